Source: an optimization exercise on an open RTL-to-GDS flow (aim: small area). Production flows keep margins and buffers that such runs may drop. Where RTL was checked, it was by simulation tests only, not by an equivalence proof against the original. The runs stand in the order in which they began. Some may have run side by side, so a run need not build on the results above it, and the first need not be the original design. The series may have gaps, and a smaller design here may also do less where the tests do not look. Function not checked in runs 8, 10, 11 and 13: the RTL went through the layout flow alone. The clock cells of runs 15 to 21 come from the design's own scripts or RTL, not from TritonCTS. The clock port is modelled as an ideal driver, which makes a skipped or thinned clock tree look cheaper than it is; a real chip needs a root buffer or a tree. Power and IR drop assume default switching activity.

==> flow/run.sh <==
#!/bin/bash
# synth_recipe.tcl (not shown) runs the flow's synth.tcl, then flattens the netlist and writes it again
# the make line also repeats each setting of config.mk as NAME=value (left out here)
make -C /OpenROAD-flow-scripts/flow DESIGN_CONFIG=/design/flow/config.mk WORK_HOME=/design/flow/orfs CLKGATE_MAP_FILE= SYNTH_SCRIPT=/design/flow/synth_recipe.tcl finish
==> flow/config.mk <==
export PLATFORM = sky130hd
export DESIGN_NAME = ALU_DESIGN
export DESIGN_NICKNAME = ALU_DESIGN
export VERILOG_FILES = /design/flow/design.v
export SDC_FILE = /design/flow/constraint.sdc
export NUM_CORES = 4
export LEC_CHECK = 0
export CAP_MARGIN = 20
export CORE_MARGIN = 2
export CORE_UTILIZATION = 40
export SLEW_MARGIN = 20
==> flow/constraint.sdc <==
create_clock -name core_clock -period 6.0 [get_ports {CLK}]
set_input_delay 1.2000 -clock core_clock [delete_from_list [all_inputs] [get_ports {CLK}]]
set_output_delay 1.2000 -clock core_clock [all_outputs]
set_load 0.01 [all_outputs]
==> flow/design.v <==
module ALU_DESIGN #(parameter DW = 8, CW = 4)(INP_VALID,OPA,OPB,CIN,CLK,RST,CMD,CE,MODE,COUT,OFLOW,RES,G,E,L,ERR);
  input [DW-1:0] OPA,OPB;
  input CLK,RST,CE,MODE,CIN;
  input [CW-1:0] CMD;
  input [1:0] INP_VALID;
  output reg [DW:0] RES;
  output reg COUT;
  output reg OFLOW;
  output reg G;
  output reg E;
  output reg L;
  output reg ERR;
  reg [DW-1:0] OPA_1, OPB_1;
  reg [DW-1:0] oprd1, oprd2;
  reg [3:0] CMD_tmp;
  reg [DW-1:0] AU_out_tmp1,AU_out_tmp2 ;
  reg [4:0] wait_counter;
  reg oprd1_valid, oprd2_valid;
  always @ (posedge CLK) begin
      if(RST) begin
        oprd1<=0;
        oprd2<=0;
        CMD_tmp<=0;
        wait_counter<=0;
        oprd1_valid<=0;
        oprd2_valid<=0;
      end
      else if (INP_VALID==2'b01)  begin    
        oprd1<=OPA;
        CMD_tmp<=CMD;
        oprd1_valid<=1;
        wait_counter<=0;
      end
      else if (INP_VALID==2'b10)  begin    
        oprd2<=OPB;
        CMD_tmp<=CMD;
        oprd2_valid<=1;
        wait_counter<=0;
      end
      else if (INP_VALID==2'b11)  begin    
        oprd1<=OPA;
        oprd2<=OPB;
        CMD_tmp<=CMD;
        oprd1_valid<=1;
        oprd2_valid<=1;
        wait_counter<=0;
      end
      else begin    
        if((oprd1_valid && !oprd2_valid) || (!oprd1_valid && oprd2_valid)) begin
          if(wait_counter < 16) begin
            wait_counter <= wait_counter + 1;
          end else begin
            wait_counter <= 16;
          end
        end
      end
    end
    always@(posedge CLK)
      begin
       if(CE)                   
        begin
         if(RST)                
          begin
            RES=9'b0;
            COUT=1'b0;
            OFLOW=1'b0;
            G=1'b0;
            E=1'b0;
            L=1'b0;
            ERR=1'b0;
            AU_out_tmp1=0;
            AU_out_tmp2=0;
          end
         else if(MODE && oprd1_valid && oprd2_valid)          
         begin
           RES=9'b0;
           COUT=1'b0;
           OFLOW=1'b0;
           G=1'b0;
           E=1'b0;
           L=1'b0;
           ERR=1'b0;
          case(CMD_tmp)             
    4'b0000:                   begin             
              RES=oprd1+oprd2;
              COUT=RES[8]?1:0;
            end
      4'b0001 :                begin
             OFLOW=(oprd1<oprd2)?1:0;
             RES=oprd1-oprd2;
            end
           4'h2:            
            begin
             RES=oprd1+oprd2+CIN;
             COUT=RES[8]?1:0;
            end
           4'b0011:             
           begin
            OFLOW=(oprd1<oprd2)?1:0;
            RES=oprd1-oprd2-CIN;
           end
           4'b0100:RES=oprd1+1;    
           4'b0101:RES=oprd1-1;    
           4'b0110:RES=oprd2+1;    
           4'b0111:RES=oprd2-1;    
           4'b1000:              
           begin
            RES=9'b0;
            if(oprd1==oprd2)
             begin
               E=1'b1;
               G=1'b0;
               L=1'b0;
             end
            else if(oprd1>oprd2)
             begin
               E=1'b0;
               G=1'b1;
               L=1'b0;
             end
            else 
             begin
               E=1'b0;
               G=1'b0;
               L=1'b1;
             end
           end
	   4'b1001: begin   
                    RES =AU_out_tmp1 * AU_out_tmp2;
                    AU_out_tmp1 = oprd1 + 1;
                    AU_out_tmp2 = oprd2 + 1;
                  end
           4'b1010: begin   
                    RES =AU_out_tmp1 * AU_out_tmp2;
                    AU_out_tmp1 = oprd1 << 1;
                    AU_out_tmp2 = oprd2;
                  end
           default:   
            begin
            RES=9'b0;
            COUT=1'b0;
            OFLOW=1'b0;
            G=1'b0;
            E=1'b0;
            L=1'b0;
            ERR=1'b0;
           end
          endcase
         end
        else if(!MODE && oprd1_valid && oprd2_valid)          
        begin 
           RES=9'b0;
           COUT=1'b0;
           OFLOW=1'b0;
           G=1'b0;
           E=1'b0;
           L=1'b0;
           ERR=1'b0;
           case(CMD_tmp)    
             4'b0000:RES={1'b0,oprd1&oprd2};     
             4'b0001:RES={1'b0,~(oprd1&oprd2)};  
             4'b0010:RES={1'b0,oprd1|oprd2};     
             4'b0011:RES={1'b0,~(oprd1|oprd2)};  
             4'b0100:RES={1'b0,oprd1^oprd2};     
             4'b0101:RES={1'b0,~(oprd1^oprd2)};  
             4'b0110:RES={1'b0,~oprd1};        
             4'b0111:RES={1'b0,~oprd2};        
             4'b1000:RES={1'b0,oprd1>>1};      
             4'b1001:RES={1'b0,oprd1<<1};      
             4'b1010:RES={1'b0,oprd2>>1};      
             4'b1011:RES={1'b0,oprd2<<1};     
             4'b1100:                        
             begin
               if(oprd2[0])
                 OPA_1 = {oprd1[6:0], oprd1[7]};
               else
                 OPA_1 = oprd1;
               if(oprd2[1])
                 OPB_1 =  {OPA_1[5:0], OPA_1[7:6]}; 
               else
                 OPB_1= OPA_1;
               if(oprd2[2])
                 RES =  {OPB_1[3:0], OPB_1[7:4]} ;
               else
                 RES = OPB_1;
               if(oprd2[4] | oprd2[5] | oprd2[6] | oprd2[7])
                 ERR=1'b1;
             end
             4'b1101:                        
             begin
               if(oprd2[0])
                 OPA_1 = {oprd1[0], oprd1[7:1]};
               else
                 OPA_1 = oprd1;
               if(oprd2[1])
                 OPB_1 =  {OPA_1[1:0], OPA_1[7:2]}; 
               else
                 OPB_1= OPA_1;
               if(oprd2[2])
                 RES =  {OPB_1[3:0], OPB_1[7:4]} ;
               else
                 RES = OPB_1;
               if(oprd2[4] | oprd2[5] | oprd2[6] | oprd2[7])
                 ERR=1'b0;
             end
             default:   
               begin
               RES=9'b0;
               COUT=1'b0;
               OFLOW=1'b0;
               G=1'b0;
               E=1'b0;
               L=1'b0;
               ERR=1'b0;
               end
          endcase
     end
    end
      if(!RST && wait_counter >= 16 &&
         ((INP_VALID==2'b01 && oprd2_valid) || (INP_VALID==2'b10 && oprd1_valid)))
        ERR = 1'b1;
   end
endmodule
==> out/qor.yml, run 1 <==
run_status:
  status: "complete, no violations"
logic_synthesis:
  ys_warn_count: 1
  synthMuxAreaShare: 0.100
  synthArstFlopShare: 0
  synth_top_family_by_area: "simple AND/OR/NAND/NOR gates"
  synth.largest_area_cell: "edfxtp_1"
  ys_ff_latch: 58
  syn_nets: 996
  synth_compound_area_frac: 0.184
  yosys.cell_types.count: 76
  synth_flop_cell: "edfxtp_1"
  synth_xor_area_frac: 0.0803
  avgSynthCellArea_um2: 8.08
  synth_fa_ha_area_frac: 0.147
  synth_edf_count: 30
  synth_area_leaders: "edfxtp_1, ha_1, dfxtp_1"
  ys_seq_area_frac: 0.202
  synth_top_area_frac: 0.124
  syn_inst: 896
  yosys.area_share.simple: 0.219
  netlist_area_um2: 7240
worst_setup_path:
  crit_type: "reg2reg"
  critPathLaunchType: "flip-flop"
  rr_worst_depth: 14
  crit_path_frequent_cell: "fa_1"
  critPathSlowestCell: "fa_1"
  path_cells: "nand2_1, fa_1, inv_1, fa_1, fa_1, inv_1, fa_1, inv_1, ha_1, or3_1, a32oi_1, o221ai_1, a211oi_2, o211ai_1"
  rrSetupSlack_ns: 1.51
  arrival_ns: 4.56
  cp_top_family: "adder cells"
  critPathMaxStageDelay_ns: 0.55
  cp.depth: 14
  r2r-start: "AU_out_tmp1[0]$_SDFFCE_PP0P_"
  cp_num_buf_inv: 3
  cp-end-kind: "flip-flop"
  r2r-end: "RES[7]$_SDFFCE_PP0P_"
  cp_max_fo: 8
  required_ns: 6.06
clock_network:
  cts_sinks: 58
  h-tree-depth: 3
  cts_root_buf: "clkbuf_16"
  numCtsBuffers: 9
  holdBufCountCts: 0
  post_cts_buffers: 0
  cts.path.max_buffers: 2
  path_clk_slew_ns: 0.05
  cts_tree: "yes"
  clock_latency_ns: 0.34
  cts_resized: 0
finish:
  fillerInstances: 1783
  nNetsFinal: 1003
  syn2layout_area_growth_pct: 12.3
  antennaDiodeCount: 0
  drive_gt1_frac: 0.0705
  layout.cells.most_common: "nand2_1"
  post-route-util: 0.456
  layout_common_cells: "nand2_1, nor2_1, inv_1"
  stdcell_count: 1137
sta:
  rsz0062_at_grt: "false"
  fin_crit_sh: 0.749
  holdWs_ns: 0.506
  timing.fmax_ghz: 0.223
  drv_slew: 0
  slew_headroom: 0.314
  hold_violations: 0
  fin_ws_ns: 1.51
  min_period_ns: 4.49
  fin_setup_tns_ns: 0
  setup_viol: 0
  fin_worst_skew_ns: 0.00748
  tightest_slew_ns: 1.02
placed_design:
  dp_worst_setup_slack_ns: 1.50
  dp.cells: 1121
  gp_congestion: 0.960
  dpl.hpwl_um: 16700
  port_buffers: 41
drt:
  drt_pass1_iterations: 5
  drtIter0Drc: 659
  vias: 6705
  antenna_left: 0
  wirelength_um: 22500
  wl_per_cell_um: 19.8
  drc: 0
  drt-vias-per-instance: 5.90
hold_path:
  min_from: "ERR$_SDFFE_PP1P_"
  hold_class: "reg2reg"
  whs_path_depth: 1
  min_to: "ERR$_SDFFE_PP1P_"
flow_run:
  drv_cap: 0
die:
  start_util: 0.406
  num_rows: 49
  die_area_um2: 19200
  die_h_um: 139
  core_um2: 17800
  fp.dieW_um: 139
  pin_count: 42
global_routing:
  grt-ovfl-total: 0
  antenna_found_initial: 0
  grt_pass1_wl_um: 35900
  grt_pass1_vias: 6363
  grt_max_degree: 54
  track_usage: 0.236
pwr:
  vdd_drop_max_uv: 129
  p_leak_nw: 3.05
  powerDensity_nw_per_um2: 200
## where the power goes
part	leakage, nW	switching (mW)	internal [mW]	total, mW
registers	0.515	0.0178	0.439	0.457
clock network	0.159	0.180	0.352	0.532
logic	2.37	0.378	0.257	0.635
total	3.05	0.576	1.05	1.62
## Yosys cell counts (all sizes together), types with 4 or more instances
cell / n
o32a: 5
a21o: 4
nand3: 33
o221ai: 4
or2: 5
dfxtp: 28
and3: 9
o21ai: 37
a211oi: 10
a31oi: 6
inv: 61
nor3: 26
a221oi: 5
nand4: 7
ha: 53
a22oi: 8
nand2: 96
buf: 15
mux2: 4
nor2: 65
nand2b: 10
clkbuf: 47
nor2b: 13
mux4: 16
a21oi: 53
o211ai: 10
o22ai: 22
fa: 20
o211a: 4
and2: 27
xor2: 18
nor3b: 6
edfxtp: 30
or3: 7
xnor2: 45
mux2i: 32
nor4: 12
## per-stage QoR
step	power [mW]	instance area [um2]
floorplan	0.915	7240
global route	1.72	8130
CTS	1.63	8130
finish	1.62	8130
detailed placement	1.09	7810
global placement	1.08	7810
## worst max-delay path by stage
stage,end,from,slack (ns)
after global routing,RES[7]$_SDFFCE_PP0P_,AU_out_tmp1[0]$_SDFFCE_PP0P_,1.22
after detailed placement,RES[7]$_SDFFCE_PP0P_,AU_out_tmp1[0]$_SDFFCE_PP0P_,1.50
after floorplan,RES[7]$_SDFFCE_PP0P_,AU_out_tmp1[0]$_SDFFCE_PP0P_,1.79
after CTS,RES[7]$_SDFFCE_PP0P_,AU_out_tmp1[0]$_SDFFCE_PP0P_,1.48
after global placement,RES[7]$_SDFFCE_PP0P_,AU_out_tmp1[0]$_SDFFCE_PP0P_,1.61
final,RES[7]$_SDFFCE_PP0P_,AU_out_tmp1[0]$_SDFFCE_PP0P_,1.51
## layout make-up
type | count | area (um2) | area share
clock buffers | 14 | 307 | 0.0377
clock inverters | 2 | 13.8 | 0.00169
inverters | 61 | 229 | 0.0282
multi-input cells | 715 | 5300 | 0.651
flip-flops and latches | 58 | 1460 | 0.180
well taps | 229 | 287 | 0.0352
repair buffers | 58 | 538 | 0.0662
## registers in the layout, indices dropped and copies added (netlist names)
register / count
COUT: 1
AU_out_tmp1: 8
wait_counter: 5
OFLOW: 1
E: 1
oprd2: 8
G: 1
L: 1
oprd1: 8
AU_out_tmp2: 8
ERR: 1
oprd1_valid: 1
oprd2_valid: 1
RES: 9
CMD_tmp: 4
## cells by family after synthesis
logic type      after synthesis
compound gates              202
xor+xnor                     64
fa+ha+maj                    73
buf+inv                     123
flops                        58
mux                          52
simple gates                324
## per-layer routing
layer | track usage | share of wire | up-vias
met5 | 0 | 0 | -
met4 | 0.0811 | 0.028 | 0
met3 | 0.0439 | 0.078 | 39
met2 | 0.367 | 0.45 | 258
met1 | 0.331 | 0.44 | 3178
li1 | - | - | 3230
==> run 2, diff against run 1 <==
==> flow/design.v (replaced) <==
module ALU_DESIGN #(parameter DW = 8, CW = 4)(INP_VALID,OPA,OPB,CIN,CLK,RST,CMD,CE,MODE,COUT,OFLOW,RES,G,E,L,ERR);
  input [DW-1:0] OPA,OPB;
  input CLK,RST,CE,MODE,CIN;
  input [CW-1:0] CMD;
  input [1:0] INP_VALID;
  output reg [DW:0] RES;
  output reg COUT;
  output reg OFLOW;
  output reg G;
  output reg E;
  output reg L;
  output reg ERR;
  reg [7:0] A, B;
  reg [3:0] C;
  reg       VA, VB;
  reg [4:0] W;
  reg [8:0] P;
  always @(posedge CLK) begin
    if (INP_VALID[0]) A <= OPA;
    if (INP_VALID[1]) B <= OPB;
    if (|INP_VALID)   C <= CMD;
    if (RST) begin
      VA <= 1'b0;
      VB <= 1'b0;
      W  <= 5'd0;
    end else begin
      if (INP_VALID[0]) VA <= 1'b1;
      if (INP_VALID[1]) VB <= 1'b1;
      if (|INP_VALID) W <= 5'd0;
      else if ((VA ^ VB) && !W[4]) W <= W + 5'd1;
    end
  end
  wire both = VA & VB;
  wire tmo  = !RST && W[4] && ((INP_VALID == 2'b01 && VB) || (INP_VALID == 2'b10 && VA));
  wire [15:0] k = 16'd1 << C;
  wire am = MODE;
  wire lm = !MODE;
  wire selB = (am & (k[6] | k[7])) | (lm & (k[10] | k[11]));
  wire yB   = k[0] | k[1] | k[2] | k[3] | k[8];
  wire yI   = k[1] | k[3] | k[5] | k[7] | k[8];
  wire cin  = k[0] ? 1'b0 : k[1] ? 1'b1 : k[2] ? CIN : k[3] ? ~CIN :
              (k[4] | k[6] | k[9]);
  wire [7:0] X = selB ? B : A;
  wire [7:0] Y = ({8{yB}} & B) ^ {8{yI}};
  wire [8:0] sum = X + Y + cin;
  wire allff = &sum[7:0];
  wire cy = sum[8];
  wire lt = ~cy & ~(allff & ~cin);
  wire s9 = C[0];
  wire [7:0] U = s9 ? A + 8'd1 : {A[6:0], 1'b0};
  wire [7:0] V = B + {7'd0, s9};
  wire [8:0] prod = U * V;
  wire rot  = lm & (k[12] | k[13]);
  wire [2:0] amt = (lm & (k[8] | k[10])) ? 3'd7 :
                   (lm & (k[9] | k[11])) ? 3'd1 :
                   k[13] ? (3'd0 - B[2:0]) : B[2:0];
  wire [7:0] r1 = amt[0] ? {X[6:0], X[7]} : X;
  wire [7:0] r2 = amt[1] ? {r1[5:0], r1[7:6]} : r1;
  wire [7:0] r3 = amt[2] ? {r2[3:0], r2[7:4]} : r2;
  wire shr = lm & (k[8] | k[10]);
  wire shl = lm & (k[9] | k[11]);
  wire [7:0] rmask = {~shr, 6'b111111, ~shl};
  wire useR = lm & (C[3] & ~(C[2] & C[1]));
  wire [7:0] rv = r3 & rmask & {8{useR}};
  wire [3:0] lut = {4{lm}} & {k[0] | k[2] | k[5],
                               k[1] | k[2] | k[4] | k[7],
                               k[1] | k[2] | k[4] | k[6],
                               k[1] | k[3] | k[5] | k[6] | k[7]};
  wire [7:0] lv;
  genvar i;
  generate for (i = 0; i < 8; i = i + 1) begin : g
    assign lv[i] = lut[{A[i], B[i]}];
  end endgenerate
  wire useS = am & (k[0] | k[1] | k[2] | k[3] | k[4] | k[5] | k[6] | k[7]);
  wire useP = am & (k[9] | k[10]);
  wire [8:0] res_n = ({9{useS}} & {cy ^ yI, sum[7:0]}) | ({9{useP}} & P) | {1'b0, lv | rv};
  wire step = CE & (RST | both);
  wire mul  = am & (k[9] | k[10]);
  always @(posedge CLK) begin
    if (step) begin
      RES   <= RST ? 9'd0 : res_n;
      COUT  <= !RST & am & (k[0] | k[2]) & cy;
      OFLOW <= !RST & am & (k[1] | k[3]) & lt;
      G     <= !RST & am & k[8] & cy;
      E     <= !RST & am & k[8] & allff;
      L     <= !RST & am & k[8] & lt;
      ERR   <= !RST & lm & k[12] & (|B[7:4]);
      if (RST) P <= 9'd0;
      else if (mul) P <= prod;
    end
    if (tmo) ERR <= 1'b1;
  end
endmodule
--- a/flow/config.mk
+++ b/flow/config.mk
@@ -6,4 +6,5 @@
 export NUM_CORES = 4
 export LEC_CHECK = 0
+export ABC_AREA = 1
 export CAP_MARGIN = 20
 export CORE_MARGIN = 2
==> run 2 against run 1 <==
Net effect:
- still clean on timing, DRC and antenna
- wire length fell by 41%
- core utilization is 1.2 points higher
- worst hold slack worse by 0.021 ns
- via count shrank 32%
- synthesized cell count down 25%
- sequential share of layout area increased by 8.0 points
- cell area fell by 31%
- sequential cell count is 7 lower
- first-iteration DRC count fell by 42%
- register-to-register slack worse by 0.81 ns
- final cell count shrank 24%
- synthesized area fell by 33%
- critical endpoint is now P[8]$_SDFFCE_PP0P_
==> out/qor.yml, run 2 <==
logic_synthesis:
  synth_fa_ha_area_frac: 0.159  # was 0.147
  yosys.cell_types.count: 40  # was 76
  ys_ff_latch: 51  # was 58
  synthArstFlopShare: 0  # unchanged
  ys_top_cells_by_count: "nand2_1, inv_1, nor2_1, nand3_1"  # was nand2_1, nor2_1, inv_1, a21oi_1, ha_1
  syn_inst: 673  # was 896
  synth_flop_cell: "edfxtp_1"  # unchanged
  synth_edf_count: 43  # was 30
  yosysMostFrequentCell: "nand2_1"  # unchanged
  synth_area_leaders: "edfxtp_1, nand2_1, inv_1"  # was edfxtp_1, ha_1, dfxtp_1
  synth_top_family_by_area: "simple AND/OR/NAND/NOR gates"  # unchanged
  ys_warn_count: 1  # unchanged
  synth.largest_area_cell: "edfxtp_1"  # unchanged
  netlist_area_um2: 4890  # was 7240 um2
  avgSynthCellArea_um2: 7.26  # was 8.08 um2
  ys_seq_area_frac: 0.297  # was 0.202
  syn_nets: 750  # was 996
  synth_xor_area_frac: 0.0376  # was 0.0803
  yosys.area_share.simple: 0.288  # was 0.219
  synthMuxAreaShare: 0  # was 0.100
  synth_compound_area_frac: 0.120  # was 0.184
  synth_top_area_frac: 0.264  # was 0.124
finish:
  syn2layout_area_growth_pct: 14.5  # was 12.3%
  reg.largest.list: "P: 9 flops, RES: 9 flops"
  drive_gt1_frac: 0.0463  # was 0.0705
  nNetsFinal: 788  # was 1003
  antennaDiodeCount: 0  # unchanged
  layout.cells.most_common: "nand2_1"  # unchanged
  layout_common_cells: "nand2_1, inv_1, nor2_1"  # was nand2_1, nor2_1, inv_1
  fillerInstances: 1205  # was 1783
pwr:
  vdd_drop_max_uv: 121  # was 129 uV
  p_comb_frac: 0.514  # was 0.391
  power_frac_seq: 0.290  # was 0.281
  pwr-share-clk: 0.196  # was 0.328
  p_sw_mw: 0.668  # was 0.576 mW
  powerDensity_nw_per_um2: 283  # was 200 nW/um2
  p_leak_nw: 2.59  # was 3.05 nW
  p_sw_frac: 0.422  # was 0.355
  internal_power_mw: 0.915  # was 1.05 mW
clock_network:
  h-tree-depth: 2  # was 3
  path_clk_slew_ns: 0.07  # was 0.05 ns
  cts_tree: "yes"  # unchanged
  cts.path.max_buffers: 2  # unchanged
  clock_latency_ns: 0.29  # was 0.34 ns
  cts_sinks: 51  # was 58
  cts_root_buf: "clkbuf_16"  # unchanged
  numCtsBuffers: 5  # was 9
  post_cts_buffers: 0  # unchanged
  holdBufCountCts: 0  # unchanged
  cts_resized: 0  # unchanged
global_routing:
  grt_pass1_wl_um: 21700  # was 35900 um
  grt_pass1_vias: 4368  # was 6363
  met2_usage: 0.351  # was 0.367
  track_usage: 0.211  # was 0.236
  use_met3: 0.0270  # was 0.0439
  grt_max_degree: 24  # was 54
  grt-ovfl-total: 0  # unchanged
  grtUsageMet1: 0.293  # was 0.331
  antenna_found_initial: 0  # unchanged
  busiest_layer: "met2"  # unchanged
drt:
  wirelength_um: 13300  # was 22500 um
  drt_pass1_iterations: 5  # unchanged
  antenna_left: 0  # unchanged
  wl_per_cell_um: 15.5  # was 19.8 um
  drt-vias-per-instance: 5.33  # was 5.90
  vias: 4576  # was 6705
  drc: 0  # unchanged
  drtIter0Drc: 384  # was 659
placed_design:
  gp_congestion: 0.937  # was 0.960
  dpl.hpwl_um: 10900  # was 16700 um
  dp_worst_setup_slack_ns: 0.763  # was 1.50 ns
  port_buffers: 41  # unchanged
die:
  fp.dieW_um: 115  # was 139 um
  core_um2: 12000  # was 17800 um2
  die_area_um2: 13100  # was 19200 um2
  die_h_um: 115  # was 139 um
  num_rows: 40  # was 49
  pin_count: 42  # unchanged
  start_util: 0.408  # was 0.406
run_status:
  status: "complete, no violations"  # unchanged
sta:
  fin_setup_tns_ns: 0  # unchanged
  fin_worst_skew_ns: 0.0110  # was 0.00748 ns
  tightest_slew_ns: 0.970  # was 1.02 ns
  rsz0062_at_grt: "false"  # unchanged
  hold_violations: 0  # unchanged
  fin_crit_sh: 0.884  # was 0.749
  holdWs_ns: 0.485  # was 0.506 ns
  timing.fmax_ghz: 0.189  # was 0.223 GHz
  fin_ws_ns: 0.699  # was 1.51 ns
  setup_viol: 0  # unchanged
  drv_slew: 0  # unchanged
  min_period_ns: 5.30  # was 4.49 ns
  slew_headroom: 0.353  # was 0.314
worst_setup_path:
  cp_max_fo: 6  # was 8
  arrival_ns: 5.35  # was 4.56 ns
  required_ns: 6.05  # was 6.06 ns
  cp-end-kind: "flip-flop"  # unchanged
  critPathLaunchType: "flip-flop"  # unchanged
  crit_type: "reg2reg"  # unchanged
  rrSetupSlack_ns: 0.70  # was 1.51 ns
hold_path:
  hold_class: "reg2reg"  # unchanged
flow_run:
  drv_cap: 0  # unchanged
run 2: cell types whose count changed after synthesis, sizes merged, moves of 23 or more:
cell / previous run / this run
xnor2: 45 / 9
inv: 61 / 111
nand2: 96 / 169
and2: 27 / 0
ha: 53 / 30
nand3: 33 / 64
mux2i: 32 / 0
clkbuf: 47 / 4
run 2: final cells by class:
class / instances / area [um2] / share of cell area
multi-input combinational: 498 / 2950 / 0.527
sequential: 51 / 1450 / 0.259
timing repair buffer: 43 / 425 / 0.0760
inverter: 112 / 420 / 0.0751
tap: 147 / 184 / 0.0329
clock buffer: 6 / 150 / 0.0268
clock inverter: 2 / 13.8 / 0.00246
run 2: cell families after synthesis:
group                    count (synthesis)
AO/OA/AOI/OAI                          100
XOR/XNOR                                21
AND/OR/NAND/NOR                        327
flip-flops                              51
buffers and inverters                  124
adder cells (fa/ha/maj)                 50
run 2: power by group through the flow:
stage | Combinational, mW | Sequential (mW) | Clock (mW)
6_report | 0.814 | 0.459 | 0.311
3_3_place_gp | 0.793 | 0.466 | 0
5_1_grt | 0.933 | 0.462 | 0.327
4_1_cts | 0.812 | 0.459 | 0.315
2_1_floorplan | 0.609 | 0.452 | 0
3_5_place_dp | 0.804 | 0.467 | 0
run 2: per-stage QoR:
stage | instances | area [um2] | util | total power [mW]
floorplan | 673 | 4890 | - | 1.06
global placement | 851 | 5430 | 0.454 | 1.26
detailed placement | 851 | 5430 | 0.454 | 1.27
CTS | 859 | 5600 | 0.468 | 1.59
global route | 859 | 5600 | 0.468 | 1.72
finish | 859 | 5600 | 0.468 | 1.58
run 2: worst max-delay path, cell delays in order (launching register included):
cell	delay (ns)
edfxtp_1	0.47
ha_1	0.26
ha_1	0.19
nand2_1	0.13
nor2_1	0.07
xor2_1	0.44
nand2_1	0.16
fa_1	0.49
fa_1	0.54
inv_1	0.05
fa_1	0.47
inv_1	0.06
fa_1	0.54
inv_1	0.04
ha_1	0.35
nand2_1	0.09
nand2_1	0.04
a21oi_1	0.15
xnor2_1	0.16
nand3_1	0.13
a21oi_1	0.16
nor2_1	0.06
run 2: routing by layer:
layer / vias to the layer above / share of wire
met4: 0 / 0.016
met2: 148 / 0.46
li1: 2275 / -
met1: 2136 / 0.47
met3: 17 / 0.052
met5: - / 0
run 2: path summary, 6_finish.rpt:
kind | start | endpoint | depth (start not counted)
hold / removal | VB$_SDFFE_PP0P_ | VB$_SDFFE_PP0P_ | 2
hold reg to reg | VB$_SDFFE_PP0P_ | VB$_SDFFE_PP0P_ | 2
setup / recovery | B[0]$_DFFE_PP_ | P[8]$_SDFFCE_PP0P_ | 21
setup reg to reg | B[0]$_DFFE_PP_ | P[8]$_SDFFCE_PP0P_ | 21
==> run 3, diff against run 2 <==
==> flow/flow/run.sh (new file) <==
#!/bin/bash
# Own layout flow: the standard ORFS flow (standard.sh), with two changes:
#  - synthesis maps logic with an area-only ABC script (flow/abc_area.script);
#    everything else in synthesis, including flip-flop mapping, is the standard one;
#  - every input and output port still gets a buffer, but a buf_1 one.
# Each step's full output goes to a log file in the work folder.
set -euo pipefail
W="$(pwd)"
S="SYNTH_SCRIPT=$W/flow/synth_area.tcl"
bash standard.sh "$S" synth > "$W/log_synth.txt" 2>&1
bash standard.sh "$S" "BUFFER_PORTS_ARGS=-buffer_cell sky130_fd_sc_hd__buf_1" finish > "$W/log_layout.txt" 2>&1
==> flow/flow/abc_area.script (new file) <==
strash
dch -f
amap
strash
dc2
dch -f
amap
topo
==> flow/flow/synth_area.tcl (new file) <==
# Standard synthesis (synth_recipe.tcl), except that the final ABC mapping uses
# an area-only script without a delay target.
set ::own_flow_dir [file dirname [file normalize [info script]]]
proc abc {args} {
  set i [lsearch -exact $args -script]
  if {$i >= 0} {
    set args [lreplace $args [expr {$i + 1}] [expr {$i + 1}] [file join $::own_flow_dir abc_area.script]]
  }
  set j [lsearch -exact $args -D]
  if {$j >= 0} { set args [lreplace $args $j [expr {$j + 1}]] }
  yosys abc {*}$args
}
source [file join [file dirname $::own_flow_dir] synth_recipe.tcl]
==> flow/standard.sh (new file) <==
#!/bin/bash
# synth_recipe.tcl (not shown) runs the flow's synth.tcl, then flattens the netlist and writes it again
# the make line also repeats each setting of config.mk as NAME=value (left out here)
make -C /OpenROAD-flow-scripts/flow DESIGN_CONFIG=/design/flow/config.mk WORK_HOME=/design/flow/orfs CLKGATE_MAP_FILE= SYNTH_SCRIPT=/design/flow/synth_recipe.tcl "${@:-finish}"
removed: flow/run.sh
==> run 3 against run 2 <==
Net effect:
- worst hold slack improved by 0.0032 ns
- sequential share of layout area grew 4.3 points
- largest cell class unchanged
- non-clock buffer count increased by 7
- sequential cell count unchanged
- sequential power fell by 2%
- wire length down 6.3%
- combinational power decreased by 11%
- via count decreased by 11%
- maximum frequency is 6.1% lower
==> out/qor.yml, run 3 <==
logic_synthesis:
  syn_nets: 596  # was 750
  yosysMostFrequentCell: "nor2_1"  # was nand2_1
  synthArstFlopShare: 0  # unchanged
  ys_seq_area_frac: 0.336  # was 0.297
  synth.largest_area_cell: "edfxtp_1"  # unchanged
  synth_top_area_frac: 0.299  # was 0.264
  syn_inst: 519  # was 673
  synth_area_leaders: "edfxtp_1, nor2_1, fa_1"  # was edfxtp_1, nand2_1, inv_1
  synth_edf_count: 43  # unchanged
  ys_warn_count: 1  # unchanged
  ys_top_cells_by_count: "nor2_1, clkinv_1, edfxtp_1, a21oi_1, o22ai_1"  # was nand2_1, inv_1, nor2_1, nand3_1
  ys_ff_latch: 51  # unchanged
  avgSynthCellArea_um2: 8.31  # was 7.26 um2
  yosys.cell_types.count: 35  # was 40
  synth_flop_cell: "edfxtp_1"  # unchanged
  netlist_area_um2: 4320  # was 4890 um2
clock_network:
  post_cts_buffers: 0  # unchanged
  numCtsBuffers: 5  # unchanged
  cts_tree: "yes"  # unchanged
  cts_root_buf: "clkbuf_8"  # was clkbuf_16
  holdBufCountCts: 0  # unchanged
  cts.path.max_buffers: 2  # unchanged
  clock_latency_ns: 0.32  # was 0.29 ns
  cts_sinks: 51  # unchanged
  cts_resized: 0  # unchanged
  h-tree-depth: 2  # unchanged
  path_clk_slew_ns: 0.11  # was 0.07 ns
global_routing:
  grt_pass1_wl_um: 20200  # was 21700 um
  antenna_found_initial: 0  # unchanged
  grt_max_degree: 25  # was 24
  grt-ovfl-total: 0  # unchanged
  track_usage: 0.227  # was 0.211
  grt_pass1_vias: 3798  # was 4368
hold_path:
  whs_path_depth: 2  # unchanged
  hold_class: "reg2reg"  # unchanged
pwr:
  powerDensity_nw_per_um2: 290  # was 283 nW/um2
  p_leak_nw: 1.67  # was 2.59 nW
  vdd_drop_max_uv: 189  # was 121 uV
  finalPower_mw: 1.39  # was 1.58 mW
finish:
  syn2layout_area_growth_pct: 11.3  # was 14.5%
  register_area_um2: 1450  # unchanged
  fillerInstances: 1052  # was 1205
  antennaDiodeCount: 0  # unchanged
  nNetsFinal: 653  # was 788
  drive_gt1_frac: 0.0295  # was 0.0463
  layout.cells.most_common: "nor2_1"  # was nand2_1
  multi_input_area_um2: 2560  # was 2950 um2
  reg.largest.list: "P: 9 flops, RES: 9 flops"  # unchanged
  post-route-util: 0.461  # was 0.468
  layout_common_cells: "nor2_1, clkinv_1, edfxtp_1"  # was nand2_1, inv_1, nor2_1
placed_design:
  gp_congestion: 0.995  # was 0.937
  dpl.hpwl_um: 9950  # was 10900 um
  dp_worst_setup_slack_ns: 0.424  # was 0.763 ns
  port_buffers: 41  # unchanged
worst_setup_path:
  arrival_ns: 5.73  # was 5.35 ns
  critPathLaunchType: "flip-flop"  # unchanged
  crit_type: "reg2reg"  # unchanged
  rr_worst_depth: 22  # was 21
  cp_max_fo: 11  # was 6
  required_ns: 6.08  # was 6.05 ns
  cp-end-kind: "flip-flop"  # unchanged
flow_run:
  drv_cap: 0  # unchanged
sta:
  setup_viol: 0  # unchanged
  tightest_slew_ns: 0.945  # was 0.970 ns
  slew_headroom: 0.353  # about the same
  fin_worst_skew_ns: 0.0172  # was 0.0110 ns
  timing.fmax_ghz: 0.177  # was 0.189 GHz
  fin_crit_sh: 0.941  # was 0.884
  min_period_ns: 5.65  # was 5.30 ns
  holdWs_ns: 0.488  # was 0.485 ns
  fin_setup_tns_ns: 0  # unchanged
  hold_violations: 0  # unchanged
  drv_slew: 0  # unchanged
  rsz0062_at_grt: "false"  # unchanged
  fin_ws_ns: 0.354  # was 0.699 ns
drt:
  drtIter0Drc: 430  # was 384
  wl_per_cell_um: 17.5  # was 15.5 um
  drt_pass1_iterations: 8  # was 5
  antenna_left: 0  # unchanged
  wirelength_um: 12500  # was 13300 um
  drc: 0  # unchanged
  vias: 4061  # was 4576
  drt-vias-per-instance: 5.70  # was 5.33
die:
  fp.dieW_um: 108  # was 115 um
  die_h_um: 108  # was 115 um
  start_util: 0.414  # was 0.408
  die_area_um2: 11600  # was 13100 um2
  num_rows: 37  # was 40
  pin_count: 42  # unchanged
  core_um2: 10400  # was 12000 um2
run_status:
  status: "complete, no violations"  # unchanged
==> run 3: cell types whose count changed after synthesis, moves of 11 or more <==
| cell | previous run | this run |
|---|---|---|
| or2_0 | 0 | 20 |
| nor2_1 | 68 | 109 |
| o22ai_1 | 1 | 38 |
| nand3_1 | 64 | 3 |
| clkinv_1 | 1 | 80 |
| inv_1 | 109 | 0 |
| nor3_1 | 5 | 17 |
| xor2_1 | 12 | 0 |
| nand2_1 | 163 | 19 |
| nand4_1 | 11 | 0 |
==> run 3: power by group <==
| group | leakage, nW | switching, mW | total [mW] | internal [mW] |
|---|---|---|---|---|
| logic | 1.14 | 0.450 | 0.724 | 0.274 |
| clock network | 0.0491 | 0.132 | 0.218 | 0.0862 |
| registers | 0.487 | 0.0239 | 0.450 | 0.426 |
| total | 1.67 | 0.606 | 1.39 | 0.786 |
==> run 3: cells by family (layout without fill, tap and decap cells) <==
logic type               after synthesis  after routing  synth area share
AND/OR/NAND/NOR                      188            188             0.194
flip-flops                            51             51             0.336
AO/OA/AOI/OAI                        150            150             0.221
adder cells (fa/ha/maj)               50             50             0.180
buffers and inverters                 80            138            0.0696
==> run 3: routing by layer <==
layer / GRT usage / vias to the layer above / part of all wire / wire (um)
met1: 0.320 / 1880 / 0.46 / 5770
met3: 0.0345 / 18 / 0.071 / 889
li1: - / 1977 / - / -
met5: 0 / - / 0 / 0
met4: 0.0604 / 0 / 0.014 / 177
met2: 0.363 / 186 / 0.45 / 5660
==> run 3: area by class of cell <==
class | instances | share of cell area
inverters | 80 | 0.0625
repair buffers | 50 | 0.0461
clock buffers | 5 | 0.0143
clock inverters | 3 | 0.00547
multi-input cells | 388 | 0.534
flip-flops and latches | 51 | 0.302
well taps | 136 | 0.0354
==> run 3: final timing paths <==
| check | to | startpoint | slack [ns] |
|---|---|---|---|
| worst min-delay path | ERR$_SDFFE_PP1P_ | ERR$_SDFFE_PP1P_ | 0.49 |
| worst min register to register | ERR$_SDFFE_PP1P_ | ERR$_SDFFE_PP1P_ | 0.49 |
| worst max register to register | P[8]$_SDFFCE_PP0P_ | C[0]$_DFFE_PP_ | 0.35 |
| worst max-delay path | P[8]$_SDFFCE_PP0P_ | C[0]$_DFFE_PP_ | 0.35 |
==> run 3: critical path, stage by stage (launching register included) <==
cell and delay (ns):
edfxtp_1 0.60, ha_1 0.25, ha_1 0.17, clkinv_1 0.08, nor3_1 0.27, clkinv_1 0.13, nor3_1 0.19, o21ai_0 0.19
or2_0 0.27, fa_1 0.49, fa_1 0.52, fa_1 0.55, fa_1 0.56, clkinv_1 0.07, ha_1 0.29, clkinv_1 0.07
nor2_1 0.04, nor2_1 0.11, nor2_1 0.06, a21oi_1 0.13, o21ai_0 0.12, o21ai_0 0.17, a21oi_1 0.06
==> run 3: per-stage QoR <==
stage	std cells	area [um2]
2_1_floorplan	519	4320
3_3_place_gp	705	4710
3_5_place_dp	705	4710
4_1_cts	713	4800
5_1_grt	713	4800
6_report	713	4800
==> run 4, diff against run 3 <==
--- a/flow/design.v
+++ b/flow/design.v
@@ -36,5 +36,5 @@
   wire am = MODE;
   wire lm = !MODE;
-  wire selB = (am & (k[6] | k[7])) | (lm & (k[10] | k[11]));
+  wire selB = k[6] | k[7] | k[10] | k[11];
   wire yB   = k[0] | k[1] | k[2] | k[3] | k[8];
   wire yI   = k[1] | k[3] | k[5] | k[7] | k[8];
@@ -43,13 +43,131 @@
   wire [7:0] X = selB ? B : A;
   wire [7:0] Y = ({8{yB}} & B) ^ {8{yI}};
-  wire [8:0] sum = X + Y + cin;
-  wire allff = &sum[7:0];
-  wire cy = sum[8];
+  wire [8:0] cc;
+  wire [7:0] sum;
+  assign cc[0] = cin;
+  genvar i;
+  generate for (i = 0; i < 8; i = i + 1) begin : add
+    fa_m f(.a(X[i]), .b(Y[i]), .c(cc[i]), .s(sum[i]), .co(cc[i+1]));
+  end endgenerate
+  wire cy = cc[8];
+  wire allff = &sum;
   wire lt = ~cy & ~(allff & ~cin);
   wire s9 = C[0];
   wire [7:0] U = s9 ? A + 8'd1 : {A[6:0], 1'b0};
   wire [7:0] V = B + {7'd0, s9};
-  wire [8:0] prod = U * V;
-  wire rot  = lm & (k[12] | k[13]);
+  wire [8:0] prod;
+  wire mp0_0 = U[0] & V[0];
+  wire mp0_1 = U[0] & V[1];
+  wire mp0_2 = U[0] & V[2];
+  wire mp0_3 = U[0] & V[3];
+  wire mp0_4 = U[0] & V[4];
+  wire mp0_5 = U[0] & V[5];
+  wire mp0_6 = U[0] & V[6];
+  wire mp0_7 = U[0] & V[7];
+  wire mp1_0 = U[1] & V[0];
+  wire mp1_1 = U[1] & V[1];
+  wire mp1_2 = U[1] & V[2];
+  wire mp1_3 = U[1] & V[3];
+  wire mp1_4 = U[1] & V[4];
+  wire mp1_5 = U[1] & V[5];
+  wire mp1_6 = U[1] & V[6];
+  wire mp1_7 = U[1] & V[7];
+  wire mp2_0 = U[2] & V[0];
+  wire mp2_1 = U[2] & V[1];
+  wire mp2_2 = U[2] & V[2];
+  wire mp2_3 = U[2] & V[3];
+  wire mp2_4 = U[2] & V[4];
+  wire mp2_5 = U[2] & V[5];
+  wire mp2_6 = U[2] & V[6];
+  wire mp3_0 = U[3] & V[0];
+  wire mp3_1 = U[3] & V[1];
+  wire mp3_2 = U[3] & V[2];
+  wire mp3_3 = U[3] & V[3];
+  wire mp3_4 = U[3] & V[4];
+  wire mp3_5 = U[3] & V[5];
+  wire mp4_0 = U[4] & V[0];
+  wire mp4_1 = U[4] & V[1];
+  wire mp4_2 = U[4] & V[2];
+  wire mp4_3 = U[4] & V[3];
+  wire mp4_4 = U[4] & V[4];
+  wire mp5_0 = U[5] & V[0];
+  wire mp5_1 = U[5] & V[1];
+  wire mp5_2 = U[5] & V[2];
+  wire mp5_3 = U[5] & V[3];
+  wire mp6_0 = U[6] & V[0];
+  wire mp6_1 = U[6] & V[1];
+  wire mp6_2 = U[6] & V[2];
+  wire mp7_0 = U[7] & V[0];
+  wire mp7_1 = U[7] & V[1];
+  wire ms0, mc0;
+  ha_m u1(.a(mp0_1), .b(mp1_0), .s(ms0), .co(mc0));
+  wire ms1, mc1;
+  fa_m u2(.a(mp0_2), .b(mp1_1), .c(mp2_0), .s(ms1), .co(mc1));
+  wire ms2, mc2;
+  ha_m u3(.a(mc0), .b(ms1), .s(ms2), .co(mc2));
+  wire ms3, mc3;
+  fa_m u4(.a(mp0_3), .b(mp1_2), .c(mp2_1), .s(ms3), .co(mc3));
+  wire ms4, mc4;
+  fa_m u5(.a(mp3_0), .b(mc1), .c(ms3), .s(ms4), .co(mc4));
+  wire ms5, mc5;
+  ha_m u6(.a(mc2), .b(ms4), .s(ms5), .co(mc5));
+  wire ms6, mc6;
+  fa_m u7(.a(mp0_4), .b(mp1_3), .c(mp2_2), .s(ms6), .co(mc6));
+  wire ms7, mc7;
+  fa_m u8(.a(mp3_1), .b(mp4_0), .c(mc3), .s(ms7), .co(mc7));
+  wire ms8, mc8;
+  fa_m u9(.a(ms6), .b(mc4), .c(ms7), .s(ms8), .co(mc8));
+  wire ms9, mc9;
+  ha_m u10(.a(mc5), .b(ms8), .s(ms9), .co(mc9));
+  wire ms10, mc10;
+  fa_m u11(.a(mp0_5), .b(mp1_4), .c(mp2_3), .s(ms10), .co(mc10));
+  wire ms11, mc11;
+  fa_m u12(.a(mp3_2), .b(mp4_1), .c(mp5_0), .s(ms11), .co(mc11));
+  wire ms12, mc12;
+  fa_m u13(.a(mc6), .b(ms10), .c(ms11), .s(ms12), .co(mc12));
+  wire ms13, mc13;
+  fa_m u14(.a(mc7), .b(ms12), .c(mc8), .s(ms13), .co(mc13));
+  wire ms14, mc14;
+  ha_m u15(.a(mc9), .b(ms13), .s(ms14), .co(mc14));
+  wire ms15, mc15;
+  fa_m u16(.a(mp0_6), .b(mp1_5), .c(mp2_4), .s(ms15), .co(mc15));
+  wire ms16, mc16;
+  fa_m u17(.a(mp3_3), .b(mp4_2), .c(mp5_1), .s(ms16), .co(mc16));
+  wire ms17, mc17;
+  fa_m u18(.a(mp6_0), .b(mc10), .c(mc11), .s(ms17), .co(mc17));
+  wire ms18, mc18;
+  fa_m u19(.a(ms15), .b(ms16), .c(mc12), .s(ms18), .co(mc18));
+  wire ms19, mc19;
+  fa_m u20(.a(ms17), .b(ms18), .c(mc13), .s(ms19), .co(mc19));
+  wire ms20, mc20;
+  ha_m u21(.a(mc14), .b(ms19), .s(ms20), .co(mc20));
+  wire ms21, mc21;
+  fa_m u22(.a(mp0_7), .b(mp1_6), .c(mp2_5), .s(ms21), .co(mc21));
+  wire ms22, mc22;
+  fa_m u23(.a(mp3_4), .b(mp4_3), .c(mp5_2), .s(ms22), .co(mc22));
+  wire ms23, mc23;
+  fa_m u24(.a(mp6_1), .b(mp7_0), .c(mc15), .s(ms23), .co(mc23));
+  wire ms24, mc24;
+  fa_m u25(.a(mc16), .b(ms21), .c(ms22), .s(ms24), .co(mc24));
+  wire ms25, mc25;
+  fa_m u26(.a(mc17), .b(ms23), .c(ms24), .s(ms25), .co(mc25));
+  wire ms26, mc26;
+  fa_m u27(.a(mc18), .b(ms25), .c(mc19), .s(ms26), .co(mc26));
+  wire ms27, mc27;
+  ha_m u28(.a(mc20), .b(ms26), .s(ms27), .co(mc27));
+  wire mx28 = mp1_7 ^ mp2_6;
+  wire mx29 = mp3_5 ^ mp4_4;
+  wire mx30 = mp5_3 ^ mp6_2;
+  wire mx31 = mp7_1 ^ mx28;
+  wire mx32 = mx29 ^ mx30;
+  wire mx33 = mc21 ^ mc22;
+  wire mx34 = mx31 ^ mx32;
+  wire mx35 = mx33 ^ mx34;
+  wire mx36 = mc23 ^ mc24;
+  wire mx37 = mx35 ^ mx36;
+  wire mx38 = mc25 ^ mx37;
+  wire mx39 = mx38 ^ mc26;
+  wire mx40 = mx39 ^ mc27;
+  assign prod = {mx40, ms27, ms20, ms14, ms9, ms5, ms2, ms0, mp0_0};
   wire [2:0] amt = (lm & (k[8] | k[10])) ? 3'd7 :
                    (lm & (k[9] | k[11])) ? 3'd1 :
@@ -68,5 +186,4 @@
                                k[1] | k[3] | k[5] | k[6] | k[7]};
   wire [7:0] lv;
-  genvar i;
   generate for (i = 0; i < 8; i = i + 1) begin : g
     assign lv[i] = lut[{A[i], B[i]}];
@@ -74,5 +191,5 @@
   wire useS = am & (k[0] | k[1] | k[2] | k[3] | k[4] | k[5] | k[6] | k[7]);
   wire useP = am & (k[9] | k[10]);
-  wire [8:0] res_n = ({9{useS}} & {cy ^ yI, sum[7:0]}) | ({9{useP}} & P) | {1'b0, lv | rv};
+  wire [8:0] res_n = ({9{useS}} & {cy ^ yI, sum}) | ({9{useP}} & P) | {1'b0, lv | rv};
   wire step = CE & (RST | both);
   wire mul  = am & (k[9] | k[10]);
@@ -92,2 +209,10 @@
   end
 endmodule
+module fa_m(input a, input b, input c, output s, output co);
+  assign s = a ^ b ^ c;
+  assign co = (a & b) | (a & c) | (b & c);
+endmodule
+module ha_m(input a, input b, output s, output co);
+  assign s = a ^ b;
+  assign co = a & b;
+endmodule
--- a/flow/config.mk
+++ b/flow/config.mk
@@ -11,2 +11,4 @@
 export CORE_UTILIZATION = 40
 export SLEW_MARGIN = 20
+export SYNTH_HIERARCHICAL = 1
+export SYNTH_MINIMUM_KEEP_SIZE = 0
==> run 4 against run 3 <==
Net effect:
- non-clock buffer count grew 6
- via count fell by 13%
- sequential cell count unchanged
- worst hold slack got worse by 0.026 ns
- clock power rose by 3%
- critical endpoint is now L$_DFFE_PP_
- die area is 8.3% lower
- core utilization is 0.13 points higher
- largest power group unchanged
- critical path depth is 6 lower
- clock skew decreased by 0.0066 ns
- sequential power rose by 1%
- maximum frequency hardly changed
- cell area is 6.8% lower
==> out/qor.yml, run 4 <==
run_status:
  status: "complete, no violations"  # unchanged
worst_setup_path:
  required_ns: 6.09  # was 6.08 ns
  critPathLaunchType: "flip-flop"  # unchanged
  arrival_ns: 5.73  # about the same
  cp_max_fo: 9  # was 11
  cp-end-kind: "flip-flop"  # unchanged
  crit_type: "reg2reg"  # unchanged
placed_design:
  dpl.hpwl_um: 8390  # was 9950 um
  dp.cells: 625  # was 705
  gp_congestion: 0.983  # was 0.995
  port_buffers: 41  # unchanged
  placed_cell_area_um2: 4370  # was 4710 um2
hold_path:
  hold_class: "reg2reg"  # unchanged
pwr:
  finalPower_mw: 1.32  # was 1.39 mW
  p_leak_nw: 1.62  # was 1.67 nW
  powerDensity_nw_per_um2: 294  # was 290 nW/um2
  vdd_drop_max_uv: 138  # was 189 uV
sta:
  timing.fmax_ghz: 0.177  # about the same
  fin_crit_sh: 0.941  # about the same
  tightest_slew_ns: 0.808  # was 0.945 ns
  rsz0062_at_grt: "false"  # unchanged
  fin_setup_tns_ns: 0  # unchanged
  min_period_ns: 5.64  # was 5.65 ns
  holdWs_ns: 0.461  # was 0.488 ns
  setup_viol: 0  # unchanged
  slew_headroom: 0.456  # was 0.353
  fin_worst_skew_ns: 0.0105  # was 0.0172 ns
  drv_slew: 0  # unchanged
  hold_violations: 0  # unchanged
drt:
  vias: 3533  # was 4061
  drtIter0Drc: 308  # was 430
  m1WireLength_um: 4790  # was 5770 um
  wl_met3_um: 667  # was 889 um
  drt_pass1_iterations: 5  # was 8
  drc: 0  # unchanged
  wirelength_um: 10600  # was 12500 um
  met2_length_um: 4990  # was 5660 um
  antenna_left: 0  # unchanged
  drt-vias-per-instance: 5.58  # was 5.70
  top_layer: "met4"  # unchanged
  wl_per_cell_um: 16.8  # was 17.5 um
finish:
  drive_gt1_frac: 0.0460  # was 0.0295
  stdcell_count: 633  # was 713
  nNetsFinal: 568  # was 653
  antennaDiodeCount: 0  # unchanged
  syn2layout_area_growth_pct: 13.6  # was 11.3%
  fin_area_um2: 4480  # was 4800 um2
  reg.largest.list: "P: 9 flops, RES: 9 flops"  # unchanged
  layout_common_cells: "nor2_1, edfxtp_1, clkinv_1"  # was nor2_1, clkinv_1, edfxtp_1
  layout.cells.most_common: "nor2_1"  # unchanged
global_routing:
  track_usage: 0.216  # was 0.227
  antenna_found_initial: 0  # unchanged
  grt_max_degree: 25  # unchanged
  grt_pass1_wl_um: 17500  # was 20200 um
  grt-ovfl-total: 0  # unchanged
  grt_pass1_vias: 3360  # was 3798
die:
  die_h_um: 103  # was 108 um
  core_um2: 9680  # was 10400 um2
  num_rows: 36  # was 37
  die_area_um2: 10700  # was 11600 um2
  pin_count: 42  # unchanged
  fp.dieW_um: 103  # was 108 um
  start_util: 0.407  # was 0.414
clock_network:
  holdBufCountCts: 0  # unchanged
  post_cts_buffers: 0  # unchanged
  path_clk_slew_ns: 0.11  # about the same
  clock_latency_ns: 0.32  # about the same
  cts_resized: 0  # unchanged
  cts_sinks: 51  # unchanged
  h-tree-depth: 2  # unchanged
  numCtsBuffers: 5  # unchanged
  cts_root_buf: "clkbuf_8"  # unchanged
  cts_tree: "yes"  # unchanged
  cts.path.max_buffers: 2  # unchanged
logic_synthesis:
  syn_inst: 436  # was 519
  ys_top_cells_by_count: "nor2_1, edfxtp_1, clkinv_1, a21oi_1, o22ai_1"  # was nor2_1, clkinv_1, edfxtp_1, a21oi_1, o22ai_1
  synth_flop_cell: "edfxtp_1"  # unchanged
  ys_warn_count: 7  # was 1
  synth_area_leaders: "edfxtp_1, fa_1, nor2_1"  # was edfxtp_1, nor2_1, fa_1
  ys_ff_latch: 51  # unchanged
  ys_seq_area_frac: 0.368  # was 0.336
  synth_top_area_frac: 0.328  # was 0.299
  synth_edf_count: 43  # unchanged
  avgSynthCellArea_um2: 9.04  # was 8.31 um2
  synthArstFlopShare: 0  # unchanged
  synth.largest_area_cell: "edfxtp_1"  # unchanged
  yosys.cell_types.count: 30  # was 35
  yosysMostFrequentCell: "nor2_1"  # unchanged
  netlist_area_um2: 3940  # was 4320 um2
  syn_nets: 505  # was 596
flow_run:
  drv_cap: 0  # unchanged
[run 4: cell types whose count changed after synthesis, moves of 6 or more]
cell and change:
clkinv_1 -38, or2_0 -19, ha_1 -17, o221a_1 +10
a21oi_1 -9, fa_1 +9, o21ai_0 -9, nand2_1 +8
o22ai_1 -8, nor3_1 -6
[run 4: area by class of cell]
cell class                      count  area (um2)
Timing Repair Buffer               56         267
Sequential cell                    51        1450
Multi-Input combinational cell    343        2330
Tap cell                          133         166
Clock inverter                      3        33.8
Clock buffer                        5        68.8
Inverter                           42         158
Fill cell                         979        5210
[run 4: cells by family (layout without fill, tap and decap cells)]
family,Yosys count,count (layout),synth area share
compound gates,126,126,0.218
xor+xnor,1,1,0.00222
fa+ha+maj,42,42,0.189
buf+inv,42,106,0.0400
flops,51,51,0.368
simple gates,174,174,0.183
[run 4: final timing paths]
check,cells after the start,endpoint,slack (ns),start
min,1,W[3]$_SDFFE_PP0P_,0.46,W[3]$_SDFFE_PP0P_
max,16,L$_DFFE_PP_,0.36,C[0]$_DFFE_PP_
max reg2reg,16,L$_DFFE_PP_,0.36,C[0]$_DFFE_PP_
min reg2reg,1,W[3]$_SDFFE_PP0P_,0.46,W[3]$_SDFFE_PP0P_
[run 4: where the power goes]
group / internal, mW / leakage [nW] / switching, mW
Clock: 0.0889 / 0.0519 / 0.136
Sequential: 0.431 / 0.488 / 0.0253
Combinational: 0.263 / 1.08 / 0.374
[run 4: routing by layer]
metal,GRT usage,vias to the layer above
met3,0.0222,15
met4,0.0557,0
li1,-,1734
met2,0.351,150
met5,0,-
met1,0.310,1634
[run 4: per-module statistics from Yosys (local to each module, per instance)]
| module | cells inside | cell area [um2] | flip-flops and latches |
|---|---|---|---|
| fa_m | 1 | 20.0 | 0 |
| ALU_DESIGN | 400 | 3270 | 51 |
| ha_m | 1 | 12.5 | 0 |
[run 4: per-stage QoR]
step                      worst slack, ns  utilization
after floorplan                     0.286            -
after global placement              0.358        0.452
after detailed placement            0.286        0.452
after CTS                           0.386        0.462
after global routing               0.0520        0.462
final                               0.355        0.462
[run 4: critical path, cell delays in order, from the launching register on]
cell	delay, ns
edfxtp_1	0.51
nor2_1	0.22
nand3_1	0.17
o21ai_1	0.34
a21oi_1	0.18
fa_1	0.44
fa_1	0.40
fa_1	0.40
fa_1	0.39
fa_1	0.40
fa_1	0.41
fa_1	0.40
fa_1	0.52
nand4_1	0.10
or2_0	0.26
o211ai_1	0.21
nor2_1	0.07
==> run 5, diff against run 4 <==
--- a/flow/flow/run.sh
+++ b/flow/flow/run.sh
@@ -9,3 +9,3 @@
 S="SYNTH_SCRIPT=$W/flow/synth_area.tcl"
 bash standard.sh "$S" synth > "$W/log_synth.txt" 2>&1
-bash standard.sh "$S" "BUFFER_PORTS_ARGS=-buffer_cell sky130_fd_sc_hd__buf_1" finish > "$W/log_layout.txt" 2>&1
+bash standard.sh "$S" "BUFFER_PORTS_ARGS=-buffer_cell sky130_fd_sc_hd__buf_1" "CTS_ARGS=-sink_clustering_enable -repair_clock_nets -dont_use_dummy_load" finish > "$W/log_layout.txt" 2>&1
--- a/flow/config.mk
+++ b/flow/config.mk
@@ -7,8 +7,9 @@
 export LEC_CHECK = 0
 export ABC_AREA = 1
-export CAP_MARGIN = 20
+export CAP_MARGIN = 0
 export CORE_MARGIN = 2
 export CORE_UTILIZATION = 40
-export SLEW_MARGIN = 20
+export GPL_TIMING_DRIVEN = 0
+export SLEW_MARGIN = 0
 export SYNTH_HIERARCHICAL = 1
 export SYNTH_MINIMUM_KEEP_SIZE = 0
==> run 5 against run 4 <==
Net effect:
- critical path depth is 1 higher
- power is 4.3% lower
- wire length is 1.1% lower
- die area unchanged
- setup slack got worse by 0.18 ns
==> out/qor.yml, run 5 <==
placed_design:
  dp_worst_setup_slack_ns: -0.633  # was 0.286 ns
  gp_congestion: 0.969  # was 0.983
  port_buffers: 41  # unchanged
  dpl.hpwl_um: 8190  # was 8390 um
run_status:
  status: "complete, no violations"  # unchanged
clock_network:
  clock_latency_ns: 0.31  # was 0.32 ns
  h-tree-depth: 2  # unchanged
  cts.path.max_buffers: 2  # unchanged
  path_clk_slew_ns: 0.10  # was 0.11 ns
  cts_tree: "yes"  # unchanged
  holdBufCountCts: 0  # unchanged
  numCtsBuffers: 5  # unchanged
  cts_root_buf: "clkbuf_8"  # unchanged
  cts_sinks: 51  # unchanged
sta:
  fin_worst_skew_ns: 0.0227  # was 0.0105 ns
  fin_ws_ns: 0.177  # was 0.355 ns
  drv_slew: 0  # unchanged
  setup_viol: 0  # unchanged
  timing.fmax_ghz: 0.172  # was 0.177 GHz
  slew_headroom: 0.212  # was 0.456
  tightest_slew_ns: 1.18  # was 0.808 ns
  hold_violations: 0  # unchanged
  fin_crit_sh: 0.970  # was 0.941
  min_period_ns: 5.82  # was 5.64 ns
die:
  start_util: 0.407  # unchanged
  pin_count: 42  # unchanged
  core_um2: 9680  # unchanged
  die_h_um: 103  # unchanged
  num_rows: 36  # unchanged
  fp.dieW_um: 103  # unchanged
  die_area_um2: 10700  # unchanged
logic_synthesis:
  avgSynthCellArea_um2: 9.04  # unchanged
  yosysMostFrequentCell: "nor2_1"  # unchanged
  synth_top_area_frac: 0.328  # unchanged
  synth_flop_cell: "edfxtp_1"  # unchanged
  netlist_area_um2: 3940  # unchanged
  ys_ff_latch: 51  # unchanged
  syn_nets: 505  # unchanged
  yosys.cell_types.count: 30  # unchanged
  synthArstFlopShare: 0  # unchanged
  ys_top_cells_by_count: "nor2_1, edfxtp_1, clkinv_1, a21oi_1, o22ai_1"  # unchanged
  synth_edf_count: 43  # unchanged
  synth_area_leaders: "edfxtp_1, fa_1, nor2_1"  # unchanged
  synth.largest_area_cell: "edfxtp_1"  # unchanged
  syn_inst: 436  # unchanged
  ys_warn_count: 7  # unchanged
  ys_seq_area_frac: 0.368  # unchanged
worst_setup_path:
  cp_top_family: "adder cells"  # unchanged
  r2r-start: "C[2]$_DFFE_PP_"  # was C[0]$_DFFE_PP_
  cp-startpoint: "C[2]$_DFFE_PP_"  # was C[0]$_DFFE_PP_
  cp_num_buf_inv: 2  # was 0
  critPathSlowestCell: "fa_1"  # unchanged
  crit_path_frequent_cell: "fa_1"  # unchanged
  cp-end-kind: "flip-flop"  # unchanged
  crit_type: "reg2reg"  # unchanged
  cp_max_fo: 6  # was 9
  required_ns: 6.05  # was 6.09 ns
  critPathMaxStageDelay_ns: 0.53  # was 0.52 ns
  cp.depth: 17  # was 16
  path_cells: "buf_4, nor2_2, clkinv_1, o211ai_1, o22ai_2, fa_1, fa_1, fa_1, fa_1, fa_1, fa_1, fa_1, fa_1, nand4_1, or2_0, o211ai_1, nor2_1"  # was nor2_1, nand3_1, o21ai_1, a21oi_1, fa_1, fa_1, fa_1, fa_1, fa_1, fa_1, fa_1, fa_1, nand4_1, or2_0, o211ai_1, nor2_1
  rrSetupSlack_ns: 0.18  # was 0.36 ns
  critPathCapture: "L$_DFFE_PP_"  # unchanged
  critPathLaunchType: "flip-flop"  # unchanged
  arrival_ns: 5.87  # was 5.73 ns
  rr_worst_depth: 17  # was 16
  r2r-end: "L$_DFFE_PP_"  # unchanged
global_routing:
  antenna_found_initial: 0  # unchanged
  use_met3: 0.0450  # was 0.0222
  grt-ovfl-total: 0  # unchanged
  grt_pass1_vias: 3375  # was 3360
  met2_usage: 0.334  # was 0.351
  grt_pass1_wl_um: 16900  # was 17500 um
  grtUsageMet1: 0.286  # was 0.310
  grt_max_degree: 25  # unchanged
  busiest_layer: "met2"  # unchanged
  track_usage: 0.210  # was 0.216
finish:
  nNetsFinal: 565  # was 568
  antennaDiodeCount: 0  # unchanged
  layout_common_cells: "nor2_1, edfxtp_1, buf_1"  # was nor2_1, edfxtp_1, clkinv_1
  syn2layout_area_growth_pct: 13.0  # was 13.6%
  layout.cells.most_common: "nor2_1"  # unchanged
  reg.largest.list: "P: 9 flops, RES: 9 flops"  # unchanged
  drive_gt1_frac: 0.0486  # was 0.0460
  post-route-util: 0.460  # was 0.462
pwr:
  p_leak_nw: 1.60  # was 1.62 nW
  vdd_drop_max_uv: 160  # was 138 uV
  powerDensity_nw_per_um2: 283  # was 294 nW/um2
drt:
  wirelength_um: 10500  # was 10600 um
  drt-vias-per-instance: 5.66  # was 5.58
  antenna_left: 0  # unchanged
  drc: 0  # unchanged
  drt_pass1_iterations: 5  # unchanged
  vias: 3546  # was 3533
  drtIter0Drc: 190  # was 308
  wl_per_cell_um: 16.8  # about the same
hold_path:
  hold_class: "reg2reg"  # unchanged
flow_run:
  drv_cap: 0  # unchanged
## run 5: cell counts after synthesis
Identical to the previous run, type by type.
## run 5: cell families after synthesis
| group | count (synthesis) | synth area share |
|---|---|---|
| flops | 51 | 0.368 |
| fa+ha+maj | 42 | 0.189 |
| xor+xnor | 1 | 0.00222 |
| simple gates | 174 | 0.183 |
| compound gates | 126 | 0.218 |
| buf+inv | 42 | 0.0400 |
## run 5: through the flow
stage	power [mW]	area, um2	instances	hold WS, ns	setup TNS [ns]
finish	1.26	4450	627	0.460	0
global route	1.37	4450	627	0.498	-0.156
CTS	1.26	4360	617	0.464	0
detailed placement	1.07	4260	610	0.448	-2.72
global placement	1.06	4260	610	0.437	-2.31
floorplan	0.900	3940	436	0.422	0
## run 5: routing by layer
metal,routed length (um),up-vias
li1,-,1721
met5,0,-
met1,4840,1668
met2,4770,134
met3,608,23
met4,287,0
## run 5: worst min path at each step
stage	from	to	slack, ns	depth (start not counted)
after detailed placement	W[3]$_SDFFE_PP0P_	W[3]$_SDFFE_PP0P_	0.45	1
after CTS	W[3]$_SDFFE_PP0P_	W[3]$_SDFFE_PP0P_	0.46	1
after global placement	W[3]$_SDFFE_PP0P_	W[3]$_SDFFE_PP0P_	0.44	1
after global routing	W[3]$_SDFFE_PP0P_	W[3]$_SDFFE_PP0P_	0.50	1
after floorplan	W[3]$_SDFFE_PP0P_	W[3]$_SDFFE_PP0P_	0.42	1
final	W[3]$_SDFFE_PP0P_	W[3]$_SDFFE_PP0P_	0.46	1
## run 5: timing repair
action                                  CTS  global route
setup buffers                             2             9
gates resized for setup                   4             6
endpoints found under the setup margin    8             5
pin swaps                                 0             1
## run 5: report_power, final
| part | internal, mW | switching [mW] | total, mW |
|---|---|---|---|
| combinational | 0.257 | 0.368 | 0.625 |
| clock | 0.0755 | 0.105 | 0.181 |
| sequential | 0.431 | 0.0244 | 0.456 |
## run 5: cell type report
class / count / area [um2]
fillers: 975 / 5230
multi-input cells: 343 / 2360
flip-flops and latches: 51 / 1450
repair buffers: 53 / 241
well taps: 133 / 166
inverters: 42 / 159
clock buffers: 5 / 68.8
## run 5: worst reg2reg max path, stage by stage, from the launching register on
cell	delay [ns]
edfxtp_1	0.49
buf_4	0.19
nor2_2	0.23
clkinv_1	0.14
o211ai_1	0.28
o22ai_2	0.23
fa_1	0.47
fa_1	0.39
fa_1	0.39
fa_1	0.40
fa_1	0.40
fa_1	0.39
fa_1	0.39
fa_1	0.53
nand4_1	0.10
or2_0	0.26
o211ai_1	0.22
nor2_1	0.07
## run 5: per-module statistics from Yosys (local to each module, per instance)
| module | cell area, um2 | cells | flip-flops and latches | times used |
|---|---|---|---|---|
| ALU_DESIGN | 3270 | 400 | 51 | 1 |
| fa_m | 20.0 | 1 | 0 | 29 |
| ha_m | 12.5 | 1 | 0 | 7 |
==> run 6, diff against run 5 <==
--- a/flow/design.v
+++ b/flow/design.v
@@ -5,9 +5,9 @@
   input [1:0] INP_VALID;
   output reg [DW:0] RES;
-  output reg COUT;
-  output reg OFLOW;
-  output reg G;
-  output reg E;
-  output reg L;
+  output COUT;
+  output OFLOW;
+  output G;
+  output E;
+  output L;
   output reg ERR;
   reg [7:0] A, B;
@@ -16,4 +16,10 @@
   reg [4:0] W;
   reg [8:0] P;
+  reg [2:0] F;
+  assign COUT  = F[0] & ~F[2];
+  assign OFLOW = F[1] & ~F[2];
+  assign G     = F[0] & F[2];
+  assign L     = F[1] & F[2];
+  assign E     = F[2] & ~F[0] & ~F[1];
   always @(posedge CLK) begin
     if (INP_VALID[0]) A <= OPA;
@@ -197,9 +203,7 @@
     if (step) begin
       RES   <= RST ? 9'd0 : res_n;
-      COUT  <= !RST & am & (k[0] | k[2]) & cy;
-      OFLOW <= !RST & am & (k[1] | k[3]) & lt;
-      G     <= !RST & am & k[8] & cy;
-      E     <= !RST & am & k[8] & allff;
-      L     <= !RST & am & k[8] & lt;
+      F[0]  <= !RST & am & (k[0] | k[2] | k[8]) & cy;
+      F[1]  <= !RST & am & (k[1] | k[3] | k[8]) & lt;
+      F[2]  <= !RST & am & k[8];
       ERR   <= !RST & lm & k[12] & (|B[7:4]);
       if (RST) P <= 9'd0;
==> flow/flow/run.sh (replaced) <==
#!/bin/bash
# Own layout flow: the standard ORFS flow (standard.sh), with three changes:
#  - synthesis maps logic with an area-only ABC script (flow/abc_area.script);
#    everything else in synthesis, including flip-flop mapping, is the standard one;
#  - every input and output port still gets a buffer, but a buf_1 one;
#  - clock tree synthesis adds no dummy loads.
# Each step's full output goes to a log file in the work folder.
set -euo pipefail
W="$(pwd)"
S="SYNTH_SCRIPT=$W/flow/synth_area.tcl"
bash standard.sh "$S" synth > "$W/log_synth.txt" 2>&1
bash standard.sh "$S" "BUFFER_PORTS_ARGS=-buffer_cell sky130_fd_sc_hd__buf_1" "CTS_ARGS=-sink_clustering_enable -repair_clock_nets -dont_use_dummy_load -buf_list sky130_fd_sc_hd__clkbuf_16 -sink_clustering_size 60 -sink_clustering_max_diameter 500" finish > "$W/log_layout.txt" 2>&1
==> flow/flow/abc_area.script (replaced) <==
strash
&get -n
&deepsyn -T 30
&put
dch -f
amap
topo
--- a/flow/config.mk
+++ b/flow/config.mk
@@ -10,4 +10,7 @@
 export CORE_MARGIN = 2
 export CORE_UTILIZATION = 40
+export CTS_BUF_LIST = sky130_fd_sc_hd__clkbuf_16
+export CTS_CLUSTER_DIAMETER = 500
+export CTS_CLUSTER_SIZE = 60
 export GPL_TIMING_DRIVEN = 0
 export SLEW_MARGIN = 0
==> run 6 against run 5 <==
Net effect:
- synthesized area decreased by 1.7%
- global-route usage decreased by 0.45 points
- sequential share of layout area decreased by 1.2 points
- worst hold slack improved by 0.0022 ns
- clock skew decreased by 0.0027 ns
- largest power group unchanged
- core utilization increased by 1.6 points
- sequential cell count decreased by 2
- die area decreased by 1.6%
- still clean on timing, DRC and antenna
- count of clock-buffer cells in the layout unchanged
- maximum frequency increased by 0.76%
==> out/qor.yml, run 6 <==
logic_synthesis:
  syn_inst: 434  # was 436
  synth_top_area_frac: 0.318  # was 0.328
  yosysMostFrequentCell: "nor2_1"  # unchanged
  yosys.cell_types.count: 34  # was 30
  syn_nets: 503  # was 505
  netlist_area_um2: 3870  # was 3940 um2
  synth.largest_area_cell: "edfxtp_1"  # unchanged
  synth_edf_count: 41  # was 43
  ys_ff_latch: 49  # was 51
  ys_warn_count: 7  # unchanged
  synthArstFlopShare: 0  # unchanged
  ys_top_cells_by_count: "nor2_1, clkinv_1, edfxtp_1, o22ai_1, fa_1"  # was nor2_1, edfxtp_1, clkinv_1, a21oi_1, o22ai_1
  synth_area_leaders: "edfxtp_1, fa_1, nor2_1"  # unchanged
  avgSynthCellArea_um2: 8.93  # was 9.04 um2
  synth_flop_cell: "edfxtp_1"  # unchanged
  ys_seq_area_frac: 0.359  # was 0.368
global_routing:
  grt-ovfl-total: 0  # unchanged
  track_usage: 0.205  # was 0.210
  met2_usage: 0.338  # was 0.334
  antenna_found_initial: 0  # unchanged
  grtUsageMet1: 0.283  # was 0.286
  grt_pass1_wl_um: 16500  # was 16900 um
  use_met3: 0.0376  # was 0.0450
  grt_pass1_vias: 3240  # was 3375
  grt_max_degree: 26  # was 25
  busiest_layer: "met2"  # unchanged
die:
  num_rows: 35  # was 36
  die_area_um2: 10500  # was 10700 um2
  fp.dieW_um: 102  # was 103 um
  pin_count: 42  # unchanged
  die_h_um: 102  # was 103 um
  core_um2: 9330  # was 9680 um2
  start_util: 0.415  # was 0.407
clock_network:
  numCtsBuffers: 5  # unchanged
  cts_root_buf: "clkbuf_16"  # was clkbuf_8
  h-tree-depth: 2  # unchanged
  path_clk_slew_ns: 0.07  # was 0.10 ns
  holdBufCountCts: 0  # unchanged
  cts_sinks: 49  # was 51
  clock_latency_ns: 0.29  # was 0.31 ns
  cts.path.max_buffers: 2  # unchanged
  cts_tree: "yes"  # unchanged
drt:
  drtIter0Drc: 279  # was 190
  drt-vias-per-instance: 5.66  # about the same
  wl_per_cell_um: 16.6  # was 16.8 um
  drt_pass1_iterations: 5  # unchanged
  drc: 0  # unchanged
  antenna_left: 0  # unchanged
  vias: 3491  # was 3546
  wirelength_um: 10200  # was 10500 um
finish:
  layout.cells.most_common: "nor2_1"  # unchanged
  nNetsFinal: 559  # was 565
  antennaDiodeCount: 0  # unchanged
  post-route-util: 0.476  # was 0.460
  layout_common_cells: "nor2_1, clkinv_1, edfxtp_1, buf_1, fa_1"  # was nor2_1, edfxtp_1, buf_1
  stdcell_count: 617  # was 627
  syn2layout_area_growth_pct: 14.5  # was 13.0%
  drive_gt1_frac: 0.0533  # was 0.0486
  reg.largest.list: "P: 9 flops, RES: 9 flops"  # unchanged
worst_setup_path:
  path_cells: "clkinvlp_4, a22oi_1, nor2_4, buf_4, o22ai_2, clkinv_1, fa_1, fa_1, fa_1, fa_1, fa_1, fa_1, fa_1, fa_1, clkinv_1, o21ai_0, nor4_1, nor2_1"  # was buf_4, nor2_2, clkinv_1, o211ai_1, o22ai_2, fa_1, fa_1, fa_1, fa_1, fa_1, fa_1, fa_1, fa_1, nand4_1, or2_0, o211ai_1, nor2_1
  rr_worst_depth: 18  # was 17
  rrSetupSlack_ns: 0.22  # was 0.18 ns
  crit_type: "reg2reg"  # unchanged
  cp-startpoint: "C[2]$_DFFE_PP_"  # unchanged
  crit_path_frequent_cell: "fa_1"  # unchanged
  critPathSlowestCell: "edfxtp_1"  # was fa_1
  cp-end-kind: "flip-flop"  # unchanged
  r2r-end: "RES[7]$_SDFFCE_PP0P_"  # was L$_DFFE_PP_
  required_ns: 5.99  # was 6.05 ns
  cp_num_buf_inv: 4  # was 2
  cp_top_family: "adder cells"  # unchanged
  cp_max_fo: 9  # was 6
  critPathMaxStageDelay_ns: 0.45  # was 0.53 ns
  arrival_ns: 5.77  # was 5.87 ns
  critPathLaunchType: "flip-flop"  # unchanged
  r2r-start: "C[2]$_DFFE_PP_"  # unchanged
sta:
  holdWs_ns: 0.462  # was 0.460 ns
  slew_headroom: 0.170  # was 0.212
  fin_crit_sh: 0.963  # was 0.970
  drv_slew: 0  # unchanged
  min_period_ns: 5.78  # was 5.82 ns
  setup_viol: 0  # unchanged
  timing.fmax_ghz: 0.173  # was 0.172 GHz
  hold_violations: 0  # unchanged
  tightest_slew_ns: 1.25  # was 1.18 ns
  fin_worst_skew_ns: 0.0200  # was 0.0227 ns
hold_path:
  hold_class: "reg2reg"  # unchanged
  whs_path_depth: 2  # was 1
  min_from: "W[3]$_SDFFE_PP0P_"  # unchanged
  min_to: "W[3]$_SDFFE_PP0P_"  # unchanged
run_status:
  status: "complete, no violations"  # unchanged
placed_design:
  port_buffers: 41  # unchanged
  dpl.hpwl_um: 7940  # was 8190 um
  gp_congestion: 0.976  # was 0.969
  dp.cells: 604  # was 610
flow_run:
  drv_cap: 0  # unchanged
pwr:
  vdd_drop_max_uv: 146  # was 160 uV
  p_leak_nw: 1.56  # was 1.60 nW
  powerDensity_nw_per_um2: 288  # was 283 nW/um2
## run 6: how the worst max path moves through the flow
stage                                 to  slack (ns)  cells past startpoint
floorplan           RES[7]$_SDFFCE_PP0P_        0.50                     18
global placement    RES[7]$_SDFFCE_PP0P_       -0.44                     18
detailed placement  RES[7]$_SDFFCE_PP0P_       -0.44                     18
CTS                 RES[7]$_SDFFCE_PP0P_       0.006                     18
global route          P[8]$_SDFFCE_PP0P_       -0.03                     22
finish              RES[7]$_SDFFCE_PP0P_        0.22                     18
## run 6: per-layer routing
layer | wire, um | share of wire
met1 | 4560 | 0.45
met2 | 4750 | 0.46
met3 | 735 | 0.072
met4 | 168 | 0.016
met5 | 0 | 0
## run 6: where the power goes
part	switching [mW]	leakage, nW	internal (mW)
Sequential	0.0231	0.468	0.410
Clock	0.116	0.0616	0.148
Combinational	0.344	1.03	0.235
## run 6: area by class of cell
type | instances | area [um2]
fill | 904 | 4890
inverter | 51 | 200
multi-input combinational | 334 | 2340
tap | 129 | 161
clock buffer | 5 | 125
timing repair buffer | 49 | 214
sequential | 49 | 1390
## run 6: worst min-delay path, cell delays in order (launching register included)
cell and delay (ns):
dfxtp_1 0.31, clkinv_1 0.05, a211oi_1 0.06
## run 6: kinds of logic after synthesis
kind of cell / Yosys count / synth area share
fa+ha+maj: 42 / 0.192
simple gates: 170 / 0.190
xor+xnor: 1 / 0.00226
buf+inv: 51 / 0.0494
compound gates: 121 / 0.207
flops: 49 / 0.359
## run 6: stage by stage
stage               setup slack [ns]  power, mW  setup TNS (ns)  cell area [um2]
global placement              -0.437      0.991           -1.56             4190
CTS                          0.00620       1.26               0             4340
floorplan                      0.499      0.853               0             3870
finish                         0.221       1.28               0             4440
global route                 -0.0286       1.38         -0.0400             4440
detailed placement            -0.438      0.994           -1.67             4190
## run 6: repair_timing
item                       4_1_cts  5_1_grt
setup endpoints to repair        6        5
buffers inserted                 0        8
pin swaps                        0        1
gates resized for setup          7       10
## run 6: per-module statistics from Yosys, one instance, submodules excluded
module / times used / flops+latches / cells inside
ALU_DESIGN: 1 / 49 / 398
fa_m: 29 / 0 / 1
ha_m: 7 / 0 / 1
==> run 7, diff against run 6 <==
--- a/flow/flow/run.sh
+++ b/flow/flow/run.sh
@@ -10,3 +10,3 @@
 S="SYNTH_SCRIPT=$W/flow/synth_area.tcl"
 bash standard.sh "$S" synth > "$W/log_synth.txt" 2>&1
-bash standard.sh "$S" "BUFFER_PORTS_ARGS=-buffer_cell sky130_fd_sc_hd__buf_1" "CTS_ARGS=-sink_clustering_enable -repair_clock_nets -dont_use_dummy_load -buf_list sky130_fd_sc_hd__clkbuf_16 -sink_clustering_size 60 -sink_clustering_max_diameter 500" finish > "$W/log_layout.txt" 2>&1
+bash standard.sh "$S" "BUFFER_PORTS_ARGS=-buffer_cell sky130_fd_sc_hd__buf_1" "CTS_ARGS=-sink_clustering_enable -repair_clock_nets -dont_use_dummy_load" finish > "$W/log_layout.txt" 2>&1
--- a/flow/config.mk
+++ b/flow/config.mk
@@ -10,7 +10,4 @@
 export CORE_MARGIN = 2
 export CORE_UTILIZATION = 40
-export CTS_BUF_LIST = sky130_fd_sc_hd__clkbuf_16
-export CTS_CLUSTER_DIAMETER = 500
-export CTS_CLUSTER_SIZE = 60
 export GPL_TIMING_DRIVEN = 0
 export SLEW_MARGIN = 0
==> run 7 against run 6 <==
Net effect:
- synthesized area is the same
- first-iteration DRC count is 16% lower
- setup slack worse by 0.057 ns
- critical path type unchanged
- highest routed layer unchanged
==> out/qor.yml, run 7 <==
run_status:
  status: "complete, no violations"  # unchanged
placed_design:
  gp_congestion: 0.976  # unchanged
  placed_cell_area_um2: 4190  # unchanged
  port_buffers: 41  # unchanged
  dpl.hpwl_um: 7940  # unchanged
worst_setup_path:
  critPathMaxStageDelay_ns: 0.49  # was 0.45 ns
  cp_top_family: "adder cells"  # unchanged
  crit_path_frequent_cell: "fa_1"  # unchanged
  arrival_ns: 5.85  # was 5.77 ns
  critPathSlowestCell: "edfxtp_1"  # unchanged
  critPathLaunchType: "flip-flop"  # unchanged
  crit_type: "reg2reg"  # unchanged
  path_cells: "clkinvlp_4, a22oi_1, nor2_4, clkinvlp_4, o22ai_2, clkinv_1, fa_1, fa_1, fa_1, fa_1, fa_1, fa_1, fa_1, fa_1, clkinv_1, o21ai_0, nor4_1, nor2_1"  # was clkinvlp_4, a22oi_1, nor2_4, buf_4, o22ai_2, clkinv_1, fa_1, fa_1, fa_1, fa_1, fa_1, fa_1, fa_1, fa_1, clkinv_1, o21ai_0, nor4_1, nor2_1
  cp_max_fo: 9  # unchanged
  cp_num_buf_inv: 4  # unchanged
  cp-end-kind: "flip-flop"  # unchanged
  required_ns: 6.02  # was 5.99 ns
logic_synthesis:
  ys_seq_area_frac: 0.359  # unchanged
  syn_nets: 503  # unchanged
  avgSynthCellArea_um2: 8.93  # unchanged
  ys_ff_latch: 49  # unchanged
  synth.largest_area_cell: "edfxtp_1"  # unchanged
  synth_edf_count: 41  # unchanged
  netlist_area_um2: 3870  # unchanged
  ys_warn_count: 7  # unchanged
  ys_top_cells_by_count: "nor2_1, clkinv_1, edfxtp_1, o22ai_1, fa_1"  # unchanged
  synth_area_leaders: "edfxtp_1, fa_1, nor2_1"  # unchanged
  yosysMostFrequentCell: "nor2_1"  # unchanged
  yosys.cell_types.count: 34  # unchanged
  syn_inst: 434  # unchanged
  synth_top_area_frac: 0.318  # unchanged
  synth_flop_cell: "edfxtp_1"  # unchanged
  synthArstFlopShare: 0  # unchanged
global_routing:
  antenna_found_initial: 0  # unchanged
  grt_max_degree: 26  # unchanged
  track_usage: 0.205  # about the same
  grt_pass1_wl_um: 16400  # was 16500 um
  grt-ovfl-total: 0  # unchanged
  grt_pass1_vias: 3254  # was 3240
drt:
  vias: 3489  # was 3491
  top_layer: "met4"  # unchanged
  wl_met3_um: 766  # was 735 um
  met2_length_um: 4700  # was 4750 um
  m1WireLength_um: 4540  # was 4560 um
  wl_per_cell_um: 16.5  # was 16.6 um
  antenna_left: 0  # unchanged
  drtIter0Drc: 234  # was 279
  drc: 0  # unchanged
  drt-vias-per-instance: 5.66  # about the same
  wirelength_um: 10200  # about the same
  drt_pass1_iterations: 5  # unchanged
finish:
  syn2layout_area_growth_pct: 13.1  # was 14.5%
  layout.cells.most_common: "nor2_1"  # unchanged
  reg.largest.list: "P: 9 flops, RES: 9 flops"  # unchanged
  fin_area_um2: 4380  # was 4440 um2
  drive_gt1_frac: 0.0534  # was 0.0533
  layout_common_cells: "nor2_1, clkinv_1, edfxtp_1, buf_1, fa_1"  # unchanged
  antennaDiodeCount: 0  # unchanged
  nNetsFinal: 558  # was 559
  post-route-util: 0.470  # was 0.476
die:
  die_area_um2: 10500  # unchanged
  start_util: 0.415  # unchanged
  num_rows: 35  # unchanged
  core_um2: 9330  # unchanged
  die_h_um: 102  # unchanged
  pin_count: 42  # unchanged
  fp.dieW_um: 102  # unchanged
sta:
  timing.fmax_ghz: 0.171  # was 0.173 GHz
  min_period_ns: 5.84  # was 5.78 ns
  fin_setup_tns_ns: 0  # unchanged
  hold_violations: 0  # unchanged
  setup_viol: 0  # unchanged
  fin_worst_skew_ns: 0.0329  # was 0.0200 ns
  drv_slew: 0  # unchanged
  holdWs_ns: 0.467  # was 0.462 ns
  fin_crit_sh: 0.973  # was 0.963
  tightest_slew_ns: 1.25  # about the same
  slew_headroom: 0.168  # was 0.170
hold_path:
  hold_class: "reg2reg"  # unchanged
clock_network:
  cts_tree: "yes"  # unchanged
  cts_sinks: 49  # unchanged
  h-tree-depth: 2  # unchanged
  cts_root_buf: "clkbuf_8"  # was clkbuf_16
  numCtsBuffers: 5  # unchanged
  cts.path.max_buffers: 2  # unchanged
  path_clk_slew_ns: 0.11  # was 0.07 ns
  holdBufCountCts: 0  # unchanged
  clock_latency_ns: 0.31  # was 0.29 ns
pwr:
  p_leak_nw: 1.53  # was 1.56 nW
  vdd_drop_max_uv: 99.7  # was 146 uV
  powerDensity_nw_per_um2: 272  # was 288 nW/um2
flow_run:
  drv_cap: 0  # unchanged
run 7: path summary, 6_finish.rpt:
path	slack (ns)	endpoint	startpoint	depth (start not counted)
setup / recovery	0.16	RES[7]$_SDFFCE_PP0P_	C[2]$_DFFE_PP_	18
hold / removal	0.47	W[3]$_SDFFE_PP0P_	W[3]$_SDFFE_PP0P_	2
setup reg to reg	0.16	RES[7]$_SDFFCE_PP0P_	C[2]$_DFFE_PP_	18
hold reg to reg	0.47	W[3]$_SDFFE_PP0P_	W[3]$_SDFFE_PP0P_	2
run 7: cells by family (layout without fill, tap and decap cells):
family,after synthesis,after routing,synth area share
and+or+nand+nor,170,170,0.190
AOI/OAI and AO/OA,121,121,0.207
buffers and inverters,51,104,0.0494
DFF,49,49,0.359
adders and majority gates,42,42,0.192
xor gates and xnor gates,1,1,0.00226
run 7: where the power goes:
group | leakage, nW | switching (mW) | internal [mW] | total, mW
Sequential | 0.468 | 0.0232 | 0.409 | 0.432
Combinational | 1.03 | 0.344 | 0.235 | 0.579
Clock | 0.0359 | 0.106 | 0.0756 | 0.182
run 7: repair_timing:
| action | CTS | global route |
|---|---|---|
| resized for setup | 7 | 12 |
| setup buffers | 0 | 7 |
| endpoints found under the setup margin | 6 | 5 |
| pin swaps | 0 | 1 |
run 7: stage by stage:
stage          std cells  setup WS [ns]  power (mW)
2_1_floorplan        434          0.499       0.853
3_3_place_gp         604         -0.437       0.991
3_5_place_dp         604         -0.438       0.994
4_1_cts              609        0.00752        1.18
5_1_grt              616        -0.0269        1.30
6_report             616          0.164        1.19
run 7: metal layers:
layer,up-vias,track usage
met5,-,0
met4,0,0.0492
met3,17,0.0376
met2,159,0.337
met1,1633,0.282
li1,1680,-
run 7: layout make-up:
type                       count  area, um2
fill                         917       4950
tap                          129        161
sequential                    49       1390
inverter                      51        200
timing repair buffer          48        206
multi-input combinational    334       2350
clock buffer                   5       68.8
run 7: tightest hold or removal path: cells and delay by family, from the launching register on:
kind                   cells  cell delay, ns
flip-flops                 1            0.33
buffers and inverters      1            0.05
AO/OA/AOI/OAI              1            0.06
run 7: modules after synthesis, one instance, submodules excluded:
module / flops+latches / cells
ALU_DESIGN: 49 / 398
fa_m: 0 / 1
ha_m: 0 / 1
==> run 8, diff against run 7 <==
--- a/flow/design.v
+++ b/flow/design.v
@@ -200,15 +200,16 @@
   wire step = CE & (RST | both);
   wire mul  = am & (k[9] | k[10]);
+  wire hold = ~step;
+  wire ld   = step & ~RST;
   always @(posedge CLK) begin
+    RES  <= ({9{hold}} & RES) | ({9{ld}} & res_n);
+    F[0] <= (hold & F[0]) | (ld & am & (k[0] | k[2] | k[8]) & cy);
+    F[1] <= (hold & F[1]) | (ld & am & (k[1] | k[3] | k[8]) & lt);
+    F[2] <= (hold & F[2]) | (ld & am & k[8]);
+    ERR  <= tmo | (hold & ERR) | (ld & lm & k[12] & (|B[7:4]));
     if (step) begin
-      RES   <= RST ? 9'd0 : res_n;
-      F[0]  <= !RST & am & (k[0] | k[2] | k[8]) & cy;
-      F[1]  <= !RST & am & (k[1] | k[3] | k[8]) & lt;
-      F[2]  <= !RST & am & k[8];
-      ERR   <= !RST & lm & k[12] & (|B[7:4]);
       if (RST) P <= 9'd0;
       else if (mul) P <= prod;
     end
-    if (tmo) ERR <= 1'b1;
   end
 endmodule
==> run 8 against run 7 <==
Net effect:
- still clean on timing, DRC and antenna
- register-to-register slack about the same
- combinational power increased by 14%
- via count increased by 3.0%
- highest routed layer unchanged
==> out/qor.yml, run 8 <==
global_routing:
  grt_pass1_wl_um: 17000  # was 16400 um
  antenna_found_initial: 0  # unchanged
  grt-ovfl-total: 0  # unchanged
  grt_max_degree: 19  # was 26
  track_usage: 0.212  # was 0.205
  grt_pass1_vias: 3331  # was 3254
clock_network:
  h-tree-depth: 2  # unchanged
  path_clk_slew_ns: 0.10  # was 0.11 ns
  cts_root_buf: "clkbuf_8"  # unchanged
  holdBufCountCts: 0  # unchanged
  clock_latency_ns: 0.31  # about the same
  numCtsBuffers: 5  # unchanged
  cts.path.max_buffers: 2  # unchanged
  cts_tree: "yes"  # unchanged
  cts_sinks: 49  # unchanged
sta:
  fin_worst_skew_ns: 0.0282  # was 0.0329 ns
  tightest_slew_ns: 1.28  # was 1.25 ns
  timing.fmax_ghz: 0.171  # about the same
  setup_viol: 0  # unchanged
  fin_setup_tns_ns: 0  # unchanged
  hold_violations: 0  # unchanged
  fin_crit_sh: 0.974  # was 0.973
  min_period_ns: 5.84  # about the same
  drv_slew: 0  # unchanged
  rsz0062_at_grt: "true"
  slew_headroom: 0.142  # was 0.168
worst_setup_path:
  critPathLaunchType: "flip-flop"  # unchanged
  crit_type: "reg2reg"  # unchanged
  cp_max_fo: 9  # unchanged
  arrival_ns: 5.88  # was 5.85 ns
  cp-end-kind: "flip-flop"  # unchanged
  r2r-start: "A[0]$_DFFE_PP_"  # was C[2]$_DFFE_PP_
  required_ns: 6.04  # was 6.02 ns
  cp-startpoint: "A[0]$_DFFE_PP_"  # was C[2]$_DFFE_PP_
pwr:
  p_comb_frac: 0.529  # was 0.485
  p_leak_nw: 1.63  # was 1.53 nW
  power_frac_seq: 0.329  # was 0.362
  vdd_drop_max_uv: 161  # was 99.7 uV
  pwr-share-clk: 0.142  # was 0.152
  finalPower_mw: 1.25  # was 1.19 mW
  p_sw_frac: 0.401  # was 0.397
  p_sw_mw: 0.502  # was 0.473 mW
  internal_power_mw: 0.750  # was 0.720 mW
  powerDensity_nw_per_um2: 268  # was 272 nW/um2
finish:
  nNetsFinal: 563  # was 558
  antennaDiodeCount: 0  # unchanged
  reg.largest.list: "P: 9 flops, RES: 9 flops"  # unchanged
  layout_common_cells: "nor2_1, buf_1, clkinv_1"  # was nor2_1, clkinv_1, edfxtp_1, buf_1, fa_1
  drive_gt1_frac: 0.154  # was 0.0534
  fin_area_um2: 4670  # was 4380 um2
  syn2layout_area_growth_pct: 22.2  # was 13.1%
  post-route-util: 0.505  # was 0.470
  layout.cells.most_common: "nor2_1"  # unchanged
  fillerInstances: 888  # was 917
die:
  num_rows: 35  # unchanged
  core_um2: 9240  # was 9330 um2
  pin_count: 42  # unchanged
  die_h_um: 102  # about the same
  start_util: 0.414  # was 0.415
  fp.dieW_um: 102  # about the same
  die_area_um2: 10400  # was 10500 um2
placed_design:
  gp_congestion: 0.888  # was 0.976
  dpl.hpwl_um: 8190  # was 7940 um
  placed_cell_area_um2: 4150  # was 4190 um2
  port_buffers: 41  # unchanged
logic_synthesis:
  synth_top_area_frac: 0.228  # was 0.318
  yosysMostFrequentCell: "nor2_1"  # unchanged
  synthMuxAreaShare: 0  # unchanged
  yosys.cell_types.count: 36  # was 34
  syn_inst: 423  # was 434
  synth.largest_area_cell: "edfxtp_1"  # unchanged
  netlist_area_um2: 3820  # was 3870 um2
  synth_fa_ha_area_frac: 0.194  # was 0.192
  synth_compound_area_frac: 0.256  # was 0.207
  ys_seq_area_frac: 0.332  # was 0.359
  ys_top_cells_by_count: "nor2_1, clkinv_1, edfxtp_1, fa_1, o22ai_1"  # was nor2_1, clkinv_1, edfxtp_1, o22ai_1, fa_1
  ys_ff_latch: 49  # unchanged
  ys_warn_count: 7  # unchanged
  syn_nets: 492  # was 503
  synth_area_leaders: "edfxtp_1, fa_1, dfxtp_1"  # was edfxtp_1, fa_1, nor2_1
  synth_edf_count: 29  # was 41
  synth_top_family_by_area: "compound AO/OA/AOI/OAI gates"  # unchanged
  avgSynthCellArea_um2: 9.04  # was 8.93 um2
  synthArstFlopShare: 0  # unchanged
  yosys.area_share.simple: 0.173  # was 0.190
  synth_flop_cell: "edfxtp_1"  # unchanged
  synth_xor_area_frac: 0  # was 0.00226
hold_path:
  min_from: "RES[8]$_DFF_P_"  # was W[3]$_SDFFE_PP0P_
  hold_class: "reg2reg"  # unchanged
flow_run:
  drv_cap: 0  # unchanged
drt:
  wirelength_um: 10900  # was 10200 um
  drtIter0Drc: 302  # was 234
  antenna_left: 0  # unchanged
  drc: 0  # unchanged
  vias: 3593  # was 3489
  wl_per_cell_um: 17.6  # was 16.5 um
  drt_pass1_iterations: 5  # unchanged
  drt-vias-per-instance: 5.79  # was 5.66
run_status:
  status: "complete, no violations"  # unchanged
[run 8: cell count changes after synthesis, moves of 7 or more]
cell and delta:
nand2_1 -7, a21oi_1 -7, o22a_1 +10, dfxtp_1 +12, edfxtp_1 -12, o22ai_1 -8
[run 8: power by group through the flow]
| stage | Sequential (mW) | Clock (mW) | Combinational [mW] |
|---|---|---|---|
| after CTS | 0.410 | 0.184 | 0.594 |
| after detailed placement | 0.421 | 0 | 0.566 |
| after global placement | 0.420 | 0 | 0.554 |
| after floorplan | 0.413 | 0 | 0.429 |
| final | 0.411 | 0.177 | 0.662 |
| after global routing | 0.413 | 0.198 | 0.741 |
[run 8: area by class of cell]
type                       count  area (um2)  area share
tap                          129         161      0.0346
multi-input combinational    329        2640       0.566
sequential                    49        1270       0.272
inverter                      45         191      0.0410
clock buffer                   5        68.8      0.0147
timing repair buffer          64         334      0.0715
[run 8: per-stage QoR]
stage	instances	setup slack [ns]	hold WS [ns]
global placement	593	-0.807	0.439
detailed placement	593	-0.845	0.446
finish	621	0.155	0.458
floorplan	423	0.297	0.438
CTS	610	0.00445	0.465
global route	621	-0.119	0.490
[run 8: timing repair]
action | 4_1_cts | 5_1_grt
hold endpoints to repair | 0 | 0
resized for setup | 22 | 49
setup endpoints to repair | 4 | 2
pin swaps | 3 | 11
setup buffers | 12 | 11
[run 8: modules after synthesis (local to each module, per instance)]
module      copies in the design  cells  area [um2]  flops+latches
ha_m                           7      1        12.5              0
fa_m                          29      1        20.0              0
ALU_DESIGN                     1    387        3160             49
[run 8: worst paths after layout]
kind                              to  slack, ns  depth (start not counted)
setup / recovery  P[8]$_SDFFCE_PP0P_       0.16                         27
hold / removal        RES[8]$_DFF_P_       0.46                          2
setup reg to reg  P[8]$_SDFFCE_PP0P_       0.16                         27
hold reg to reg       RES[8]$_DFF_P_       0.46                          2
[run 8: logic make-up after synthesis]
| group | after synthesis |
|---|---|
| flops | 49 |
| simple gates | 154 |
| compound gates | 133 |
| buf+inv | 45 |
| fa+ha+maj | 42 |
[run 8: worst max-delay path, cell delays in order, from the launching register on]
cell      delay (ns)
edfxtp_1        0.46
clkinv_1        0.24
nand2_8         0.17
o211ai_1        0.17
nor2_1          0.18
o21ai_2         0.12
nor2_2          0.14
a21oi_4         0.06
nor2_1          0.13
fa_1            0.46
fa_2            0.36
fa_1            0.49
fa_2            0.37
fa_1            0.50
ha_2            0.20
nor2_1          0.05
a21oi_2         0.15
nor2_2          0.06
a21oi_2         0.14
nor2_1          0.07
a21oi_2         0.15
a21oi_2         0.09
buf_4           0.15
o31ai_4         0.20
nor2_1          0.08
a21oi_2         0.16
o21a_1          0.16
nor3_2          0.06
[run 8: per-layer routing]
layer  vias up  GRT usage  wire length, um
met2       140      0.351             5180
met4         0     0.0374              102
li1       1718          -                -
met5         -          0                0
met1      1718      0.299             5010
met3        17     0.0331              646
==> run 9, diff against run 8 <==
--- a/flow/design.v
+++ b/flow/design.v
@@ -200,16 +200,15 @@
   wire step = CE & (RST | both);
   wire mul  = am & (k[9] | k[10]);
-  wire hold = ~step;
-  wire ld   = step & ~RST;
   always @(posedge CLK) begin
-    RES  <= ({9{hold}} & RES) | ({9{ld}} & res_n);
-    F[0] <= (hold & F[0]) | (ld & am & (k[0] | k[2] | k[8]) & cy);
-    F[1] <= (hold & F[1]) | (ld & am & (k[1] | k[3] | k[8]) & lt);
-    F[2] <= (hold & F[2]) | (ld & am & k[8]);
-    ERR  <= tmo | (hold & ERR) | (ld & lm & k[12] & (|B[7:4]));
     if (step) begin
+      RES   <= RST ? 9'd0 : res_n;
+      F[0]  <= !RST & am & (k[0] | k[2] | k[8]) & cy;
+      F[1]  <= !RST & am & (k[1] | k[3] | k[8]) & lt;
+      F[2]  <= !RST & am & k[8];
+      ERR   <= !RST & lm & k[12] & (|B[7:4]);
       if (RST) P <= 9'd0;
       else if (mul) P <= prod;
     end
+    if (tmo) ERR <= 1'b1;
   end
 endmodule
--- a/flow/flow/run.sh
+++ b/flow/flow/run.sh
@@ -10,3 +10,3 @@
 S="SYNTH_SCRIPT=$W/flow/synth_area.tcl"
 bash standard.sh "$S" synth > "$W/log_synth.txt" 2>&1
-bash standard.sh "$S" "BUFFER_PORTS_ARGS=-buffer_cell sky130_fd_sc_hd__buf_1" "CTS_ARGS=-sink_clustering_enable -repair_clock_nets -dont_use_dummy_load" finish > "$W/log_layout.txt" 2>&1
+bash standard.sh "$S" "BUFFER_PORTS_ARGS=-buffer_cell sky130_fd_sc_hd__buf_1" "CTS_ARGS=-sink_clustering_enable -repair_clock_nets -dont_use_dummy_load -buf_list {sky130_fd_sc_hd__clkbuf_4 sky130_fd_sc_hd__clkbuf_8}" finish > "$W/log_layout.txt" 2>&1
==> run 9 against run 8 <==
Net effect:
- still clean on timing, DRC and antenna
- register-to-register slack about the same
- non-clock buffer count shrank 16
- core utilization shrank 3.6 points
- worst hold slack better by 0.0086 ns
- synthesized area increased by 1.3%
- largest cell class unchanged
- largest power group unchanged
==> out/qor.yml, run 9 <==
finish:
  drive_gt1_frac: 0.0534  # was 0.154
  syn2layout_area_growth_pct: 13.1  # was 22.2%
  fin_area_um2: 4380  # was 4670 um2
  stdcell_count: 616  # was 621
  nNetsFinal: 558  # was 563
  layout.cells.most_common: "nor2_1"  # unchanged
  layout_common_cells: "nor2_1, clkinv_1, edfxtp_1, buf_1, fa_1"  # was nor2_1, buf_1, clkinv_1
  antennaDiodeCount: 0  # unchanged
  reg.largest.list: "P: 9 flops, RES: 9 flops"  # unchanged
placed_design:
  gp_congestion: 0.976  # was 0.888
  dpl.hpwl_um: 7940  # was 8190 um
  port_buffers: 41  # unchanged
  placed_cell_area_um2: 4190  # was 4150 um2
  dp.cells: 604  # was 593
worst_setup_path:
  rr_worst_depth: 18  # was 27
  crit_type: "reg2reg"  # unchanged
  required_ns: 6.02  # was 6.04 ns
  critPathLaunchType: "flip-flop"  # unchanged
  cp_max_fo: 9  # unchanged
  cp-end-kind: "flip-flop"  # unchanged
  cp_num_buf_inv: 4  # was 2
  cp.depth: 18  # was 27
  path_cells: "clkinvlp_4, a22oi_1, nor2_4, clkinvlp_4, o22ai_2, clkinv_1, fa_1, fa_1, fa_1, fa_1, fa_1, fa_1, fa_1, fa_1, clkinv_1, o21ai_0, nor4_1, nor2_1"
  cp_top_family: "adder cells"  # unchanged
  critPathSlowestCell: "edfxtp_1"  # was fa_1
  critPathMaxStageDelay_ns: 0.49  # was 0.50 ns
  arrival_ns: 5.85  # was 5.88 ns
  crit_path_frequent_cell: "fa_1"
clock_network:
  cts.path.max_buffers: 2  # unchanged
  clock_latency_ns: 0.31  # about the same
  h-tree-depth: 2  # unchanged
  cts_root_buf: "clkbuf_8"  # unchanged
  cts_tree: "yes"  # unchanged
  path_clk_slew_ns: 0.11  # was 0.10 ns
  cts_sinks: 49  # unchanged
  numCtsBuffers: 5  # unchanged
logic_synthesis:
  ys_warn_count: 7  # unchanged
  yosys.cell_types.count: 34  # was 36
  syn_nets: 503  # was 492
  synth_xor_area_frac: 0.00226  # was 0
  netlist_area_um2: 3870  # was 3820 um2
  synth_flop_cell: "edfxtp_1"  # unchanged
  yosys.area_share.simple: 0.190  # was 0.173
  synth_compound_area_frac: 0.207  # was 0.256
  synth.largest_area_cell: "edfxtp_1"  # unchanged
  synthMuxAreaShare: 0  # unchanged
  yosysMostFrequentCell: "nor2_1"  # unchanged
  synthArstFlopShare: 0  # unchanged
  ys_seq_area_frac: 0.359  # was 0.332
  synth_top_area_frac: 0.318  # was 0.228
  ys_top_cells_by_count: "nor2_1, clkinv_1, edfxtp_1, o22ai_1, fa_1"  # was nor2_1, clkinv_1, edfxtp_1, fa_1, o22ai_1
  synth_top_family_by_area: "compound AO/OA/AOI/OAI gates"  # unchanged
  avgSynthCellArea_um2: 8.93  # was 9.04 um2
  synth_area_leaders: "edfxtp_1, fa_1, nor2_1"  # was edfxtp_1, fa_1, dfxtp_1
  synth_edf_count: 41  # was 29
  synth_fa_ha_area_frac: 0.192  # was 0.194
  ys_ff_latch: 49  # unchanged
  syn_inst: 434  # was 423
drt:
  antenna_left: 0  # unchanged
  drc: 0  # unchanged
  drtIter0Drc: 234  # was 302
  drt-vias-per-instance: 5.66  # was 5.79
  wirelength_um: 10200  # was 10900 um
  wl_per_cell_um: 16.5  # was 17.6 um
  vias: 3489  # was 3593
  drt_pass1_iterations: 5  # unchanged
global_routing:
  track_usage: 0.205  # was 0.212
  grt-ovfl-total: 0  # unchanged
  met2_usage: 0.337  # was 0.351
  grt_pass1_vias: 3254  # was 3331
  use_met3: 0.0376  # was 0.0331
  antenna_found_initial: 0  # unchanged
  grt_pass1_wl_um: 16400  # was 17000 um
  grtUsageMet1: 0.282  # was 0.299
  grt_max_degree: 26  # was 19
  busiest_layer: "met2"  # unchanged
flow_run:
  drv_cap: 0  # unchanged
die:
  fp.dieW_um: 102  # about the same
  die_area_um2: 10500  # was 10400 um2
  die_h_um: 102  # about the same
  num_rows: 35  # unchanged
  start_util: 0.415  # was 0.414
  core_um2: 9330  # was 9240 um2
  pin_count: 42  # unchanged
pwr:
  vdd_drop_max_uv: 99.7  # was 161 uV
  powerDensity_nw_per_um2: 272  # was 268 nW/um2
  p_leak_nw: 1.53  # was 1.63 nW
hold_path:
  hold_class: "reg2reg"  # unchanged
  whs_path_depth: 2  # unchanged
sta:
  fin_crit_sh: 0.973  # was 0.974
  timing.fmax_ghz: 0.171  # about the same
  fin_worst_skew_ns: 0.0329  # was 0.0282 ns
  drv_slew: 0  # unchanged
  holdWs_ns: 0.467  # was 0.458 ns
  hold_violations: 0  # unchanged
  tightest_slew_ns: 1.25  # was 1.28 ns
  min_period_ns: 5.84  # about the same
  slew_headroom: 0.168  # was 0.142
  setup_viol: 0  # unchanged
run_status:
  status: "complete, no violations"  # unchanged
-- run 9: changes by cell type after synthesis, sizes merged, moves of 7 or more --
| cell | previous run | this run |
|---|---|---|
| nand2 | 10 | 17 |
| dfxtp | 20 | 8 |
| o22ai | 24 | 32 |
| a21oi | 21 | 28 |
| o22a | 15 | 5 |
| edfxtp | 29 | 41 |
-- run 9: what timing repair did --
item                                    4_1_cts  5_1_grt
endpoints found under the setup margin        6        5
pin swaps                                     0        1
buffers inserted                              0        7
resized for setup                             7       12
gates cloned                                  0        0
hold buffers                                  0        0
-- run 9: kinds of logic after synthesis --
| logic type | Yosys count |
|---|---|
| and+or+nand+nor | 170 |
| adders and majority gates | 42 |
| xor gates and xnor gates | 1 |
| buffers and inverters | 51 |
| DFF | 49 |
| AOI/OAI and AO/OA | 121 |
-- run 9: Yosys stat by module (local to each module, per instance) --
| module | cells inside | area, um2 | flip-flops and latches | times used |
|---|---|---|---|---|
| ALU_DESIGN | 398 | 3210 | 49 | 1 |
| ha_m | 1 | 12.5 | 0 | 7 |
| fa_m | 1 | 20.0 | 0 | 29 |
-- run 9: tightest hold or removal path: stages, from the launching register on --
cell and delay [ns]:
dfxtp_1 0.33, clkinv_1 0.05, a211oi_1 0.06
-- run 9: worst paths after layout --
path | endpoint | slack (ns) | startpoint
worst min register to register | W[3]$_SDFFE_PP0P_ | 0.47 | W[3]$_SDFFE_PP0P_
worst max register to register | RES[7]$_SDFFCE_PP0P_ | 0.16 | C[2]$_DFFE_PP_
worst max-delay path | RES[7]$_SDFFCE_PP0P_ | 0.16 | C[2]$_DFFE_PP_
worst min-delay path | W[3]$_SDFFE_PP0P_ | 0.47 | W[3]$_SDFFE_PP0P_
-- run 9: where the power goes --
group / internal, mW / switching (mW)
clock network: 0.0756 / 0.106
logic: 0.235 / 0.344
registers: 0.409 / 0.0232
-- run 9: final cells by class --
type / count / area, um2
multi-input cells: 334 / 2350
inverters: 51 / 200
clock buffers: 5 / 68.8
repair buffers: 48 / 206
flip-flops and latches: 49 / 1390
fillers: 917 / 4950
well taps: 129 / 161
-- run 9: stage by stage --
step	worst slack [ns]	utilization	total power [mW]	TNS [ns]
floorplan	0.499	-	0.853	0
global placement	-0.437	0.449	0.991	-1.56
detailed placement	-0.438	0.449	0.994	-1.67
CTS	0.00752	0.459	1.18	0
global route	-0.0269	0.470	1.30	-0.0269
finish	0.164	0.470	1.19	0
-- run 9: routing by layer --
layer | wire length [um] | vias up
li1 | - | 1680
met1 | 4540 | 1633
met2 | 4700 | 159
met3 | 766 | 17
met4 | 172 | 0
met5 | 0 | -
==> run 10, diff against run 9 <==
--- a/flow/design.v
+++ b/flow/design.v
@@ -181,10 +181,9 @@
   wire [7:0] r1 = amt[0] ? {X[6:0], X[7]} : X;
   wire [7:0] r2 = amt[1] ? {r1[5:0], r1[7:6]} : r1;
-  wire [7:0] r3 = amt[2] ? {r2[3:0], r2[7:4]} : r2;
   wire shr = lm & (k[8] | k[10]);
   wire shl = lm & (k[9] | k[11]);
-  wire [7:0] rmask = {~shr, 6'b111111, ~shl};
   wire useR = lm & (C[3] & ~(C[2] & C[1]));
-  wire [7:0] rv = r3 & rmask & {8{useR}};
+  wire hi = useR & amt[2], lo = useR & ~amt[2];
+  wire [7:0] rv = (({8{hi}} & {r2[3:0], r2[7:4]}) | ({8{lo}} & r2)) & {~shr, 6'b111111, ~shl};
   wire [3:0] lut = {4{lm}} & {k[0] | k[2] | k[5],
                                k[1] | k[2] | k[4] | k[7],
@@ -200,15 +199,16 @@
   wire step = CE & (RST | both);
   wire mul  = am & (k[9] | k[10]);
+  wire hold = ~step;
+  wire ld   = step & ~RST;
   always @(posedge CLK) begin
+    RES  <= ({9{hold}} & RES) | ({9{ld}} & res_n);
+    F[0] <= (hold & F[0]) | (ld & am & (k[0] | k[2] | k[8]) & cy);
+    F[1] <= (hold & F[1]) | (ld & am & (k[1] | k[3] | k[8]) & lt);
+    F[2] <= (hold & F[2]) | (ld & am & k[8]);
+    ERR  <= tmo | (hold & ERR) | (ld & lm & k[12] & (|B[7:4]));
     if (step) begin
-      RES   <= RST ? 9'd0 : res_n;
-      F[0]  <= !RST & am & (k[0] | k[2] | k[8]) & cy;
-      F[1]  <= !RST & am & (k[1] | k[3] | k[8]) & lt;
-      F[2]  <= !RST & am & k[8];
-      ERR   <= !RST & lm & k[12] & (|B[7:4]);
       if (RST) P <= 9'd0;
       else if (mul) P <= prod;
     end
-    if (tmo) ERR <= 1'b1;
   end
 endmodule
--- a/flow/flow/run.sh
+++ b/flow/flow/run.sh
@@ -10,3 +10,3 @@
 S="SYNTH_SCRIPT=$W/flow/synth_area.tcl"
 bash standard.sh "$S" synth > "$W/log_synth.txt" 2>&1
-bash standard.sh "$S" "BUFFER_PORTS_ARGS=-buffer_cell sky130_fd_sc_hd__buf_1" "CTS_ARGS=-sink_clustering_enable -repair_clock_nets -dont_use_dummy_load -buf_list {sky130_fd_sc_hd__clkbuf_4 sky130_fd_sc_hd__clkbuf_8}" finish > "$W/log_layout.txt" 2>&1
+bash standard.sh "$S" "BUFFER_PORTS_ARGS=-buffer_cell sky130_fd_sc_hd__buf_1" "CTS_ARGS=-sink_clustering_enable -repair_clock_nets -dont_use_dummy_load" finish > "$W/log_layout.txt" 2>&1
==> run 10 against run 9 <==
Net effect:
- largest cell class unchanged
- highest routed layer unchanged
- largest power group unchanged
- via count increased by 2.6%
- final cell count increased by 1.5%
- non-clock buffer count increased by 5
- register-to-register slack improved by 0.15 ns
==> out/qor.yml, run 10 <==
pwr:
  p_leak_nw: 1.56  # was 1.53 nW
  finalPower_mw: 1.22  # was 1.19 mW
  vdd_drop_max_uv: 136  # was 99.7 uV
  powerDensity_nw_per_um2: 284  # was 272 nW/um2
drt:
  vias: 3578  # was 3489
  drt_pass1_iterations: 6  # was 5
  drt-vias-per-instance: 5.72  # was 5.66
  antenna_left: 0  # unchanged
  drtIter0Drc: 392  # was 234
  drc: 0  # unchanged
  wirelength_um: 11000  # was 10200 um
  wl_per_cell_um: 17.6  # was 16.5 um
clock_network:
  clock_latency_ns: 0.32  # was 0.31 ns
  numCtsBuffers: 5  # unchanged
  cts_root_buf: "clkbuf_8"  # unchanged
  cts.path.max_buffers: 2  # unchanged
  cts_sinks: 49  # unchanged
  h-tree-depth: 2  # unchanged
  cts_tree: "yes"  # unchanged
  path_clk_slew_ns: 0.09  # was 0.11 ns
global_routing:
  met2_usage: 0.339  # was 0.337
  use_met3: 0.0462  # was 0.0376
  antenna_found_initial: 0  # unchanged
  grt_pass1_vias: 3333  # was 3254
  grt-ovfl-total: 0  # unchanged
  busiest_layer: "met2"  # unchanged
  grt_pass1_wl_um: 17500  # was 16400 um
  grt_max_degree: 17  # was 26
  track_usage: 0.219  # was 0.205
  grtUsageMet1: 0.306  # was 0.282
sta:
  drv_slew: 0  # unchanged
  timing.fmax_ghz: 0.176  # was 0.171 GHz
  fin_worst_skew_ns: 0.0247  # was 0.0329 ns
  setup_viol: 0  # unchanged
  hold_violations: 0  # unchanged
  holdWs_ns: 0.453  # was 0.467 ns
  min_period_ns: 5.68  # was 5.84 ns
  slew_headroom: 0.205  # was 0.168
  fin_crit_sh: 0.947  # was 0.973
  tightest_slew_ns: 1.18  # was 1.25 ns
  fin_ws_ns: 0.317  # was 0.164 ns
finish:
  nNetsFinal: 567  # was 558
  stdcell_count: 625  # was 616
  drive_gt1_frac: 0.0464  # was 0.0534
  reg.largest.list: "P: 9 flops, RES: 9 flops"  # unchanged
  antennaDiodeCount: 0  # unchanged
  layout.cells.most_common: "nor2_1"  # unchanged
  post-route-util: 0.466  # was 0.470
  layout_common_cells: "nor2_1, buf_1, clkinv_1"  # was nor2_1, clkinv_1, edfxtp_1, buf_1, fa_1
  syn2layout_area_growth_pct: 12.9  # was 13.1%
die:
  start_util: 0.413  # was 0.415
  pin_count: 42  # unchanged
  core_um2: 9240  # was 9330 um2
  num_rows: 35  # unchanged
  fp.dieW_um: 102  # about the same
  die_h_um: 102  # about the same
  die_area_um2: 10300  # was 10500 um2
logic_synthesis:
  syn_inst: 438  # was 434
  netlist_area_um2: 3810  # was 3870 um2
  yosys.cell_types.count: 34  # unchanged
  yosysMostFrequentCell: "nor2_1"  # unchanged
  ys_ff_latch: 49  # unchanged
  synth_top_area_frac: 0.228  # was 0.318
  avgSynthCellArea_um2: 8.70  # was 8.93 um2
  ys_seq_area_frac: 0.333  # was 0.359
  syn_nets: 507  # was 503
  synthArstFlopShare: 0  # unchanged
  synth.largest_area_cell: "edfxtp_1"  # unchanged
  ys_warn_count: 7  # unchanged
  synth_area_leaders: "edfxtp_1, fa_1, dfxtp_1"  # was edfxtp_1, fa_1, nor2_1
  synth_flop_cell: "edfxtp_1"  # unchanged
  synth_edf_count: 29  # was 41
  ys_top_cells_by_count: "nor2_1, clkinv_1, o22ai_1, nand2_1"  # was nor2_1, clkinv_1, edfxtp_1, o22ai_1, fa_1
worst_setup_path:
  cp-end-kind: "flip-flop"  # unchanged
  crit_path_frequent_cell: "fa_1"  # unchanged
  critPathSlowestCell: "fa_1"  # was edfxtp_1
  critPathMaxStageDelay_ns: 0.50  # was 0.49 ns
  required_ns: 6.18  # was 6.02 ns
  path_cells: "clkinvlp_4, nor2_1, clkinv_1, nor2_2, nor2_2, inv_2, o22ai_1, fa_1, fa_1, fa_1, fa_1, fa_1, fa_1, fa_1, fa_1, a221oi_2, o21ai_0, nor4_1, o21ai_0"  # was clkinvlp_4, a22oi_1, nor2_4, clkinvlp_4, o22ai_2, clkinv_1, fa_1, fa_1, fa_1, fa_1, fa_1, fa_1, fa_1, fa_1, clkinv_1, o21ai_0, nor4_1, nor2_1
  critPathLaunchType: "flip-flop"  # unchanged
  arrival_ns: 5.86  # was 5.85 ns
  crit_type: "reg2reg"  # unchanged
  cp_max_fo: 9  # unchanged
flow_run:
  drv_cap: 0  # unchanged
placed_design:
  gp_congestion: 0.948  # was 0.976
  dpl.hpwl_um: 8590  # was 7940 um
  port_buffers: 41  # unchanged
  dp_worst_setup_slack_ns: -0.137  # was -0.438 ns
  dp.cells: 609  # was 604
hold_path:
  hold_class: "reg2reg"  # unchanged
run_status:
  status: "complete, no violations"  # unchanged
==> run 10: repair_timing <==
| item | 4_1_cts | 5_1_grt |
|---|---|---|
| setup endpoints to repair | 1 | 3 |
| buffers inserted | 0 | 11 |
| pin swaps | 0 | 1 |
| hold buffers | 0 | 0 |
| resized for setup | 1 | 5 |
==> run 10: stage by stage <==
step                area, um2  TNS [ns]
detailed placement       4140    -0.137
floorplan                3810         0
global placement         4130    -0.136
CTS                      4210         0
finish                   4300         0
global route             4300   -0.0406
==> run 10: kinds of logic after synthesis <==
kind of cell / Yosys count / share of synthesized area
fa+ha+maj: 42 / 0.195
compound gates: 128 / 0.229
simple gates: 176 / 0.199
xor+xnor: 1 / 0.00230
flops: 49 / 0.333
buf+inv: 42 / 0.0414
==> run 10: per-module statistics from Yosys, one instance, submodules excluded <==
| module | times used | flip-flops and latches | area, um2 | cells |
|---|---|---|---|---|
| fa_m | 29 | 0 | 20.0 | 1 |
| ha_m | 7 | 0 | 12.5 | 1 |
| ALU_DESIGN | 1 | 49 | 3140 | 402 |
==> run 10: worst max-delay path: cells and delay by family (launching register included) <==
family | cells | cell delay (ns)
AO/OA/AOI/OAI | 4 | 0.66
adder cells (fa/ha/maj) | 8 | 3.36
buffers and inverters | 3 | 0.42
flip-flops | 1 | 0.43
AND/OR/NAND/NOR | 4 | 0.69
==> run 10: metal layers <==
layer | vias to the layer above | routed length [um]
li1 | 1723 | -
met1 | 1643 | 4880
met2 | 186 | 4900
met3 | 26 | 913
met4 | 0 | 330
met5 | - | 0
==> run 10: worst paths after layout <==
path                            slack, ns           start  cells past startpoint        endpoint
worst max-delay path                 0.32  C[2]$_DFFE_PP_                     19  RES[7]$_DFF_P_
worst min-delay path                 0.45  RES[7]$_DFF_P_                      2  RES[7]$_DFF_P_
worst max register to register       0.32  C[2]$_DFFE_PP_                     19  RES[7]$_DFF_P_
worst min register to register       0.45  RES[7]$_DFF_P_                      2  RES[7]$_DFF_P_
==> run 10: layout make-up <==
| class | count | area, um2 |
|---|---|---|
| Fill cell | 920 | 4940 |
| Multi-Input combinational cell | 347 | 2390 |
| Sequential cell | 49 | 1270 |
| Timing Repair Buffer | 53 | 244 |
| Inverter | 42 | 163 |
| Tap cell | 129 | 161 |
| Clock buffer | 5 | 68.8 |
==> run 10: report_power, final <==
| part | switching (mW) | internal [mW] |
|---|---|---|
| clock network | 0.108 | 0.0756 |
| logic | 0.359 | 0.250 |
| registers | 0.0279 | 0.402 |
==> run 11, diff against run 10 <==
==> flow/flow/run.sh (replaced) <==
#!/bin/bash
# Own layout flow: the standard ORFS flow (standard.sh), with three changes:
#  - synthesis maps logic with an area-only ABC script (flow/abc_area.script);
#    everything else in synthesis, including flip-flop mapping, is the standard one;
#  - every input and output port still gets a buffer, but a buf_1 one;
#  - the clock tree is a single clkbuf_16 (flow/cts_one_buffer.tcl, run as the
#    CTS step's pre-hook, replaces the H-tree builder).
# Each step's full output goes to a log file in the work folder.
set -euo pipefail
W="$(pwd)"
S="SYNTH_SCRIPT=$W/flow/synth_area.tcl"
bash standard.sh "$S" synth > "$W/log_synth.txt" 2>&1
bash standard.sh "$S" "BUFFER_PORTS_ARGS=-buffer_cell sky130_fd_sc_hd__buf_1" "PRE_CTS_TCL=$W/flow/cts_one_buffer.tcl" finish > "$W/log_layout.txt" 2>&1
==> flow/flow/cts_one_buffer.tcl (new file) <==
# Clock tree for this small design: a single clkbuf_16, placed at the centre
# of the flip-flops, drives every flip-flop clock pin, so the clock port drives
# only that buffer. It replaces TritonCTS's H-tree (a root and four leaf
# buffers) in the standard CTS step; the rest of that step (legalization,
# timing repair) runs as usual.
rename clock_tree_synthesis orfs_clock_tree_synthesis_unused
proc clock_tree_synthesis {args} {
  set block [ord::get_db_block]
  set dbu [$block getDbUnitsPerMicron]
  set net [$block findNet CLK]
  set sx 0.0
  set sy 0.0
  set n 0
  foreach it [$net getITerms] {
    lassign [[$it getInst] getLocation] x y
    set sx [expr {$sx + $x}]
    set sy [expr {$sy + $y}]
    incr n
  }
  set cx [expr {$sx / $n / $dbu}]
  set cy [expr {$sy / $n / $dbu}]
  puts "one-buffer clock tree: $n sinks, buffer at ($cx, $cy)"
  insert_buffer -buffer_cell sky130_fd_sc_hd__clkbuf_16 -net CLK \
    -location [list $cx $cy] -buffer_name clkbuf_root -net_name clknet_root
  [$block findNet clknet_root] setSigType CLOCK
  set_propagated_clock [all_clocks]
}
==> run 11 against run 10 <==
Net effect:
- synthesized area unchanged
- synthesized cell count unchanged
- the flow now stops in clock tree synthesis
==> out/qor.yml, run 11 <==
logic_synthesis:
  ys_seq_area_frac: 0.333  # unchanged
  syn_inst: 438  # unchanged
  synthArstFlopShare: 0  # unchanged
  syn_nets: 507  # unchanged
  ys_ff_latch: 49  # unchanged
  yosysMostFrequentCell: "nor2_1"  # unchanged
  ys_warn_count: 7  # unchanged
  netlist_area_um2: 3810  # unchanged
  synth_top_area_frac: 0.228  # unchanged
  synth_flop_cell: "edfxtp_1"  # unchanged
  synth_area_leaders: "edfxtp_1, fa_1, dfxtp_1"  # unchanged
  yosys.cell_types.count: 34  # unchanged
  ys_top_cells_by_count: "nor2_1, clkinv_1, o22ai_1, nand2_1"  # unchanged
  synth_edf_count: 29  # unchanged
  avgSynthCellArea_um2: 8.70  # unchanged
  synth.largest_area_cell: "edfxtp_1"  # unchanged
placed_design:
  dpl.hpwl_um: 8590  # unchanged
  port_buffers: 41  # unchanged
  dp_worst_setup_slack_ns: -0.137  # unchanged
  gp_congestion: 0.948  # unchanged
run_status:
  error: "Error: cts.tcl, 36 invalid command name \"NULL\""
  status: "aborted with a tool error"  # was complete, no violations
  haltStage: "clock tree synthesis"
die:
  die_h_um: 102  # unchanged
  pin_count: 42  # unchanged
  num_rows: 35  # unchanged
  start_util: 0.413  # unchanged
  fp.dieW_um: 102  # unchanged
-- run 11: cells by family after synthesis --
family	count (synthesis)	share of synthesized area
flops	49	0.333
simple gates	176	0.199
compound gates	128	0.229
xor+xnor	1	0.00230
buf+inv	42	0.0414
fa+ha+maj	42	0.195
-- run 11: worst min-delay path by stage --
stage                      start                end  slack, ns
3_5_place_dp      RES[6]$_DFF_P_     RES[6]$_DFF_P_       0.44
3_3_place_gp      RES[7]$_DFF_P_     RES[7]$_DFF_P_       0.43
2_1_floorplan  W[3]$_SDFFE_PP0P_  W[3]$_SDFFE_PP0P_       0.44
-- run 11: per-stage QoR --
step,util,power (mW),TNS [ns],area [um2],std cells
detailed placement,0.448,1.02,-0.137,4140,609
floorplan,-,0.855,0,3810,438
global placement,0.447,1.01,-0.136,4130,608
-- run 11: power by group through the flow --
stage               combinational (mW)  sequential, mW  clock [mW]
floorplan                        0.420           0.434           0
global placement                 0.575           0.439           0
detailed placement               0.583           0.440           0
-- run 11: Yosys stat by module (local to each module, per instance) --
module / flip-flops and latches / copies in the design
ha_m: 0 / 7
fa_m: 0 / 29
ALU_DESIGN: 49 / 1
==> run 12, diff against run 11 <==
--- a/flow/design.v
+++ b/flow/design.v
@@ -106,74 +106,87 @@
   wire mp7_0 = U[7] & V[0];
   wire mp7_1 = U[7] & V[1];
-  wire ms0, mc0;
-  ha_m u1(.a(mp0_1), .b(mp1_0), .s(ms0), .co(mc0));
   wire ms1, mc1;
-  fa_m u2(.a(mp0_2), .b(mp1_1), .c(mp2_0), .s(ms1), .co(mc1));
+  ha_m u1(.a(mp0_1), .b(mp1_0), .s(ms1), .co(mc1));
   wire ms2, mc2;
-  ha_m u3(.a(mc0), .b(ms1), .s(ms2), .co(mc2));
+  fa_m u2(.a(mp1_1), .b(mp0_2), .c(mp2_0), .s(ms2), .co(mc2));
   wire ms3, mc3;
-  fa_m u4(.a(mp0_3), .b(mp1_2), .c(mp2_1), .s(ms3), .co(mc3));
+  ha_m u3(.a(mc1), .b(ms2), .s(ms3), .co(mc3));
   wire ms4, mc4;
-  fa_m u5(.a(mp3_0), .b(mc1), .c(ms3), .s(ms4), .co(mc4));
+  fa_m u4(.a(mp1_2), .b(mp2_1), .c(mp0_3), .s(ms4), .co(mc4));
   wire ms5, mc5;
-  ha_m u6(.a(mc2), .b(ms4), .s(ms5), .co(mc5));
+  fa_m u5(.a(mp3_0), .b(mc2), .c(ms4), .s(ms5), .co(mc5));
   wire ms6, mc6;
-  fa_m u7(.a(mp0_4), .b(mp1_3), .c(mp2_2), .s(ms6), .co(mc6));
+  ha_m u6(.a(mc3), .b(ms5), .s(ms6), .co(mc6));
   wire ms7, mc7;
-  fa_m u8(.a(mp3_1), .b(mp4_0), .c(mc3), .s(ms7), .co(mc7));
+  fa_m u7(.a(mp2_2), .b(mp1_3), .c(mp3_1), .s(ms7), .co(mc7));
   wire ms8, mc8;
-  fa_m u9(.a(ms6), .b(mc4), .c(ms7), .s(ms8), .co(mc8));
+  fa_m u8(.a(mp0_4), .b(mp4_0), .c(mc4), .s(ms8), .co(mc8));
   wire ms9, mc9;
-  ha_m u10(.a(mc5), .b(ms8), .s(ms9), .co(mc9));
+  fa_m u9(.a(ms7), .b(mc5), .c(ms8), .s(ms9), .co(mc9));
   wire ms10, mc10;
-  fa_m u11(.a(mp0_5), .b(mp1_4), .c(mp2_3), .s(ms10), .co(mc10));
+  ha_m u10(.a(mc6), .b(ms9), .s(ms10), .co(mc10));
   wire ms11, mc11;
-  fa_m u12(.a(mp3_2), .b(mp4_1), .c(mp5_0), .s(ms11), .co(mc11));
+  fa_m u11(.a(mp2_3), .b(mp3_2), .c(mp1_4), .s(ms11), .co(mc11));
   wire ms12, mc12;
-  fa_m u13(.a(mc6), .b(ms10), .c(ms11), .s(ms12), .co(mc12));
+  fa_m u12(.a(mp4_1), .b(mp0_5), .c(mp5_0), .s(ms12), .co(mc12));
   wire ms13, mc13;
-  fa_m u14(.a(mc7), .b(ms12), .c(mc8), .s(ms13), .co(mc13));
+  fa_m u13(.a(mc7), .b(ms11), .c(ms12), .s(ms13), .co(mc13));
   wire ms14, mc14;
-  ha_m u15(.a(mc9), .b(ms13), .s(ms14), .co(mc14));
+  fa_m u14(.a(mc8), .b(ms13), .c(mc9), .s(ms14), .co(mc14));
   wire ms15, mc15;
-  fa_m u16(.a(mp0_6), .b(mp1_5), .c(mp2_4), .s(ms15), .co(mc15));
+  ha_m u15(.a(mc10), .b(ms14), .s(ms15), .co(mc15));
   wire ms16, mc16;
-  fa_m u17(.a(mp3_3), .b(mp4_2), .c(mp5_1), .s(ms16), .co(mc16));
+  fa_m u16(.a(mp3_3), .b(mp2_4), .c(mp4_2), .s(ms16), .co(mc16));
   wire ms17, mc17;
-  fa_m u18(.a(mp6_0), .b(mc10), .c(mc11), .s(ms17), .co(mc17));
+  fa_m u17(.a(mp1_5), .b(mp5_1), .c(mp0_6), .s(ms17), .co(mc17));
   wire ms18, mc18;
-  fa_m u19(.a(ms15), .b(ms16), .c(mc12), .s(ms18), .co(mc18));
+  fa_m u18(.a(mp6_0), .b(mc11), .c(ms16), .s(ms18), .co(mc18));
   wire ms19, mc19;
-  fa_m u20(.a(ms17), .b(ms18), .c(mc13), .s(ms19), .co(mc19));
+  fa_m u19(.a(mc12), .b(ms17), .c(ms18), .s(ms19), .co(mc19));
   wire ms20, mc20;
-  ha_m u21(.a(mc14), .b(ms19), .s(ms20), .co(mc20));
+  fa_m u20(.a(mc13), .b(ms19), .c(mc14), .s(ms20), .co(mc20));
   wire ms21, mc21;
-  fa_m u22(.a(mp0_7), .b(mp1_6), .c(mp2_5), .s(ms21), .co(mc21));
+  ha_m u21(.a(mc15), .b(ms20), .s(ms21), .co(mc21));
   wire ms22, mc22;
-  fa_m u23(.a(mp3_4), .b(mp4_3), .c(mp5_2), .s(ms22), .co(mc22));
+  fa_m u22(.a(mp3_4), .b(mp4_3), .c(mp2_5), .s(ms22), .co(mc22));
   wire ms23, mc23;
-  fa_m u24(.a(mp6_1), .b(mp7_0), .c(mc15), .s(ms23), .co(mc23));
+  fa_m u23(.a(mp5_2), .b(mp1_6), .c(mp6_1), .s(ms23), .co(mc23));
   wire ms24, mc24;
-  fa_m u25(.a(mc16), .b(ms21), .c(ms22), .s(ms24), .co(mc24));
+  fa_m u24(.a(mp0_7), .b(mp7_0), .c(mc16), .s(ms24), .co(mc24));
   wire ms25, mc25;
-  fa_m u26(.a(mc17), .b(ms23), .c(ms24), .s(ms25), .co(mc25));
+  fa_m u25(.a(ms22), .b(mc17), .c(ms23), .s(ms25), .co(mc25));
   wire ms26, mc26;
-  fa_m u27(.a(mc18), .b(ms25), .c(mc19), .s(ms26), .co(mc26));
+  fa_m u26(.a(mc18), .b(ms24), .c(ms25), .s(ms26), .co(mc26));
   wire ms27, mc27;
-  ha_m u28(.a(mc20), .b(ms26), .s(ms27), .co(mc27));
-  wire mx28 = mp1_7 ^ mp2_6;
-  wire mx29 = mp3_5 ^ mp4_4;
-  wire mx30 = mp5_3 ^ mp6_2;
-  wire mx31 = mp7_1 ^ mx28;
-  wire mx32 = mx29 ^ mx30;
-  wire mx33 = mc21 ^ mc22;
-  wire mx34 = mx31 ^ mx32;
-  wire mx35 = mx33 ^ mx34;
-  wire mx36 = mc23 ^ mc24;
-  wire mx37 = mx35 ^ mx36;
-  wire mx38 = mc25 ^ mx37;
-  wire mx39 = mx38 ^ mc26;
-  wire mx40 = mx39 ^ mc27;
-  assign prod = {mx40, ms27, ms20, ms14, ms9, ms5, ms2, ms0, mp0_0};
+  fa_m u27(.a(mc19), .b(ms26), .c(mc20), .s(ms27), .co(mc27));
+  wire ms28, mc28;
+  ha_m u28(.a(mc21), .b(ms27), .s(ms28), .co(mc28));
+  wire mx29;
+  xo_m u29(.a(mp4_4), .b(mp3_5), .y(mx29));
+  wire mx30;
+  xo_m u30(.a(mp5_3), .b(mp2_6), .y(mx30));
+  wire mx31;
+  xo_m u31(.a(mp6_2), .b(mp1_7), .y(mx31));
+  wire mx32;
+  xo_m u32(.a(mp7_1), .b(mx29), .y(mx32));
+  wire mx33;
+  xo_m u33(.a(mx30), .b(mc22), .y(mx33));
+  wire mx34;
+  xo_m u34(.a(mx31), .b(mc23), .y(mx34));
+  wire mx35;
+  xo_m u35(.a(mx32), .b(mx33), .y(mx35));
+  wire mx36;
+  xo_m u36(.a(mc24), .b(mx34), .y(mx36));
+  wire mx37;
+  xo_m u37(.a(mx35), .b(mc25), .y(mx37));
+  wire mx38;
+  xo_m u38(.a(mx36), .b(mx37), .y(mx38));
+  wire mx39;
+  xo_m u39(.a(mc26), .b(mx38), .y(mx39));
+  wire mx40;
+  xo_m u40(.a(mx39), .b(mc27), .y(mx40));
+  wire mx41;
+  xo_m u41(.a(mx40), .b(mc28), .y(mx41));
+  assign prod = {mx41, ms28, ms21, ms15, ms10, ms6, ms3, ms1, mp0_0};
   wire [2:0] amt = (lm & (k[8] | k[10])) ? 3'd7 :
                    (lm & (k[9] | k[11])) ? 3'd1 :
@@ -221,2 +234,5 @@
   assign co = a & b;
 endmodule
+module xo_m(input a, input b, output y);
+  assign y = a ^ b;
+endmodule
==> flow/flow/run.sh (replaced) <==
#!/bin/bash
# Own layout flow: the standard ORFS flow (standard.sh), with three changes:
#  - synthesis maps logic with an area-only ABC script (flow/abc_area.script);
#    everything else in synthesis, including flip-flop mapping, is the standard one;
#  - every input and output port still gets a buffer, but a buf_1 one;
#  - clock tree synthesis adds no dummy loads.
# Each step's full output goes to a log file in the work folder.
set -euo pipefail
W="$(pwd)"
S="SYNTH_SCRIPT=$W/flow/synth_area.tcl"
bash standard.sh "$S" synth > "$W/log_synth.txt" 2>&1
bash standard.sh "$S" "BUFFER_PORTS_ARGS=-buffer_cell sky130_fd_sc_hd__buf_1" "CTS_ARGS=-sink_clustering_enable -repair_clock_nets -dont_use_dummy_load" finish > "$W/log_layout.txt" 2>&1
removed: flow/flow/cts_one_buffer.tcl
==> run 12 against run 11 <==
Net effect:
- the run now finishes clean
- synthesized area about the same
- synthesized cell count up 2.1%
==> out/qor.yml, run 12 <==
run_status:
  status: "complete, no violations"  # was aborted with a tool error
worst_setup_path:
  path_cells: "clkinv_2, nor2_1, nor2_1, clkinv_1, a22oi_1, o32ai_1, fa_1, fa_1, fa_1, fa_1, fa_1, fa_1, fa_1, fa_1, a22oi_1, o311a_1, o21a_1, o21ai_0"
  critPathMaxStageDelay_ns: 0.52
  cp_max_fo: 13
  critPathLaunchType: "flip-flop"
  cp-end-kind: "flip-flop"
  critPathSlowestCell: "fa_1"
  arrival_ns: 5.97
  crit_type: "reg2reg"
  required_ns: 6.19
  crit_path_frequent_cell: "fa_1"
drt:
  antenna_left: 0
  vias: 3588
  drt_pass1_iterations: 5
  drt-vias-per-instance: 5.72
  wirelength_um: 10900
  wl_per_cell_um: 17.4
  drtIter0Drc: 338
  drc: 0
die:
  pin_count: 42  # unchanged
  core_um2: 9240
  die_h_um: 102  # about the same
  num_rows: 35  # unchanged
  start_util: 0.413  # about the same
  die_area_um2: 10300
  fp.dieW_um: 102  # about the same
finish:
  fin_area_um2: 4250
  layout_common_cells: "nor2_1, clkinv_1, buf_1"
  nNetsFinal: 569
  layout.cells.most_common: "nor2_1"
  syn2layout_area_growth_pct: 11.5
  reg.largest.list: "P: 9 flops, RES: 9 flops"
  antennaDiodeCount: 0
  post-route-util: 0.460
  drive_gt1_frac: 0.0301
logic_synthesis:
  synth_area_leaders: "edfxtp_1, fa_1, dfxtp_1"  # unchanged
  synth_top_family_by_area: "compound AO/OA/AOI/OAI gates"  # unchanged
  yosysMostFrequentCell: "nor2_1"  # unchanged
  syn_nets: 516  # was 507
  synthMuxAreaShare: 0  # unchanged
  yosys.area_share.simple: 0.189  # was 0.199
  ys_warn_count: 7  # unchanged
  synthArstFlopShare: 0  # unchanged
  syn_inst: 447  # was 438
  ys_seq_area_frac: 0.333  # about the same
  synth_xor_area_frac: 0  # was 0.00230
  avgSynthCellArea_um2: 8.53  # was 8.70 um2
  synth_edf_count: 29  # unchanged
  synth_flop_cell: "edfxtp_1"  # unchanged
  ys_ff_latch: 49  # unchanged
  synth.largest_area_cell: "edfxtp_1"  # unchanged
  ys_top_cells_by_count: "nor2_1, clkinv_1, a21oi_1, o21ai_0, o22ai_1"  # was nor2_1, clkinv_1, o22ai_1, nand2_1
  netlist_area_um2: 3810  # about the same
  yosys.cell_types.count: 34  # unchanged
  synth_top_area_frac: 0.228  # about the same
  synth_compound_area_frac: 0.236  # was 0.229
  synth_fa_ha_area_frac: 0.195  # about the same
clock_network:
  cts_tree: "yes"
  clock_latency_ns: 0.31
  path_clk_slew_ns: 0.09
  holdBufCountCts: 0
  cts_sinks: 49
  numCtsBuffers: 5
  h-tree-depth: 2
  cts_root_buf: "clkbuf_8"
  cts.path.max_buffers: 2
sta:
  fin_setup_tns_ns: 0
  min_period_ns: 5.78
  slew_headroom: 0.230
  drv_slew: 0
  rsz0062_at_grt: "false"
  setup_viol: 0
  fin_worst_skew_ns: 0.0235
  fin_crit_sh: 0.964
  hold_violations: 0
  timing.fmax_ghz: 0.173
  tightest_slew_ns: 1.15
global_routing:
  use_met3: 0.0283
  grt_max_degree: 19
  grt_pass1_vias: 3377
  busiest_layer: "met2"
  track_usage: 0.225
  grt_pass1_wl_um: 17700
  grtUsageMet1: 0.325
  met2_usage: 0.351
  antenna_found_initial: 0
  grt-ovfl-total: 0
placed_design:
  port_buffers: 41  # unchanged
  gp_congestion: 0.981  # was 0.948
  placed_cell_area_um2: 4140  # about the same
  dpl.hpwl_um: 8460  # was 8590 um
pwr:
  finalPower_mw: 1.21
  p_leak_nw: 1.51
  vdd_drop_max_uv: 114
  powerDensity_nw_per_um2: 285
flow_run:
  drv_cap: 0
hold_path:
  hold_class: "reg2reg"
run 12: cell types whose count changed after synthesis, moves of 5 or more:
cell and delta:
a21oi_1 +12, a22oi_1 +9, clkinv_1 +5, nand2_1 -12, nor2_1 +7, o221a_1 -10, or2_0 -7
run 12: power by group:
| part | total [mW] | leakage [nW] | internal [mW] | switching [mW] |
|---|---|---|---|---|
| Combinational | 0.591 | 1.03 | 0.245 | 0.346 |
| Clock | 0.187 | 0.0359 | 0.0757 | 0.112 |
| Sequential | 0.432 | 0.447 | 0.401 | 0.0307 |
| Total | 1.21 | 1.51 | 0.722 | 0.489 |
run 12: per-module statistics from Yosys (local to each module, per instance):
module,flops+latches,area (um2)
ALU_DESIGN,49,3030
fa_m,0,20.0
ha_m,0,12.5
xo_m,0,8.76
run 12: what timing repair did:
action	CTS	global route
buffers inserted	0	4
pin swaps	0	0
gates resized for setup	2	3
setup endpoints to repair	2	3
run 12: per-layer routing:
metal  wire length, um  vias to the layer above
li1                  -                     1735
met5                 0                        -
met2              4890                      180
met1              4970                     1652
met3               807                       21
met4               248                        0
run 12: path summary, 6_finish.rpt:
check                 start              to  slack, ns  depth (start not counted)
max          C[0]$_DFFE_PP_  RES[7]$_DFF_P_       0.22                         18
min          RES[7]$_DFF_P_  RES[7]$_DFF_P_       0.46                          2
max reg2reg  C[0]$_DFFE_PP_  RES[7]$_DFF_P_       0.22                         18
min reg2reg  RES[7]$_DFF_P_  RES[7]$_DFF_P_       0.46                          2
run 12: layout make-up:
type	instances	area [um2]
multi-input combinational	351	2380
clock buffer	5	68.8
sequential	49	1270
timing repair buffer	46	191
tap	129	161
fill	929	4990
inverter	47	178
run 12: stage by stage:
step | instances | hold WS (ns) | setup slack (ns)
floorplan | 447 | 0.430 | 0.805
global placement | 617 | 0.435 | -0.0978
detailed placement | 618 | 0.448 | -0.0431
CTS | 623 | 0.468 | 0.0219
global route | 627 | 0.482 | 0.0195
finish | 627 | 0.461 | 0.216
run 12: critical path: cells and delay by family (launching register included):
family,cells,cell delay [ns]
compound gates,6,1.20
buf+inv,2,0.35
fa+ha+maj,8,3.28
simple gates,2,0.37
flops,1,0.47
run 12: kinds of logic (layout without fill, tap and decap cells):
| kind of cell | count (synthesis) | in the layout |
|---|---|---|
| AOI/OAI and AO/OA | 140 | 140 |
| and+or+nand+nor | 169 | 169 |
| DFF | 49 | 49 |
| adders and majority gates | 42 | 42 |
| buffers and inverters | 47 | 98 |
==> run 13, diff against run 12 <==
==> flow/design.v: back to that of run 10 <==
==> flow/flow/run.sh (replaced) <==
#!/bin/bash
# Own layout flow: the standard ORFS flow (standard.sh), with three changes:
#  - synthesis maps logic with an area-only ABC script (flow/abc_area.script);
#    everything else in synthesis, including flip-flop mapping, is the standard one;
#  - every input and output port still gets a buffer, but a buf_1 one;
#  - the clock tree is a single clkbuf_16 (flow/cts_one_buffer.tcl, run as the
#    CTS step's pre-hook, replaces the H-tree builder).
# Each step's full output goes to a log file in the work folder.
set -euo pipefail
W="$(pwd)"
S="SYNTH_SCRIPT=$W/flow/synth_area.tcl"
bash standard.sh "$S" synth > "$W/log_synth.txt" 2>&1
bash standard.sh "$S" "BUFFER_PORTS_ARGS=-buffer_cell sky130_fd_sc_hd__buf_1" "PRE_CTS_TCL=$W/flow/cts_one_buffer.tcl" finish > "$W/log_layout.txt" 2>&1
==> flow/flow/cts_one_buffer.tcl (new file) <==
# Clock tree for this small design: a single clkbuf_16, placed at the centre
# of the flip-flops, drives every flip-flop clock pin, so the clock port drives
# only that buffer. It replaces TritonCTS's H-tree (a root and four leaf
# buffers) in the standard CTS step; the rest of that step (legalization,
# timing repair) runs as usual.
rename clock_tree_synthesis orfs_clock_tree_synthesis_unused
proc clock_tree_synthesis {args} {
  set block [ord::get_db_block]
  set dbu [$block getDbUnitsPerMicron]
  set net [$block findNet CLK]
  set sx 0.0
  set sy 0.0
  set n 0
  foreach it [$net getITerms] {
    lassign [[$it getInst] getLocation] x y
    set sx [expr {$sx + $x}]
    set sy [expr {$sy + $y}]
    incr n
  }
  set cx [expr {$sx / $n / $dbu}]
  set cy [expr {$sy / $n / $dbu}]
  puts "one-buffer clock tree: $n sinks, buffer at ($cx, $cy)"
  insert_buffer -buffer_cell sky130_fd_sc_hd__clkbuf_16 -net CLK \
    -location [list $cx $cy] -buffer_name clkbuf_root
  set buf [$block findInst clkbuf_root]
  foreach pin {A X} {
    set bnet [[$buf findITerm $pin] getNet]
    $bnet setSigType CLOCK
    puts "one-buffer clock tree: $pin on net [$bnet getName], [llength [$bnet getITerms]] pins"
  }
  set_propagated_clock [all_clocks]
}
==> run 13 against run 12 <==
Net effect:
- synthesized area is essentially flat
- synthesized cell count is 2.0% lower
- the flow now stops in clock tree synthesis
==> out/qor.yml, run 13 <==
placed_design:
  dpl.hpwl_um: 8590  # was 8460 um
  port_buffers: 41  # unchanged
  dp_worst_setup_slack_ns: -0.137  # was -0.0431 ns
  gp_congestion: 0.948  # was 0.981
logic_synthesis:
  ys_ff_latch: 49  # unchanged
  ys_top_cells_by_count: "nor2_1, clkinv_1, o22ai_1, nand2_1"  # was nor2_1, clkinv_1, a21oi_1, o21ai_0, o22ai_1
  syn_nets: 507  # was 516
  synth_edf_count: 29  # unchanged
  synth_top_area_frac: 0.228  # about the same
  syn_inst: 438  # was 447
  synthArstFlopShare: 0  # unchanged
  ys_warn_count: 7  # unchanged
  netlist_area_um2: 3810  # about the same
  synth_area_leaders: "edfxtp_1, fa_1, dfxtp_1"  # unchanged
  yosys.cell_types.count: 34  # unchanged
  avgSynthCellArea_um2: 8.70  # was 8.53 um2
  yosysMostFrequentCell: "nor2_1"  # unchanged
  ys_seq_area_frac: 0.333  # about the same
  synth.largest_area_cell: "edfxtp_1"  # unchanged
  synth_flop_cell: "edfxtp_1"  # unchanged
run_status:
  error: "Error: cts.tcl, 36 invalid command name \"NULL\""
  status: "aborted with a tool error"  # was complete, no violations
  haltStage: "clock tree synthesis"
die:
  num_rows: 35  # unchanged
  start_util: 0.413  # about the same
  pin_count: 42  # unchanged
  die_h_um: 102  # about the same
  fp.dieW_um: 102  # about the same
-- run 13: worst min path at each step --
stage                            startpoint           endpoint  slack, ns  cells after the start
after floorplan           W[3]$_SDFFE_PP0P_  W[3]$_SDFFE_PP0P_       0.44                      2
after global placement       RES[7]$_DFF_P_     RES[7]$_DFF_P_       0.43                      2
after detailed placement     RES[6]$_DFF_P_     RES[6]$_DFF_P_       0.44                      2
-- run 13: cell families after synthesis --
group | count (synthesis) | share of synthesized area
AOI/OAI and AO/OA | 128 | 0.229
xor gates and xnor gates | 1 | 0.00230
adders and majority gates | 42 | 0.195
buffers and inverters | 42 | 0.0414
DFF | 49 | 0.333
and+or+nand+nor | 176 | 0.199
-- run 13: per-module statistics from Yosys (local to each module, per instance) --
module	flops+latches	area, um2	copies in the design
fa_m	0	20.0	29
ha_m	0	12.5	7
ALU_DESIGN	49	3140	1
-- run 13: per-stage QoR --
stage | instances | cell area [um2] | setup TNS (ns) | total power, mW | hold slack [ns]
after floorplan | 438 | 3810 | 0 | 0.855 | 0.439
after global placement | 608 | 4130 | -0.136 | 1.01 | 0.433
after detailed placement | 609 | 4140 | -0.137 | 1.02 | 0.444
-- run 13: power groups by stage --
stage               Combinational, mW  Clock [mW]  Sequential [mW]
floorplan                       0.420           0            0.434
global placement                0.575           0            0.439
detailed placement              0.583           0            0.440
==> run 14, diff against run 13 <==
==> flow/design.v: back to that of run 12 <==
==> flow/flow/run.sh (replaced) <==
#!/bin/bash
# Own layout flow: the standard ORFS flow (standard.sh), with three changes:
#  - synthesis maps logic with an area-only ABC script (flow/abc_area.script);
#    everything else in synthesis, including flip-flop mapping, is the standard one;
#  - every input and output port still gets a buffer, but a buf_1 one;
#  - clock tree synthesis adds no dummy loads.
# Each step's full output goes to a log file in the work folder.
set -euo pipefail
W="$(pwd)"
S="SYNTH_SCRIPT=$W/flow/synth_area.tcl"
bash standard.sh "$S" synth > "$W/log_synth.txt" 2>&1
bash standard.sh "$S" "BUFFER_PORTS_ARGS=-buffer_cell sky130_fd_sc_hd__buf_1" "CTS_ARGS=-sink_clustering_enable -repair_clock_nets -dont_use_dummy_load" finish > "$W/log_layout.txt" 2>&1
--- a/flow/config.mk
+++ b/flow/config.mk
@@ -9,5 +9,5 @@
 export CAP_MARGIN = 0
 export CORE_MARGIN = 2
-export CORE_UTILIZATION = 40
+export CORE_UTILIZATION = 60
 export GPL_TIMING_DRIVEN = 0
 export SLEW_MARGIN = 0
removed: flow/flow/cts_one_buffer.tcl
==> run 14 against run 13 <==
Net effect:
- the run now finishes clean
- synthesized cell count increased by 2.1%
- synthesized area about the same
==> out/qor.yml, run 14 <==
pwr:
  finalPower_mw: 1.23
  powerDensity_nw_per_um2: 295
  internal_power_mw: 0.733
  p_leak_nw: 1.49
  p_sw_frac: 0.405
  p_comb_frac: 0.504
  p_sw_mw: 0.500
  pwr-share-clk: 0.146
  vdd_drop_max_uv: 236
  power_frac_seq: 0.349
drt:
  drt_pass1_iterations: 6
  vias: 3650
  drtIter0Drc: 505
  wl_per_cell_um: 17.4
  drt-vias-per-instance: 6.38
  wirelength_um: 9980
  antenna_left: 0
  drc: 0
logic_synthesis:
  syn_inst: 447  # was 438
  netlist_area_um2: 3810  # about the same
  synth_edf_count: 29  # unchanged
  synth_area_leaders: "edfxtp_1, fa_1, dfxtp_1"  # unchanged
  synth_top_area_frac: 0.228  # about the same
  yosys.cell_types.count: 34  # unchanged
  ys_warn_count: 7  # unchanged
  ys_ff_latch: 49  # unchanged
  avgSynthCellArea_um2: 8.53  # was 8.70 um2
  ys_top_cells_by_count: "nor2_1, clkinv_1, a21oi_1, o21ai_0, o22ai_1"  # was nor2_1, clkinv_1, o22ai_1, nand2_1
  synth_flop_cell: "edfxtp_1"  # unchanged
  synthArstFlopShare: 0  # unchanged
  syn_nets: 516  # was 507
  yosysMostFrequentCell: "nor2_1"  # unchanged
  synth.largest_area_cell: "edfxtp_1"  # unchanged
  ys_seq_area_frac: 0.333  # about the same
worst_setup_path:
  critPathLaunchType: "flip-flop"
  crit_type: "reg2reg"
  cp-startpoint: "C[2]$_DFFE_PP_"
  arrival_ns: 6.06
  r2r-start: "C[2]$_DFFE_PP_"
  r2r-end: "RES[7]$_DFF_P_"
  rr_worst_depth: 16
  critPathCapture: "RES[7]$_DFF_P_"
  cp_max_fo: 9
  rrSetupSlack_ns: 0.13
  required_ns: 6.19
  cp-end-kind: "flip-flop"
sta:
  rsz0062_at_grt: "false"
  fin_setup_tns_ns: 0
  fin_worst_skew_ns: 0.0251
  timing.fmax_ghz: 0.170
  holdWs_ns: 0.452
  setup_viol: 0
  tightest_slew_ns: 1.07
  hold_violations: 0
  drv_slew: 0
  slew_headroom: 0.284
  fin_crit_sh: 0.978
  min_period_ns: 5.87
finish:
  layout.cells.most_common: "nor2_1"
  stdcell_count: 572
  syn2layout_area_growth_pct: 9.58
  antennaDiodeCount: 0
  drive_gt1_frac: 0.0263
  reg.largest.list: "P: 9 flops, RES: 9 flops"
  nNetsFinal: 566
  layout_common_cells: "nor2_1, clkinv_1, buf_1"
  post-route-util: 0.670
die:
  num_rows: 29  # was 35
  fp.dieW_um: 83.7  # was 102 um
  pin_count: 42  # unchanged
  core_um2: 6240
  start_util: 0.611  # was 0.413
  die_h_um: 83.7  # was 102 um
  die_area_um2: 7010
clock_network:
  numCtsBuffers: 5
  cts_sinks: 49
  cts_root_buf: "clkbuf_8"
  cts_tree: "yes"
  holdBufCountCts: 0
  clock_latency_ns: 0.31
  h-tree-depth: 2
  path_clk_slew_ns: 0.09
  cts.path.max_buffers: 2
global_routing:
  antenna_found_initial: 0
  grt_pass1_wl_um: 16300
  track_usage: 0.291
  grt_max_degree: 19
  grt-ovfl-total: 0
  grt_pass1_vias: 3379
placed_design:
  gp_congestion: 0.995  # was 0.948
  port_buffers: 41  # unchanged
  dpl.hpwl_um: 7810  # was 8590 um
  dp.cells: 565  # was 609
flow_run:
  drv_cap: 0
run_status:
  status: "complete, no violations"  # was aborted with a tool error
hold_path:
  hold_class: "reg2reg"
-- run 14: changes by cell type after synthesis, sizes merged, moves of 3 or more --
cell and change:
a21oi +12, nand2 -12, o221a -10, a22oi +9
nor2 +7, or2 -7, clkinv +5, o21ai +4
o221ai +4, a2111oi -3, a31oi -3, o21a +3
o22ai -3
-- run 14: layout make-up --
type | count | area, um2
fill | 545 | 2060
clock buffer | 5 | 68.8
inverter | 47 | 180
tap | 77 | 96.3
timing repair buffer | 43 | 169
multi-input combinational | 351 | 2390
sequential | 49 | 1270
-- run 14: stage by stage --
step | cell area [um2] | setup WS (ns)
2_1_floorplan | 3810 | 0.805
4_1_cts | 4160 | 0.219
5_1_grt | 4180 | 0.0134
6_report | 4180 | 0.132
3_3_place_gp | 4070 | 0.00663
3_5_place_dp | 4070 | -0.135
-- run 14: power groups by stage --
stage	sequential (mW)	combinational, mW	clock, mW
floorplan	0.434	0.430	0
global placement	0.438	0.577	0
detailed placement	0.439	0.603	0
CTS	0.430	0.611	0.182
global route	0.434	0.698	0.197
finish	0.431	0.622	0.180
-- run 14: worst min path at each step --
stage	slack, ns	cells after the start	endpoint	startpoint
final	0.45	2	RES[5]$_DFF_P_	RES[5]$_DFF_P_
after CTS	0.46	2	RES[5]$_DFF_P_	RES[5]$_DFF_P_
after global routing	0.48	2	W[4]$_SDFFE_PP0P_	W[4]$_SDFFE_PP0P_
after floorplan	0.43	2	W[4]$_SDFFE_PP0P_	W[4]$_SDFFE_PP0P_
after global placement	0.43	2	RES[7]$_DFF_P_	RES[7]$_DFF_P_
after detailed placement	0.44	2	RES[5]$_DFF_P_	RES[5]$_DFF_P_
-- run 14: cell families after synthesis --
family | share of synthesized area
DFF | 0.333
adders and majority gates | 0.195
AOI/OAI and AO/OA | 0.236
buffers and inverters | 0.0462
and+or+nand+nor | 0.189
-- run 14: worst max-delay path, cell delays in order, from the launching register on --
cell,delay [ns]
edfxtp_1,0.52
clkinv_1,0.16
nor2_1,0.06
o21ai_1,0.55
o22ai_1,0.26
fa_1,0.50
fa_1,0.43
fa_1,0.41
fa_1,0.40
fa_1,0.40
fa_1,0.41
fa_1,0.42
fa_1,0.49
a22oi_1,0.26
o311a_1,0.26
o21a_1,0.13
o21ai_0,0.06
-- run 14: per-module statistics from Yosys, one instance, submodules excluded --
module	times used	cell area (um2)	flops+latches	cells
ALU_DESIGN	1	3030	49	385
fa_m	29	20.0	0	1
ha_m	7	12.5	0	1
xo_m	13	8.76	0	2
-- run 14: what timing repair did --
item	CTS	global route
resized for setup	2	4
endpoints found under the setup margin	2	2
setup buffers	2	0
hold endpoints to repair	0	0
-- run 14: metal layers --
layer  part of all wire  up-vias  track usage  wire (um)
li1                   -     1726            -          -
met3              0.095       36       0.0495        948
met5                  0        -            0          0
met1               0.42     1658        0.413       4230
met4              0.033        0        0.107        325
met2               0.45      230        0.453       4470
==> run 15, diff against run 14 <==
==> flow/flow/run.sh (replaced) <==
#!/bin/bash
# Own layout flow: the standard ORFS flow (standard.sh), with three changes:
#  - synthesis maps logic with an area-only ABC script (flow/abc_area.script);
#    everything else in synthesis, including flip-flop mapping, is the standard one;
#  - every input and output port still gets a buffer, but a buf_1 one;
#  - the clock tree is three clkbuf_8, each driving a group of flip-flops
#    straight from the clock port (flow/cts_flat.tcl, run as the CTS step's
#    pre-hook, replaces the H-tree builder).
# Each step's full output goes to a log file in the work folder.
set -euo pipefail
W="$(pwd)"
S="SYNTH_SCRIPT=$W/flow/synth_area.tcl"
bash standard.sh "$S" synth > "$W/log_synth.txt" 2>&1
bash standard.sh "$S" "BUFFER_PORTS_ARGS=-buffer_cell sky130_fd_sc_hd__buf_1" "PRE_CTS_TCL=$W/flow/cts_flat.tcl" finish > "$W/log_layout.txt" 2>&1
==> flow/flow/cts_flat.tcl (new file) <==
# Clock tree for this small design: the flip-flops are split by position into
# three groups, and each group gets one clkbuf_8, placed at its centre and
# driven straight from the clock port. So the port drives three buffer pins and
# every flip-flop sits one buffer from the port. This replaces TritonCTS's
# H-tree (a root buffer and four leaf buffers) in the standard CTS step; the rest
# of that step (legalization, timing repair) runs as usual.
rename clock_tree_synthesis orfs_clock_tree_synthesis_unused
proc clock_tree_synthesis {args} {
  set k 3
  set block [ord::get_db_block]
  set dbu [$block getDbUnitsPerMicron]
  set net [$block findNet CLK]
  set pins {}
  foreach it [$net getITerms] {
    lassign [[$it getInst] getLocation] x y
    lappend pins [list [$it getInst] [$it getMTerm] $x $y]
  }
  # k-means on the sink positions, seeded with sinks spread along x
  set sorted [lsort -real -index 2 $pins]
  set n [llength $sorted]
  set cent {}
  for {set c 0} {$c < $k} {incr c} {
    set p [lindex $sorted [expr {int(($c + 0.5) * $n / $k)}]]
    lappend cent [list [lindex $p 2] [lindex $p 3]]
  }
  for {set iter 0} {$iter < 20} {incr iter} {
    set groups {}
    for {set c 0} {$c < $k} {incr c} { lappend groups {} }
    foreach p $pins {
      set best 0
      set bd 1e30
      for {set c 0} {$c < $k} {incr c} {
        lassign [lindex $cent $c] cx cy
        set d [expr {abs([lindex $p 2] - $cx) + abs([lindex $p 3] - $cy)}]
        if {$d < $bd} { set bd $d; set best $c }
      }
      lset groups $best [concat [lindex $groups $best] [list $p]]
    }
    set cent {}
    foreach g $groups {
      set sx 0.0; set sy 0.0
      foreach p $g { set sx [expr {$sx + [lindex $p 2]}]; set sy [expr {$sy + [lindex $p 3]}] }
      set m [expr {max(1, [llength $g])}]
      lappend cent [list [expr {$sx / $m}] [expr {$sy / $m}]]
    }
  }
  for {set c 0} {$c < $k} {incr c} {
    set g [lindex $groups $c]
    if {[llength $g] == 0} { continue }
    set loads {}
    foreach p $g {
      lappend loads [sta::find_pin "[[lindex $p 0] getName]/[[lindex $p 1] getName]"]
    }
    lassign [lindex $cent $c] cx cy
    puts "flat clock tree: group $c, [llength $g] sinks, buffer at ([expr {$cx / $dbu}], [expr {$cy / $dbu}])"
    insert_buffer -buffer_cell sky130_fd_sc_hd__clkbuf_8 -net CLK -load_pins $loads \
      -location [list [expr {$cx / $dbu}] [expr {$cy / $dbu}]] -buffer_name clkbuf_leaf
  }
  foreach inst [$block getInsts] {
    if {[string match clkbuf_leaf* [$inst getName]]} {
      foreach pin {A X} { [[$inst findITerm $pin] getNet] setSigType CLOCK }
      puts "flat clock tree: [$inst getName] drives [llength [[[$inst findITerm X] getNet] getITerms]] pins"
    }
  }
  set_propagated_clock [all_clocks]
}
--- a/flow/config.mk
+++ b/flow/config.mk
@@ -9,5 +9,5 @@
 export CAP_MARGIN = 0
 export CORE_MARGIN = 2
-export CORE_UTILIZATION = 60
+export CORE_UTILIZATION = 40
 export GPL_TIMING_DRIVEN = 0
 export SLEW_MARGIN = 0
==> run 15 against run 14 <==
Net effect:
- largest power group unchanged
- still clean on timing, DRC and antenna
- maximum frequency up 2.2%
- setup slack better by 0.13 ns
- critical path type unchanged
- worst hold slack better by 0.0066 ns
- first-iteration DRC count down 41%
- critical endpoint unchanged
==> out/qor.yml, run 15 <==
logic_synthesis:
  synthArstFlopShare: 0  # unchanged
  ys_top_cells_by_count: "nor2_1, clkinv_1, a21oi_1, o21ai_0, o22ai_1"  # unchanged
  synth.largest_area_cell: "edfxtp_1"  # unchanged
  ys_ff_latch: 49  # unchanged
  syn_nets: 516  # unchanged
  yosys.cell_types.count: 34  # unchanged
  yosysMostFrequentCell: "nor2_1"  # unchanged
  synth_flop_cell: "edfxtp_1"  # unchanged
  synth_top_area_frac: 0.228  # unchanged
  syn_inst: 447  # unchanged
  ys_seq_area_frac: 0.333  # unchanged
  synth_area_leaders: "edfxtp_1, fa_1, dfxtp_1"  # unchanged
  ys_warn_count: 7  # unchanged
  synth_edf_count: 29  # unchanged
  netlist_area_um2: 3810  # unchanged
  avgSynthCellArea_um2: 8.53  # unchanged
placed_design:
  dpl.hpwl_um: 8460  # was 7810 um
  placed_cell_area_um2: 4140  # was 4070 um2
  gp_congestion: 0.981  # was 0.995
  dp_worst_setup_slack_ns: -0.0431  # was -0.135 ns
  port_buffers: 41  # unchanged
sta:
  drv_slew: 0  # unchanged
  tightest_slew_ns: 1.16  # was 1.07 ns
  hold_violations: 0  # unchanged
  slew_headroom: 0.224  # was 0.284
  rsz0062_at_grt: "false"  # unchanged
  setup_viol: 0  # unchanged
  fin_ws_ns: 0.258  # was 0.132 ns
  fin_crit_sh: 0.957  # was 0.978
  fin_worst_skew_ns: 0.0348  # was 0.0251 ns
  min_period_ns: 5.74  # was 5.87 ns
  timing.fmax_ghz: 0.174  # was 0.170 GHz
clock_network:
  clock_latency_ns: 0.18  # was 0.31 ns
  holdBufCountCts: 0  # unchanged
  path_clk_slew_ns: 0.12  # was 0.09 ns
global_routing:
  grt_pass1_wl_um: 17400  # was 16300 um
  grtUsageMet1: 0.324  # was 0.413
  grt_max_degree: 25  # was 19
  met2_usage: 0.337  # was 0.453
  use_met3: 0.00897  # was 0.0495
  grt_pass1_vias: 3339  # was 3379
  busiest_layer: "met2"  # unchanged
  grt-ovfl-total: 0  # unchanged
  antenna_found_initial: 0  # unchanged
  track_usage: 0.215  # was 0.291
finish:
  drive_gt1_frac: 0.0263  # unchanged
  nNetsFinal: 566  # unchanged
  antennaDiodeCount: 0  # unchanged
  fin_area_um2: 4220  # was 4180 um2
  layout_common_cells: "nor2_1, clkinv_1, buf_1"  # unchanged
  syn2layout_area_growth_pct: 10.7  # was 9.58%
  reg.largest.list: "P: 9 flops, RES: 9 flops"  # unchanged
  layout.cells.most_common: "nor2_1"  # unchanged
die:
  fp.dieW_um: 102  # was 83.7 um
  num_rows: 35  # was 29
  pin_count: 42  # unchanged
  core_um2: 9240  # was 6240 um2
  die_h_um: 102  # was 83.7 um
  die_area_um2: 10300  # was 7010 um2
  start_util: 0.413  # was 0.611
worst_setup_path:
  crit_type: "reg2reg"  # unchanged
  arrival_ns: 5.77  # was 6.06 ns
  critPathMaxStageDelay_ns: 0.52  # was 0.55 ns
  cp-end-kind: "flip-flop"  # unchanged
  path_cells: "clkinv_2, nor2_1, nor2_2, clkinv_1, a22oi_1, o32ai_1, fa_1, fa_1, fa_1, fa_1, fa_1, fa_1, fa_1, fa_1, a22oi_1, o311a_1, o21a_1, o21ai_0"  # was clkinv_1, nor2_1, o21ai_1, o22ai_1, fa_1, fa_1, fa_1, fa_1, fa_1, fa_1, fa_1, fa_1, a22oi_1, o311a_1, o21a_1, o21ai_0
  critPathLaunchType: "flip-flop"  # unchanged
  crit_path_frequent_cell: "fa_1"  # unchanged
  critPathSlowestCell: "fa_1"  # was o21ai_1
  required_ns: 6.03  # was 6.19 ns
  cp_max_fo: 13  # was 9
drt:
  drtIter0Drc: 300  # was 505
  drc: 0  # unchanged
  antenna_left: 0  # unchanged
  drt_pass1_iterations: 5  # was 6
  wl_per_cell_um: 17.1  # was 17.4 um
  wirelength_um: 10600  # was 9980 um
  drt-vias-per-instance: 5.70  # was 6.38
  vias: 3558  # was 3650
pwr:
  powerDensity_nw_per_um2: 271  # was 295 nW/um2
  p_leak_nw: 1.49  # about the same
  vdd_drop_max_uv: 193  # was 236 uV
flow_run:
  drv_cap: 0  # unchanged
hold_path:
  hold_class: "reg2reg"  # unchanged
run_status:
  status: "complete, no violations"  # unchanged
-- run 15: changes by cell type in the layout (fill, tap and decap cells not counted) --
cell        delta
a22oi_1        +1
a22oi_2        -1
buf_4          +2
clkbuf_8       -2
clkinv_1       -1
clkinv_2       +1
clkinvlp_4     -1
inv_2          +1
o21ai_1        -1
o21ai_2        +1
o32ai_1        +1
o32ai_2        -1
-- run 15: path summary, 6_finish.rpt --
| kind | cells after the start | startpoint | end | slack (ns) |
|---|---|---|---|---|
| min | 2 | RES[7]$_DFF_P_ | RES[7]$_DFF_P_ | 0.46 |
| min reg2reg | 2 | RES[7]$_DFF_P_ | RES[7]$_DFF_P_ | 0.46 |
| max reg2reg | 18 | C[0]$_DFFE_PP_ | RES[7]$_DFF_P_ | 0.26 |
| max | 18 | C[0]$_DFFE_PP_ | RES[7]$_DFF_P_ | 0.26 |
-- run 15: per-module statistics from Yosys (local to each module, per instance) --
module	times used	flops+latches
ALU_DESIGN	1	49
ha_m	7	0
fa_m	29	0
xo_m	13	0
-- run 15: logic make-up after synthesis --
kind of cell | synth area share
flip-flops | 0.333
AND/OR/NAND/NOR | 0.189
AO/OA/AOI/OAI | 0.236
adder cells (fa/ha/maj) | 0.195
buffers and inverters | 0.0462
-- run 15: routing by layer --
metal | vias up | wire, um
met2 | 163 | 4810
met4 | 0 | 244
met3 | 17 | 741
met5 | - | 0
li1 | 1725 | -
met1 | 1653 | 4850
-- run 15: critical path, delay by kind of cell (launching register included) --
kind / cells / cell delay, ns
adders and majority gates: 8 / 3.28
AOI/OAI and AO/OA: 6 / 1.18
DFF: 1 / 0.48
and+or+nand+nor: 2 / 0.34
buffers and inverters: 2 / 0.33
-- run 15: report_power, final --
| part | switching, mW | internal [mW] |
|---|---|---|
| Clock | 0.0793 | 0.0464 |
| Sequential | 0.0305 | 0.401 |
| Combinational | 0.343 | 0.244 |
-- run 15: repair_timing --
action / in CTS / in global routing
gates resized for setup: 2 / 4
setup buffers: 3 / 0
endpoints found under the hold margin: 0 / 0
cloned: 0 / 0
pin swaps: 0 / 0
setup endpoints to repair: 2 / 2
-- run 15: area by class of cell, without the clock buffers --
| cell class | instances | area, um2 |
|---|---|---|
| tap | 129 | 161 |
| timing repair buffer | 45 | 184 |
| inverter | 47 | 178 |
| sequential | 49 | 1270 |
| multi-input combinational | 351 | 2390 |
| fill | 929 | 5020 |
-- run 15: per-stage QoR --
| stage | hold WS [ns] | instances | TNS, ns | total power, mW | util |
|---|---|---|---|---|---|
| floorplan | 0.430 | 447 | 0 | 0.864 | - |
| detailed placement | 0.448 | 618 | -0.0841 | 1.02 | 0.448 |
| global route | 0.483 | 624 | 0 | 1.26 | 0.457 |
| finish | 0.459 | 624 | 0 | 1.14 | 0.457 |
| CTS | 0.468 | 624 | 0 | 1.15 | 0.456 |
| global placement | 0.435 | 617 | -0.159 | 1.01 | 0.447 |
==> run 16, diff against run 15 <==
--- a/flow/flow/run.sh
+++ b/flow/flow/run.sh
@@ -4,5 +4,5 @@
 #    everything else in synthesis, including flip-flop mapping, is the standard one;
 #  - every input and output port still gets a buffer, but a buf_1 one;
-#  - the clock tree is three clkbuf_8, each driving a group of flip-flops
+#  - the clock tree is four clkbuf_8, each driving a group of flip-flops
 #    straight from the clock port (flow/cts_flat.tcl, run as the CTS step's
 #    pre-hook, replaces the H-tree builder).
--- a/flow/flow/cts_flat.tcl
+++ b/flow/flow/cts_flat.tcl
@@ -1,5 +1,5 @@
 # Clock tree for this small design: the flip-flops are split by position into
-# three groups, and each group gets one clkbuf_8, placed at its centre and
-# driven straight from the clock port. So the port drives three buffer pins and
+# four groups, and each group gets one clkbuf_8, placed at its centre and
+# driven straight from the clock port. So the port drives four buffer pins and
 # every flip-flop sits one buffer from the port. This replaces TritonCTS's
 # H-tree (a root buffer and four leaf buffers) in the standard CTS step; the rest
@@ -7,5 +7,5 @@
 rename clock_tree_synthesis orfs_clock_tree_synthesis_unused
 proc clock_tree_synthesis {args} {
-  set k 3
+  set k 4
   set block [ord::get_db_block]
   set dbu [$block getDbUnitsPerMicron]
==> run 16 against run 15 <==
Net effect:
- clock skew is 0.018 ns lower
- sequential cell count stayed put
- cell area is 0.27% higher
- synthesized cell count stayed put
- final cell count is 0.16% higher
- synthesized area stayed put
- sequential share of layout area is 0.080 points lower
- global-route usage stayed put
- via count is 0.56% lower
- die area stayed put
- combinational power hardly changed
- worst hold slack worse by 0.0048 ns
==> out/qor.yml, run 16 <==
sta:
  min_period_ns: 5.84  # was 5.74 ns
  timing.fmax_ghz: 0.171  # was 0.174 GHz
  fin_worst_skew_ns: 0.0172  # was 0.0348 ns
  tightest_slew_ns: 1.19  # was 1.16 ns
  fin_crit_sh: 0.974  # was 0.957
  drv_slew: 0  # unchanged
  fin_ws_ns: 0.157  # was 0.258 ns
  slew_headroom: 0.203  # was 0.224
  hold_violations: 0  # unchanged
  setup_viol: 0  # unchanged
drt:
  drt_pass1_iterations: 5  # unchanged
  vias: 3538  # was 3558
  drc: 0  # unchanged
  wirelength_um: 10700  # was 10600 um
  drtIter0Drc: 292  # was 300
  drt-vias-per-instance: 5.66  # was 5.70
  wl_per_cell_um: 17.1  # about the same
  antenna_left: 0  # unchanged
placed_design:
  dpl.hpwl_um: 8460  # unchanged
  port_buffers: 41  # unchanged
  gp_congestion: 0.981  # unchanged
  dp.cells: 618  # unchanged
  dp_worst_setup_slack_ns: -0.0431  # unchanged
  placed_cell_area_um2: 4140  # unchanged
logic_synthesis:
  syn_inst: 447  # unchanged
  syn_nets: 516  # unchanged
  synth_top_area_frac: 0.228  # unchanged
  synth_flop_cell: "edfxtp_1"  # unchanged
  synthArstFlopShare: 0  # unchanged
  ys_top_cells_by_count: "nor2_1, clkinv_1, a21oi_1, o21ai_0, o22ai_1"  # unchanged
  synth_edf_count: 29  # unchanged
  synth.largest_area_cell: "edfxtp_1"  # unchanged
  ys_warn_count: 7  # unchanged
  ys_seq_area_frac: 0.333  # unchanged
  avgSynthCellArea_um2: 8.53  # unchanged
  ys_ff_latch: 49  # unchanged
  yosys.cell_types.count: 34  # unchanged
  yosysMostFrequentCell: "nor2_1"  # unchanged
  netlist_area_um2: 3810  # unchanged
  synth_area_leaders: "edfxtp_1, fa_1, dfxtp_1"  # unchanged
finish:
  post-route-util: 0.458  # was 0.457
  layout.cells.most_common: "nor2_1"  # unchanged
  drive_gt1_frac: 0.0262  # was 0.0263
  antennaDiodeCount: 0  # unchanged
  fin_area_um2: 4230  # was 4220 um2
  reg.largest.list: "P: 9 flops, RES: 9 flops"  # unchanged
  fillerInstances: 932  # was 929
  syn2layout_area_growth_pct: 11.0  # was 10.7%
  stdcell_count: 625  # was 624
  nNetsFinal: 567  # was 566
  layout_common_cells: "nor2_1, clkinv_1, buf_1"  # unchanged
pwr:
  finalPower_mw: 1.16  # was 1.14 mW
  pwr-share-clk: 0.120  # was 0.110
  powerDensity_nw_per_um2: 274  # was 271 nW/um2
  p_leak_nw: 1.50  # was 1.49 nW
  power_frac_seq: 0.373  # was 0.377
  p_sw_frac: 0.391  # was 0.396
  p_comb_frac: 0.507  # was 0.513
  vdd_drop_max_uv: 195  # was 193 uV
  p_sw_mw: 0.454  # was 0.453 mW
  internal_power_mw: 0.706  # was 0.691 mW
worst_setup_path:
  arrival_ns: 5.85  # was 5.77 ns
  cp-end-kind: "flip-flop"  # unchanged
  critPathLaunchType: "flip-flop"  # unchanged
  rr_worst_depth: 18  # unchanged
  rrSetupSlack_ns: 0.16  # was 0.26 ns
  r2r-end: "RES[7]$_DFF_P_"  # unchanged
  crit_type: "reg2reg"  # unchanged
  cp_max_fo: 13  # unchanged
  r2r-start: "C[0]$_DFFE_PP_"  # unchanged
  required_ns: 6.01  # was 6.03 ns
die:
  core_um2: 9240  # unchanged
  num_rows: 35  # unchanged
  die_h_um: 102  # unchanged
  start_util: 0.413  # unchanged
  die_area_um2: 10300  # unchanged
  fp.dieW_um: 102  # unchanged
  pin_count: 42  # unchanged
flow_run:
  drv_cap: 0  # unchanged
global_routing:
  grt_pass1_wl_um: 17400  # about the same
  track_usage: 0.215  # unchanged
  grt_max_degree: 17  # was 25
  grt-ovfl-total: 0  # unchanged
  grt_pass1_vias: 3330  # was 3339
  antenna_found_initial: 0  # unchanged
hold_path:
  whs_path_depth: 2  # unchanged
  hold_class: "reg2reg"  # unchanged
  min_from: "RES[7]$_DFF_P_"  # unchanged
  min_to: "RES[7]$_DFF_P_"  # unchanged
clock_network:
  clock_latency_ns: 0.14  # was 0.18 ns
  holdBufCountCts: 0  # unchanged
  path_clk_slew_ns: 0.08  # was 0.12 ns
run_status:
  status: "complete, no violations"  # unchanged
[run 16: what timing repair did]
item / in CTS / in global routing
buffers inserted: 0 / 3
setup endpoints to repair: 2 / 3
resized for setup: 2 / 3
[run 16: cell families (layout without fill, tap and decap cells)]
family          after synthesis  count (layout)  synth area share
compound gates              140             140             0.236
fa+ha+maj                    42              42             0.195
buf+inv                      47              96            0.0462
flops                        49              49             0.333
simple gates                169             169             0.189
[run 16: worst max path at each step]
stage                        start             end  slack (ns)  depth (start not counted)
floorplan           C[3]$_DFFE_PP_  RES[7]$_DFF_P_        0.81                         16
global placement    C[3]$_DFFE_PP_  RES[8]$_DFF_P_        -0.1                         16
detailed placement  C[3]$_DFFE_PP_  RES[8]$_DFF_P_       -0.04                         16
CTS                 C[0]$_DFFE_PP_  RES[8]$_DFF_P_        0.04                         18
global route        C[0]$_DFFE_PP_  RES[7]$_DFF_P_      -0.006                         18
finish              C[0]$_DFFE_PP_  RES[7]$_DFF_P_        0.16                         18
[run 16: modules after synthesis, one instance, submodules excluded]
module	flip-flops and latches	cells inside	cell area, um2
ha_m	0	1	12.5
xo_m	0	2	8.76
ALU_DESIGN	49	385	3030
fa_m	0	1	20.0
[run 16: critical path: stages, from the launching register on]
cell and delay, ns:
edfxtp_1 0.46, clkinv_2 0.20, nor2_1 0.14, nor2_1 0.26
clkinv_1 0.16, a22oi_1 0.28, o32ai_1 0.18, fa_1 0.40
fa_1 0.39, fa_1 0.39, fa_1 0.39, fa_1 0.39
fa_1 0.39, fa_1 0.41, fa_1 0.52, a22oi_1 0.27
o311a_1 0.28, o21a_1 0.14, o21ai_0 0.06
[run 16: per-stage QoR]
| step | hold slack, ns | TNS (ns) |
|---|---|---|
| final | 0.454 | 0 |
| after detailed placement | 0.448 | -0.0841 |
| after CTS | 0.463 | 0 |
| after floorplan | 0.430 | 0 |
| after global placement | 0.435 | -0.159 |
| after global routing | 0.479 | -0.00616 |
[run 16: power groups by stage]
stage	clock (mW)	sequential [mW]	combinational, mW
final	0.140	0.432	0.588
after global routing	0.159	0.436	0.679
after floorplan	0	0.434	0.430
after global placement	0	0.441	0.568
after CTS	0.146	0.434	0.584
after detailed placement	0	0.442	0.582
[run 16: layout make-up, without the clock buffers]
| type | instances | area (um2) | share of cell area |
|---|---|---|---|
| sequential | 49 | 1270 | 0.300 |
| inverter | 47 | 178 | 0.0420 |
| timing repair buffer | 45 | 184 | 0.0435 |
| tap | 129 | 161 | 0.0381 |
| multi-input combinational | 351 | 2380 | 0.563 |
[run 16: metal layers]
| layer | track usage | wire, um |
|---|---|---|
| met2 | 0.338 | 4790 |
| met1 | 0.321 | 5000 |
| met3 | 0.0131 | 633 |
| met5 | 0 | 0 |
| met4 | 0.0561 | 251 |
==> run 17, diff against run 16 <==
--- a/flow/config.mk
+++ b/flow/config.mk
@@ -9,5 +9,5 @@
 export CAP_MARGIN = 0
 export CORE_MARGIN = 2
-export CORE_UTILIZATION = 40
+export CORE_UTILIZATION = 60
 export GPL_TIMING_DRIVEN = 0
 export SLEW_MARGIN = 0
==> run 17 against run 16 <==
Net effect:
- sequential share of layout area is 0.40 points higher
- still clean
- core utilization is 21 points higher
- global-route usage is 6.4 points higher
- power is 3.0% higher
- critical endpoint unchanged
- via count is 2.2% higher
- setup slack worse by 0.0088 ns
- critical path depth stayed put
- wire length is 7.5% lower
- synthesized area stayed put
- worst hold slack worse by 0.0046 ns
- largest cell class unchanged
- critical path type unchanged
==> out/qor.yml, run 17 <==
run_status:
  status: "complete, no violations"  # unchanged
finish:
  antennaDiodeCount: 0  # unchanged
  multi_input_area_um2: 2400  # was 2380 um2
  layout_common_cells: "nor2_1, clkinv_1, buf_1"  # unchanged
  fin_area_um2: 4180  # was 4230 um2
  layout.cells.most_common: "nor2_1"  # unchanged
  nNetsFinal: 566  # was 567
  drive_gt1_frac: 0.0283  # was 0.0262
  reg.largest.list: "P: 9 flops, RES: 9 flops"  # unchanged
  register_area_um2: 1270  # unchanged
  syn2layout_area_growth_pct: 9.51  # was 11.0%
  stdcell_count: 572  # was 625
  fillerInstances: 547  # was 932
hold_path:
  min_from: "RES[0]$_DFF_P_"  # was RES[7]$_DFF_P_
  hold_class: "reg2reg"  # unchanged
  whs_path_depth: 2  # unchanged
  min_to: "RES[0]$_DFF_P_"  # was RES[7]$_DFF_P_
sta:
  rsz0062_at_grt: "false"
  timing.fmax_ghz: 0.171  # about the same
  fin_crit_sh: 0.975  # was 0.974
  slew_headroom: 0.289  # was 0.203
  tightest_slew_ns: 1.06  # was 1.19 ns
  drv_slew: 0  # unchanged
  setup_viol: 0  # unchanged
  fin_ws_ns: 0.148  # was 0.157 ns
  hold_violations: 0  # unchanged
  holdWs_ns: 0.449  # was 0.454 ns
  min_period_ns: 5.85  # was 5.84 ns
  fin_worst_skew_ns: 0.0292  # was 0.0172 ns
logic_synthesis:
  synth_area_leaders: "edfxtp_1, fa_1, dfxtp_1"  # unchanged
  synth_edf_count: 29  # unchanged
  yosys.cell_types.count: 34  # unchanged
  synthArstFlopShare: 0  # unchanged
  avgSynthCellArea_um2: 8.53  # unchanged
  ys_top_cells_by_count: "nor2_1, clkinv_1, a21oi_1, o21ai_0, o22ai_1"  # unchanged
  synth.largest_area_cell: "edfxtp_1"  # unchanged
  syn_nets: 516  # unchanged
  synth_flop_cell: "edfxtp_1"  # unchanged
  ys_seq_area_frac: 0.333  # unchanged
  netlist_area_um2: 3810  # unchanged
  syn_inst: 447  # unchanged
  synth_top_area_frac: 0.228  # unchanged
  ys_ff_latch: 49  # unchanged
  ys_warn_count: 7  # unchanged
  yosysMostFrequentCell: "nor2_1"  # unchanged
worst_setup_path:
  cp_max_fo: 13  # unchanged
  cp-startpoint: "C[0]$_DFFE_PP_"  # unchanged
  rr_worst_depth: 18  # unchanged
  r2r-end: "RES[7]$_DFF_P_"  # unchanged
  crit_type: "reg2reg"  # unchanged
  required_ns: 5.99  # was 6.01 ns
  cp-end-kind: "flip-flop"  # unchanged
  critPathLaunchType: "flip-flop"  # unchanged
  rrSetupSlack_ns: 0.15  # was 0.16 ns
  r2r-start: "C[0]$_DFFE_PP_"  # unchanged
  arrival_ns: 5.85  # about the same
pwr:
  power_frac_seq: 0.360  # was 0.373
  powerDensity_nw_per_um2: 286  # was 274 nW/um2
  finalPower_mw: 1.19  # was 1.16 mW
  p_sw_frac: 0.397  # was 0.391
  p_sw_mw: 0.474  # was 0.454 mW
  p_leak_nw: 1.49  # was 1.50 nW
  internal_power_mw: 0.720  # was 0.706 mW
  vdd_drop_max_uv: 233  # was 195 uV
  pwr-share-clk: 0.116  # was 0.120
  p_comb_frac: 0.524  # was 0.507
drt:
  drtIter0Drc: 481  # was 292
  drt-vias-per-instance: 6.32  # was 5.66
  antenna_left: 0  # unchanged
  vias: 3615  # was 3538
  drc: 0  # unchanged
  wirelength_um: 9880  # was 10700 um
  wl_per_cell_um: 17.3  # was 17.1 um
  drt_pass1_iterations: 5  # unchanged
die:
  pin_count: 42  # unchanged
  core_um2: 6240  # was 9240 um2
  start_util: 0.611  # was 0.413
  die_h_um: 83.7  # was 102 um
  fp.dieW_um: 83.7  # was 102 um
  die_area_um2: 7010  # was 10300 um2
  num_rows: 29  # was 35
placed_design:
  port_buffers: 41  # unchanged
  dp_worst_setup_slack_ns: -0.135  # was -0.0431 ns
  dpl.hpwl_um: 7810  # was 8460 um
  dp.cells: 565  # was 618
  placed_cell_area_um2: 4070  # was 4140 um2
  gp_congestion: 0.995  # was 0.981
flow_run:
  drv_cap: 0  # unchanged
global_routing:
  track_usage: 0.278  # was 0.215
  grt_pass1_wl_um: 16100  # was 17400 um
  grt_pass1_vias: 3353  # was 3330
  grt-ovfl-total: 0  # unchanged
  antenna_found_initial: 0  # unchanged
  grt_max_degree: 17  # unchanged
clock_network:
  path_clk_slew_ns: 0.09  # was 0.08 ns
  clock_latency_ns: 0.15  # was 0.14 ns
  holdBufCountCts: 0  # unchanged
## run 17: per-layer routing
metal | global-route usage | share of wire | vias to the layer above
met2 | 0.449 | 0.45 | 210
li1 | - | - | 1727
met3 | 0.0297 | 0.094 | 33
met1 | 0.403 | 0.42 | 1645
met4 | 0.0792 | 0.032 | 0
met5 | 0 | 0 | -
## run 17: repair_timing
item | CTS | global route
endpoints found under the setup margin | 2 | 2
resized for setup | 2 | 5
setup buffers | 2 | 1
## run 17: power by group through the flow
stage                     sequential (mW)  combinational [mW]  clock [mW]
after floorplan                     0.434               0.430           0
after global placement              0.438               0.577           0
after detailed placement            0.439               0.603           0
after CTS                           0.430               0.611       0.140
after global routing                0.433               0.700       0.151
final                               0.430               0.625       0.139
## run 17: layout make-up, without the clock buffers
| cell class | instances | share of cell area |
|---|---|---|
| multi-input cells | 351 | 0.574 |
| flip-flops and latches | 49 | 0.304 |
| inverters | 47 | 0.0431 |
| repair buffers | 44 | 0.0422 |
| well taps | 77 | 0.0231 |
## run 17: worst max path at each step
| stage | cells after the start | to | slack, ns |
|---|---|---|---|
| finish | 18 | RES[7]$_DFF_P_ | 0.15 |
| global route | 18 | RES[7]$_DFF_P_ | 0.04 |
| CTS | 18 | RES[7]$_DFF_P_ | 0.21 |
| detailed placement | 16 | RES[8]$_DFF_P_ | -0.13 |
| global placement | 16 | RES[8]$_DFF_P_ | 0.007 |
| floorplan | 16 | RES[7]$_DFF_P_ | 0.81 |
## run 17: cells by family after synthesis
family,count (synthesis),share of synthesized area
buf+inv,47,0.0462
compound gates,140,0.236
flops,49,0.333
fa+ha+maj,42,0.195
simple gates,169,0.189
## run 17: modules after synthesis, one instance, submodules excluded
module / area, um2 / cells inside / flops+latches
fa_m: 20.0 / 1 / 0
xo_m: 8.76 / 2 / 0
ha_m: 12.5 / 1 / 0
ALU_DESIGN: 3030 / 385 / 49
## run 17: through the flow
stage | utilization | TNS (ns)
floorplan | - | 0
global placement | 0.651 | 0
detailed placement | 0.652 | -0.145
CTS | 0.665 | 0
global route | 0.669 | 0
finish | 0.669 | 0
## run 17: critical path, stage by stage (launching register included)
cell        delay, ns
edfxtp_1         0.45
clkinvlp_4       0.22
nor2_1           0.14
nor2_2           0.21
clkinv_1         0.15
a22oi_2          0.26
o32ai_2          0.16
fa_1             0.42
fa_1             0.43
fa_1             0.43
fa_1             0.40
fa_1             0.40
fa_1             0.41
fa_1             0.42
fa_1             0.48
a22oi_1          0.27
o311a_1          0.25
o21a_1           0.13
o21ai_0          0.07
==> run 18, diff against run 17 <==
--- a/flow/design.v
+++ b/flow/design.v
@@ -42,5 +42,5 @@
   wire am = MODE;
   wire lm = !MODE;
-  wire selB = k[6] | k[7] | k[10] | k[11];
+  wire selB = k[6] | k[7];
   wire yB   = k[0] | k[1] | k[2] | k[3] | k[8];
   wire yI   = k[1] | k[3] | k[5] | k[7] | k[8];
@@ -189,17 +189,7 @@
   xo_m u41(.a(mx40), .b(mc28), .y(mx41));
   assign prod = {mx41, ms28, ms21, ms15, ms10, ms6, ms3, ms1, mp0_0};
-  wire [2:0] amt = (lm & (k[8] | k[10])) ? 3'd7 :
-                   (lm & (k[9] | k[11])) ? 3'd1 :
-                   k[13] ? (3'd0 - B[2:0]) : B[2:0];
-  wire [7:0] r1 = amt[0] ? {X[6:0], X[7]} : X;
-  wire [7:0] r2 = amt[1] ? {r1[5:0], r1[7:6]} : r1;
-  wire shr = lm & (k[8] | k[10]);
-  wire shl = lm & (k[9] | k[11]);
-  wire useR = lm & (C[3] & ~(C[2] & C[1]));
-  wire hi = useR & amt[2], lo = useR & ~amt[2];
-  wire [7:0] rv = (({8{hi}} & {r2[3:0], r2[7:4]}) | ({8{lo}} & r2)) & {~shr, 6'b111111, ~shl};
-  wire [3:0] lut = {4{lm}} & {k[0] | k[2] | k[5],
-                               k[1] | k[2] | k[4] | k[7],
-                               k[1] | k[2] | k[4] | k[6],
+  wire [3:0] lut = {4{lm}} & {k[0] | k[2] | k[5] | k[8] | k[9] | k[10] | k[11] | k[12] | k[13],
+                               k[1] | k[2] | k[4] | k[7] | k[8] | k[9] | k[12] | k[13],
+                               k[1] | k[2] | k[4] | k[6] | k[10] | k[11],
                                k[1] | k[3] | k[5] | k[6] | k[7]};
   wire [7:0] lv;
@@ -207,7 +197,17 @@
     assign lv[i] = lut[{A[i], B[i]}];
   end endgenerate
+  wire [2:0] amt = (k[8] | k[10]) ? 3'd7 :
+                   (k[9] | k[11]) ? 3'd1 :
+                   k[13] ? (3'd0 - B[2:0]) :
+                   k[12] ? B[2:0] : 3'd0;
+  wire [7:0] r1 = amt[0] ? {lv[6:0], lv[7]} : lv;
+  wire [7:0] r2 = amt[1] ? {r1[5:0], r1[7:6]} : r1;
+  wire shr = k[8] | k[10];
+  wire shl = k[9] | k[11];
+  wire hi = amt[2], lo = ~amt[2];
+  wire [7:0] rv = (({8{hi}} & {r2[3:0], r2[7:4]}) | ({8{lo}} & r2)) & {~shr, 6'b111111, ~shl};
   wire useS = am & (k[0] | k[1] | k[2] | k[3] | k[4] | k[5] | k[6] | k[7]);
   wire useP = am & (k[9] | k[10]);
-  wire [8:0] res_n = ({9{useS}} & {cy ^ yI, sum}) | ({9{useP}} & P) | {1'b0, lv | rv};
+  wire [8:0] res_n = ({9{useS}} & {cy ^ yI, sum}) | ({9{useP}} & P) | {1'b0, rv};
   wire step = CE & (RST | both);
   wire mul  = am & (k[9] | k[10]);
--- a/flow/config.mk
+++ b/flow/config.mk
@@ -9,5 +9,5 @@
 export CAP_MARGIN = 0
 export CORE_MARGIN = 2
-export CORE_UTILIZATION = 60
+export CORE_UTILIZATION = 40
 export GPL_TIMING_DRIVEN = 0
 export SLEW_MARGIN = 0
==> run 18 against run 17 <==
Net effect:
- combinational power shrank 3%
- worst hold slack better by 0.0067 ns
- critical path depth down 2
- power fell by 0.77%
- critical path type unchanged
- wire length down 0.44%
==> out/qor.yml, run 18 <==
die:
  die_h_um: 101  # was 83.7 um
  pin_count: 42  # unchanged
  start_util: 0.410  # was 0.611
  num_rows: 35  # was 29
  core_um2: 9200  # was 6240 um2
  fp.dieW_um: 101  # was 83.7 um
  die_area_um2: 10200  # was 7010 um2
sta:
  fin_worst_skew_ns: 0.0368  # was 0.0292 ns
  slew_headroom: 0.290  # was 0.289
  setup_viol: 0  # unchanged
  fin_setup_tns_ns: 0  # unchanged
  drv_slew: 0  # unchanged
  rsz0062_at_grt: "false"  # unchanged
  fin_crit_sh: 0.955  # was 0.975
  hold_violations: 0  # unchanged
  tightest_slew_ns: 1.05  # was 1.06 ns
  timing.fmax_ghz: 0.175  # was 0.171 GHz
  min_period_ns: 5.73  # was 5.85 ns
placed_design:
  gp_congestion: 0.926  # was 0.995
  port_buffers: 41  # unchanged
  dpl.hpwl_um: 7800  # was 7810 um
hold_path:
  whs_path_depth: 2  # unchanged
  min_from: "W[3]$_SDFFE_PP0P_"  # was RES[0]$_DFF_P_
  min_to: "W[3]$_SDFFE_PP0P_"  # was RES[0]$_DFF_P_
  hold_class: "reg2reg"  # unchanged
flow_run:
  drv_cap: 0  # unchanged
finish:
  reg.largest.list: "P: 9 flops, RES: 9 flops"  # unchanged
  syn2layout_area_growth_pct: 10.2  # was 9.51%
  antennaDiodeCount: 0  # unchanged
  layout_common_cells: "nor2_1, clkinv_1, buf_1"  # unchanged
  layout.cells.most_common: "nor2_1"  # unchanged
  nNetsFinal: 546  # was 566
  drive_gt1_frac: 0.0211  # was 0.0283
  fillerInstances: 944  # was 547
logic_synthesis:
  syn_nets: 495  # was 516
  ys_ff_latch: 49  # unchanged
  netlist_area_um2: 3770  # was 3810 um2
  syn_inst: 426  # was 447
  synth_top_area_frac: 0.231  # was 0.228
  yosysMostFrequentCell: "nor2_1"  # unchanged
  yosys.area_share.simple: 0.178  # was 0.189
  synthArstFlopShare: 0  # unchanged
  synth_flop_cell: "edfxtp_1"  # unchanged
  ys_warn_count: 7  # unchanged
  ys_seq_area_frac: 0.337  # was 0.333
  synth_edf_count: 29  # unchanged
  synth_compound_area_frac: 0.239  # was 0.236
  synth_fa_ha_area_frac: 0.197  # was 0.195
  synth_area_leaders: "edfxtp_1, fa_1, dfxtp_1"  # unchanged
  ys_top_cells_by_count: "nor2_1, clkinv_1, edfxtp_1, fa_1, a21oi_1"  # was nor2_1, clkinv_1, a21oi_1, o21ai_0, o22ai_1
  yosys.cell_types.count: 35  # was 34
  synthMuxAreaShare: 0  # unchanged
  synth_top_family_by_area: "compound AO/OA/AOI/OAI gates"  # unchanged
  synth_xor_area_frac: 0  # unchanged
  avgSynthCellArea_um2: 8.84  # was 8.53 um2
  synth.largest_area_cell: "edfxtp_1"  # unchanged
worst_setup_path:
  required_ns: 5.99  # about the same
  critPathLaunchType: "flip-flop"  # unchanged
  rr_worst_depth: 16  # was 18
  cp_max_fo: 11  # was 13
  r2r-end: "F[1]$_DFF_P_"  # was RES[7]$_DFF_P_
  cp-end-kind: "flip-flop"  # unchanged
  r2r-start: "C[3]$_DFFE_PP_"  # was C[0]$_DFFE_PP_
  critPathMaxStageDelay_ns: 0.57  # was 0.48 ns
  crit_path_frequent_cell: "fa_1"  # unchanged
  rrSetupSlack_ns: 0.27  # was 0.15 ns
  critPathSlowestCell: "fa_1"  # unchanged
  crit_type: "reg2reg"  # unchanged
  path_cells: "clkinv_1, nor3_1, nand2_1, o21ai_0, o22a_1, fa_1, fa_1, fa_1, fa_1, fa_1, fa_1, fa_1, fa_1, nand4_1, o311ai_0, o22ai_1"  # was clkinvlp_4, nor2_1, nor2_2, clkinv_1, a22oi_2, o32ai_2, fa_1, fa_1, fa_1, fa_1, fa_1, fa_1, fa_1, fa_1, a22oi_1, o311a_1, o21a_1, o21ai_0
  arrival_ns: 5.72  # was 5.85 ns
run_status:
  status: "complete, no violations"  # unchanged
clock_network:
  clock_latency_ns: 0.16  # was 0.15 ns
  holdBufCountCts: 0  # unchanged
  path_clk_slew_ns: 0.08  # was 0.09 ns
drt:
  drt_pass1_iterations: 5  # unchanged
  antenna_left: 0  # unchanged
  drc: 0  # unchanged
  vias: 3433  # was 3615
  wirelength_um: 9830  # was 9880 um
  drtIter0Drc: 265  # was 481
  wl_per_cell_um: 16.8  # was 17.3 um
  drt-vias-per-instance: 5.86  # was 6.32
global_routing:
  grt_pass1_vias: 3235  # was 3353
  antenna_found_initial: 0  # unchanged
  track_usage: 0.195  # was 0.278
  grt_pass1_wl_um: 15900  # was 16100 um
  grt-ovfl-total: 0  # unchanged
  grt_max_degree: 19  # was 17
pwr:
  finalPower_mw: 1.19  # about the same
  vdd_drop_max_uv: 180  # was 233 uV
  powerDensity_nw_per_um2: 285  # was 286 nW/um2
  p_leak_nw: 1.47  # was 1.49 nW
[run 18: cell count changes after synthesis, sizes merged, moves of 3 or more]
cell | before | now
a22oi | 14 | 1
nor2 | 105 | 96
a222oi | 0 | 8
o21ai | 30 | 23
a31oi | 0 | 6
or2 | 3 | 9
a21oi | 33 | 28
nand2 | 19 | 14
nor4 | 7 | 2
o22ai | 30 | 25
o22a | 8 | 12
o221a | 2 | 5
[run 18: repair_timing]
| action | 4_1_cts | 5_1_grt |
|---|---|---|
| setup buffers | 0 | 3 |
| setup endpoints to repair | 0 | 3 |
| gates resized for setup | 0 | 2 |
[run 18: through the flow]
stage	area (um2)	util	setup WS, ns	hold WS (ns)	instances
final	4150	0.451	0.270	0.456	586
after global routing	4150	0.451	0.0216	0.503	586
after CTS	4120	0.448	0.0487	0.459	583
after detailed placement	4070	0.442	0.0753	0.448	579
after global placement	4060	0.441	0.0792	0.440	578
after floorplan	3770	-	0.778	0.429	426
[run 18: Yosys stat by module, one instance, submodules excluded]
| module | copies in the design | area, um2 | cells inside |
|---|---|---|---|
| ha_m | 7 | 12.5 | 1 |
| ALU_DESIGN | 1 | 2990 | 364 |
| fa_m | 29 | 20.0 | 1 |
| xo_m | 13 | 8.76 | 2 |
[run 18: kinds of logic (layout without fill, tap and decap cells)]
group | count (synthesis) | in the layout
flops | 49 | 49
compound gates | 132 | 132
fa+ha+maj | 42 | 42
simple gates | 155 | 155
buf+inv | 48 | 97
[run 18: report_power, final]
group,switching [mW],internal (mW)
logic,0.356,0.252
clock network,0.0767,0.0610
registers,0.0326,0.406
[run 18: cell type report, without the clock buffers]
| cell class | count | area [um2] | area share |
|---|---|---|---|
| Timing Repair Buffer | 45 | 184 | 0.0443 |
| Inverter | 48 | 184 | 0.0443 |
| Tap cell | 111 | 139 | 0.0335 |
| Multi-Input combinational cell | 329 | 2320 | 0.558 |
| Sequential cell | 49 | 1270 | 0.306 |
[run 18: routing by layer]
layer / global-route usage / share of wire
met1: 0.264 / 0.44
met2: 0.331 / 0.47
met3: 0.0215 / 0.065
met4: 0.0551 / 0.033
met5: 0 / 0
[run 18: worst max path at each step]
| stage | startpoint | endpoint | slack (ns) | cells past startpoint |
|---|---|---|---|---|
| 2_1_floorplan | CIN | F[1]$_DFF_P_ | 0.78 | 14 |
| 5_1_grt | C[3]$_DFFE_PP_ | F[1]$_DFF_P_ | 0.02 | 16 |
| 3_5_place_dp | C[0]$_DFFE_PP_ | F[1]$_DFF_P_ | 0.08 | 15 |
| 3_3_place_gp | C[0]$_DFFE_PP_ | F[1]$_DFF_P_ | 0.08 | 15 |
| 4_1_cts | C[0]$_DFFE_PP_ | F[1]$_DFF_P_ | 0.05 | 15 |
| 6_report | C[3]$_DFFE_PP_ | F[1]$_DFF_P_ | 0.27 | 16 |
[run 18: worst max-delay path: cells and delay by family (launching register included)]
family / cells / cell delay (ns)
adders and majority gates: 8 / 3.28
AOI/OAI and AO/OA: 4 / 1.23
buffers and inverters: 1 / 0.21
and+or+nand+nor: 3 / 0.31
DFF: 1 / 0.56
==> run 19, diff against run 18 <==
--- a/flow/design.v
+++ b/flow/design.v
@@ -14,5 +14,5 @@
   reg [3:0] C;
   reg       VA, VB;
-  reg [4:0] W;
+  reg [4:0] W;   
   reg [8:0] P;
   reg [2:0] F;
@@ -29,14 +29,14 @@
       VA <= 1'b0;
       VB <= 1'b0;
-      W  <= 5'd0;
+      W  <= 5'd1;
     end else begin
       if (INP_VALID[0]) VA <= 1'b1;
       if (INP_VALID[1]) VB <= 1'b1;
-      if (|INP_VALID) W <= 5'd0;
-      else if ((VA ^ VB) && !W[4]) W <= W + 5'd1;
+      if (|INP_VALID) W <= 5'd1;
+      else if ((VA ^ VB) && W != 5'd24) W <= {W[3:0], W[4] ^ W[2]};
     end
   end
   wire both = VA & VB;
-  wire tmo  = !RST && W[4] && ((INP_VALID == 2'b01 && VB) || (INP_VALID == 2'b10 && VA));
+  wire tmo  = !RST && (W == 5'd24) && ((INP_VALID == 2'b01 && VB) || (INP_VALID == 2'b10 && VA));
   wire [15:0] k = 16'd1 << C;
   wire am = MODE;
@@ -220,8 +220,5 @@
     F[2] <= (hold & F[2]) | (ld & am & k[8]);
     ERR  <= tmo | (hold & ERR) | (ld & lm & k[12] & (|B[7:4]));
-    if (step) begin
-      if (RST) P <= 9'd0;
-      else if (mul) P <= prod;
-    end
+    P    <= ({9{~(step & (RST | mul))}} & P) | ({9{ld & mul}} & prod);
   end
 endmodule
==> run 19 against run 18 <==
Net effect:
- sequential share of layout area shrank 1.1 points
- wire length shrank 2.4%
- critical endpoint is now RES[7]$_DFF_P_
- clock skew shrank 0.020 ns
- register-to-register slack gained 0.03 ns
- via count shrank 0.23%
- largest cell class unchanged
- still clean on timing, DRC and antenna
- setup slack gained 0.025 ns
- global-route usage shrank 0.065 points
- critical path depth is the same
==> out/qor.yml, run 19 <==
flow_run:
  drv_cap: 0  # unchanged
sta:
  timing.fmax_ghz: 0.175  # about the same
  fin_ws_ns: 0.296  # was 0.270 ns
  tightest_slew_ns: 1.13  # was 1.05 ns
  hold_violations: 0  # unchanged
  slew_headroom: 0.250  # was 0.290
  setup_viol: 0  # unchanged
  drv_slew: 0  # unchanged
  min_period_ns: 5.70  # was 5.73 ns
  rsz0062_at_grt: "false"  # unchanged
  fin_worst_skew_ns: 0.0164  # was 0.0368 ns
  fin_crit_sh: 0.951  # was 0.955
logic_synthesis:
  syn_nets: 498  # was 495
  synth.largest_area_cell: "edfxtp_1"  # unchanged
  yosys.area_share.simple: 0.165  # was 0.178
  syn_inst: 430  # was 426
  netlist_area_um2: 3650  # was 3770 um2
  synth_top_area_frac: 0.165  # was 0.231
  synthMuxAreaShare: 0  # unchanged
  synth_top_family_by_area: "compound AO/OA/AOI/OAI gates"  # unchanged
  synth_compound_area_frac: 0.252  # was 0.239
  synth_flop_cell: "dfxtp_1"  # was edfxtp_1
  yosysMostFrequentCell: "nor2_1"  # unchanged
  synth_edf_count: 20  # was 29
  avgSynthCellArea_um2: 8.48  # was 8.84 um2
  ys_warn_count: 7  # unchanged
  synthArstFlopShare: 0  # unchanged
  synth_area_leaders: "edfxtp_1, dfxtp_1, fa_1"  # was edfxtp_1, fa_1, dfxtp_1
  ys_ff_latch: 49  # unchanged
  synth_fa_ha_area_frac: 0.200  # was 0.197
  ys_top_cells_by_count: "nor2_1, clkinv_1, o22ai_1, nand2_1"  # was nor2_1, clkinv_1, edfxtp_1, fa_1, a21oi_1
  ys_seq_area_frac: 0.324  # was 0.337
  synth_xor_area_frac: 0  # unchanged
  yosys.cell_types.count: 33  # was 35
worst_setup_path:
  crit_path_frequent_cell: "fa_1"  # unchanged
  critPathLaunchType: "flip-flop"  # unchanged
  rrSetupSlack_ns: 0.30  # was 0.27 ns
  critPathMaxStageDelay_ns: 0.66  # was 0.57 ns
  cp_max_fo: 14  # was 11
  cp-end-kind: "flip-flop"  # unchanged
  rr_worst_depth: 16  # unchanged
  r2r-start: "C[0]$_DFFE_PP_"  # was C[3]$_DFFE_PP_
  arrival_ns: 5.74  # was 5.72 ns
  crit_type: "reg2reg"  # unchanged
  r2r-end: "RES[7]$_DFF_P_"  # was F[1]$_DFF_P_
  critPathSlowestCell: "edfxtp_1"  # was fa_1
  path_cells: "clkinv_2, nand3_1, nor2_1, nor2_2, o22ai_1, fa_1, fa_1, fa_1, fa_1, fa_1, fa_1, fa_1, fa_1, clkinv_1, o221ai_1, a221o_1"  # was clkinv_1, nor3_1, nand2_1, o21ai_0, o22a_1, fa_1, fa_1, fa_1, fa_1, fa_1, fa_1, fa_1, fa_1, nand4_1, o311ai_0, o22ai_1
  required_ns: 6.03  # was 5.99 ns
placed_design:
  port_buffers: 41  # unchanged
  placed_cell_area_um2: 3940  # was 4070 um2
  gp_congestion: 0.937  # was 0.926
  dpl.hpwl_um: 7690  # was 7800 um
  dp.cells: 579  # unchanged
  dp_worst_setup_slack_ns: -0.0522  # was 0.0753 ns
drt:
  wl_per_cell_um: 16.5  # was 16.8 um
  antenna_left: 0  # unchanged
  wirelength_um: 9600  # was 9830 um
  drt-vias-per-instance: 5.87  # was 5.86
  drtIter0Drc: 367  # was 265
  vias: 3425  # was 3433
  drc: 0  # unchanged
  drt_pass1_iterations: 5  # unchanged
finish:
  fin_area_um2: 4000  # was 4150 um2
  syn2layout_area_growth_pct: 9.53  # was 10.2%
  fillerInstances: 884  # was 944
  layout_common_cells: "nor2_1, clkinv_1, buf_1"  # unchanged
  drive_gt1_frac: 0.0126  # was 0.0211
  register_area_um2: 1180  # was 1270 um2
  layout.cells.most_common: "nor2_1"  # unchanged
  multi_input_area_um2: 2260  # was 2320 um2
  antennaDiodeCount: 0  # unchanged
  nNetsFinal: 545  # was 546
  post-route-util: 0.456  # was 0.451
  stdcell_count: 583  # was 586
  reg.largest.list: "P: 9 flops, RES: 9 flops"  # unchanged
hold_path:
  min_to: "W[2]$_SDFFE_PP0P_"  # was W[3]$_SDFFE_PP0P_
  min_from: "W[1]$_SDFFE_PP0P_"  # was W[3]$_SDFFE_PP0P_
  hold_class: "reg2reg"  # unchanged
  whs_path_depth: 2  # unchanged
die:
  start_util: 0.416  # was 0.410
  die_h_um: 99.5  # was 101 um
  core_um2: 8760  # was 9200 um2
  num_rows: 34  # was 35
  fp.dieW_um: 99.5  # was 101 um
  die_area_um2: 9900  # was 10200 um2
  pin_count: 42  # unchanged
clock_network:
  path_clk_slew_ns: 0.08  # about the same
  holdBufCountCts: 0  # unchanged
  clock_latency_ns: 0.15  # was 0.16 ns
pwr:
  finalPower_mw: 1.07  # was 1.19 mW
  p_sw_frac: 0.405  # was 0.393
  pwr-share-clk: 0.134  # was 0.116
  p_leak_nw: 1.44  # was 1.47 nW
  power_frac_seq: 0.363  # was 0.370
  powerDensity_nw_per_um2: 268  # was 285 nW/um2
  p_sw_mw: 0.434  # was 0.465 mW
  internal_power_mw: 0.638  # was 0.720 mW
  vdd_drop_max_uv: 140  # was 180 uV
  p_comb_frac: 0.503  # was 0.513
global_routing:
  grt_max_degree: 17  # was 19
  grt_pass1_vias: 3194  # was 3235
  grt-ovfl-total: 0  # unchanged
  antenna_found_initial: 0  # unchanged
  grt_pass1_wl_um: 15900  # about the same
  track_usage: 0.194  # was 0.195
run_status:
  status: "complete, no violations"  # unchanged
-- run 19: cell types whose count changed after synthesis, moves of 5 or more --
| cell | change |
|---|---|
| or2_0 | -7 |
| a32o_1 | +6 |
| nor2b_1 | -9 |
| a21oi_1 | -5 |
| edfxtp_1 | -9 |
| o22a_1 | -11 |
| clkinv_1 | +9 |
| nand2_1 | +22 |
| nor3_1 | -8 |
| a221oi_1 | +13 |
| nor2_1 | -5 |
| o22ai_1 | +12 |
| dfxtp_1 | +9 |
-- run 19: layout make-up, without the clock buffers --
class,count,share of cell area
well taps,108,0.0338
repair buffers,41,0.0385
inverters,57,0.0539
flip-flops and latches,49,0.296
multi-input cells,324,0.564
-- run 19: power by group through the flow --
stage / Combinational, mW / Clock, mW / Sequential [mW]
after floorplan: 0.381 / 0 / 0.392
final: 0.539 / 0.144 / 0.389
after global routing: 0.617 / 0.162 / 0.392
after CTS: 0.546 / 0.145 / 0.389
after detailed placement: 0.542 / 0 / 0.396
after global placement: 0.536 / 0 / 0.396
-- run 19: layer usage --
metal / GRT usage / share of wire / vias to the layer above / wire, um
met3: 0.0246 / 0.083 / 15 / 792
met5: 0 / 0 / - / 0
met2: 0.301 / 0.43 / 160 / 4110
li1: - / - / 1680 / -
met4: 0.0379 / 0.020 / 0 / 191
met1: 0.294 / 0.47 / 1570 / 4500
-- run 19: repair_timing --
item                                    CTS  global route
buffers inserted                          0             0
hold endpoints to repair                  0             0
gates resized for setup                   1             1
endpoints found under the setup margin    2             2
-- run 19: worst max-delay path by stage --
| stage | startpoint | end | slack, ns |
|---|---|---|---|
| after floorplan | C[0]$_DFFE_PP_ | RES[7]$_DFF_P_ | 0.74 |
| after global placement | C[0]$_DFFE_PP_ | RES[7]$_DFF_P_ | -0.009 |
| after detailed placement | C[0]$_DFFE_PP_ | RES[8]$_DFF_P_ | -0.05 |
| after CTS | C[0]$_DFFE_PP_ | RES[8]$_DFF_P_ | 0.14 |
| after global routing | C[0]$_DFFE_PP_ | RES[8]$_DFF_P_ | 0.009 |
| final | C[0]$_DFFE_PP_ | RES[7]$_DFF_P_ | 0.30 |
-- run 19: per-module statistics from Yosys, one instance, submodules excluded --
module,flops+latches,copies in the design,cells,area [um2]
ALU_DESIGN,49,1,368,2870
fa_m,0,29,1,20.0
ha_m,0,7,1,12.5
xo_m,0,13,2,8.76
-- run 19: logic make-up after synthesis --
kind of cell	after synthesis
compound gates	134
fa+ha+maj	41
buf+inv	57
flops	49
simple gates	149
-- run 19: critical path, delay by kind of cell (launching register included) --
kind	cells	cell delay (ns)
compound gates	3	0.60
buf+inv	2	0.41
flops	1	0.66
fa+ha+maj	8	3.28
simple gates	3	0.62
-- run 19: stage by stage --
step	hold slack [ns]	TNS, ns
after floorplan	0.439	0
after global placement	0.461	-0.00915
after detailed placement	0.470	-0.0896
after CTS	0.482	0
after global routing	0.508	0
final	0.482	0
==> run 20, diff against run 19 <==
--- a/flow/config.mk
+++ b/flow/config.mk
@@ -10,5 +10,5 @@
 export CORE_MARGIN = 2
 export CORE_UTILIZATION = 40
-export GPL_TIMING_DRIVEN = 0
+export GPL_TIMING_DRIVEN = 1
 export SLEW_MARGIN = 0
 export SYNTH_HIERARCHICAL = 1
==> run 20 against run 19 <==
Net effect:
- still clean
- clock skew rose by 0.0066 ns
- critical path depth fell by 1
- clock power barely moved
- first-iteration DRC count rose by 7.1%
- final cell count rose by 1.2%
- critical endpoint unchanged
- largest power group unchanged
- highest routed layer unchanged
==> out/qor.yml, run 20 <==
worst_setup_path:
  path_cells: "buf_1, clkinv_1, a21oi_1, o41ai_1, fa_1, fa_1, fa_1, fa_1, fa_1, fa_1, fa_1, fa_1, clkinv_1, o221ai_1, a221o_1"  # was clkinv_2, nand3_1, nor2_1, nor2_2, o22ai_1, fa_1, fa_1, fa_1, fa_1, fa_1, fa_1, fa_1, fa_1, clkinv_1, o221ai_1, a221o_1
  critPathLaunchType: "primary input"  # was flip-flop
  cp_top_family: "adder cells"  # unchanged
  required_ns: 6.02  # was 6.03 ns
  cp_num_buf_inv: 3  # was 2
  critPathMaxStageDelay_ns: 0.47  # was 0.66 ns
  crit_type: "in2reg"  # was reg2reg
  cp-end-kind: "flip-flop"  # unchanged
  arrival_ns: 5.36  # was 5.74 ns
  crit_path_frequent_cell: "fa_1"  # unchanged
  cp_max_fo: 3  # was 14
  critPathSlowestCell: "fa_1"  # was edfxtp_1
sta:
  drv_slew: 0  # unchanged
  min_period_ns: 5.34  # was 5.70 ns
  timing.fmax_ghz: 0.187  # was 0.175 GHz
  slew_headroom: 0.265  # was 0.250
  tightest_slew_ns: 1.10  # was 1.13 ns
  fin_crit_sh: 0.890  # was 0.951
  holdWs_ns: 0.487  # was 0.482 ns
  setup_viol: 0  # unchanged
  fin_setup_tns_ns: 0  # unchanged
  fin_worst_skew_ns: 0.0230  # was 0.0164 ns
  hold_violations: 0  # unchanged
  rsz0062_at_grt: "false"  # unchanged
run_status:
  status: "complete, no violations"  # unchanged
clock_network:
  post_cts_buffers: 0  # unchanged
  cts_resized: 0  # was 1
  holdBufCountCts: 0  # unchanged
  path_clk_slew_ns: 0.09  # was 0.08 ns
  clock_latency_ns: 0.15  # about the same
die:
  num_rows: 34  # unchanged
  pin_count: 42  # unchanged
  start_util: 0.416  # unchanged
  core_um2: 8760  # unchanged
  die_h_um: 99.5  # unchanged
  die_area_um2: 9900  # unchanged
  fp.dieW_um: 99.5  # unchanged
drt:
  vias: 3473  # was 3425
  antenna_left: 0  # unchanged
  drc: 0  # unchanged
  drt-vias-per-instance: 5.89  # was 5.87
  wl_per_cell_um: 16.6  # was 16.5 um
  drt_pass1_iterations: 6  # was 5
  wirelength_um: 9810  # was 9600 um
  drtIter0Drc: 393  # was 367
global_routing:
  antenna_found_initial: 0  # unchanged
  grt_pass1_wl_um: 16400  # was 15900 um
  grt_pass1_vias: 3213  # was 3194
  grt-ovfl-total: 0  # unchanged
  grt_max_degree: 17  # unchanged
  track_usage: 0.202  # was 0.194
logic_synthesis:
  syn_inst: 430  # unchanged
  synth_flop_cell: "dfxtp_1"  # unchanged
  avgSynthCellArea_um2: 8.48  # unchanged
  synth_top_area_frac: 0.165  # unchanged
  yosys.cell_types.count: 33  # unchanged
  syn_nets: 498  # unchanged
  ys_ff_latch: 49  # unchanged
  ys_seq_area_frac: 0.324  # unchanged
  ys_top_cells_by_count: "nor2_1, clkinv_1, o22ai_1, nand2_1"  # unchanged
  yosysMostFrequentCell: "nor2_1"  # unchanged
  netlist_area_um2: 3650  # unchanged
  synth_area_leaders: "edfxtp_1, dfxtp_1, fa_1"  # unchanged
  synth_edf_count: 20  # unchanged
  synthArstFlopShare: 0  # unchanged
  ys_warn_count: 7  # unchanged
  synth.largest_area_cell: "edfxtp_1"  # unchanged
finish:
  drive_gt1_frac: 0.0228  # was 0.0126
  syn2layout_area_growth_pct: 10.9  # was 9.53%
  layout.cells.most_common: "nor2_1"  # unchanged
  reg.largest.list: "P: 9 flops, RES: 9 flops"  # unchanged
  antennaDiodeCount: 0  # unchanged
  fillerInstances: 863  # was 884
  nNetsFinal: 552  # was 545
  register_area_um2: 1180  # unchanged
  multi_input_area_um2: 2250  # was 2260 um2
  layout_common_cells: "nor2_1, clkinv_1, buf_1"  # unchanged
pwr:
  p_leak_nw: 1.47  # was 1.44 nW
  powerDensity_nw_per_um2: 265  # was 268 nW/um2
  vdd_drop_max_uv: 173  # was 140 uV
hold_path:
  hold_class: "reg2reg"  # unchanged
flow_run:
  drv_cap: 0  # unchanged
placed_design:
  dpl.hpwl_um: 8010  # was 7690 um
  port_buffers: 41  # unchanged
  gp_congestion: 0.955  # was 0.937
## run 20: cell types whose count changed in the layout (fill, tap and decap cells not counted)
| cell | delta |
|---|---|
| buf_4 | +7 |
| clkinv_1 | +1 |
| clkinv_2 | -1 |
| nor2_1 | +1 |
| nor2_2 | -1 |
## run 20: final cells by class, without the clock buffers
| type | count | area share |
|---|---|---|
| Multi-Input combinational cell | 324 | 0.557 |
| Tap cell | 108 | 0.0334 |
| Timing Repair Buffer | 48 | 0.0510 |
| Inverter | 57 | 0.0529 |
| Sequential cell | 49 | 0.292 |
## run 20: routing by layer
layer / track usage / wire [um]
met5: 0 / 0
met4: 0.0316 / 193
met3: 0.0155 / 659
met2: 0.314 / 4290
met1: 0.315 / 4660
## run 20: path summary, 6_finish.rpt
check | slack (ns) | startpoint | depth (start not counted) | to
worst min register to register | 0.49 | P[0]$_DFF_P_ | 2 | P[0]$_DFF_P_
worst max-delay path | 0.66 | CIN | 15 | RES[7]$_DFF_P_
worst min-delay path | 0.49 | P[0]$_DFF_P_ | 2 | P[0]$_DFF_P_
worst max register to register | 0.68 | C[2]$_DFFE_PP_ | 16 | RES[7]$_DFF_P_
## run 20: logic make-up (layout without fill, tap and decap cells)
| group | after synthesis | count (layout) | share of synthesized area |
|---|---|---|---|
| simple gates | 149 | 149 | 0.165 |
| compound gates | 134 | 134 | 0.252 |
| buf+inv | 57 | 109 | 0.0586 |
| flops | 49 | 49 | 0.324 |
| fa+ha+maj | 41 | 41 | 0.200 |
## run 20: per-module statistics from Yosys, one instance, submodules excluded
module	cells	flops+latches	copies in the design	cell area (um2)
fa_m	1	0	29	20.0
ha_m	1	0	7	12.5
ALU_DESIGN	368	49	1	2870
xo_m	2	0	13	8.76
## run 20: power breakdown
group / switching (mW) / total, mW / leakage, nW / internal [mW]
clock: 0.0804 / 0.141 / 0.0288 / 0.0611
sequential: 0.0195 / 0.387 / 0.432 / 0.368
combinational: 0.330 / 0.544 / 1.01 / 0.213
## run 20: worst reg2reg max path: cells and delay by family (launching register included)
kind	cells	cell delay (ns)
adders and majority gates	8	3.33
buffers and inverters	3	0.48
AOI/OAI and AO/OA	3	0.56
and+or+nand+nor	2	0.38
DFF	1	0.46
## run 20: metrics by stage
stage	power (mW)	cells	util	area, um2	worst slack (ns)
2_1_floorplan	0.772	430	-	3650	0.736
5_1_grt	1.18	590	0.462	4050	0.433
6_report	1.07	590	0.462	4050	0.659
4_1_cts	1.07	590	0.462	4050	0.717
3_5_place_dp	0.933	586	0.455	3990	0.573
3_3_place_gp	0.929	586	0.455	3990	0.601
==> run 21, diff against run 20 <==
--- a/flow/config.mk
+++ b/flow/config.mk
@@ -9,6 +9,6 @@
 export CAP_MARGIN = 0
 export CORE_MARGIN = 2
-export CORE_UTILIZATION = 40
-export GPL_TIMING_DRIVEN = 1
+export CORE_UTILIZATION = 55
+export GPL_TIMING_DRIVEN = 0
 export SLEW_MARGIN = 0
 export SYNTH_HIERARCHICAL = 1
==> run 21 against run 20 <==
Net effect:
- maximum frequency decreased by 7.3%
- power about the same
- setup slack got worse by 0.42 ns
- register-to-register slack got worse by 0.44 ns
- clock skew increased by 0.0032 ns
- clock power decreased by 4%
- synthesized area unchanged
- critical path type is now reg2reg
- largest power group unchanged
- highest routed layer unchanged
==> out/qor.yml, run 21 <==
finish:
  layout.cells.most_common: "nor2_1"  # unchanged
  antennaDiodeCount: 0  # unchanged
  fillerInstances: 580  # was 863
  reg.largest.list: "P: 9 flops, RES: 9 flops"  # unchanged
  stdcell_count: 552  # was 590
  drive_gt1_frac: 0.0126  # was 0.0228
  nNetsFinal: 545  # was 552
  layout_common_cells: "nor2_1, clkinv_1, buf_1"  # unchanged
  syn2layout_area_growth_pct: 8.47  # was 10.9%
logic_synthesis:
  synthArstFlopShare: 0  # unchanged
  syn_inst: 430  # unchanged
  netlist_area_um2: 3650  # unchanged
  ys_warn_count: 7  # unchanged
  ys_ff_latch: 49  # unchanged
  yosys.cell_types.count: 33  # unchanged
  synth.largest_area_cell: "edfxtp_1"  # unchanged
  synth_flop_cell: "dfxtp_1"  # unchanged
  avgSynthCellArea_um2: 8.48  # unchanged
  ys_seq_area_frac: 0.324  # unchanged
  synth_area_leaders: "edfxtp_1, dfxtp_1, fa_1"  # unchanged
  syn_nets: 498  # unchanged
  ys_top_cells_by_count: "nor2_1, clkinv_1, o22ai_1, nand2_1"  # unchanged
  yosysMostFrequentCell: "nor2_1"  # unchanged
  synth_edf_count: 20  # unchanged
  synth_top_area_frac: 0.165  # unchanged
worst_setup_path:
  cp_top_family: "adder cells"  # unchanged
  cp_max_fo: 14  # was 3
  cp-end-kind: "flip-flop"  # unchanged
  arrival_ns: 5.77  # was 5.36 ns
  critPathSlowestCell: "edfxtp_1"  # was fa_1
  critPathLaunchType: "flip-flop"  # was primary input
  crit_path_frequent_cell: "fa_1"  # unchanged
  path_cells: "clkinv_2, nand3_1, nor2_1, nor2_2, o22ai_1, fa_1, fa_1, fa_1, fa_1, fa_1, fa_1, fa_1, fa_1, nand2_1, nand2b_1, a222oi_1, clkinv_1"  # was buf_1, clkinv_1, a21oi_1, o41ai_1, fa_1, fa_1, fa_1, fa_1, fa_1, fa_1, fa_1, fa_1, clkinv_1, o221ai_1, a221o_1
  required_ns: 6.01  # was 6.02 ns
  crit_type: "reg2reg"  # was in2reg
  critPathMaxStageDelay_ns: 0.66  # was 0.47 ns
  cp_num_buf_inv: 2  # was 3
run_status:
  status: "complete, no violations"  # unchanged
die:
  fp.dieW_um: 85.4  # was 99.5 um
  core_um2: 6390  # was 8760 um2
  num_rows: 29  # was 34
  die_area_um2: 7300  # was 9900 um2
  pin_count: 42  # unchanged
  start_util: 0.571  # was 0.416
  die_h_um: 85.4  # was 99.5 um
sta:
  fin_ws_ns: 0.237  # was 0.659 ns
  hold_violations: 0  # unchanged
  drv_slew: 0  # unchanged
  rsz0062_at_grt: "false"  # unchanged
  setup_viol: 0  # unchanged
  fin_crit_sh: 0.960  # was 0.890
  fin_setup_tns_ns: 0  # unchanged
  fin_worst_skew_ns: 0.0261  # was 0.0230 ns
  slew_headroom: 0.215  # was 0.265
  tightest_slew_ns: 1.18  # was 1.10 ns
  timing.fmax_ghz: 0.174  # was 0.187 GHz
  min_period_ns: 5.76  # was 5.34 ns
placed_design:
  dp.cells: 548  # was 586
  dp_worst_setup_slack_ns: -0.0173  # was 0.573 ns
  port_buffers: 41  # unchanged
  dpl.hpwl_um: 7510  # was 8010 um
  gp_congestion: 0.899  # was 0.955
clock_network:
  holdBufCountCts: 0  # unchanged
  post_cts_buffers: 0  # unchanged
  path_clk_slew_ns: 0.09  # about the same
  clock_latency_ns: 0.15  # about the same
drt:
  vias: 3470  # was 3473
  wl_per_cell_um: 17.0  # was 16.6 um
  wirelength_um: 9370  # was 9810 um
  antenna_left: 0  # unchanged
  drtIter0Drc: 370  # was 393
  drt-vias-per-instance: 6.29  # was 5.89
  drt_pass1_iterations: 6  # unchanged
  drc: 0  # unchanged
global_routing:
  grt_max_degree: 19  # was 17
  track_usage: 0.269  # was 0.202
  grt-ovfl-total: 0  # unchanged
  antenna_found_initial: 0  # unchanged
  grt_pass1_wl_um: 15900  # was 16400 um
  grt_pass1_vias: 3278  # was 3213
pwr:
  vdd_drop_max_uv: 224  # was 173 uV
  p_leak_nw: 1.44  # was 1.47 nW
  finalPower_mw: 1.07  # about the same
  powerDensity_nw_per_um2: 271  # was 265 nW/um2
hold_path:
  hold_class: "reg2reg"  # unchanged
flow_run:
  drv_cap: 0  # unchanged
==> run 21: cell counts after synthesis <==
No cell type changed its count.
==> run 21: metrics by stage <==
stage | cell area (um2) | hold WS (ns) | util
final | 3960 | 0.478 | 0.620
after global routing | 3960 | 0.502 | 0.620
after CTS | 3960 | 0.479 | 0.619
after detailed placement | 3900 | 0.467 | 0.611
after global placement | 3900 | 0.455 | 0.611
after floorplan | 3650 | 0.439 | -
==> run 21: where the power goes <==
part	leakage (nW)	total [mW]	internal, mW	switching, mW
Sequential	0.432	0.389	0.368	0.0217
Combinational	0.975	0.548	0.212	0.335
Clock	0.0288	0.135	0.0609	0.0742
Total	1.44	1.07	0.641	0.431
==> run 21: worst register-to-register path, stage by stage (launching register included) <==
cell and delay, ns:
edfxtp_1 0.66, clkinv_2 0.33, nand3_1 0.20, nor2_1 0.10, nor2_2 0.34, o22ai_1 0.16
fa_1 0.44, fa_1 0.39, fa_1 0.39, fa_1 0.40, fa_1 0.39, fa_1 0.41
fa_1 0.40, fa_1 0.45, nand2_1 0.13, nand2b_1 0.07, a222oi_1 0.26, clkinv_1 0.10
==> run 21: what timing repair did <==
item / in CTS / in global routing
setup endpoints to repair: 2 / 2
hold endpoints to repair: 0 / 0
gates resized for setup: 1 / 1
==> run 21: layout make-up, without the clock buffers <==
| cell class | instances | area (um2) | area share |
|---|---|---|---|
| timing repair buffer | 41 | 154 | 0.0389 |
| multi-input combinational | 324 | 2260 | 0.570 |
| sequential | 49 | 1180 | 0.298 |
| inverter | 57 | 215 | 0.0544 |
| tap | 77 | 96.3 | 0.0243 |
==> run 21: path summary, 6_finish.rpt <==
check,slack [ns],from,cells past startpoint,end
worst max-delay path,0.24,C[0]$_DFFE_PP_,17,RES[8]$_DFF_P_
worst min-delay path,0.48,W[3]$_SDFFE_PP0P_,2,W[4]$_SDFFE_PP0P_
worst max register to register,0.24,C[0]$_DFFE_PP_,17,RES[8]$_DFF_P_
worst min register to register,0.48,W[3]$_SDFFE_PP0P_,2,W[4]$_SDFFE_PP0P_
==> run 21: logic make-up after synthesis <==
| logic type | after synthesis | synth area share |
|---|---|---|
| flops | 49 | 0.324 |
| simple gates | 149 | 0.165 |
| fa+ha+maj | 41 | 0.200 |
| compound gates | 134 | 0.252 |
| buf+inv | 57 | 0.0586 |
==> run 21: layer usage <==
layer / share of wire / up-vias / track usage
met1: 0.46 / 1618 / 0.400
li1: - / 1686 / -
met2: 0.44 / 150 / 0.424
met5: 0 / - / 0
met4: 0.020 / 0 / 0.0505
met3: 0.073 / 16 / 0.0370
==> run 21: modules after synthesis (local to each module, per instance) <==
module,cell area [um2],copies in the design,cells inside
ALU_DESIGN,2870,1,368
fa_m,20.0,29,1
ha_m,12.5,7,1
xo_m,8.76,13,2

## port drivers added, routing unchanged
How much do the figures lean on ideal ports? The routed layouts below were timed once more, with nothing changed but the port constraints. Step 1: set_driving_cell puts a clkbuf_16 on CLK and a buf_2 on each other input, an assumption about the parent block. Step 2 moves the port delays by t, midway between the first and last clock arrival at a register: inputs arrive t later, outputs are due t later. That takes back most of the time a late clock gives input paths. Slacks: no drivers / after step 1 / after step 2; pairs: no drivers / after step 1.
run	shift t [ns]	slack for setup (ns)	worst hold slack (ns)	slew at the worst register clock pin (ns)	worst slew at a driven data input, ns
run 1	0.381	1.506 / 1.506 / 1.506	0.506 / 0.506 / 0.506	0.05 / 0.05	0.03
run 2	0.326	0.699 / 0.699 / 0.699	0.485 / 0.485 / 0.485	0.07 / 0.07	0.04
run 3	0.349	0.354 / 0.354 / 0.310	0.488 / 0.488 / 0.488	0.11 / 0.11	0.04
run 4	0.346	0.355 / 0.355 / 0.256	0.461 / 0.461 / 0.461	0.11 / 0.11	0.04
run 5	0.327	0.177 / 0.177 / 0.177	0.460 / 0.460 / 0.460	0.10 / 0.10	0.03
run 6	0.319	0.221 / 0.221 / 0.184	0.462 / 0.462 / 0.462	0.07 / 0.07	0.03
run 7	0.328	0.164 / 0.164 / 0.164	0.467 / 0.467 / 0.467	0.11 / 0.11	0.03
run 8	0.328	0.155 / 0.155 / 0.107	0.458 / 0.458 / 0.458	0.10 / 0.10	0.03
run 9	0.328	0.164 / 0.164 / 0.164	0.467 / 0.467 / 0.467	0.11 / 0.11	0.03
run 10	0.335	0.317 / 0.317 / 0.093	0.453 / 0.453 / 0.453	0.10 / 0.10	0.03
run 12	0.333	0.216 / 0.216 / 0.216	0.461 / 0.461 / 0.461	0.11 / 0.11	0.04
run 14	0.329	0.132 / 0.132 / 0.078	0.452 / 0.452 / 0.452	0.10 / 0.10	0.03
run 15	0.215	0.258 / 0.258 / 0.258	0.459 / 0.459 / 0.459	0.12 / 0.12	0.04
run 16	0.203	0.157 / 0.157 / 0.157	0.454 / 0.454 / 0.454	0.08 / 0.08	0.04
run 17	0.202	0.148 / 0.148 / 0.038	0.449 / 0.449 / 0.449	0.09 / 0.09	0.03
run 18	0.208	0.270 / 0.270 / 0.270	0.456 / 0.456 / 0.456	0.10 / 0.10	0.03
run 19	0.197	0.296 / 0.296 / 0.296	0.482 / 0.482 / 0.482	0.09 / 0.09	0.04
run 20	0.201	0.659 / 0.684 / 0.497	0.487 / 0.487 / 0.487	0.09 / 0.09	0.03
run 21	0.206	0.237 / 0.237 / 0.237	0.478 / 0.478 / 0.478	0.09 / 0.09	0.03
After both steps every run listed still meets setup and hold. For run 10, which loses most, drivers alone change the setup slack by 0.000 ns; drivers and shift together by -0.224 ns.
